Source: an optimization exercise on an open RTL-to-GDS flow (aim: small area). Production flows keep margins and buffers that such runs may drop.
Where RTL was checked, it was by simulation tests only, not by an equivalence proof against the original.
Runs are listed by start time; runs that overlapped did not see each other's results, and the first one shown may already differ from the original design.
Not every run is shown, and edits may drop behaviour that the tests do not exercise.
The RTL of run 3 was laid out without a check of its function.
The clock port is modelled as an ideal driver; clocking choices that lean on that would not hold on a real chip.

<file path="config.mk">
export PLATFORM = sky130hd
export DESIGN_NAME = FSM
export DESIGN_NICKNAME = FSM
export VERILOG_FILES = /design/flow/design.v
export SDC_FILE = /design/flow/constraint.sdc
export NUM_CORES = 4
export LEC_CHECK = 0
export CAP_MARGIN = 20
export CORE_MARGIN = 2
export CORE_UTILIZATION = 40
export SLEW_MARGIN = 20
</file>
<file path="constraint.sdc">
create_clock -name core_clock -period 10.0 [get_ports {clk}]
set_input_delay 2.0000 -clock core_clock [delete_from_list [all_inputs] [get_ports {clk}]]
set_output_delay 2.0000 -clock core_clock [all_outputs]
set_load 0.01 [all_outputs]
</file>
<file path="design.v">
`timescale 1ns / 1ps
module CLKGEN(
	input wire clk,
	input wire reset,
	input wire DXMIT_BAR,
	output reg SYS_CLK,
	output  DCLK,
	input wire [31:0] TINT,
	output reg CONV,
	output wire sys_tick
    );
	 reg [4:0] cnt_10M;  
	 reg [27:0] cnt_int;  
	 assign sys_tick = !(cnt_10M<5-1) && !SYS_CLK;
	 always @(posedge clk or posedge reset)
	 begin
		if (reset)
		begin
			cnt_10M <=0;
			SYS_CLK <=0;
		end
		else
		begin
			if (cnt_10M<5-1) 
			begin
				cnt_10M 	<=cnt_10M+1;
			end
			else
			begin
				SYS_CLK	<=~SYS_CLK;
				cnt_10M 	<=0;
			end
		end
	 end	
	reg dxmit_bar_del;
	 always @(posedge clk or posedge reset)
	 begin
		if (reset)
		begin
			cnt_int 	<=0;
			CONV		<=0;
			dxmit_bar_del<=0;
		end
		else if (sys_tick)
		begin
			dxmit_bar_del<=DXMIT_BAR;
			if (cnt_int<TINT-1) 
			begin
				cnt_int <=cnt_int+1;
			end
			else
			begin
				CONV		<=~CONV;
				cnt_int 	<=0;
			end
		end
	 end
assign 	 DCLK = (dxmit_bar_del==0)? SYS_CLK:0;
endmodule
`timescale 1ns / 1ps
module READOUT(
	input wire clk,
	input wire sys_tick,
	input wire RST,
	input wire DVALID_BAR,
	input wire DOUT,
	input wire  [9:0] fifo_cnt,
	input wire  [31:0] TINT,
	output reg DXMIT_BAR,
	output wire fifo_flag,
	output reg [64-1:0] data2pipe,
	output reg state,
	output reg done,
	output reg [31:0] fifo_th
    );
	 parameter bitnum=40; 
	 reg [8:0] bitcnt;
	 reg [bitnum-1:0] doutreg;
	 reg dxmit_bar_old;
	 reg dvalid_bar_old;
	 parameter IDLE=0, RETRIEVE=1;
	 wire tintless1msec;
	 wire tintless5msec;
	 wire tintless10msec;
	 wire tintless05msec;
	 assign tintless05msec = ((TINT<5000))? 1:0;
	 assign tintless1msec = ((TINT<10000)&&(TINT>5000-1))? 1:0;
	 assign tintless5msec = ((TINT<50000)&&(TINT>10000-1))? 1:0;
	 assign tintless10msec = ((TINT<100000)&&(TINT>50000-1))? 1:0;
	 assign fifo_flag= (fifo_cnt>(2*fifo_th))? 1:0;
	 always @(posedge clk or posedge RST)
	 begin
		if (RST)
		begin
			doutreg			<=0;
			dxmit_bar_old	<=1;
			dvalid_bar_old	<=1;
			bitcnt			<=0;
			state				<= IDLE;
			done 				<=0;
			data2pipe 		<=0;
			DXMIT_BAR 		<=1;
			fifo_th			<=100;
		end
		else if (sys_tick)
		begin
			if (tintless05msec)
			begin
				fifo_th <= 400;
			end
			else
			begin
				if (tintless1msec)
				begin
					fifo_th <= 200;
				end
				else
				begin
					if (tintless5msec)
					begin
						fifo_th <= 50;
					end
					else
					begin
						if (tintless10msec)
						begin
							fifo_th <= 25;
						end
						else
						begin
							fifo_th <= 20;
						end
					end
				end
			end
			dvalid_bar_old	<=DVALID_BAR;
			case (state)
			IDLE:
			begin
				done 			<= 0;
				if ((DVALID_BAR==0)&(dvalid_bar_old==1))  
				begin
					state <=RETRIEVE;
					DXMIT_BAR <=0;
				end
				else
				begin
					state <=IDLE;
					DXMIT_BAR <=1;
				end
			end
			RETRIEVE:
			begin
				if (bitcnt<bitnum) 
				begin
					doutreg[bitcnt]	<=DOUT;  
					bitcnt	<= bitcnt+1;
					done 		<= 0;
					DXMIT_BAR<= 0;
				end
				else
				begin
					done 			<= 1;
					data2pipe 	<= doutreg;  
					state 		<= IDLE;
					DXMIT_BAR	<= 1;
					bitcnt		<= 0;
				end
			end
			default:
			begin
				doutreg		<= 0;
				data2pipe	<= 0;
				done			<= 0;
				bitcnt		<= 0;
				dxmit_bar_old		<= 1;
				state 		<= IDLE;
				DXMIT_BAR	<= 1;
			end
			endcase
		end
	 end
endmodule
`timescale 1ns / 1ps
module FSM(
        input wire clk,				 
		  input wire reset_fsm, 		 
		  input wire DOUT, 				 
		  input wire DVALID_BAR, 		 
		  output wire DXMIT_BAR, 		 
		  output wire SYS_CLK, 			 
		  output wire DCLK, 				 
		  output wire CONV, 				 
		  output wire fifo_flag, 		 
		  input wire [9:0] fifo_cnt,	 
		  output wire [63:0] data2pipe,	 
		  output wire done,				 
		  input [31:0] TINT,  
		  output [31:0] fifo_th 
    );
    wire sys_tick;
	 wire state;
	 CLKGEN clkgen1 (
			.clk(clk),
			.reset(reset_fsm),
			.DXMIT_BAR(DXMIT_BAR),
			.SYS_CLK(SYS_CLK),
			.DCLK(DCLK),
			.TINT(TINT),
			.CONV(CONV),
			.sys_tick(sys_tick)
		);
	READOUT readout1(
			.clk(clk),
			.sys_tick(sys_tick),
			.RST(reset_fsm),
			.DVALID_BAR(DVALID_BAR),
			.DOUT(DOUT),
			.DXMIT_BAR(DXMIT_BAR),
			.fifo_flag(fifo_flag),
			.data2pipe(data2pipe),
			.state(state),
			.done(done),
			.fifo_cnt(fifo_cnt),
			.fifo_th(fifo_th),
			.TINT(TINT)
    );
endmodule
</file>
<file path="run.sh">
#!/bin/bash
# synth_recipe.tcl (not shown) runs the flow's synth.tcl, then flattens the netlist and writes it again
# the make line also repeats each setting of config.mk as NAME=value (left out here)
make -C /OpenROAD-flow-scripts/flow DESIGN_CONFIG=/design/flow/config.mk WORK_HOME=/design/flow/orfs CLKGATE_MAP_FILE= SYNTH_SCRIPT=/design/flow/synth_recipe.tcl finish
</file>
==> flow_summary.yaml, run 1 <==
yosys:
  synth_top_flop_cell: "dfrtp_1"
  synthesis.area_per_instance_um2: 9.13
  number_of_enable_type_register_cells_in_the_synthesized_netlist: 0
  mappedNetlistArea_um2: 7900
  synth-seq-cells: 138
  share_of_async_settable_or_async_resettable_flops_after_synthesis_pct: 100
  synth_warnings: 2
  synthesis.instances: 865
  yosysSeqAreaShare_pct: 43.8
  synth_cell_types: 61
critical_path:
  timing.critical_path.cells: "clkdlybuf4s50_1 -> inv_1 -> ha_1 -> nand4_1 -> or4b_2 -> and3_1 -> a211o_1 -> clkdlybuf4s50_1"
  crit_fanout: 3
  rrSetupSlack_ns: 6.82
  crit_buf_inv: 3
  timing.rr.start: "readout1.bitcnt[3]"
  critPathCaptureType: "output port"
  critical_path.slowest_cell: "or4b_2"
  r2r.worst_path.cells: 7
  cpPeakStageDelay_ns: 0.67
  arrival_ns: 4.47
  timing_worst_setup_path_type: "in -> out"
  worst_ep_required_time_ns: 8.00
  worst_path_dominant_cell_family: "buffers and inverters"
  worst_path_most_repeated_cell: "clkdlybuf4s50_1"
  worstReg2RegEnd: "readout1.doutreg[31]"
  worstSetupStartpointType: "primary input"
finish:
  stdcell_count: 1238
  area_growth_pct: 20.8
  finish.net_count: 1051
  layout.cells.most_common: "nand2_1"
  fraction_of_layout_instances_using_a_drive_strength_above_1_pct: 9.56
  insertedDiodeCount: 0
  layout.cells.most_common_list: "nand2_1 (175), dfrtp_1 (133), clkdlybuf4s50_1 (100), nor2_1 (95), conb_1 (49)"
  fillers: 1901
floorplanning:
  core_box_area_um2: 19400
  die-area_um2: 20900
  die_y_um: 144
  num_io_pins: 148
  rows: 51
  die_width_um: 144
  initial_utilization_pct: 40.7
hold_path:
  hold_path.startpoint: "clkgen1.cnt_10M[0]"
  holdPathEnd: "clkgen1.cnt_10M[0]"
  min-delay-path-class: "reg -> reg"
  hold_path_depth: 1
timing:
  rsz0062_at_grt: "no"
  finalWorstPathRequiredPeriod_ns: 6.47
  fin_crit_share_pct: 64.7
  setup-violations-final: 0
  final_max_slew_viol_count: 0
  relSlewSlack_pct: 35.8
  final-hold-violation-count: 0
  timing.clock.skew_ns: 0.00832
  finalSetupTns_ns: 0
  maxClockFrequency_mhz: 155
  worstMarginPinSlew_ns: 0.963
routing:
  routed-via-count: 6100
  viasPerCell: 4.93
  drt_first_iter_violations: 327
  drtAntennaViolNets: 0
  drt-wirelength-per-cell_um: 14.5
  post-route-drc-count: 0
  drt-total-wl_um: 18000
  detail_route.first_pass.iterations: 4
placement:
  port_buffers: 100
  dp_hpwl_um: 13200
  finalWeightedCongestion: 0.873
  dp_cells: 1209
run_status:
  outcome: "complete, no violations"
grt:
  grt_overflow: 0
  grt_max_degree: 75
  vias_in_the_first_global_route: 5888
  antenna_found_initial: 0
  grt_first_pass_wirelength_um: 29900
  grt_usage_pct: 18.3
clock_tree:
  post_cts_buffers: 0
  cts_num_sinks: 138
  cts_inserted_buffers: 17
  cts-root-buf: "clkbuf_16"
  max-clock-path-buffers: 2
  cts.reportedPaths.clkPinSlew_ns: 0.06
  tritoncts_clock_tree: "yes"
  worstSkewPairLatency_ns: 0.42
  clock_tree.htree_level_count: 4
  cts_hold_buf: 0
  ctsResizeCount: 0
flow_run:
  max_capacitance_violation_count: 0
metal layers:
metal	part of all wire [%]	global-route usage, %	vias to the layer above
met2	44	27.5	151
met1	50	26.4	2905
met3	4.2	4.11	27
li1	-	-	3017
met5	0	0	-
met4	1.6	5.31	0
worst reg2reg max path, cell delays in order (launching register included):
cell,delay (ns)
dfrtp_1,0.48
or2_4,0.31
a2111oi_4,0.38
nand3_1,0.19
or4_4,0.58
or3b_1,0.60
nor2_2,0.18
mux2_1,0.34
cell usage after synthesis (3+ instances only):
| cell type | instances | share of area, % |
|---|---|---|
| a21oi_1 | 21 | 1.3 |
| a31oi_1 | 5 | 0.40 |
| and2_1 | 3 | 0.24 |
| and3_1 | 7 | 0.55 |
| buf_4 | 50 | 4.8 |
| clkbuf_1 | 22 | 1.0 |
| dfrtp_1 | 133 | 42 |
| dfstp_2 | 5 | 1.7 |
| ha_1 | 42 | 6.7 |
| inv_1 | 23 | 1.1 |
| mux2_1 | 8 | 1.1 |
| mux2_2 | 33 | 4.7 |
| nand2_1 | 175 | 8.3 |
| nand2b_1 | 7 | 0.55 |
| nand3_1 | 25 | 1.6 |
| nand4_1 | 15 | 1.2 |
| nor2_1 | 96 | 4.6 |
| nor2_2 | 9 | 0.71 |
| nor2b_1 | 8 | 0.63 |
| nor3_1 | 17 | 1.1 |
| nor3b_1 | 3 | 0.29 |
| nor4_1 | 13 | 1.0 |
| o211ai_1 | 4 | 0.38 |
| o21a_1 | 4 | 0.38 |
| o21ai_0 | 24 | 1.5 |
| or2_2 | 4 | 0.32 |
| or3_1 | 9 | 0.71 |
| or4_1 | 6 | 0.57 |
| xnor2_1 | 34 | 3.8 |
| xor2_1 | 25 | 2.8 |
stage by stage:
stage          cell area, µm²  hold WS [ns]  worst slack [ns]  util [%]
2_1_floorplan            8080         0.410              4.31         -
3_3_place_gp             8980         0.436              3.45      46.3
3_5_place_dp             8980         0.430              3.27      46.3
4_1_cts                  9540         0.445              3.50      49.2
5_1_grt                  9540         0.462              3.18      49.2
6_report                 9540         0.443              3.53      49.2
state kept, by name, indices dropped and copies added, names as in the netlist:
| name | flops |
|---|---|
| clkgen1.cnt_int | 28 |
| readout1.state | 1 |
| readout1.DXMIT_BAR | 1 |
| clkgen1.CONV | 1 |
| readout1.bitcnt | 9 |
| readout1.data2pipe | 40 |
| clkgen1.cnt_10M | 5 |
| clkgen1.dxmit_bar_del | 1 |
| clkgen1.SYS_CLK | 1 |
| readout1.done | 1 |
| readout1.doutreg | 40 |
| readout1.fifo_th | 9 |
| readout1.dvalid_bar_old | 1 |
worst max path at each step:
stage	start	end	slack, ns	cells after the start
after global routing	TINT[0]	clkgen1.CONV	3.18	17
after CTS	fifo_cnt[9]	fifo_flag	3.50	7
after global placement	TINT[0]	clkgen1.CONV	3.45	17
final	fifo_cnt[1]	fifo_flag	3.53	8
after detailed placement	TINT[0]	clkgen1.CONV	3.27	17
after floorplan	reset_fsm	clkgen1.CONV	4.31	1
final cells by class:
| cell class | instances | area [µm²] | area share, % |
|---|---|---|---|
| well taps | 265 | 332 | 3.48 |
| repair buffers | 106 | 1050 | 11.0 |
| multi-input cells | 677 | 4050 | 42.5 |
| inverters | 23 | 91.3 | 0.958 |
| flip-flops and latches | 138 | 3460 | 36.3 |
| clock buffers | 18 | 429 | 4.50 |
| clock inverters | 11 | 126 | 1.32 |
cells by family (layout without fill, tap and decap cells):
logic type | count (synthesis) | after routing | share of synthesized area, %
XOR/XNOR | 59 | 59 | 6.55
other | 1 | 49 | 0.0475
AO/OA/AOI/OAI | 76 | 76 | 6.12
flip-flops | 138 | 138 | 43.8
multiplexers | 42 | 42 | 5.97
buffers and inverters | 98 | 158 | 7.15
adder cells (fa/ha/maj) | 42 | 42 | 6.66
AND/OR/NAND/NOR | 409 | 409 | 23.7
Power of run 1 is not shown: the default activity estimate is doubtful for this run.
==> inputs of run 2 (changes only) <==
==> design.v (replaced) <==
`timescale 1ns / 1ps
module CLKGEN(
	input  wire        clk,
	input  wire        reset,
	input  wire [31:0] TINT,
	output reg         SYS_CLK,
	output reg         CONV,
	output wire        sys_tick
    );
	reg  [2:0]  cnt_10M;
	reg  [27:0] cnt_int;
	wire        last = (cnt_10M == 3'd4);
	assign sys_tick = last && !SYS_CLK;
	always @(posedge clk or posedge reset)
		if (reset) begin
			cnt_10M <= 0;
			SYS_CLK <= 0;
		end else if (last) begin
			cnt_10M <= 0;
			SYS_CLK <= ~SYS_CLK;
		end else
			cnt_10M <= cnt_10M + 1'b1;
	wire [28:0] k;
	wire [27:0] inc;
	assign k[0] = 1'b1;
	genvar i;
	generate for (i = 0; i < 28; i = i + 1) begin : g_inc
		assign k[i+1] = k[i] & cnt_int[i];
		assign inc[i] = cnt_int[i] ^ k[i];
	end endgenerate
	wire [32:0] ge;               
	assign ge[0] = 1'b1;
	generate for (i = 0; i < 32; i = i + 1) begin : g_cmp
		wire a = (i < 28) ? inc[i] : (i == 28) ? k[28] : 1'b0;
		assign ge[i+1] = (a & ~TINT[i]) | ((a | ~TINT[i]) & ge[i]);
	end endgenerate
	wire lt  = ~ge[32] | (TINT == 32'd0);
	wire clr = sys_tick & ~lt;
	always @(posedge clk or posedge reset)
		if (reset) begin
			cnt_int <= 0;
			CONV    <= 0;
		end else begin
			cnt_int <= clr ? 28'd0 : (sys_tick ? inc : cnt_int);
			if (clr)
				CONV <= ~CONV;
		end
endmodule
`timescale 1ns / 1ps
module READOUT(
	input  wire        clk,
	input  wire        RST,
	input  wire        sys_tick,
	input  wire        SYS_CLK,
	input  wire        DVALID_BAR,
	input  wire        DOUT,
	input  wire [9:0]  fifo_cnt,
	input  wire [31:0] TINT,
	output wire        DXMIT_BAR,
	output wire        DCLK,
	output wire        done,
	output wire [63:0] data2pipe,
	output wire [31:0] fifo_th,
	output wire        fifo_flag
    );
	reg [5:0]  st;
	reg        dvalid_old;
	reg [39:0] doutreg;
	reg [2:0]  th;
	wire idle = (st == 6'd0) || (st == 6'd42);
	assign DXMIT_BAR = idle;
	assign done      = (st == 6'd42);
	assign DCLK      = SYS_CLK && (st >= 6'd2);
	assign data2pipe = {24'd0, doutreg};
	always @(posedge clk or posedge RST)
		if (RST) begin
			st         <= 0;
			dvalid_old <= 1;
		end else if (sys_tick) begin
			dvalid_old <= DVALID_BAR;
			if (idle)
				st <= (!DVALID_BAR && dvalid_old) ? 6'd1 : 6'd0;
			else
				st <= st + 1'b1;
		end
	always @(posedge clk)
		if (sys_tick && !idle && st <= 6'd40)
			doutreg <= {DOUT, doutreg[39:1]};
	always @(posedge clk or posedge RST)
		if (RST)
			th <= 0;
		else if (sys_tick)
			th <= (TINT < 5000)   ? 3'd1 :
			      (TINT < 10000)  ? 3'd2 :
			      (TINT < 50000)  ? 3'd3 :
			      (TINT < 100000) ? 3'd4 : 3'd5;
	reg [8:0] thv;
	always @*
		case (th)
			3'd1: thv = 9'd400;
			3'd2: thv = 9'd200;
			3'd3: thv = 9'd50;
			3'd4: thv = 9'd25;
			3'd5: thv = 9'd20;
			default: thv = 9'd100;
		endcase
	assign fifo_th   = {23'd0, thv};
	assign fifo_flag = fifo_cnt > {thv, 1'b0};
endmodule
`timescale 1ns / 1ps
module FSM(
	input  wire        clk,
	input  wire        reset_fsm,
	input  wire        DOUT,
	input  wire        DVALID_BAR,
	output wire        DXMIT_BAR,
	output wire        SYS_CLK,
	output wire        DCLK,
	output wire        CONV,
	output wire        fifo_flag,
	input  wire [9:0]  fifo_cnt,
	output wire [63:0] data2pipe,
	output wire        done,
	input  wire [31:0] TINT,
	output wire [31:0] fifo_th
    );
	wire sys_tick;
	CLKGEN clkgen1 (
		.clk(clk), .reset(reset_fsm), .TINT(TINT),
		.SYS_CLK(SYS_CLK), .CONV(CONV), .sys_tick(sys_tick));
	READOUT readout1 (
		.clk(clk), .RST(reset_fsm), .sys_tick(sys_tick), .SYS_CLK(SYS_CLK),
		.DVALID_BAR(DVALID_BAR), .DOUT(DOUT), .fifo_cnt(fifo_cnt), .TINT(TINT),
		.DXMIT_BAR(DXMIT_BAR), .DCLK(DCLK), .done(done), .data2pipe(data2pipe),
		.fifo_th(fifo_th), .fifo_flag(fifo_flag));
endmodule
==> flow_summary.yaml, run 2 <==
run_status:
  outcome: "complete, no violations"
floorplanning:
  die_width_um: 114
  die_y_um: 114
  initial_utilization_pct: 40.5
  die-area_um2: 12900
  core_box_area_um2: 11900
  rows: 40
  num_io_pins: 148
grt:
  antenna_found_initial: 0
  grt_first_pass_wirelength_um: 16900
  grt_overflow: 0
  grt_max_degree: 44
  vias_in_the_first_global_route: 3454
  grt_usage_pct: 16.7
yosys:
  synth.area.top_cells: "edfxtp_1 (25%), dfrtp_1 (22%), ha_1 (11%)"
  synthesis.instances: 471
  mappedNetlistArea_um2: 4820
  number_of_enable_type_register_cells_in_the_synthesized_netlist: 40
  synth-seq-cells: 83
  share_of_async_settable_or_async_resettable_flops_after_synthesis_pct: 51.8
  synth_largest_type_area_fraction_pct: 24.9
  synth_top_flop_cell: "dfrtp_1"
  yosys.cell_count.top_type: "nor2_1"
  yosys-top-cells-count: "nor2_1 (61), buf_4 (47), dfrtp_1 (42), ha_1 (41), edfxtp_1 (40)"
  yosysSeqAreaShare_pct: 47.2
  synth_top_area_cell: "edfxtp_1"
  synth_cell_types: 56
  synth_warnings: 2
  synthesis.area_per_instance_um2: 10.2
hold_path:
  min-delay-path-class: "reg -> reg"
  hold_path.startpoint: "readout1.doutreg[33]"
  hold_path_depth: 0
  holdPathEnd: "readout1.doutreg[32]"
finish:
  insertedDiodeCount: 0
  stdcell_count: 725
  largest-register: "readout1.doutreg"
  finish.net_count: 660
  largest_reg_flops: 40
  layout.cells.most_common_list: "clkdlybuf4s50_1 (100), nor2_1 (60), conb_1 (47), dfrtp_1 (42), ha_1 (41)"
  fillers: 1113
  fraction_of_layout_instances_using_a_drive_strength_above_1_pct: 6.23
  reg.largest.list: "readout1.doutreg: 40 flops, clkgen1.cnt_int: 28 flops, readout1.st: 6 flops"
  area_growth_pct: 26.9
  layout.cells.most_common: "clkdlybuf4s50_1"
timing:
  timing.clock.skew_ns: 0.00503
  finalSetupTns_ns: 0
  setup-violations-final: 0
  relSlewSlack_pct: 49.9
  final-hold-violation-count: 0
  finalWorstPathRequiredPeriod_ns: 7.05
  maxClockFrequency_mhz: 142
  final_max_slew_viol_count: 0
  fin_crit_share_pct: 70.5
  rsz0062_at_grt: "no"
  worstMarginPinSlew_ns: 0.750
routing:
  drt-total-wl_um: 10300
  drtAntennaViolNets: 0
  viasPerCell: 4.95
  post-route-drc-count: 0
  drt-wirelength-per-cell_um: 14.2
  detail_route.first_pass.iterations: 4
  drt_first_iter_violations: 255
  routed-via-count: 3587
critical_path:
  worstSetupStartpointType: "flop"
  crit_fanout: 25
  worst_path_most_repeated_cell: "ha_1"
  arrival_ns: 7.30
  critPathCaptureType: "flop"
  cpPeakStageDelay_ns: 0.41
  critical_path.slowest_cell: "dfrtp_1"
  worst_path_dominant_cell_family: "adder cells"
  timing.rr.start: "clkgen1.cnt_int[0]"
  r2r.worst_path.cells: 33
  worst_ep_required_time_ns: 10.25
  worstReg2RegEnd: "clkgen1.cnt_int[22]"
  crit_buf_inv: 1
  rrSetupSlack_ns: 2.95
  timing_worst_setup_path_type: "reg -> reg"
flow_run:
  max_capacitance_violation_count: 0
clock_tree:
  tritoncts_clock_tree: "yes"
  cts-root-buf: "clkbuf_16"
  max-clock-path-buffers: 2
  post_cts_buffers: 0
  ctsResizeCount: 0
  cts_inserted_buffers: 9
  cts.reportedPaths.clkPinSlew_ns: 0.06
  cts_num_sinks: 83
  clock_tree.htree_level_count: 3
  cts_hold_buf: 0
  worstSkewPairLatency_ns: 0.35
placement:
  finalWeightedCongestion: 0.780
  port_buffers: 100
  dp_cells: 709
  dp_hpwl_um: 7740
-- run 2: cell count changes after synthesis, sizes merged, moves of 32 or more --
cell / delta
nor2: -45
nand2: -156
dfrtp: -91
xnor2: -32
mux2: -40
edfxtp: +40
-- run 2: cell type report --
cell class              count  area, µm²  share of cell area (%)
inverters                  38        143                    2.33
clock inverters             4       50.0                   0.818
multi-input cells         336       2180                    35.6
flip-flops and latches     83       2280                    37.2
repair buffers            105       1040                    17.0
well taps                 147        184                    3.01
clock buffers              12        246                    4.03
-- run 2: cells by family (layout without fill, tap and decap cells) --
logic type                 count (synthesis)  after routing  share of synthesized area, %
buffers and inverters                     98            159                          11.6
other                                      1             47                        0.0778
DFF                                       83             83                          47.2
muxes                                      2              2                         0.441
xor gates and xnor gates                   6              6                          1.09
and+or+nand+nor                          163            163                          17.2
adders and majority gates                 49             49                          12.4
AOI/OAI and AO/OA                         69             69                          9.99
-- run 2: worst max path at each step --
stage          cells after the start  slack (ns)          startpoint             endpoint
3_3_place_gp                      33        3.06  clkgen1.cnt_int[0]   clkgen1.cnt_int[3]
6_report                          33        2.95  clkgen1.cnt_int[0]  clkgen1.cnt_int[22]
3_5_place_dp                      33        2.95  clkgen1.cnt_int[0]   clkgen1.cnt_int[8]
5_1_grt                           33        2.57  clkgen1.cnt_int[0]   clkgen1.cnt_int[7]
4_1_cts                           33        2.90  clkgen1.cnt_int[0]  clkgen1.cnt_int[22]
2_1_floorplan                     34        3.47  clkgen1.cnt_int[0]   clkgen1.cnt_int[1]
-- run 2: per-stage QoR --
step | hold slack [ns] | setup slack [ns] | util [%] | cell area, µm²
CTS | 0.449 | 2.90 | 51.4 | 6120
global placement | 0.433 | 3.06 | 48.9 | 5820
floorplan | 0.427 | 3.47 | - | 4990
global route | 0.460 | 2.57 | 51.4 | 6120
finish | 0.448 | 2.95 | 51.4 | 6120
detailed placement | 0.434 | 2.95 | 48.9 | 5820
-- run 2: worst reg2reg max path: cells and delay by family (launching register included) --
| family | cells | cell delay, ns |
|---|---|---|
| adder cells (fa/ha/maj) | 29 | 5.81 |
| flip-flops | 1 | 0.41 |
| AO/OA/AOI/OAI | 2 | 0.32 |
| buffers and inverters | 1 | 0.29 |
| AND/OR/NAND/NOR | 1 | 0.10 |
-- run 2: per-layer routing --
metal | share of wire [%] | vias up | wire (µm) | global-route usage (%)
met3 | 6.5 | 14 | 666 | 4.57
met4 | 1.6 | 0 | 165 | 6.02
met5 | 0 | - | 0 | 0
met2 | 45 | 110 | 4600 | 26.8
li1 | - | 1776 | - | -
met1 | 47 | 1687 | 4880 | 21.9
Power of run 2 is not shown: the default activity estimate is doubtful for this run.
==> inputs of run 3 (changes only) <==
--- a/design.v
+++ b/design.v
@@ -67,24 +67,25 @@
 	reg        dvalid_old;
 	reg [39:0] doutreg;
 	reg [2:0]  th;
-	wire idle = (st == 6'd0) || (st == 6'd42);
+	wire idle = st[5] & st[4];
 	assign DXMIT_BAR = idle;
-	assign done      = (st == 6'd42);
-	assign DCLK      = SYS_CLK && (st >= 6'd2);
+	assign done      = idle & st[0];
+	wire r0 = st[5] & ~st[4] & st[3] & ~st[2] & ~st[1] & ~st[0];
+	assign DCLK      = SYS_CLK & ~(idle & ~st[0]) & ~r0;
 	assign data2pipe = {24'd0, doutreg};
 	always @(posedge clk or posedge RST)
 		if (RST) begin
-			st         <= 0;
+			st         <= 6'd62;
 			dvalid_old <= 1;
 		end else if (sys_tick) begin
 			dvalid_old <= DVALID_BAR;
 			if (idle)
-				st <= (!DVALID_BAR && dvalid_old) ? 6'd1 : 6'd0;
+				st <= (!DVALID_BAR && dvalid_old) ? 6'd40 : 6'd62;
 			else
-				st <= st + 1'b1;
+				st <= st - 1'b1;
 		end
 	always @(posedge clk)
-		if (sys_tick && !idle && st <= 6'd40)
+		if (sys_tick && !idle && st != 6'd0)
 			doutreg <= {DOUT, doutreg[39:1]};
 	always @(posedge clk or posedge RST)
 		if (RST)
==> flow/run.sh (new file) <==
#!/bin/bash
# ORFS layout (standard.sh) with these changes:
# - synthesis maps logic with an area-oriented ABC script (flow/abc_area.script);
#   everything else in synthesis is the standard flow's own script, so registers are unchanged
# - port buffers are buf_1
# - one tie cell per constant value (no tie fanout repair)
# - clock tree built from small clock buffers, without dummy loads
set -euo pipefail
W=$(pwd)
{
  echo 'proc abc {args} {'
  echo '  set i [lsearch $args -script]'
  echo "  if {\$i >= 0} { set args [lreplace \$args \$i [expr {\$i+1}] -script $W/flow/abc_area.script] }"
  echo '  yosys abc {*}$args'
  echo '}'
  cat synth_recipe.tcl
} > my_synth.tcl
sed "s#SYNTH_SCRIPT=[^ ]*#SYNTH_SCRIPT=$W/my_synth.tcl#" standard.sh > my_standard.sh
grep -q "SYNTH_SCRIPT=$W/my_synth.tcl" my_standard.sh
export BUFFER_PORTS_ARGS="-buffer_cell sky130_fd_sc_hd__buf_1"
export SKIP_REPAIR_TIE_FANOUT=1
export CTS_ARGS="${CTS_ARGS_OVERRIDE:--sink_clustering_enable -repair_clock_nets -buf_list sky130_fd_sc_hd__clkbuf_8 -root_buf sky130_fd_sc_hd__clkbuf_8 -sink_clustering_size 20 -dont_use_dummy_load}"
bash my_standard.sh finish > standard.log 2>&1
==> flow/abc_area.script (new file) <==
strash
dch -f
map -a
strash
dch -f
map -a
strash
dch -f
map -a
topo
==> standard.sh (new file) <==
#!/bin/bash
# synth_recipe.tcl (not shown) runs the flow's synth.tcl, then flattens the netlist and writes it again
# the make line also repeats each setting of config.mk as NAME=value (left out here)
make -C /OpenROAD-flow-scripts/flow DESIGN_CONFIG=/design/flow/config.mk WORK_HOME=/design/flow/orfs CLKGATE_MAP_FILE= SYNTH_SCRIPT=/design/flow/synth_recipe.tcl "${@:-finish}"
removed: run.sh
==> flow_summary.yaml, run 3 <==
timing:
  fin_crit_share_pct: 70.7
  rsz0062_at_grt: "no"
  timing.clock.skew_ns: 0.0275
  maxClockFrequency_mhz: 141
  worstMarginPinSlew_ns: 0.687
  finalSetupTns_ns: 0
  setup-violations-final: 0
  final-hold-violation-count: 0
  finalWorstPathRequiredPeriod_ns: 7.07
  final_max_slew_viol_count: 0
  relSlewSlack_pct: 54.1
grt:
  use_met3_pct: 3.62
  grt_usage_pct: 16.1
  grt_overflow: 0
  met2_usage_pct: 28.4
  grt_max_degree: 48
  grt_first_pass_wirelength_um: 15000
  grt.met1_usage_pct: 19.2
  vias_in_the_first_global_route: 3304
  top_usage_layer: "met2"
  antenna_found_initial: 0
floorplanning:
  rows: 38
  initial_utilization_pct: 41.1
  num_io_pins: 148
  die_y_um: 110
  die-area_um2: 12000
  core_box_area_um2: 10800
  die_width_um: 110
yosys:
  yosys.cell_count.top_type: "clkinv_1"
  synth_top_area_cell: "edfxtp_1"
  share_of_async_settable_or_async_resettable_flops_after_synthesis_pct: 51.8
  synth_warnings: 2
  synthesis.area_per_instance_um2: 9.97
  synth_top_flop_cell: "edfxtp_1"
  synth.area.top_cells: "edfxtp_1 (27%), dfrtp_1 (21%), ha_1 (11%)"
  yosysSeqAreaShare_pct: 51.3
  number_of_enable_type_register_cells_in_the_synthesized_netlist: 40
  synthesis.instances: 447
  yosys-top-cells-count: "clkinv_1 (69), nand2_1 (57), buf_4 (47), edfxtp_1 (40), ha_1 (40)"
  synth_cell_types: 31
  synth_largest_type_area_fraction_pct: 27.0
  synth-seq-cells: 83
  mappedNetlistArea_um2: 4460
finish:
  finish.net_count: 601
  layout.cells.most_common_list: "buf_1 (100), clkinv_1 (69), nand2_1 (57), ha_1 (40), edfxtp_1 (40)"
  largest_reg_flops: 40
  largest-register: "readout1.doutreg"
  area_growth_pct: 8.31
  fraction_of_layout_instances_using_a_drive_strength_above_1_pct: 4.48
  insertedDiodeCount: 0
  layout.cells.most_common: "buf_1"
  reg.largest.list: "readout1.doutreg: 40 flops, clkgen1.cnt_int: 28 flops, readout1.st: 6 flops"
placement:
  dp_hpwl_um: 7010
  finalWeightedCongestion: 0.858
  port_buffers: 100
critical_path:
  critPathCaptureType: "flop"
  cpPeakStageDelay_ns: 0.56
  critical_path.startpoint: "clkgen1.cnt_int[0]"
  worst_path_most_repeated_cell: "ha_1"
  worstSetupStartpointType: "flop"
  timing.rr.start: "clkgen1.cnt_int[0]"
  critical_path.slowest_cell: "nand2_1"
  worst_ep_required_time_ns: 10.23
  timing_worst_setup_path_type: "reg -> reg"
  arrival_ns: 7.30
  crit_fanout: 23
routing:
  routed-via-count: 3249
  detail_route.first_pass.iterations: 7
  viasPerCell: 4.98
  drt-total-wl_um: 9140
  drt_first_iter_violations: 105
  drt-wirelength-per-cell_um: 14.0
  post-route-drc-count: 0
  drtAntennaViolNets: 0
clock_tree:
  cts.reportedPaths.clkPinSlew_ns: 0.09
  tritoncts_clock_tree: "yes"
  worstSkewPairLatency_ns: 0.35
  clock_tree.htree_level_count: 3
  cts_inserted_buffers: 9
  cts-root-buf: "clkbuf_8"
  cts_hold_buf: 0
  ctsResizeCount: 0
  cts_num_sinks: 83
  max-clock-path-buffers: 2
  post_cts_buffers: 0
run_status:
  outcome: "complete, no violations"
hold_path:
  hold_path.startpoint: "readout1.doutreg[6]"
  min-delay-path-class: "reg -> reg"
flow_run:
  max_capacitance_violation_count: 0
run 3: cell count changes in the layout (fill, tap and decap cells not counted), sizes merged, moves of 12 or more:
cell           before  now
nor2b              12    0
nor2               61   25
o22ai               6   19
inv                39    0
clkinv              1   69
o21ai              12   36
buf                 5  104
nand2              19   57
conb               47    1
nor3               30    9
clkdlybuf4s50     100    0
run 3: kinds of logic after synthesis:
group           Yosys count  synth area share, %
other cells               1               0.0842
xor+xnor                  3                0.590
compound gates           95                 12.9
fa+ha+maj                40                 11.2
flops                    83                 51.3
buf+inv                 116                 13.7
simple gates            109                 10.2
run 3: worst paths after layout:
| check | depth (start not counted) | slack, ns | end |
|---|---|---|---|
| min | 0 | 0.43 | readout1.doutreg[5] |
| max in group asynchronous | 3 | 7.83 | readout1.th[0] |
| min reg2reg | 0 | 0.43 | readout1.doutreg[5] |
| max reg2reg | 32 | 2.93 | clkgen1.cnt_int[15] |
| min in group asynchronous | 3 | 1.76 | clkgen1.cnt_int[27] |
| max | 32 | 2.93 | clkgen1.cnt_int[15] |
run 3: per-stage QoR:
step / utilization [%] / hold slack (ns) / instances / setup slack [ns] / instance area, µm²
6_report: 44.5 / 0.429 / 653 / 2.93 / 4830
5_1_grt: 44.5 / 0.441 / 653 / 2.41 / 4830
4_1_cts: 44.5 / 0.431 / 653 / 2.86 / 4830
3_5_place_dp: 43.4 / 0.431 / 644 / 2.91 / 4700
3_3_place_gp: 43.4 / 0.426 / 644 / 3.10 / 4700
2_1_floorplan: - / 0.435 / 447 / 3.67 / 4460
run 3: layout make-up:
type,instances,area [µm²]
fill,1086,6010
sequential,83,2280
multi-input combinational,248,1580
timing repair buffer,104,405
inverter,69,259
tap,140,175
clock buffer,9,124
run 3: routing by layer:
| layer | vias up | wire length, µm |
|---|---|---|
| met2 | 84 | 4620 |
| met3 | 11 | 449 |
| met4 | 0 | 131 |
| li1 | 1635 | - |
| met5 | - | 0 |
| met1 | 1519 | 3950 |
run 3: worst max-delay path, delay by kind of cell, from the launching register on:
kind / cells / cell delay, ns
and+or+nand+nor: 1 / 0.56
DFF: 1 / 0.40
adders and majority gates: 27 / 5.02
AOI/OAI and AO/OA: 4 / 1.00
Power of run 3 is not shown: the default activity estimate is doubtful for this run.
==> inputs of run 4 (changes only) <==
--- a/design.v
+++ b/design.v
@@ -20,28 +20,27 @@
 			SYS_CLK <= ~SYS_CLK;
 		end else
 			cnt_10M <= cnt_10M + 1'b1;
-	wire [28:0] k;
-	wire [27:0] inc;
-	assign k[0] = 1'b1;
+	wire [28:0] t;
+	wire [27:0] xn;
+	assign t[0] = sys_tick;
 	genvar i;
 	generate for (i = 0; i < 28; i = i + 1) begin : g_inc
-		assign k[i+1] = k[i] & cnt_int[i];
-		assign inc[i] = cnt_int[i] ^ k[i];
+		assign t[i+1] = t[i] & cnt_int[i];
+		assign xn[i]  = ~(cnt_int[i] ^ t[i]);
 	end endgenerate
-	wire [32:0] ge;               
-	assign ge[0] = 1'b1;
+	wire [32:0] lt;
+	assign lt[0] = 1'b0;
 	generate for (i = 0; i < 32; i = i + 1) begin : g_cmp
-		wire a = (i < 28) ? inc[i] : (i == 28) ? k[28] : 1'b0;
-		assign ge[i+1] = (a & ~TINT[i]) | ((a | ~TINT[i]) & ge[i]);
+		wire na = (i < 28) ? xn[i] : (i == 28) ? ~t[28] : 1'b1;
+		assign lt[i+1] = (na & TINT[i]) | ((na | TINT[i]) & lt[i]);
 	end endgenerate
-	wire lt  = ~ge[32] | (TINT == 32'd0);
-	wire clr = sys_tick & ~lt;
+	wire clr = sys_tick & ~(lt[32] | (TINT == 32'd0));
 	always @(posedge clk or posedge reset)
 		if (reset) begin
 			cnt_int <= 0;
 			CONV    <= 0;
 		end else begin
-			cnt_int <= clr ? 28'd0 : (sys_tick ? inc : cnt_int);
+			cnt_int <= ~xn & {28{~clr}};
 			if (clr)
 				CONV <= ~CONV;
 		end
@@ -66,7 +65,6 @@
 	reg [5:0]  st;
 	reg        dvalid_old;
 	reg [39:0] doutreg;
-	reg [2:0]  th;
 	wire idle = st[5] & st[4];
 	assign DXMIT_BAR = idle;
 	assign done      = idle & st[0];
@@ -87,24 +85,23 @@
 	always @(posedge clk)
 		if (sys_tick && !idle && st != 6'd0)
 			doutreg <= {DOUT, doutreg[39:1]};
+	wire z   = (TINT[31:17] == 15'd0);
+	wire t1  = z && (TINT[16:0] < 17'd5000);
+	wire t2  = z && (TINT[16:0] < 17'd10000);
+	wire t3  = z && (TINT[16:0] < 17'd50000);
+	wire t4  = z && (TINT[16:0] < 17'd100000);
+	reg th7, th5, th4, th3;
 	always @(posedge clk or posedge RST)
-		if (RST)
-			th <= 0;
-		else if (sys_tick)
-			th <= (TINT < 5000)   ? 3'd1 :
-			      (TINT < 10000)  ? 3'd2 :
-			      (TINT < 50000)  ? 3'd3 :
-			      (TINT < 100000) ? 3'd4 : 3'd5;
-	reg [8:0] thv;
-	always @*
-		case (th)
-			3'd1: thv = 9'd400;
-			3'd2: thv = 9'd200;
-			3'd3: thv = 9'd50;
-			3'd4: thv = 9'd25;
-			3'd5: thv = 9'd20;
-			default: thv = 9'd100;
-		endcase
+		if (RST) begin
+			th7 <= 0; th5 <= 1; th4 <= 0; th3 <= 0;
+		end else if (sys_tick) begin
+			th7 <= t2;
+			th5 <= t3 & ~t2;
+			th4 <= t1 | ~t2;
+			th3 <= (t2 & ~t1) | (t4 & ~t3);
+		end
+	wire [8:0] thv = {th4 & th7, th7, ~th4, th5, th4, th3,
+	                  ~th7 & ~th3 & (th4 ^ th5), th4 & th5, th4 & th3};
 	assign fifo_th   = {23'd0, thv};
 	assign fifo_flag = fifo_cnt > {thv, 1'b0};
 endmodule
==> flow/run.sh (replaced) <==
#!/bin/bash
# ORFS layout (standard.sh) with these changes:
# - synthesis maps logic with an area-oriented ABC script (flow/abc_area.script) and
#   leaves adders to ABC (no half/full adder cells); everything else in synthesis is
#   the standard flow's own script, so the registers are the same
# - port buffers are buf_1
# - one tie cell per constant value (no tie fanout repair)
# - clock tree from mid-size clock buffers, without dummy loads
set -euo pipefail
W=$(pwd)
{
  echo 'proc abc {args} {'
  echo '  set i [lsearch $args -script]'
  echo "  if {\$i >= 0} { set args [lreplace \$args \$i [expr {\$i+1}] -script $W/flow/abc_area.script] }"
  echo '  yosys abc {*}$args'
  echo '}'
  cat synth_recipe.tcl
} > my_synth.tcl
sed "s#SYNTH_SCRIPT=[^ ]*#SYNTH_SCRIPT=$W/my_synth.tcl#" standard.sh > my_standard.sh
grep -q "SYNTH_SCRIPT=$W/my_synth.tcl" my_standard.sh
export ADDER_MAP_FILE=
export BUFFER_PORTS_ARGS="-buffer_cell sky130_fd_sc_hd__buf_1"
export SKIP_REPAIR_TIE_FANOUT=1
export CTS_ARGS="-sink_clustering_enable -repair_clock_nets -buf_list sky130_fd_sc_hd__clkbuf_4 -root_buf sky130_fd_sc_hd__clkbuf_8 -sink_clustering_size 7 -dont_use_dummy_load"
bash my_standard.sh finish > standard.log 2>&1
==> flow/abc_area.script (replaced) <==
strash
dc2
&get -n
&st
&dch -f
&nf -R 1000
&st
&dch -f
&nf -R 1000
&put
topo
==> flow_summary.yaml, run 4 <==
run_status:
  outcome: "complete, no violations"
critical_path:
  cpPeakStageDelay_ns: 0.90
  crit_buf_inv: 0
  crit_fanout: 29
  worst_path_dominant_cell_family: "simple AND/OR/NAND/NOR gates"
  critical_path.slowest_cell: "and4_1"
  critPathCaptureType: "flop"
  worst_path_most_repeated_cell: "nor2_1"
  worstSetupStartpointType: "flop"
  arrival_ns: 6.72
  worst_ep_required_time_ns: 10.16
  rrSetupSlack_ns: 3.44
  timing_worst_setup_path_type: "reg -> reg"
routing:
  drt-total-wl_um: 8180
  routed-via-count: 3037
  post-route-drc-count: 0
  drt_first_iter_violations: 193
  viasPerCell: 5.20
  detail_route.first_pass.iterations: 4
  drtAntennaViolNets: 0
  drt-wirelength-per-cell_um: 14.0
floorplanning:
  die-area_um2: 11100
  initial_utilization_pct: 40.6
  core_box_area_um2: 10100
  die_y_um: 105
  die_width_um: 105
  num_io_pins: 148
  rows: 37
yosys:
  yosys-top-cells-count: "nor2_1 (52), buf_4 (51), edfxtp_1 (40), dfrtp_1 (37), nand2_1 (31)"
  synth-seq-cells: 84
  number_of_enable_type_register_cells_in_the_synthesized_netlist: 40
  share_of_async_settable_or_async_resettable_flops_after_synthesis_pct: 52.4
  synth_largest_type_area_fraction_pct: 29.2
  yosysSeqAreaShare_pct: 56.2
  synthesis.instances: 388
  yosys.cell_count.top_type: "nor2_1"
  synth.area.top_cells: "edfxtp_1 (29%), dfrtp_1 (23%), buf_4 (9.3%)"
  synth_top_flop_cell: "edfxtp_1"
  synth_cell_types: 45
  synth_top_area_cell: "edfxtp_1"
  synthesis.area_per_instance_um2: 10.6
  synth_warnings: 2
  mappedNetlistArea_um2: 4110
finish:
  area_growth_pct: 7.82
  area_of_the_multi_input_gates_um2: 1350
  fraction_of_layout_instances_using_a_drive_strength_above_1_pct: 4.24
  regArea_um2: 2310
  layout.cells.most_common: "buf_1"
  insertedDiodeCount: 0
  largest-register: "readout1.doutreg"
  fillers: 986
  layout.cells.most_common_list: "buf_1 (100), nor2_1 (51), edfxtp_1 (40), dfrtp_1 (37), nand2_1 (31)"
  reg.largest.list: "readout1.doutreg: 40 flops, clkgen1.cnt_int: 28 flops, readout1.st: 6 flops"
  largest_reg_flops: 40
  finish.net_count: 496
grt:
  grt_usage_pct: 14.8
  grt_max_degree: 48
  top_usage_layer: "met2"
  antenna_found_initial: 0
  use_met3_pct: 3.28
  met2_usage_pct: 24.1
  grt_overflow: 0
  grt.met1_usage_pct: 19.1
  grt_first_pass_wirelength_um: 13000
  vias_in_the_first_global_route: 2783
timing:
  worstMarginPinSlew_ns: 1.05
  finalWorstPathRequiredPeriod_ns: 6.56
  timing.clock.skew_ns: 0.0284
  fin_crit_share_pct: 65.6
  rsz0062_at_grt: "no"
  setup-violations-final: 0
  maxClockFrequency_mhz: 152
  final_max_slew_viol_count: 0
  relSlewSlack_pct: 29.7
  final-hold-violation-count: 0
  finalSetupTns_ns: 0
clock_tree:
  cts_hold_buf: 0
  post_cts_buffers: 0
  worstSkewPairLatency_ns: 0.34
  cts_inserted_buffers: 9
  max-clock-path-buffers: 2
  cts-root-buf: "clkbuf_8"
  tritoncts_clock_tree: "yes"
  cts.reportedPaths.clkPinSlew_ns: 0.09
  clock_tree.htree_level_count: 3
  cts_num_sinks: 84
  ctsResizeCount: 0
placement:
  finalWeightedCongestion: 0.816
  dp_hpwl_um: 6070
  port_buffers: 100
flow_run:
  max_capacitance_violation_count: 0
hold_path:
  min-delay-path-class: "reg -> reg"
==> run 4: cell types whose count changed in the layout (fill, tap and decap cells not counted), sizes merged, moves of 7 or more <==
cell / previous run / this run
xnor2: 2 / 18
o21ai: 36 / 16
a21o: 0 / 7
nand2: 57 / 31
ha: 40 / 0
clkinv: 69 / 19
nor2: 25 / 52
==> run 4: through the flow <==
step / worst slack (ns) / util [%] / area, µm² / hold slack, ns / instances
3_3_place_gp: 3.61 / 42.3 / 4290 / 0.429 / 574
5_1_grt: 2.43 / 43.7 / 4430 / 0.449 / 584
2_1_floorplan: 4.40 / - / 4110 / 0.422 / 388
6_report: 3.44 / 43.7 / 4430 / 0.434 / 584
3_5_place_dp: 3.43 / 42.3 / 4290 / 0.433 / 574
4_1_cts: 3.40 / 43.5 / 4410 / 0.440 / 583
==> run 4: worst paths after layout <==
check | endpoint | depth (start not counted) | from
max | clkgen1.CONV | 27 | clkgen1.cnt_10M[0]
min | readout1.doutreg[34] | 0 | readout1.doutreg[35]
max reg2reg | clkgen1.CONV | 27 | clkgen1.cnt_10M[0]
min reg2reg | readout1.doutreg[34] | 0 | readout1.doutreg[35]
max in group asynchronous | clkgen1.cnt_int[25] | 3 | reset_fsm
min in group asynchronous | clkgen1.SYS_CLK | 3 | reset_fsm
==> run 4: final cells by class <==
cell class	count	share of cell area, %
multi-input combinational	234	30.5
tap	136	3.84
inverter	19	1.61
sequential	84	52.1
clock buffer	9	2.79
timing repair buffer	102	9.09
==> run 4: logic make-up (layout without fill, tap and decap cells) <==
| logic type | after synthesis | after routing | share of synthesized area, % |
|---|---|---|---|
| and+or+nand+nor | 123 | 123 | 13.4 |
| DFF | 84 | 84 | 56.2 |
| other | 1 | 1 | 0.0912 |
| adders and majority gates | 1 | 1 | 0.243 |
| AOI/OAI and AO/OA | 87 | 87 | 14.4 |
| xor gates and xnor gates | 22 | 22 | 4.69 |
| buffers and inverters | 70 | 130 | 11.0 |
==> run 4: metal layers <==
metal  wire (µm)  vias to the layer above
met5           0                        -
met4         175                        0
met3         382                       15
met2        3870                       80
met1        3750                     1465
li1            -                     1477
==> run 4: worst reg2reg max path, cell delays in order, from the launching register on <==
cell and delay [ns]:
dfrtp_1 0.40, nor2_1 0.20, nand2_1 0.11, nor2_1 0.60
and3_1 0.33, and3_1 0.23, nand3_1 0.16, nor2_1 0.23
nand3_1 0.17, nor2_1 0.21, nand3_1 0.16, nor2_1 0.21
nand3_1 0.16, nor2_1 0.21, nand3_1 0.16, nor2_1 0.22
nand3_1 0.17, nor2_1 0.23, nand3_1 0.17, nor2_1 0.26
xnor2_1 0.16, o22ai_1 0.15, a21oi_1 0.07, a221oi_1 0.20
o21ai_0 0.11, o21ai_0 0.07, and4_1 0.90, xor2_1 0.15
Power of run 4 is not shown: the default activity estimate is doubtful for this run.
==> inputs of run 5 (changes only) <==
--- a/flow/run.sh
+++ b/flow/run.sh
@@ -21,5 +21,5 @@
 export ADDER_MAP_FILE=
 export BUFFER_PORTS_ARGS="-buffer_cell sky130_fd_sc_hd__buf_1"
 export SKIP_REPAIR_TIE_FANOUT=1
-export CTS_ARGS="-sink_clustering_enable -repair_clock_nets -buf_list sky130_fd_sc_hd__clkbuf_4 -root_buf sky130_fd_sc_hd__clkbuf_8 -sink_clustering_size 7 -dont_use_dummy_load"
+export CTS_ARGS="-sink_clustering_enable -repair_clock_nets -buf_list sky130_fd_sc_hd__clkbuf_8 -root_buf sky130_fd_sc_hd__clkbuf_8 -sink_clustering_size 20 -dont_use_dummy_load"
 bash my_standard.sh finish > standard.log 2>&1
==> flow_summary.yaml, run 5 <==
grt:
  grt_first_pass_wirelength_um: 13000
  grt_max_degree: 48
  antenna_found_initial: 0
  grt_overflow: 0
  grt_usage_pct: 14.8
  vias_in_the_first_global_route: 2783
critical_path:
  worstSetupStartpointType: "flop"
  worst_path_most_repeated_cell: "nor2_1"
  timing_worst_setup_path_type: "reg -> reg"
  arrival_ns: 6.72
  worst_path_dominant_cell_family: "simple AND/OR/NAND/NOR gates"
  worst_ep_required_time_ns: 10.16
  cpPeakStageDelay_ns: 0.90
  r2r.worst_path.cells: 27
  critPathCaptureType: "flop"
  crit_buf_inv: 0
  critical_path.slowest_cell: "and4_1"
  crit_fanout: 29
  crit_cells: 27
yosys:
  synth_top_flop_cell: "edfxtp_1"
  yosys.cell_count.top_type: "nor2_1"
  synth_warnings: 2
  yosysSeqAreaShare_pct: 56.2
  synth_top_area_cell: "edfxtp_1"
  synth_largest_type_area_fraction_pct: 29.2
  yosys-top-cells-count: "nor2_1 (52), buf_4 (51), edfxtp_1 (40), dfrtp_1 (37), nand2_1 (31)"
  synth.area.top_cells: "edfxtp_1 (29%), dfrtp_1 (23%), buf_4 (9.3%)"
  synth-seq-cells: 84
  share_of_async_settable_or_async_resettable_flops_after_synthesis_pct: 52.4
  synth_cell_types: 45
  mappedNetlistArea_um2: 4110
  number_of_enable_type_register_cells_in_the_synthesized_netlist: 40
  synthesis.area_per_instance_um2: 10.6
  synthesis.instances: 388
finish:
  layout.cells.most_common_list: "buf_1 (100), nor2_1 (51), edfxtp_1 (40), dfrtp_1 (37), nand2_1 (31)"
  largest-register: "readout1.doutreg"
  layout.cells.most_common: "buf_1"
  fraction_of_layout_instances_using_a_drive_strength_above_1_pct: 4.24
  finish.net_count: 496
  insertedDiodeCount: 0
  reg.largest.list: "readout1.doutreg: 40 flops, clkgen1.cnt_int: 28 flops, readout1.st: 6 flops"
  area_growth_pct: 7.82
  largest_reg_flops: 40
floorplanning:
  die_width_um: 105
  initial_utilization_pct: 40.6
  num_io_pins: 148
  die-area_um2: 11100
  rows: 37
  die_y_um: 105
  core_box_area_um2: 10100
timing:
  finalSetupTns_ns: 0
  final-hold-violation-count: 0
  rsz0062_at_grt: "no"
  worstMarginPinSlew_ns: 1.05
  timing.clock.skew_ns: 0.0284
  finalWorstPathRequiredPeriod_ns: 6.56
  setup-violations-final: 0
  maxClockFrequency_mhz: 152
  fin_crit_share_pct: 65.6
  final_max_slew_viol_count: 0
  relSlewSlack_pct: 29.7
clock_tree:
  cts_inserted_buffers: 9
  cts.reportedPaths.clkPinSlew_ns: 0.09
  cts_hold_buf: 0
  tritoncts_clock_tree: "yes"
  max-clock-path-buffers: 2
  clock_tree.htree_level_count: 3
  cts_num_sinks: 84
  cts-root-buf: "clkbuf_8"
  worstSkewPairLatency_ns: 0.34
  post_cts_buffers: 0
  ctsResizeCount: 0
run_status:
  outcome: "complete, no violations"
flow_run:
  max_capacitance_violation_count: 0
routing:
  drt_first_iter_violations: 193
  post-route-drc-count: 0
  drtAntennaViolNets: 0
  routed-via-count: 3037
  drt-total-wl_um: 8180
  detail_route.first_pass.iterations: 4
  drt-wirelength-per-cell_um: 14.0
  viasPerCell: 5.20
hold_path:
  hold_path_depth: 0
  min-delay-path-class: "reg -> reg"
placement:
  dp_hpwl_um: 6070
  port_buffers: 100
  finalWeightedCongestion: 0.816
-- run 5: cell counts in the layout (fill, tap and decap cells not counted) --
No cell type changed its count.
-- run 5: metal layers --
layer  routed length, µm  up-vias  global-route usage, %
li1                    -     1477                      -
met1                3750     1465                   19.1
met2                3870       80                   24.1
met3                 382       15                   3.28
met4                 175        0                   6.48
met5                   0        -                      0
-- run 5: path summary, 6_finish.rpt --
kind | from | to | slack [ns]
max reg2reg | clkgen1.cnt_10M[0] | clkgen1.CONV | 3.44
max in group asynchronous | reset_fsm | clkgen1.cnt_int[25] | 7.84
min | readout1.doutreg[35] | readout1.doutreg[34] | 0.43
min in group asynchronous | reset_fsm | clkgen1.SYS_CLK | 1.76
min reg2reg | readout1.doutreg[35] | readout1.doutreg[34] | 0.43
max | clkgen1.cnt_10M[0] | clkgen1.CONV | 3.44
-- run 5: kinds of logic (layout without fill, tap and decap cells) --
kind of cell	Yosys count	count (layout)	synth area share, %
buf+inv	70	130	11.0
flops	84	84	56.2
fa+ha+maj	1	1	0.243
other cells	1	1	0.0912
compound gates	87	87	14.4
simple gates	123	123	13.4
xor+xnor	22	22	4.69
-- run 5: final cells by class --
cell class	instances	area [µm²]
Multi-Input combinational cell	234	1350
Tap cell	136	170
Fill cell	986	5710
Clock buffer	9	124
Inverter	19	71.3
Sequential cell	84	2310
Timing Repair Buffer	102	403
-- run 5: metrics by stage --
| step | utilization [%] | std cells | area, µm² | hold WS, ns | setup WS (ns) |
|---|---|---|---|---|---|
| global placement | 42.3 | 574 | 4290 | 0.429 | 3.61 |
| finish | 43.7 | 584 | 4430 | 0.434 | 3.44 |
| floorplan | - | 388 | 4110 | 0.422 | 4.40 |
| global route | 43.7 | 584 | 4430 | 0.449 | 2.43 |
| detailed placement | 42.3 | 574 | 4290 | 0.433 | 3.43 |
| CTS | 43.5 | 583 | 4410 | 0.440 | 3.40 |
Power of run 5 is not shown: the default activity estimate is doubtful for this run.
==> inputs of run 6 (changes only) <==
--- a/flow/run.sh
+++ b/flow/run.sh
@@ -5,7 +5,6 @@
 #   the standard flow's own script, so the registers are the same
 # - port buffers are buf_1
 # - one tie cell per constant value (no tie fanout repair)
-# - clock tree from mid-size clock buffers, without dummy loads
 set -euo pipefail
 W=$(pwd)
 {
@@ -21,5 +20,6 @@
 export ADDER_MAP_FILE=
 export BUFFER_PORTS_ARGS="-buffer_cell sky130_fd_sc_hd__buf_1"
 export SKIP_REPAIR_TIE_FANOUT=1
-export CTS_ARGS="-sink_clustering_enable -repair_clock_nets -buf_list sky130_fd_sc_hd__clkbuf_8 -root_buf sky130_fd_sc_hd__clkbuf_8 -sink_clustering_size 20 -dont_use_dummy_load"
+export CTS_ARGS="-sink_clustering_enable -repair_clock_nets -buf_list sky130_fd_sc_hd__clkbuf_4 -root_buf sky130_fd_sc_hd__clkbuf_4 -dont_use_dummy_load"
+export POST_CTS_TCL=$W/flow/post_cts.tcl
 bash my_standard.sh finish > standard.log 2>&1
==> flow/post_cts.tcl (new file) <==
estimate_parasitics -placement
set n_up 0
foreach inst [get_cells -hierarchical *] {
  if {[get_property $inst ref_name] != "sky130_fd_sc_hd__clkbuf_4"} { continue }
  set out [get_pins -of $inst -filter "direction == output"]
  set worst 0
  foreach p [get_pins -of [get_nets -of $out] -filter "direction == input"] {
    set s [get_property $p slew_max]
    if {$s > $worst} { set worst $s }
  }
  if {$worst > 0.118} {
    puts "upsizing [get_full_name $inst]: sink slew $worst"
    replace_cell $inst sky130_fd_sc_hd__clkbuf_8
    incr n_up
  }
}
if {$n_up > 0} {
  detailed_placement
  estimate_parasitics -placement
}
--- a/config.mk
+++ b/config.mk
@@ -7,5 +7,6 @@
 export LEC_CHECK = 0
 export CAP_MARGIN = 20
 export CORE_MARGIN = 2
-export CORE_UTILIZATION = 40
+export CORE_UTILIZATION = 65
+export PLACE_DENSITY = 0.75
 export SLEW_MARGIN = 20
==> flow_summary.yaml, run 6 <==
yosys:
  synth_top_area_cell: "edfxtp_1"
  synth_warnings: 2
  number_of_enable_type_register_cells_in_the_synthesized_netlist: 40
  yosys.cell_count.top_type: "nor2_1"
  yosys-top-cells-count: "nor2_1 (52), buf_4 (51), edfxtp_1 (40), dfrtp_1 (37), nand2_1 (31)"
  synth-seq-cells: 84
  synth.area.top_cells: "edfxtp_1 (29%), dfrtp_1 (23%), buf_4 (9.3%)"
  mappedNetlistArea_um2: 4110
  synthesis.instances: 388
  synth_top_flop_cell: "edfxtp_1"
  yosysSeqAreaShare_pct: 56.2
  share_of_async_settable_or_async_resettable_flops_after_synthesis_pct: 52.4
  synth_largest_type_area_fraction_pct: 29.2
  synthesis.area_per_instance_um2: 10.6
  synth_cell_types: 45
critical_path:
  worst_path_dominant_cell_family: "simple AND/OR/NAND/NOR gates"
  crit_fanout: 29
  critical_path.slowest_cell: "and4_1"
  r2r.worst_path.cells: 27
  crit_buf_inv: 1
  critPathCaptureType: "flop"
  arrival_ns: 6.31
  worst_ep_required_time_ns: 10.19
  cpPeakStageDelay_ns: 0.89
  worstReg2RegEnd: "clkgen1.CONV"
  worst_path_most_repeated_cell: "nor2_1"
  rrSetupSlack_ns: 3.88
  timing_worst_setup_path_type: "reg -> reg"
  worstSetupStartpointType: "flop"
  timing.rr.start: "clkgen1.cnt_10M[0]"
hold_path:
  hold_path.startpoint: "readout1.doutreg[33]"
  min-delay-path-class: "reg -> reg"
  holdPathEnd: "readout1.doutreg[32]"
  hold_path_depth: 0
clock_tree:
  tritoncts_clock_tree: "yes"
  cts.reportedPaths.clkPinSlew_ns: 0.10
  cts_num_sinks: 84
  worstSkewPairLatency_ns: 0.34
timing:
  worstMarginPinSlew_ns: 1.05
  rsz0062_at_grt: "no"
  setup-violations-final: 0
  timing.clock.skew_ns: 0.0292
  final-hold-violation-count: 0
  fin_crit_share_pct: 61.2
  finalWorstPathRequiredPeriod_ns: 6.12
  finalSetupTns_ns: 0
  final_max_slew_viol_count: 0
  maxClockFrequency_mhz: 163
  relSlewSlack_pct: 29.9
routing:
  viasPerCell: 5.76
  drt-total-wl_um: 7790
  drt-wirelength-per-cell_um: 14.9
  detail_route.first_pass.iterations: 4
  post-route-drc-count: 0
  routed-via-count: 3014
  drtAntennaViolNets: 0
  drt_first_iter_violations: 227
floorplanning:
  num_io_pins: 148
  initial_utilization_pct: 68.2
  core_box_area_um2: 6030
  die_width_um: 83.5
  die_y_um: 83.5
  rows: 28
  die-area_um2: 6980
grt:
  use_met3_pct: 4.95
  grt_usage_pct: 23.6
  top_usage_layer: "met2"
  antenna_found_initial: 0
  met2_usage_pct: 35.9
  vias_in_the_first_global_route: 2856
  grt_first_pass_wirelength_um: 13100
  grt_max_degree: 48
  grt.met1_usage_pct: 33.9
  grt_overflow: 0
flow_run:
  max_capacitance_violation_count: 0
finish:
  fillers: 508
  finish.net_count: 496
  area_growth_pct: 4.90
  reg.largest.list: "readout1.doutreg: 40 flops, clkgen1.cnt_int: 28 flops, readout1.st: 6 flops"
  fraction_of_layout_instances_using_a_drive_strength_above_1_pct: 4.24
  layout.cells.most_common: "buf_1"
  largest-register: "readout1.doutreg"
  largest_reg_flops: 40
  layout.cells.most_common_list: "buf_1 (100), nor2_1 (51), edfxtp_1 (40), dfrtp_1 (37), nand2_1 (31)"
  insertedDiodeCount: 0
run_status:
  outcome: "complete, no violations"
placement:
  finalWeightedCongestion: 0.871
  dp_hpwl_um: 5760
  port_buffers: 100
## run 6: cell count changes in the layout (fill, tap and decap cells not counted)
cell / before / now
buf_12: 1 / 0
buf_4: 1 / 2
clkbuf_4: 0 / 5
clkbuf_8: 9 / 4
## run 6: area by class of cell
type                            instances  area, µm²  area share [%]
Clock buffer                            9       92.6            2.15
Inverter                               19       71.3            1.65
Multi-Input combinational cell        234       1350            31.4
Sequential cell                        84       2310            53.6
Tap cell                               75       93.8            2.18
Timing Repair Buffer                  102        390            9.05
## run 6: worst max path at each step
stage / from / endpoint / slack [ns] / cells after the start
after floorplan: clkgen1.cnt_10M[0] / clkgen1.CONV / 4.40 / 26
after global placement: TINT[1] / clkgen1.CONV / 3.89 / 24
final: clkgen1.cnt_10M[0] / clkgen1.CONV / 3.88 / 27
after detailed placement: TINT[1] / clkgen1.CONV / 3.87 / 24
after global routing: clkgen1.cnt_10M[0] / clkgen1.CONV / 2.92 / 28
## run 6: layer usage
| metal | vias up | part of all wire (%) | routed length (µm) |
|---|---|---|---|
| met1 | 1412 | 44 | 3470 |
| li1 | 1482 | - | - |
| met4 | 0 | 0.73 | 57 |
| met3 | 6 | 7.2 | 561 |
| met2 | 114 | 48 | 3700 |
| met5 | - | 0 | 0 |
## run 6: cells by family (layout without fill, tap and decap cells)
group           after synthesis  in the layout  share of synthesized area, %
compound gates               87             87                          14.4
fa+ha+maj                     1              1                         0.243
simple gates                123            123                          13.4
xor+xnor                     22             22                          4.69
flops                        84             84                          56.2
other cells                   1              1                        0.0912
buf+inv                      70            130                          11.0
## run 6: stage by stage
step	utilization [%]	std cells	setup WS, ns	cell area [µm²]	hold WS, ns
3_3_place_gp	70.0	514	3.89	4220	0.429
3_5_place_dp	70.0	514	3.87	4220	0.434
6_report	71.6	523	3.88	4310	0.449
2_1_floorplan	-	388	4.40	4110	0.422
5_1_grt	71.6	523	2.92	4310	0.460
Power of run 6 is not shown: the default activity estimate is doubtful for this run.
==> inputs of run 7 (changes only) <==
--- a/config.mk
+++ b/config.mk
@@ -7,6 +7,6 @@
 export LEC_CHECK = 0
 export CAP_MARGIN = 20
 export CORE_MARGIN = 2
-export CORE_UTILIZATION = 65
-export PLACE_DENSITY = 0.75
+export CORE_UTILIZATION = 80
+export PLACE_DENSITY = 0.9
 export SLEW_MARGIN = 20
==> flow_summary.yaml, run 7 <==
yosys:
  synth_top_area_cell: "edfxtp_1"
  post_synth_xor_area_fraction_pct: 4.69
  share_of_async_settable_or_async_resettable_flops_after_synthesis_pct: 52.4
  mappedNetlistArea_um2: 4110
  synth_warnings: 2
  synth_adder_area_share_pct: 0.243
  synthesis.instances: 388
  yosysSeqAreaShare_pct: 56.2
  number_of_enable_type_register_cells_in_the_synthesized_netlist: 40
  synth_cell_types: 45
  yosys-top-cells-count: "nor2_1 (52), buf_4 (51), edfxtp_1 (40), dfrtp_1 (37), nand2_1 (31)"
  yosys.cell_count.top_type: "nor2_1"
  synth_largest_type_area_fraction_pct: 29.2
  largest_family_of_logic_cells_by_synthesized_area: "compound AO/OA/AOI/OAI gates"
  synth_top_flop_cell: "edfxtp_1"
  synth_simple_gate_area_share_pct: 13.4
  synthMuxAreaShare_pct: 0
  synth_compound_area_share_pct: 14.4
  synth.area.top_cells: "edfxtp_1 (29%), dfrtp_1 (23%), buf_4 (9.3%)"
  synthesis.area_per_instance_um2: 10.6
  synth-seq-cells: 84
timing:
  rsz0062_at_grt: "no"
  finalSetupTns_ns: 0
  finalWorstPathRequiredPeriod_ns: 6.72
  final_max_slew_viol_count: 0
  maxClockFrequency_mhz: 149
  relSlewSlack_pct: 30.0
  final-hold-violation-count: 0
  setup-violations-final: 0
  worstMarginPinSlew_ns: 1.05
  fin_crit_share_pct: 67.2
  timing.clock.skew_ns: 0.0272
clock_tree:
  cts_num_sinks: 84
  tritoncts_clock_tree: "yes"
  cts.reportedPaths.clkPinSlew_ns: 0.11
  worstSkewPairLatency_ns: 0.35
grt:
  grt_overflow: 0
  vias_in_the_first_global_route: 2793
  grt_usage_pct: 30.5
  grt_max_degree: 48
  top_usage_layer: "met2"
  grt_first_pass_wirelength_um: 12600
  use_met3_pct: 10.4
  antenna_found_initial: 1
  grt.met1_usage_pct: 35.8
  met2_usage_pct: 52.5
critical_path:
  crit_fanout: 29
  arrival_ns: 6.89
  critPathCaptureType: "flop"
  timing_worst_setup_path_type: "reg -> reg"
  timing.rr.start: "clkgen1.cnt_10M[0]"
  worstReg2RegEnd: "clkgen1.CONV"
  r2r.worst_path.cells: 27
  rrSetupSlack_ns: 3.28
  worstSetupStartpointType: "flop"
  worst_ep_required_time_ns: 10.17
finish:
  finish.net_count: 495
  reg.largest.list: "readout1.doutreg: 40 flops, clkgen1.cnt_int: 28 flops, readout1.st: 6 flops"
  layout.cells.most_common: "buf_1"
  largest-register: "readout1.doutreg"
  fraction_of_layout_instances_using_a_drive_strength_above_1_pct: 4.03
  layout.cells.most_common_list: "buf_1 (100), nor2_1 (51), edfxtp_1 (40), dfrtp_1 (37), nand2_1 (31)"
  area_growth_pct: 4.47
  largest_reg_flops: 40
hold_path:
  hold_path.startpoint: "readout1.doutreg[35]"
  hold_path_depth: 0
  min-delay-path-class: "reg -> reg"
  holdPathEnd: "readout1.doutreg[34]"
floorplanning:
  rows: 26
  num_io_pins: 148
  initial_utilization_pct: 81.5
  die-area_um2: 5730
  die_width_um: 75.7
  die_y_um: 75.7
  core_box_area_um2: 5040
flow_run:
  max_capacitance_violation_count: 0
routing:
  detail_route.first_pass.iterations: 5
  post-route-drc-count: 0
  drt-wirelength-per-cell_um: 16.3
  routed-via-count: 3109
  drt-total-wl_um: 8440
  drt_first_iter_violations: 156
  drtAntennaViolNets: 0
  viasPerCell: 6.00
placement:
  port_buffers: 100
  dp_hpwl_um: 6340
  finalWeightedCongestion: 0.869
run_status:
  outcome: "complete, no violations"
run 7: cell counts after synthesis:
Identical to the previous run, type by type.
run 7: worst max path at each step:
stage / from / to / slack, ns
floorplan: clkgen1.cnt_10M[0] / clkgen1.CONV / 4.40
global placement: clkgen1.cnt_10M[0] / clkgen1.CONV / 3.76
detailed placement: clkgen1.cnt_10M[0] / clkgen1.CONV / 3.34
global route: clkgen1.cnt_10M[0] / clkgen1.CONV / 2.48
finish: clkgen1.cnt_10M[0] / clkgen1.CONV / 3.28
run 7: worst max-delay path: stages (launching register included):
cell and delay [ns]:
dfrtp_1 0.41, nor2_1 0.20, nand2_1 0.11, nor2_1 0.61, and3_1 0.34, and3_1 0.26, nand3_1 0.17, nor2_1 0.21
nand3_1 0.17, nor2_1 0.22, nand3_1 0.16, nor2_1 0.23, nand3_1 0.17, nor2_1 0.24, nand3_1 0.18, nor2_1 0.22
nand3_1 0.17, nor2_1 0.21, nand3_1 0.16, nor2_1 0.25, xnor2_1 0.16, o22ai_1 0.17, a21oi_1 0.06, a221oi_1 0.21
o21ai_0 0.13, o21ai_0 0.09, and4_1 0.88, xor2_1 0.14
run 7: logic make-up (layout without fill, tap and decap cells):
| logic type | Yosys count | count (layout) |
|---|---|---|
| other cells | 1 | 2 |
| buf+inv | 70 | 129 |
| simple gates | 123 | 123 |
| flops | 84 | 84 |
| xor+xnor | 22 | 22 |
| compound gates | 87 | 87 |
| fa+ha+maj | 1 | 1 |
run 7: cell type report:
cell class,instances,area [µm²]
clock buffer,9,86.3
antenna,1,2.50
sequential,84,2310
tap,70,87.6
multi-input combinational,234,1350
fill,285,747
timing repair buffer,101,383
inverter,19,71.3
run 7: metrics by stage:
step	utilization, %	instances	area [µm²]	setup slack [ns]	hold slack [ns]
2_1_floorplan	-	388	4110	4.40	0.422
3_3_place_gp	83.4	508	4210	3.76	0.431
3_5_place_dp	83.4	508	4210	3.34	0.433
5_1_grt	85.1	517	4290	2.48	0.455
6_report	85.2	518	4300	3.28	0.438
run 7: metal layers:
metal	vias up	wire, µm
li1	1472	-
met5	-	0
met2	142	4400
met3	14	704
met1	1481	3230
met4	0	108
Power of run 7 is not shown: the default activity estimate is doubtful for this run.
==> inputs of run 8 (changes only) <==
--- a/design.v
+++ b/design.v
@@ -7,19 +7,17 @@
 	output reg         CONV,
 	output wire        sys_tick
     );
-	reg  [2:0]  cnt_10M;
+	reg  [3:0]  jc;
 	reg  [27:0] cnt_int;
-	wire        last = (cnt_10M == 3'd4);
-	assign sys_tick = last && !SYS_CLK;
+	assign sys_tick = jc[3] & ~SYS_CLK;
 	always @(posedge clk or posedge reset)
 		if (reset) begin
-			cnt_10M <= 0;
+			jc      <= 0;
 			SYS_CLK <= 0;
-		end else if (last) begin
-			cnt_10M <= 0;
-			SYS_CLK <= ~SYS_CLK;
-		end else
-			cnt_10M <= cnt_10M + 1'b1;
+		end else begin
+			jc      <= {jc[2:0], ~SYS_CLK};
+			SYS_CLK <= jc[3];
+		end
 	wire [28:0] t;
 	wire [27:0] xn;
 	assign t[0] = sys_tick;
@@ -62,9 +60,10 @@
 	output wire [31:0] fifo_th,
 	output wire        fifo_flag
     );
-	reg [5:0]  st;
-	reg        dvalid_old;
-	reg [39:0] doutreg;
+	reg  [5:0]  st_n;
+	reg         dvalid_old_n;
+	reg  [39:0] doutreg;
+	wire [5:0]  st = ~st_n;
 	wire idle = st[5] & st[4];
 	assign DXMIT_BAR = idle;
 	assign done      = idle & st[0];
@@ -73,14 +72,14 @@
 	assign data2pipe = {24'd0, doutreg};
 	always @(posedge clk or posedge RST)
 		if (RST) begin
-			st         <= 6'd62;
-			dvalid_old <= 1;
+			st_n         <= ~6'd62;
+			dvalid_old_n <= 0;
 		end else if (sys_tick) begin
-			dvalid_old <= DVALID_BAR;
+			dvalid_old_n <= ~DVALID_BAR;
 			if (idle)
-				st <= (!DVALID_BAR && dvalid_old) ? 6'd40 : 6'd62;
+				st_n <= (!DVALID_BAR && !dvalid_old_n) ? ~6'd40 : ~6'd62;
 			else
-				st <= st - 1'b1;
+				st_n <= st_n + 1'b1;
 		end
 	always @(posedge clk)
 		if (sys_tick && !idle && st != 6'd0)
@@ -90,15 +89,16 @@
 	wire t2  = z && (TINT[16:0] < 17'd10000);
 	wire t3  = z && (TINT[16:0] < 17'd50000);
 	wire t4  = z && (TINT[16:0] < 17'd100000);
-	reg th7, th5, th4, th3;
+	reg th7, th5_n, th4, th3;
+	wire th5 = ~th5_n;
 	always @(posedge clk or posedge RST)
 		if (RST) begin
-			th7 <= 0; th5 <= 1; th4 <= 0; th3 <= 0;
+			th7 <= 0; th5_n <= 0; th4 <= 0; th3 <= 0;
 		end else if (sys_tick) begin
-			th7 <= t2;
-			th5 <= t3 & ~t2;
-			th4 <= t1 | ~t2;
-			th3 <= (t2 & ~t1) | (t4 & ~t3);
+			th7   <= t2;
+			th5_n <= ~(t3 & ~t2);
+			th4   <= t1 | ~t2;
+			th3   <= (t2 & ~t1) | (t4 & ~t3);
 		end
 	wire [8:0] thv = {th4 & th7, th7, ~th4, th5, th4, th3,
 	                  ~th7 & ~th3 & (th4 ^ th5), th4 & th5, th4 & th3};
==> flow_summary.yaml, run 8 <==
run_status:
  outcome: "complete, no violations"
placement:
  port_buffers: 100
  dp_hpwl_um: 6530
  placedInstanceArea_um2: 4180
  finalWeightedCongestion: 0.830
  dp_cells: 498
  dp_worst_setup_slack_ns: 3.49
grt:
  grt_overflow: 0
  antenna_found_initial: 0
  grt_usage_pct: 32.5
  grt_first_pass_wirelength_um: 13200
  grt_max_degree: 48
  vias_in_the_first_global_route: 2899
timing:
  relSlewSlack_pct: 41.3
  finalWorstPathRequiredPeriod_ns: 6.70
  final-hold-violation-count: 0
  setup-violations-final: 0
  rsz0062_at_grt: "no"
  final_max_slew_viol_count: 0
  timing.clock.skew_ns: 0.0326
  maxClockFrequency_mhz: 149
  finalWorstSetupSlack_ns: 3.30
  fin_crit_share_pct: 67.0
  finalSetupTns_ns: 0
  worstMarginPinSlew_ns: 0.880
hold_path:
  min-delay-path-class: "reg -> reg"
finish:
  largest-register: "readout1.doutreg"
  insertedDiodeCount: 0
  stdcell_count: 508
  layout.cells.most_common: "buf_1"
  area_growth_pct: 5.44
  layout.cells.most_common_list: "buf_1 (100), nor2_1 (56), dfrtp_1 (44), edfxtp_1 (40), nand2_1 (28)"
  reg.largest.list: "readout1.doutreg: 40 flops, clkgen1.cnt_int: 28 flops, readout1.st_n: 6 flops"
  final_cell_area_um2: 4290
  finish.net_count: 489
  fillers: 223
  fraction_of_layout_instances_using_a_drive_strength_above_1_pct: 3.40
  largest_reg_flops: 40
critical_path:
  worst_path_dominant_cell_family: "simple AND/OR/NAND/NOR gates"
  crit_buf_inv: 1
  timing_worst_setup_path_type: "reg -> reg"
  crit_fanout: 17
  critPathCaptureType: "flop"
  timing.critical_path.cells: "nor2b_1 -> and4_1 -> nand3_1 -> nor2_1 -> nand3_1 -> nor2_1 -> nand3_1 -> nor2_1 -> nand3_1 -> nor2_1 -> nand3_1 -> nor2_1 -> nand3_1 -> nor2_1 -> nand3_1 -> nor2_1 -> nand3_1 -> xnor2_1 -> a221o_1 -> o221ai_1 -> a21oi_1 -> a211oi_2 -> buf_4 -> xor2_1"
  arrival_ns: 6.97
  critical_path.slowest_cell: "a211oi_2"
  worstSetupStartpointType: "flop"
  worst_ep_required_time_ns: 10.27
  cpPeakStageDelay_ns: 0.75
  worst_path_most_repeated_cell: "nand3_1"
  rrSetupSlack_ns: 3.30
floorplanning:
  die_y_um: 75.3
  initial_utilization_pct: 84.5
  core_box_area_um2: 4820
  num_io_pins: 148
  die-area_um2: 5670
  die_width_um: 75.3
  rows: 25
yosys:
  yosys.cell_count.top_type: "nor2_1"
  number_of_enable_type_register_cells_in_the_synthesized_netlist: 40
  yosysSeqAreaShare_pct: 57.2
  synth_largest_type_area_fraction_pct: 29.5
  synth_top_flop_cell: "dfrtp_1"
  synth_cell_types: 42
  yosys-top-cells-count: "nor2_1 (56), buf_4 (51), dfrtp_1 (44), edfxtp_1 (40), nand2_1 (28)"
  synthesis.instances: 380
  synth_top_area_cell: "edfxtp_1"
  synth-seq-cells: 85
  synth_warnings: 2
  share_of_async_settable_or_async_resettable_flops_after_synthesis_pct: 52.9
  synth.area.top_cells: "edfxtp_1 (30%), dfrtp_1 (27%), buf_4 (9.4%)"
  mappedNetlistArea_um2: 4070
  synthesis.area_per_instance_um2: 10.7
routing:
  drt-total-wl_um: 9070
  post-route-drc-count: 0
  detail_route.first_pass.iterations: 6
  drt_first_iter_violations: 327
  viasPerCell: 6.28
  drtAntennaViolNets: 0
  drt-wirelength-per-cell_um: 17.9
  routed-via-count: 3189
flow_run:
  max_capacitance_violation_count: 0
clock_tree:
  worstSkewPairLatency_ns: 0.37
  tritoncts_clock_tree: "yes"
  cts.reportedPaths.clkPinSlew_ns: 0.10
  cts_num_sinks: 85
[run 8: changes by cell type after synthesis, moves of 4 or more]
| cell | before | now |
|---|---|---|
| dfrtp_1 | 37 | 44 |
| nor2_1 | 52 | 56 |
| nor4_1 | 10 | 2 |
| dfstp_2 | 7 | 1 |
[run 8: layer usage]
metal	global-route usage (%)	vias up	share of wire [%]
met1	40.1	1473	36
met2	56.4	255	50
li1	-	1428	-
met4	10.7	0	2.9
met5	0	-	0
met3	8.33	33	11
[run 8: stage by stage]
stage	util [%]	hold WS (ns)
floorplan	-	0.331
global placement	86.7	0.333
detailed placement	86.7	0.337
global route	89.1	0.380
finish	89.1	0.363
[run 8: worst paths after layout]
check                                         to             from  cells past startpoint
min in group asynchronous  readout1.dvalid_old_n        reset_fsm                      3
hold reg to reg                    clkgen1.jc[1]    clkgen1.jc[0]                      0
max in group asynchronous    clkgen1.cnt_int[25]        reset_fsm                      3
hold / removal                     clkgen1.jc[1]    clkgen1.jc[0]                      0
setup reg to reg                    clkgen1.CONV  clkgen1.SYS_CLK                     24
setup / recovery                    clkgen1.CONV  clkgen1.SYS_CLK                     24
[run 8: layout make-up]
type	instances	area, µm²	share of cell area (%)
inverter	18	67.6	1.57
timing repair buffer	103	418	9.74
multi-input combinational	226	1310	30.5
tap	67	83.8	1.95
clock buffer	9	86.3	2.01
sequential	85	2330	54.3
[run 8: cell families after synthesis]
family | synth area share (%)
xor gates and xnor gates | 4.73
and+or+nand+nor | 13.0
AOI/OAI and AO/OA | 13.4
other | 0.0921
DFF | 57.2
adders and majority gates | 0.492
buffers and inverters | 11.1
Power of run 8 is not shown: the default activity estimate is doubtful for this run.
==> inputs of run 9 (changes only) <==
==> flow/abc_area.script (replaced) <==
strash
dc2
&get -n
&st
&dch -f
&nf -R 1000 -C 32 -p
&st
&dch -f
&nf -R 1000 -C 32 -p
&put
topo
==> flow_summary.yaml, run 9 <==
placement:
  dp_hpwl_um: 6380
  port_buffers: 100
  dp_cells: 488
  finalWeightedCongestion: 0.904
  placedInstanceArea_um2: 4160
grt:
  antenna_found_initial: 0
  vias_in_the_first_global_route: 2791
  grt_usage_pct: 32.6
  grt_first_pass_wirelength_um: 13100
  grt_overflow: 0
  grt_max_degree: 48
yosys:
  share_of_async_settable_or_async_resettable_flops_after_synthesis_pct: 52.9
  synth_warnings: 2
  synth_top_area_cell: "edfxtp_1"
  mappedNetlistArea_um2: 4050
  post_synth_xor_area_fraction_pct: 4.54
  synth_cell_types: 42
  synth_compound_area_share_pct: 13.5
  synthMuxAreaShare_pct: 0
  synth.area.top_cells: "edfxtp_1 (30%), dfrtp_1 (27%), buf_4 (9.4%)"
  largest_family_of_logic_cells_by_synthesized_area: "simple AND/OR/NAND/NOR gates"
  synth_top_flop_cell: "dfrtp_1"
  synth_simple_gate_area_share_pct: 13.5
  synth-seq-cells: 85
  number_of_enable_type_register_cells_in_the_synthesized_netlist: 40
  yosys-top-cells-count: "buf_4 (51), nor2_1 (48), dfrtp_1 (44), edfxtp_1 (40), nand2_1 (27)"
  yosys.cell_count.top_type: "buf_4"
  yosysSeqAreaShare_pct: 57.4
  synthesis.instances: 370
  synth_largest_type_area_fraction_pct: 29.6
  synth_adder_area_share_pct: 0.494
  synthesis.area_per_instance_um2: 11.0
finish:
  area_growth_pct: 5.62
  stdcell_count: 498
  largest-register: "readout1.doutreg"
  fillers: 238
  final_cell_area_um2: 4280
  largest_reg_flops: 40
  fraction_of_layout_instances_using_a_drive_strength_above_1_pct: 3.48
  layout.cells.most_common: "buf_1"
  insertedDiodeCount: 0
  layout.cells.most_common_list: "buf_1 (100), nor2_1 (48), dfrtp_1 (44), edfxtp_1 (40), nand2_1 (27)"
  finish.net_count: 479
  reg.largest.list: "readout1.doutreg: 40 flops, clkgen1.cnt_int: 28 flops, readout1.st_n: 6 flops"
timing:
  hold-worst-slack_ns: 0.369
  timing.clock.skew_ns: 0.0239
  maxClockFrequency_mhz: 148
  finalSetupTns_ns: 0
  final-hold-violation-count: 0
  setup-violations-final: 0
  rsz0062_at_grt: "no"
  final_max_slew_viol_count: 0
  relSlewSlack_pct: 50.0
  fin_crit_share_pct: 67.7
  worstMarginPinSlew_ns: 0.749
  finalWorstPathRequiredPeriod_ns: 6.77
floorplanning:
  num_io_pins: 148
  core_box_area_um2: 4820
  die_width_um: 75.2
  die_y_um: 75.2
  die-area_um2: 5650
  rows: 25
  initial_utilization_pct: 84.2
flow_run:
  max_capacitance_violation_count: 0
routing:
  drt-total-wl_um: 8890
  drt_first_iter_violations: 270
  drt-wirelength-per-cell_um: 17.8
  post-route-drc-count: 0
  drtAntennaViolNets: 0
  detail_route.first_pass.iterations: 6
  routed-via-count: 3080
  viasPerCell: 6.18
critical_path:
  worst_ep_required_time_ns: 10.22
  critPathCaptureType: "flop"
  crit_fanout: 20
  worstSetupStartpointType: "flop"
  arrival_ns: 6.99
  timing_worst_setup_path_type: "reg -> reg"
run_status:
  outcome: "complete, no violations"
clock_tree:
  worstSkewPairLatency_ns: 0.36
  cts.reportedPaths.clkPinSlew_ns: 0.09
  cts_num_sinks: 85
  tritoncts_clock_tree: "yes"
hold_path:
  min-delay-path-class: "reg -> reg"
## run 9: cell types whose count changed in the layout (fill, tap and decap cells not counted), moves of 8 or more
cell	previous run	this run
xor2_1	2	11
clkinv_1	18	10
nor2b_1	2	10
xnor2_1	20	10
nor2_1	56	48
## run 9: cell type report
| cell class | instances | area (µm²) | area share (%) |
|---|---|---|---|
| repair buffers | 103 | 418 | 9.76 |
| well taps | 67 | 83.8 | 1.96 |
| inverters | 10 | 37.5 | 0.877 |
| multi-input cells | 224 | 1320 | 30.9 |
| clock buffers | 9 | 92.6 | 2.16 |
| flip-flops and latches | 85 | 2330 | 54.4 |
## run 9: path summary, 6_finish.rpt
kind                                      start                  to  slack [ns]  cells past startpoint
worst max-delay path            clkgen1.SYS_CLK  clkgen1.cnt_int[8]        3.23                     27
worst min-delay path              clkgen1.jc[1]       clkgen1.jc[2]        0.37                      0
worst max register to register  clkgen1.SYS_CLK  clkgen1.cnt_int[8]        3.23                     27
worst min register to register    clkgen1.jc[1]       clkgen1.jc[2]        0.37                      0
max in group asynchronous             reset_fsm    readout1.st_n[0]        7.86                      3
min in group asynchronous             reset_fsm  clkgen1.cnt_int[3]        1.74                      3
## run 9: logic make-up (layout without fill, tap and decap cells)
kind of cell | count (synthesis) | in the layout
AOI/OAI and AO/OA | 80 | 80
buffers and inverters | 61 | 122
adders and majority gates | 2 | 2
xor gates and xnor gates | 21 | 21
and+or+nand+nor | 120 | 120
other | 1 | 1
DFF | 85 | 85
## run 9: through the flow
stage	setup WS (ns)	util [%]
2_1_floorplan	3.21	-
3_3_place_gp	3.81	86.4
5_1_grt	2.67	88.9
6_report	3.23	88.9
3_5_place_dp	3.40	86.4
## run 9: worst max-delay path, stage by stage, from the launching register on
cell and delay (ns):
dfrtp_1 0.43, nor2b_1 0.61, nand3_1 0.25, nor2b_1 0.28, nand3_1 0.17, nor2b_1 0.25, nand3_1 0.17, nor2b_1 0.25
nand3_1 0.17, nor2b_1 0.26, nand3_1 0.18, nor2b_1 0.27, nand3_1 0.17, nor2b_1 0.26, nand3_1 0.19, nor2b_1 0.25
nand3_1 0.17, nor2b_1 0.30, a21o_1 0.17, nand2_1 0.10, o22ai_1 0.16, a21oi_1 0.08, a221o_1 0.27, o221ai_1 0.08
a21oi_1 0.11, a211oi_2 0.60, buf_4 0.37, nor2_1 0.07
## run 9: per-layer routing
layer  track usage, %  routed length [µm]  up-vias
li1                 -                   -     1411
met1             38.3                3330     1468
met2             55.2                4520      179
met3             12.9                 895       22
met4             11.1                 149        0
met5                0                   0        -
Power of run 9 is not shown: the default activity estimate is doubtful for this run.
==> inputs of run 10 (changes only) <==
--- a/flow/run.sh
+++ b/flow/run.sh
@@ -5,6 +5,7 @@
 #   the standard flow's own script, so the registers are the same
 # - port buffers are buf_1
 # - one tie cell per constant value (no tie fanout repair)
+# - power recovery after global routing (downsizes cells off the critical paths)
 set -euo pipefail
 W=$(pwd)
 {
@@ -21,5 +22,6 @@
 export BUFFER_PORTS_ARGS="-buffer_cell sky130_fd_sc_hd__buf_1"
 export SKIP_REPAIR_TIE_FANOUT=1
 export CTS_ARGS="-sink_clustering_enable -repair_clock_nets -buf_list sky130_fd_sc_hd__clkbuf_4 -root_buf sky130_fd_sc_hd__clkbuf_4 -dont_use_dummy_load"
+export RECOVER_POWER=100
 export POST_CTS_TCL=$W/flow/post_cts.tcl
 bash my_standard.sh finish > standard.log 2>&1
--- a/flow/post_cts.tcl
+++ b/flow/post_cts.tcl
@@ -8,7 +8,7 @@
     set s [get_property $p slew_max]
     if {$s > $worst} { set worst $s }
   }
-  if {$worst > 0.118} {
+  if {$worst > 0.110} {
     puts "upsizing [get_full_name $inst]: sink slew $worst"
     replace_cell $inst sky130_fd_sc_hd__clkbuf_8
     incr n_up
==> flow_summary.yaml, run 10 <==
timing:
  finalSetupTns_ns: 0
  fin_crit_share_pct: 75.5
  timing.clock.skew_ns: 0.0262
  final-hold-violation-count: 0
  setup-violations-final: 0
  finalWorstPathRequiredPeriod_ns: 7.55
  rsz0062_at_grt: "no"
  worstMarginPinSlew_ns: 2.35
  final_max_slew_viol_count: 46
  maxClockFrequency_mhz: 132
  relSlewSlack_pct: -56.7
routing:
  post-route-drc-count: 0
  detail_route.first_pass.iterations: 5
  drt-wirelength-per-cell_um: 17.9
  drt-total-wl_um: 8890
  viasPerCell: 6.17
  routed-via-count: 3075
  drtAntennaViolNets: 0
  drt_first_iter_violations: 337
critical_path:
  critPathCaptureType: "flop"
  worstSetupStartpointType: "flop"
  rrSetupSlack_ns: 2.45
  worst_ep_required_time_ns: 10.21
  arrival_ns: 7.76
  crit_fanout: 20
  timing_worst_setup_path_type: "reg -> reg"
finish:
  layout.cells.most_common_list: "buf_1 (100), nor2_1 (48), dfrtp_1 (44), edfxtp_1 (40), nand2_1 (27)"
  largest-register: "readout1.doutreg"
  area_growth_pct: 4.44
  layout.cells.most_common: "buf_1"
  stdcell_count: 498
  finish.net_count: 479
  insertedDiodeCount: 0
  reg.largest.list: "readout1.doutreg: 40 flops, clkgen1.cnt_int: 28 flops, readout1.st_n: 6 flops"
  fraction_of_layout_instances_using_a_drive_strength_above_1_pct: 2.32
  largest_reg_flops: 40
yosys:
  synthMuxAreaShare_pct: 0
  mappedNetlistArea_um2: 4050
  synth-seq-cells: 85
  post_synth_xor_area_fraction_pct: 4.54
  number_of_enable_type_register_cells_in_the_synthesized_netlist: 40
  synth_adder_area_share_pct: 0.494
  synthesis.area_per_instance_um2: 11.0
  yosys.cell_count.top_type: "buf_4"
  synth_warnings: 2
  yosysSeqAreaShare_pct: 57.4
  synth_compound_area_share_pct: 13.5
  synth_largest_type_area_fraction_pct: 29.6
  largest_family_of_logic_cells_by_synthesized_area: "simple AND/OR/NAND/NOR gates"
  share_of_async_settable_or_async_resettable_flops_after_synthesis_pct: 52.9
  synth_simple_gate_area_share_pct: 13.5
  yosys-top-cells-count: "buf_4 (51), nor2_1 (48), dfrtp_1 (44), edfxtp_1 (40), nand2_1 (27)"
  synth.area.top_cells: "edfxtp_1 (30%), dfrtp_1 (27%), buf_4 (9.4%)"
  synth_top_flop_cell: "dfrtp_1"
  synth_top_area_cell: "edfxtp_1"
  synthesis.instances: 370
  synth_cell_types: 42
placement:
  dp_cells: 488
  dp_hpwl_um: 6380
  finalWeightedCongestion: 0.904
  port_buffers: 100
floorplanning:
  rows: 25
  die_y_um: 75.2
  die-area_um2: 5650
  num_io_pins: 148
  core_box_area_um2: 4820
  initial_utilization_pct: 84.2
  die_width_um: 75.2
flow_run:
  max_capacitance_violation_count: 1
grt:
  antenna_found_initial: 0
  grt_overflow: 0
  grt_max_degree: 48
  vias_in_the_first_global_route: 2791
  grt_usage_pct: 32.6
  grt_first_pass_wirelength_um: 13100
run_status:
  outcome: "finished with violations"
  so_faults: "capacitance limit, slew limit"
hold_path:
  min-delay-path-class: "reg -> reg"
clock_tree:
  worstSkewPairLatency_ns: 0.36
  cts_num_sinks: 85
  tritoncts_clock_tree: "yes"
  cts.reportedPaths.clkPinSlew_ns: 0.11
==> run 10: cell counts after synthesis <==
No cell type changed its count.
==> run 10: cells by family (layout without fill, tap and decap cells) <==
family | count (synthesis) | in the layout
simple gates | 120 | 120
xor+xnor | 21 | 21
flops | 85 | 85
compound gates | 80 | 80
buf+inv | 61 | 122
fa+ha+maj | 2 | 2
other cells | 1 | 1
==> run 10: path summary, 6_finish.rpt <==
kind	depth (start not counted)	from	end
max in group asynchronous	3	reset_fsm	clkgen1.cnt_int[5]
min in group asynchronous	3	reset_fsm	clkgen1.cnt_int[17]
worst min register to register	0	clkgen1.jc[1]	clkgen1.jc[2]
worst max register to register	27	clkgen1.SYS_CLK	clkgen1.cnt_int[18]
worst min-delay path	0	clkgen1.jc[1]	clkgen1.jc[2]
worst max-delay path	27	clkgen1.SYS_CLK	clkgen1.cnt_int[18]
==> run 10: routing by layer <==
metal	global-route usage (%)	vias to the layer above	wire length, µm
li1	-	1408	-
met1	38.3	1464	3430
met3	12.9	24	796
met5	0	-	0
met2	55.2	179	4510
met4	11.1	0	157
==> run 10: layout make-up <==
type | instances | area [µm²]
Fill cell | 248 | 583
Inverter | 10 | 37.5
Clock buffer | 9 | 92.6
Timing Repair Buffer | 103 | 387
Multi-Input combinational cell | 224 | 1310
Sequential cell | 85 | 2330
Tap cell | 67 | 83.8
==> run 10: metrics by stage <==
step	util [%]	worst slack [ns]	area, µm²	hold slack (ns)
floorplan	-	3.21	4050	0.331
global placement	86.4	3.81	4160	0.333
detailed placement	86.4	3.40	4160	0.348
global route	87.9	1.82	4230	0.390
finish	87.9	2.45	4230	0.367
==> run 10: critical path, stage by stage (launching register included) <==
cell and delay [ns]:
dfrtp_1 0.43, nor2b_1 0.61, nand3_1 0.25, nor2b_1 0.27, nand3_1 0.17, nor2b_1 0.25, nand3_1 0.17, nor2b_1 0.25
nand3_1 0.17, nor2b_1 0.26, nand3_1 0.19, nor2b_1 0.27, nand3_1 0.17, nor2b_1 0.26, nand3_1 0.18, nor2b_1 0.25
nand3_1 0.17, nor2b_1 0.30, a21o_1 0.17, nand2_1 0.10, o22ai_1 0.16, a21oi_1 0.08, a221o_1 0.27, o221ai_1 0.08
a21oi_1 0.10, a211oi_1 0.96, clkbuf_1 0.74, nor2_1 0.13
Power of run 10 is not shown: the default activity estimate is doubtful for this run.
==> inputs of run 11 (changes only) <==
--- a/flow/run.sh
+++ b/flow/run.sh
@@ -5,7 +5,6 @@
 #   the standard flow's own script, so the registers are the same
 # - port buffers are buf_1
 # - one tie cell per constant value (no tie fanout repair)
-# - power recovery after global routing (downsizes cells off the critical paths)
 set -euo pipefail
 W=$(pwd)
 {
@@ -22,6 +21,5 @@
 export BUFFER_PORTS_ARGS="-buffer_cell sky130_fd_sc_hd__buf_1"
 export SKIP_REPAIR_TIE_FANOUT=1
 export CTS_ARGS="-sink_clustering_enable -repair_clock_nets -buf_list sky130_fd_sc_hd__clkbuf_4 -root_buf sky130_fd_sc_hd__clkbuf_4 -dont_use_dummy_load"
-export RECOVER_POWER=100
 export POST_CTS_TCL=$W/flow/post_cts.tcl
 bash my_standard.sh finish > standard.log 2>&1
--- a/config.mk
+++ b/config.mk
@@ -8,5 +8,6 @@
 export CAP_MARGIN = 20
 export CORE_MARGIN = 2
 export CORE_UTILIZATION = 80
+export GPL_TIMING_DRIVEN = 0
 export PLACE_DENSITY = 0.9
 export SLEW_MARGIN = 20
==> flow_summary.yaml, run 11 <==
grt:
  grt_max_degree: 48
  grt_usage_pct: 76.7
  grt_overflow: 67
  vias_in_the_first_global_route: 4878
  grt_first_pass_wirelength_um: 30200
yosys:
  mappedNetlistArea_um2: 4050
  synth.area.top_cells: "edfxtp_1 (30%), dfrtp_1 (27%), buf_4 (9.4%)"
  synth_simple_gate_area_share_pct: 13.5
  number_of_enable_type_register_cells_in_the_synthesized_netlist: 40
  yosys-top-cells-count: "buf_4 (51), nor2_1 (48), dfrtp_1 (44), edfxtp_1 (40), nand2_1 (27)"
  synthesis.area_per_instance_um2: 11.0
  synth_adder_area_share_pct: 0.494
  largest_family_of_logic_cells_by_synthesized_area: "simple AND/OR/NAND/NOR gates"
  synthMuxAreaShare_pct: 0
  synth_largest_type_area_fraction_pct: 29.6
  synth_top_area_cell: "edfxtp_1"
  synthesis.instances: 370
  post_synth_xor_area_fraction_pct: 4.54
  yosysSeqAreaShare_pct: 57.4
  share_of_async_settable_or_async_resettable_flops_after_synthesis_pct: 52.9
  synth_compound_area_share_pct: 13.5
  synth_warnings: 2
  synth_cell_types: 42
  yosys.cell_count.top_type: "buf_4"
  synth_top_flop_cell: "dfrtp_1"
  synth-seq-cells: 85
run_status:
  outcome: "stopped before the end"
  failing_step: "global routing"
  firstError: "[ERROR GRT-0116] Global routing finished with congestion. Check the congestion regions in the DRC Viewer."
placement:
  dp_hpwl_um: 9030
  finalWeightedCongestion: 0.854
  port_buffers: 100
clock_tree:
  cts_num_sinks: 85
floorplanning:
  rows: 25
  die_width_um: 75.2
  die_y_um: 75.2
  initial_utilization_pct: 84.2
  num_io_pins: 148
## run 11: cell counts after synthesis
Identical to the previous run, type by type.
## run 11: logic make-up after synthesis
logic type,after synthesis
flops,85
other cells,1
xor+xnor,21
compound gates,80
simple gates,120
fa+ha+maj,2
buf+inv,61
## run 11: stage by stage
stage	setup WS (ns)	std cells	instance area (µm²)	hold slack, ns	utilization, %
3_5_place_dp	2.75	540	4600	0.345	95.5
3_3_place_gp	1.82	537	4510	0.334	93.7
2_1_floorplan	3.21	370	4050	0.331	-
## run 11: worst max-delay path by stage
stage                     from  depth (start not counted)  slack (ns)           end
2_1_floorplan  clkgen1.SYS_CLK                         24        3.21  clkgen1.CONV
3_3_place_gp   clkgen1.SYS_CLK                         24        1.82  clkgen1.CONV
3_5_place_dp   clkgen1.SYS_CLK                         25        2.75  clkgen1.CONV
## run 11: per-layer routing
layer,GRT usage (%),GRT overflow
met1,77.1,0
met3,54.9,1
met5,4.63,0
met2,95.7,35
met4,84.8,31
==> inputs of run 12 (changes only) <==
--- a/config.mk
+++ b/config.mk
@@ -7,7 +7,7 @@
 export LEC_CHECK = 0
 export CAP_MARGIN = 20
 export CORE_MARGIN = 2
-export CORE_UTILIZATION = 80
+export CORE_UTILIZATION = 70
 export GPL_TIMING_DRIVEN = 0
-export PLACE_DENSITY = 0.9
+export PLACE_DENSITY = 0.8
 export SLEW_MARGIN = 20
==> flow_summary.yaml, run 12 <==
finish:
  area_growth_pct: 15.9
  fillers: 316
  fraction_of_layout_instances_using_a_drive_strength_above_1_pct: 13.9
  final_cell_area_um2: 4700
  finish.net_count: 530
  layout.cells.most_common: "buf_1"
  largest_reg_flops: 40
  layout.cells.most_common_list: "buf_1 (100), buf_4 (51), nor2_1 (48), dfrtp_1 (44), edfxtp_1 (40)"
  insertedDiodeCount: 0
  reg.largest.list: "readout1.doutreg: 40 flops, clkgen1.cnt_int: 28 flops, readout1.st_n: 6 flops"
  largest-register: "readout1.doutreg"
critical_path:
  rrSetupSlack_ns: 3.24
  worst_path_dominant_cell_family: "simple AND/OR/NAND/NOR gates"
  crit_buf_inv: 1
  worstReg2RegEnd: "clkgen1.cnt_int[12]"
  r2r.worst_path.cells: 25
  crit_fanout: 20
  arrival_ns: 6.97
  critPathCaptureType: "flop"
  timing.rr.start: "clkgen1.SYS_CLK"
  worstSetupStartpointType: "flop"
  critical_path.slowest_cell: "nor2b_1"
  worst_ep_required_time_ns: 10.21
  timing_worst_setup_path_type: "reg -> reg"
  cpPeakStageDelay_ns: 0.67
  crit_cells: 25
grt:
  grt_max_degree: 48
  grt_first_pass_wirelength_um: 13700
  vias_in_the_first_global_route: 2891
  grt_overflow: 0
  antenna_found_initial: 0
  grt_usage_pct: 28.8
clock_tree:
  cts_num_sinks: 85
  worstSkewPairLatency_ns: 0.35
  tritoncts_clock_tree: "yes"
  cts.reportedPaths.clkPinSlew_ns: 0.09
timing:
  maxClockFrequency_mhz: 148
  fin_crit_share_pct: 67.6
  finalWorstPathRequiredPeriod_ns: 6.76
  finalSetupTns_ns: 0
  timing.clock.skew_ns: 0.0172
  final_max_slew_viol_count: 0
  finalWorstSetupSlack_ns: 3.24
  final-hold-violation-count: 0
  setup-violations-final: 0
  worstMarginPinSlew_ns: 0.849
  relSlewSlack_pct: 43.3
  rsz0062_at_grt: "no"
yosys:
  synthesis.area_per_instance_um2: 11.0
  synth_largest_type_area_fraction_pct: 29.6
  synth_cell_types: 42
  yosys.cell_count.top_type: "buf_4"
  synth_adder_area_share_pct: 0.494
  mappedNetlistArea_um2: 4050
  post_synth_xor_area_fraction_pct: 4.54
  synth_top_flop_cell: "dfrtp_1"
  synthesis.instances: 370
  synthMuxAreaShare_pct: 0
  yosys-top-cells-count: "buf_4 (51), nor2_1 (48), dfrtp_1 (44), edfxtp_1 (40), nand2_1 (27)"
  share_of_async_settable_or_async_resettable_flops_after_synthesis_pct: 52.9
  synth_warnings: 2
  synth.area.top_cells: "edfxtp_1 (30%), dfrtp_1 (27%), buf_4 (9.4%)"
  largest_family_of_logic_cells_by_synthesized_area: "simple AND/OR/NAND/NOR gates"
  synth_top_area_cell: "edfxtp_1"
  synth_compound_area_share_pct: 13.5
  yosysSeqAreaShare_pct: 57.4
  synth-seq-cells: 85
  number_of_enable_type_register_cells_in_the_synthesized_netlist: 40
  synth_simple_gate_area_share_pct: 13.5
flow_run:
  max_capacitance_violation_count: 0
routing:
  post-route-drc-count: 0
  routed-via-count: 3192
  drt_first_iter_violations: 168
  drtAntennaViolNets: 0
  viasPerCell: 5.76
  drt-wirelength-per-cell_um: 16.1
  drt-total-wl_um: 8940
  detail_route.first_pass.iterations: 5
placement:
  finalWeightedCongestion: 0.879
  port_buffers: 100
  dp_hpwl_um: 6800
  placedInstanceArea_um2: 4590
  dp_worst_setup_slack_ns: 3.39
floorplanning:
  die_width_um: 80.1
  rows: 27
  core_box_area_um2: 5540
  die_y_um: 80.1
  num_io_pins: 148
  initial_utilization_pct: 73.2
  die-area_um2: 6420
hold_path:
  holdPathEnd: "clkgen1.jc[1]"
  hold_path_depth: 0
  min-delay-path-class: "reg -> reg"
  hold_path.startpoint: "clkgen1.jc[0]"
run_status:
  outcome: "complete, no violations"
==> run 12: cell counts after synthesis <==
No cell type changed its count.
==> run 12: cell families after synthesis <==
| logic type | after synthesis |
|---|---|
| fa+ha+maj | 2 |
| xor+xnor | 21 |
| simple gates | 120 |
| other cells | 1 |
| compound gates | 80 |
| flops | 85 |
| buf+inv | 61 |
==> run 12: how the worst max path moves through the flow <==
stage	startpoint	to	slack (ns)
3_3_place_gp	clkgen1.SYS_CLK	clkgen1.CONV	1.66
6_report	clkgen1.SYS_CLK	clkgen1.cnt_int[12]	3.24
2_1_floorplan	clkgen1.SYS_CLK	clkgen1.CONV	3.21
5_1_grt	clkgen1.SYS_CLK	clkgen1.cnt_int[3]	2.34
3_5_place_dp	clkgen1.SYS_CLK	clkgen1.cnt_int[1]	3.39
==> run 12: through the flow <==
step | util (%) | cells | hold WS [ns]
6_report | 84.8 | 554 | 0.343
3_5_place_dp | 82.9 | 545 | 0.344
5_1_grt | 84.8 | 554 | 0.355
2_1_floorplan | - | 370 | 0.331
3_3_place_gp | 81.6 | 542 | 0.333
==> run 12: final cells by class <==
class                           instances  area (µm²)  share of cell area, %
Buffer                                 51         383                   8.15
Clock buffer                            9         105                   2.24
Inverter                               10        38.8                  0.825
Multi-Input combinational cell        224        1330                   28.3
Sequential cell                        85        2330                   49.5
Tap cell                               72        90.1                   1.92
Timing Repair Buffer                  103         425                   9.05
==> run 12: worst reg2reg max path, cell delays in order, from the launching register on <==
cell,delay (ns)
dfrtp_1,0.41
nor2b_1,0.67
nand3_1,0.28
nor2b_1,0.31
nand3_1,0.18
nor2b_1,0.27
nand3_1,0.19
nor2b_1,0.25
nand3_1,0.20
nor2b_1,0.26
nand3_1,0.18
nor2b_1,0.28
nand3_1,0.18
nor2b_1,0.26
nand3_1,0.19
nor2b_1,0.26
nand3_1,0.17
nor2b_1,0.31
nand3_1,0.21
xor2_1,0.21
a221o_1,0.36
o221ai_1,0.07
a21oi_1,0.13
a211oi_4,0.51
buf_8,0.25
nor2_1,0.06
==> run 12: routing by layer <==
| metal | routed length [µm] | vias up | track usage (%) | share of wire [%] |
|---|---|---|---|---|
| met5 | 0 | - | 0 | 0 |
| met4 | 112 | 0 | 8.98 | 1.3 |
| met3 | 680 | 14 | 7.42 | 7.6 |
| met2 | 4580 | 168 | 49.7 | 51 |
| met1 | 3570 | 1500 | 35.9 | 40 |
| li1 | - | 1510 | - | - |
Power of run 12 is not shown: the default activity estimate is doubtful for this run.
==> inputs of run 13 (changes only) <==
--- a/config.mk
+++ b/config.mk
@@ -7,7 +7,8 @@
 export LEC_CHECK = 0
 export CAP_MARGIN = 20
 export CORE_MARGIN = 2
-export CORE_UTILIZATION = 70
+export CORE_UTILIZATION = 80
+export GPL_ROUTABILITY_DRIVEN = 1
 export GPL_TIMING_DRIVEN = 0
-export PLACE_DENSITY = 0.8
+export PLACE_DENSITY = 0.9
 export SLEW_MARGIN = 20
==> flow_summary.yaml, run 13 <==
run_status:
  outcome: "stopped before the end"
  failing_step: "global routing"
  firstError: "[ERROR GRT-0116] Global routing finished with congestion. Check the congestion regions in the DRC Viewer."
yosys:
  mappedNetlistArea_um2: 4050
  yosys-top-cells-count: "buf_4 (51), nor2_1 (48), dfrtp_1 (44), edfxtp_1 (40), nand2_1 (27)"
  synth_warnings: 2
  synth_top_area_cell: "edfxtp_1"
  share_of_async_settable_or_async_resettable_flops_after_synthesis_pct: 52.9
  synth_top_flop_cell: "dfrtp_1"
  synthesis.instances: 370
  yosys.cell_count.top_type: "buf_4"
  synth_cell_types: 42
  synthesis.area_per_instance_um2: 11.0
  number_of_enable_type_register_cells_in_the_synthesized_netlist: 40
  synth.area.top_cells: "edfxtp_1 (30%), dfrtp_1 (27%), buf_4 (9.4%)"
  yosysSeqAreaShare_pct: 57.4
  synth-seq-cells: 85
  synth_largest_type_area_fraction_pct: 29.6
grt:
  vias_in_the_first_global_route: 4878
  grt_max_degree: 48
  grt_overflow: 67
  grt_usage_pct: 76.7
  grt_first_pass_wirelength_um: 30200
placement:
  dp_worst_setup_slack_ns: 2.75
  port_buffers: 100
  dp_hpwl_um: 9030
  finalWeightedCongestion: 0.854
floorplanning:
  rows: 25
  die_width_um: 75.2
  die_y_um: 75.2
  initial_utilization_pct: 84.2
  num_io_pins: 148
clock_tree:
  cts_num_sinks: 85
==> run 13: per-layer routing <==
| layer | overflow | global-route usage [%] |
|---|---|---|
| met1 | 0 | 77.1 |
| met2 | 35 | 95.7 |
| met3 | 1 | 54.9 |
| met4 | 31 | 84.8 |
| met5 | 0 | 4.63 |
==> run 13: per-stage QoR <==
step | util [%] | cells | instance area (µm²)
3_5_place_dp | 95.5 | 540 | 4600
2_1_floorplan | - | 370 | 4050
3_3_place_gp | 93.7 | 537 | 4510
==> run 13: cells by family after synthesis <==
kind of cell               synth area share [%]
AOI/OAI and AO/OA                          13.5
xor gates and xnor gates                   4.54
adders and majority gates                 0.494
buffers and inverters                      10.4
DFF                                        57.4
other                                    0.0925
and+or+nand+nor                            13.5
==> run 13: how the worst min path moves through the flow <==
stage	startpoint	to	slack (ns)	cells after the start
2_1_floorplan	clkgen1.jc[0]	clkgen1.jc[1]	0.33	0
3_3_place_gp	clkgen1.jc[1]	clkgen1.jc[2]	0.33	0
3_5_place_dp	clkgen1.jc[2]	clkgen1.jc[3]	0.34	0
==> inputs of run 14 (changes only) <==
--- a/flow/run.sh
+++ b/flow/run.sh
@@ -21,5 +21,6 @@
 export BUFFER_PORTS_ARGS="-buffer_cell sky130_fd_sc_hd__buf_1"
 export SKIP_REPAIR_TIE_FANOUT=1
 export CTS_ARGS="-sink_clustering_enable -repair_clock_nets -buf_list sky130_fd_sc_hd__clkbuf_4 -root_buf sky130_fd_sc_hd__clkbuf_4 -dont_use_dummy_load"
+export GPL_KEEP_OVERFLOW=0
 export POST_CTS_TCL=$W/flow/post_cts.tcl
 bash my_standard.sh finish > standard.log 2>&1
--- a/config.mk
+++ b/config.mk
@@ -8,7 +8,5 @@
 export CAP_MARGIN = 20
 export CORE_MARGIN = 2
 export CORE_UTILIZATION = 80
-export GPL_ROUTABILITY_DRIVEN = 1
-export GPL_TIMING_DRIVEN = 0
 export PLACE_DENSITY = 0.9
 export SLEW_MARGIN = 20
==> flow_summary.yaml, run 14 <==
hold_path:
  min-delay-path-class: "reg -> reg"
yosys:
  yosys.cell_count.top_type: "buf_4"
  synthesis.instances: 370
  synth-seq-cells: 85
  synthesis.area_per_instance_um2: 11.0
  synth_top_area_cell: "edfxtp_1"
  synth.area.top_cells: "edfxtp_1 (30%), dfrtp_1 (27%), buf_4 (9.4%)"
  share_of_async_settable_or_async_resettable_flops_after_synthesis_pct: 52.9
  synth_top_flop_cell: "dfrtp_1"
  yosys-top-cells-count: "buf_4 (51), nor2_1 (48), dfrtp_1 (44), edfxtp_1 (40), nand2_1 (27)"
  synth_largest_type_area_fraction_pct: 29.6
  mappedNetlistArea_um2: 4050
  number_of_enable_type_register_cells_in_the_synthesized_netlist: 40
  synth_warnings: 2
  yosysSeqAreaShare_pct: 57.4
  synth_cell_types: 42
floorplanning:
  rows: 25
  die-area_um2: 5650
  initial_utilization_pct: 84.2
  num_io_pins: 148
  die_width_um: 75.2
  die_y_um: 75.2
  core_box_area_um2: 4820
finish:
  layout.cells.most_common: "buf_1"
  final_cell_area_um2: 4320
  fillers: 208
  finish.net_count: 479
  stdcell_count: 498
  largest-register: "readout1.doutreg"
  insertedDiodeCount: 0
  regArea_um2: 2330
  area_of_the_multi_input_gates_um2: 1330
  largest_reg_flops: 40
  area_growth_pct: 6.51
  reg.largest.list: "readout1.doutreg: 40 flops, clkgen1.cnt_int: 28 flops, readout1.st_n: 6 flops"
  fraction_of_layout_instances_using_a_drive_strength_above_1_pct: 3.71
  layout.cells.most_common_list: "buf_1 (100), nor2_1 (48), dfrtp_1 (44), edfxtp_1 (40), nand2_1 (27)"
placement:
  dp_cells: 489
  finalWeightedCongestion: 0.893
  port_buffers: 100
  dp_hpwl_um: 6470
  placedInstanceArea_um2: 4230
timing:
  relSlewSlack_pct: 36.6
  finalWorstPathRequiredPeriod_ns: 6.79
  rsz0062_at_grt: "no"
  setup-violations-final: 0
  final_max_slew_viol_count: 0
  timing.clock.skew_ns: 0.0355
  finalSetupTns_ns: 0
  worstMarginPinSlew_ns: 0.939
  maxClockFrequency_mhz: 147
  fin_crit_share_pct: 67.9
  final-hold-violation-count: 0
  hold-worst-slack_ns: 0.361
critical_path:
  arrival_ns: 7.04
  cpPeakStageDelay_ns: 0.62
  critPathCaptureType: "flop"
  crit_fanout: 15
  worstSetupStartpointType: "flop"
  timing_worst_setup_path_type: "reg -> reg"
  critical_path.slowest_cell: "a211oi_4"
  worst_ep_required_time_ns: 10.26
routing:
  routed-via-count: 3156
  drtAntennaViolNets: 0
  viasPerCell: 6.34
  detail_route.first_pass.iterations: 5
  drt-wirelength-per-cell_um: 17.5
  post-route-drc-count: 0
  drt_first_iter_violations: 381
  drt-total-wl_um: 8740
grt:
  grt_overflow: 0
  vias_in_the_first_global_route: 2946
  grt_usage_pct: 34.2
  antenna_found_initial: 0
  grt_first_pass_wirelength_um: 13800
  grt_max_degree: 48
flow_run:
  max_capacitance_violation_count: 0
clock_tree:
  cts_num_sinks: 85
  worstSkewPairLatency_ns: 0.36
  cts.reportedPaths.clkPinSlew_ns: 0.11
  tritoncts_clock_tree: "yes"
run_status:
  outcome: "complete, no violations"
## run 14: cell counts after synthesis
Identical to the previous run, type by type.
## run 14: worst paths after layout
| path | from | end | slack, ns | cells after the start |
|---|---|---|---|---|
| setup / recovery | clkgen1.SYS_CLK | clkgen1.CONV | 3.21 | 25 |
| hold reg to reg | clkgen1.jc[0] | clkgen1.jc[1] | 0.36 | 0 |
| min in group asynchronous | reset_fsm | clkgen1.cnt_int[1] | 1.58 | 2 |
| max in group asynchronous | reset_fsm | clkgen1.cnt_int[2] | 7.95 | 3 |
| hold / removal | clkgen1.jc[0] | clkgen1.jc[1] | 0.36 | 0 |
| setup reg to reg | clkgen1.SYS_CLK | clkgen1.CONV | 3.21 | 25 |
## run 14: routing by layer
layer,vias up,global-route usage (%),part of all wire (%)
met5,-,0,0
met4,0,14.0,2.5
met3,26,11.8,10
met2,211,55.7,49
met1,1505,42.4,38
li1,1414,-,-
## run 14: cells by family (layout without fill, tap and decap cells)
kind of cell / after synthesis / in the layout / share of synthesized area (%)
AOI/OAI and AO/OA: 80 / 80 / 13.5
xor gates and xnor gates: 21 / 21 / 4.54
adders and majority gates: 2 / 2 / 0.494
buffers and inverters: 61 / 122 / 10.4
DFF: 85 / 85 / 57.4
other: 1 / 1 / 0.0925
and+or+nand+nor: 120 / 120 / 13.5
## run 14: per-stage QoR
stage               worst slack, ns  util [%]
floorplan                      3.21         -
global placement               2.17      85.7
detailed placement             3.47      87.7
global route                   2.35      89.6
finish                         3.21      89.6
## run 14: cell type report
class / count / share of cell area, %
clock buffers: 9 / 2.14
multi-input cells: 224 / 30.8
flip-flops and latches: 85 / 53.9
repair buffers: 103 / 10.3
well taps: 67 / 1.94
inverters: 10 / 0.898
## run 14: worst max-delay path: cells and delay by family, from the launching register on
kind,cells,cell delay [ns]
buffers and inverters,1,0.24
flip-flops,1,0.41
XOR/XNOR,2,0.39
AND/OR/NAND/NOR,18,4.43
AO/OA/AOI/OAI,4,1.20
Power of run 14 is not shown: the default activity estimate is doubtful for this run.
==> inputs of run 15 (changes only) <==
--- a/flow/run.sh
+++ b/flow/run.sh
@@ -21,6 +21,6 @@
 export BUFFER_PORTS_ARGS="-buffer_cell sky130_fd_sc_hd__buf_1"
 export SKIP_REPAIR_TIE_FANOUT=1
 export CTS_ARGS="-sink_clustering_enable -repair_clock_nets -buf_list sky130_fd_sc_hd__clkbuf_4 -root_buf sky130_fd_sc_hd__clkbuf_4 -dont_use_dummy_load"
-export GPL_KEEP_OVERFLOW=0
+export SYNTH_INSBUF=0
 export POST_CTS_TCL=$W/flow/post_cts.tcl
 bash my_standard.sh finish > standard.log 2>&1
--- a/config.mk
+++ b/config.mk
@@ -7,6 +7,7 @@
 export LEC_CHECK = 0
 export CAP_MARGIN = 20
 export CORE_MARGIN = 2
-export CORE_UTILIZATION = 80
-export PLACE_DENSITY = 0.9
+export CORE_UTILIZATION = 70
+export GPL_TIMING_DRIVEN = 0
+export PLACE_DENSITY = 0.8
 export SLEW_MARGIN = 20
==> flow_summary.yaml, run 15 <==
run_status:
  outcome: "complete, no violations"
timing:
  finalSetupTns_ns: 0
  final_max_slew_viol_count: 0
  finalWorstPathRequiredPeriod_ns: 6.81
  relSlewSlack_pct: 43.0
  final-hold-violation-count: 0
  finalWorstSetupSlack_ns: 3.19
  setup-violations-final: 0
  fin_crit_share_pct: 68.1
  rsz0062_at_grt: "no"
  maxClockFrequency_mhz: 147
  worstMarginPinSlew_ns: 0.853
  timing.clock.skew_ns: 0.0239
yosys:
  synth_top_flop_cell: "dfrtp_1"
  number_of_enable_type_register_cells_in_the_synthesized_netlist: 40
  yosysSeqAreaShare_pct: 63.4
  yosys.cell_count.top_type: "nor2_1"
  synthMuxAreaShare_pct: 0
  share_of_async_settable_or_async_resettable_flops_after_synthesis_pct: 52.9
  synth_simple_gate_area_share_pct: 15.0
  synth-seq-cells: 85
  synth_top_area_cell: "edfxtp_1"
  synthesis.instances: 319
  post_synth_xor_area_fraction_pct: 5.01
  synth.area.top_cells: "edfxtp_1 (33%), dfrtp_1 (30%), nor2_1 (4.9%)"
  synth_adder_area_share_pct: 0.545
  synth_largest_type_area_fraction_pct: 32.7
  mappedNetlistArea_um2: 3670
  synth_compound_area_share_pct: 14.9
  yosys-top-cells-count: "nor2_1 (48), dfrtp_1 (44), edfxtp_1 (40), nand2_1 (27), a21oi_1 (14)"
  synth_cell_types: 41
  synth_warnings: 2
  largest_family_of_logic_cells_by_synthesized_area: "simple AND/OR/NAND/NOR gates"
  synthesis.area_per_instance_um2: 11.5
flow_run:
  max_capacitance_violation_count: 0
routing:
  drtAntennaViolNets: 0
  drt-wirelength-per-cell_um: 16.3
  highest-signal-layer: "met4"
  drt-total-wl_um: 8180
  wirelength_met1_um: 3160
  drt_first_iter_violations: 192
  viasPerCell: 6.01
  detail_route.first_pass.iterations: 5
  met3_wirelength_from_detailed_routing_um: 528
  post-route-drc-count: 0
  routed-via-count: 3009
  met2_wirelength_um: 4340
clock_tree:
  cts_num_sinks: 85
  tritoncts_clock_tree: "yes"
  cts.reportedPaths.clkPinSlew_ns: 0.09
  worstSkewPairLatency_ns: 0.35
hold_path:
  min-delay-path-class: "reg -> reg"
critical_path:
  worst_ep_required_time_ns: 10.21
  cpPeakStageDelay_ns: 0.67
  timing_worst_setup_path_type: "reg -> reg"
  worstSetupStartpointType: "flop"
  critPathCaptureType: "flop"
  critical_path.slowest_cell: "nor2b_1"
  crit_buf_inv: 1
  worst_path_dominant_cell_family: "simple AND/OR/NAND/NOR gates"
  arrival_ns: 7.02
  crit_fanout: 20
finish:
  area_growth_pct: 17.9
  finish.net_count: 479
  fraction_of_layout_instances_using_a_drive_strength_above_1_pct: 3.71
  largest-register: "readout1.doutreg"
  largest_reg_flops: 40
  reg.largest.list: "readout1.doutreg: 40 flops, clkgen1.cnt_int: 28 flops, readout1.st_n: 6 flops"
  layout.cells.most_common: "buf_1"
  layout.cells.most_common_list: "buf_1 (100), nor2_1 (48), dfrtp_1 (44), edfxtp_1 (40), nand2_1 (27)"
  insertedDiodeCount: 0
placement:
  dp_hpwl_um: 6110
  dp_worst_setup_slack_ns: 3.30
  finalWeightedCongestion: 0.889
  port_buffers: 100
floorplanning:
  initial_utilization_pct: 72.3
  die_width_um: 76.4
  num_io_pins: 148
  die-area_um2: 5840
  rows: 26
  die_y_um: 76.4
  core_box_area_um2: 5070
grt:
  grt_first_pass_wirelength_um: 13400
  grt_overflow: 0
  vias_in_the_first_global_route: 2974
  antenna_found_initial: 0
  grt_max_degree: 48
  grt_usage_pct: 29.6
==> run 15: cell count changes in the layout (fill, tap and decap cells not counted) <==
cell,previous run,this run
buf_12,0,1
clkbuf_8,4,6
buf_16,2,1
clkbuf_4,5,3
==> run 15: final cells by class <==
cell class                      instances  area [µm²]
Timing Repair Buffer                  103         438
Fill cell                             294         748
Inverter                               10        38.8
Multi-Input combinational cell        224        1330
Tap cell                               70        87.6
Clock buffer                            9         105
Sequential cell                        85        2330
==> run 15: kinds of logic after synthesis <==
family                   count (synthesis)
AND/OR/NAND/NOR                        120
buffers and inverters                   10
XOR/XNOR                                21
AO/OA/AOI/OAI                           80
other                                    1
adder cells (fa/ha/maj)                  2
flip-flops                              85
==> run 15: worst paths after layout <==
| path | cells after the start | endpoint | slack [ns] | start |
|---|---|---|---|---|
| hold / removal | 0 | clkgen1.jc[3] | 0.37 | clkgen1.jc[2] |
| setup / recovery | 25 | clkgen1.cnt_int[2] | 3.19 | clkgen1.SYS_CLK |
| max in group asynchronous | 3 | clkgen1.cnt_int[6] | 8.01 | reset_fsm |
| hold reg to reg | 0 | clkgen1.jc[3] | 0.37 | clkgen1.jc[2] |
| min in group asynchronous | 2 | readout1.dvalid_old_n | 1.52 | reset_fsm |
| setup reg to reg | 25 | clkgen1.cnt_int[2] | 3.19 | clkgen1.SYS_CLK |
==> run 15: through the flow <==
step / hold WS (ns) / util [%] / area [µm²] / std cells
2_1_floorplan: 0.331 / - / 3670 / 319
3_3_place_gp: 0.336 / 81.5 / 4130 / 489
3_5_place_dp: 0.340 / 83.2 / 4220 / 492
5_1_grt: 0.385 / 85.3 / 4330 / 501
6_report: 0.375 / 85.3 / 4330 / 501
==> run 15: per-layer routing <==
metal / vias up / global-route usage, %
met5: - / 0
met4: 0 / 11.3
met3: 16 / 7.35
met2: 123 / 51.6
met1: 1464 / 35.5
li1: 1406 / -
Power of run 15 is not shown: the default activity estimate is doubtful for this run.
==> inputs of run 16 (changes only) <==
--- a/flow/run.sh
+++ b/flow/run.sh
@@ -21,6 +21,6 @@
 export BUFFER_PORTS_ARGS="-buffer_cell sky130_fd_sc_hd__buf_1"
 export SKIP_REPAIR_TIE_FANOUT=1
 export CTS_ARGS="-sink_clustering_enable -repair_clock_nets -buf_list sky130_fd_sc_hd__clkbuf_4 -root_buf sky130_fd_sc_hd__clkbuf_4 -dont_use_dummy_load"
-export SYNTH_INSBUF=0
+export DONT_USE_CELLS="sky130_fd_sc_hd__buf_8 sky130_fd_sc_hd__buf_12 sky130_fd_sc_hd__buf_16 sky130_fd_sc_hd__bufbuf_8 sky130_fd_sc_hd__bufbuf_16 sky130_fd_sc_hd__clkbuf_16"
 export POST_CTS_TCL=$W/flow/post_cts.tcl
 bash my_standard.sh finish > standard.log 2>&1
--- a/config.mk
+++ b/config.mk
@@ -7,7 +7,6 @@
 export LEC_CHECK = 0
 export CAP_MARGIN = 20
 export CORE_MARGIN = 2
-export CORE_UTILIZATION = 70
-export GPL_TIMING_DRIVEN = 0
-export PLACE_DENSITY = 0.8
+export CORE_UTILIZATION = 80
+export PLACE_DENSITY = 0.9
 export SLEW_MARGIN = 20
==> flow_summary.yaml, run 16 <==
run_status:
  outcome: "complete, no violations"
clock_tree:
  tritoncts_clock_tree: "yes"
  cts_num_sinks: 85
  worstSkewPairLatency_ns: 0.36
  cts.reportedPaths.clkPinSlew_ns: 0.09
grt:
  grt_overflow: 0
  grt_max_degree: 48
  grt_usage_pct: 32.6
  antenna_found_initial: 0
  vias_in_the_first_global_route: 2791
  grt_first_pass_wirelength_um: 13100
finish:
  reg.largest.list: "readout1.doutreg: 40 flops, clkgen1.cnt_int: 28 flops, readout1.st_n: 6 flops"
  insertedDiodeCount: 0
  largest_reg_flops: 40
  finish.net_count: 479
  fraction_of_layout_instances_using_a_drive_strength_above_1_pct: 3.48
  largest-register: "readout1.doutreg"
  final_cell_area_um2: 4280
  area_growth_pct: 5.62
  layout.cells.most_common: "buf_1"
  layout.cells.most_common_list: "buf_1 (100), nor2_1 (48), dfrtp_1 (44), edfxtp_1 (40), nand2_1 (27)"
timing:
  fin_crit_share_pct: 67.7
  relSlewSlack_pct: 50.0
  finalWorstPathRequiredPeriod_ns: 6.77
  setup-violations-final: 0
  hold-worst-slack_ns: 0.369
  final-hold-violation-count: 0
  worstMarginPinSlew_ns: 0.749
  maxClockFrequency_mhz: 148
  rsz0062_at_grt: "no"
  finalSetupTns_ns: 0
  final_max_slew_viol_count: 0
  timing.clock.skew_ns: 0.0239
critical_path:
  worstReg2RegEnd: "clkgen1.cnt_int[8]"
  critical_path.slowest_cell: "nor2b_1"
  timing.rr.start: "clkgen1.SYS_CLK"
  worstSetupStartpointType: "flop"
  arrival_ns: 6.99
  critPathCaptureType: "flop"
  worst_path_most_repeated_cell: "nor2b_1"
  timing_worst_setup_path_type: "reg -> reg"
  crit_fanout: 20
  cpPeakStageDelay_ns: 0.61
  r2r.worst_path.cells: 27
  rrSetupSlack_ns: 3.23
  worst_ep_required_time_ns: 10.22
yosys:
  synth-seq-cells: 85
  synth_largest_type_area_fraction_pct: 29.6
  synth_warnings: 2
  share_of_async_settable_or_async_resettable_flops_after_synthesis_pct: 52.9
  synthesis.instances: 370
  number_of_enable_type_register_cells_in_the_synthesized_netlist: 40
  yosysSeqAreaShare_pct: 57.4
  synth_top_area_cell: "edfxtp_1"
  yosys-top-cells-count: "buf_4 (51), nor2_1 (48), dfrtp_1 (44), edfxtp_1 (40), nand2_1 (27)"
  synth_cell_types: 42
  synth.area.top_cells: "edfxtp_1 (30%), dfrtp_1 (27%), buf_4 (9.4%)"
  mappedNetlistArea_um2: 4050
  yosys.cell_count.top_type: "buf_4"
  synth_top_flop_cell: "dfrtp_1"
  synthesis.area_per_instance_um2: 11.0
placement:
  placedInstanceArea_um2: 4160
  dp_hpwl_um: 6380
  finalWeightedCongestion: 0.904
  port_buffers: 100
floorplanning:
  die_y_um: 75.2
  num_io_pins: 148
  die_width_um: 75.2
  die-area_um2: 5650
  core_box_area_um2: 4820
  initial_utilization_pct: 84.2
  rows: 25
flow_run:
  max_capacitance_violation_count: 0
routing:
  viasPerCell: 6.18
  post-route-drc-count: 0
  drt_first_iter_violations: 270
  detail_route.first_pass.iterations: 6
  routed-via-count: 3080
  drtAntennaViolNets: 0
  drt-total-wl_um: 8890
  drt-wirelength-per-cell_um: 17.8
hold_path:
  min-delay-path-class: "reg -> reg"
  hold_path_depth: 0
  hold_path.startpoint: "clkgen1.jc[1]"
  holdPathEnd: "clkgen1.jc[2]"
==> run 16: cell count changes after synthesis, sizes merged <==
cell  before  now
buf        0   51
==> run 16: worst max path at each step <==
stage / start / end / slack [ns] / cells after the start
2_1_floorplan: clkgen1.SYS_CLK / clkgen1.CONV / 3.21 / 24
3_3_place_gp: clkgen1.SYS_CLK / clkgen1.cnt_int[15] / 3.81 / 27
3_5_place_dp: clkgen1.SYS_CLK / clkgen1.cnt_int[9] / 3.40 / 27
5_1_grt: clkgen1.SYS_CLK / clkgen1.cnt_int[8] / 2.67 / 25
6_report: clkgen1.SYS_CLK / clkgen1.cnt_int[8] / 3.23 / 27
==> run 16: layout make-up <==
cell class	count	area, µm²
flip-flops and latches	85	2330
multi-input cells	224	1320
well taps	67	83.8
clock buffers	9	92.6
fillers	238	536
repair buffers	103	418
inverters	10	37.5
==> run 16: per-stage QoR <==
step | worst slack [ns] | instances | util (%)
2_1_floorplan | 3.21 | 370 | -
3_3_place_gp | 3.81 | 488 | 86.4
3_5_place_dp | 3.40 | 488 | 86.4
5_1_grt | 2.67 | 498 | 88.9
6_report | 3.23 | 498 | 88.9
==> run 16: cell families after synthesis <==
| kind of cell | Yosys count | synth area share [%] |
|---|---|---|
| flip-flops | 85 | 57.4 |
| XOR/XNOR | 21 | 4.54 |
| other | 1 | 0.0925 |
| adder cells (fa/ha/maj) | 2 | 0.494 |
| AND/OR/NAND/NOR | 120 | 13.5 |
| buffers and inverters | 61 | 10.4 |
| AO/OA/AOI/OAI | 80 | 13.5 |
==> run 16: critical path, delay by kind of cell, from the launching register on <==
| family | cells | cell delay (ns) |
|---|---|---|
| AND/OR/NAND/NOR | 19 | 4.37 |
| AO/OA/AOI/OAI | 7 | 1.47 |
| flip-flops | 1 | 0.43 |
| buffers and inverters | 1 | 0.37 |
==> run 16: per-layer routing <==
| layer | vias up | track usage (%) | wire length, µm |
|---|---|---|---|
| met5 | - | 0 | 0 |
| met4 | 0 | 11.1 | 149 |
| met3 | 22 | 12.9 | 895 |
| met2 | 179 | 55.2 | 4520 |
| met1 | 1468 | 38.3 | 3330 |
| li1 | 1411 | - | - |
Power of run 16 is not shown: the default activity estimate is doubtful for this run.
==> inputs of run 17 (changes only) <==
--- a/flow/run.sh
+++ b/flow/run.sh
@@ -5,6 +5,7 @@
 #   the standard flow's own script, so the registers are the same
 # - port buffers are buf_1
 # - one tie cell per constant value (no tie fanout repair)
+# - the resizer may not use buffers larger than buf_6 (flow/dont_use.tcl)
 set -euo pipefail
 W=$(pwd)
 {
@@ -21,6 +22,6 @@
 export BUFFER_PORTS_ARGS="-buffer_cell sky130_fd_sc_hd__buf_1"
 export SKIP_REPAIR_TIE_FANOUT=1
 export CTS_ARGS="-sink_clustering_enable -repair_clock_nets -buf_list sky130_fd_sc_hd__clkbuf_4 -root_buf sky130_fd_sc_hd__clkbuf_4 -dont_use_dummy_load"
-export DONT_USE_CELLS="sky130_fd_sc_hd__buf_8 sky130_fd_sc_hd__buf_12 sky130_fd_sc_hd__buf_16 sky130_fd_sc_hd__bufbuf_8 sky130_fd_sc_hd__bufbuf_16 sky130_fd_sc_hd__clkbuf_16"
+for s in GLOBAL_PLACE RESIZE REPAIR_TIMING_POST_PLACE CTS GLOBAL_ROUTE DETAIL_ROUTE; do export PRE_${s}_TCL=$W/flow/dont_use.tcl; done
 export POST_CTS_TCL=$W/flow/post_cts.tcl
 bash my_standard.sh finish > standard.log 2>&1
==> flow/dont_use.tcl (new file) <==
# Keep the resizer from reaching for large buffers; it buffers with buf_2..buf_6.
set_dont_use {sky130_fd_sc_hd__buf_8 sky130_fd_sc_hd__buf_12 sky130_fd_sc_hd__buf_16 sky130_fd_sc_hd__bufbuf_8 sky130_fd_sc_hd__bufbuf_16 sky130_fd_sc_hd__clkbuf_16}
==> flow_summary.yaml, run 17 <==
run_status:
  outcome: "complete, no violations"
floorplanning:
  rows: 25
  die-area_um2: 5650
  die_y_um: 75.2
  num_io_pins: 148
  initial_utilization_pct: 84.2
  die_width_um: 75.2
  core_box_area_um2: 4820
timing:
  timing.clock.skew_ns: 0.0323
  setup-violations-final: 0
  final-hold-violation-count: 0
  relSlewSlack_pct: 42.9
  fin_crit_share_pct: 72.1
  final_max_slew_viol_count: 0
  maxClockFrequency_mhz: 139
  finalWorstPathRequiredPeriod_ns: 7.21
  finalSetupTns_ns: 0
  worstMarginPinSlew_ns: 0.857
  rsz0062_at_grt: "no"
grt:
  vias_in_the_first_global_route: 2886
  grt_first_pass_wirelength_um: 13800
  grt_max_degree: 48
  grt_usage_pct: 34.3
  grt_overflow: 0
  antenna_found_initial: 0
yosys:
  synth.area.top_cells: "edfxtp_1 (30%), dfrtp_1 (27%), buf_4 (9.4%)"
  synth_top_flop_cell: "dfrtp_1"
  synth_warnings: 2
  synthesis.instances: 370
  synthesis.area_per_instance_um2: 11.0
  share_of_async_settable_or_async_resettable_flops_after_synthesis_pct: 52.9
  yosysSeqAreaShare_pct: 57.4
  synth_cell_types: 42
  yosys.cell_count.top_type: "buf_4"
  mappedNetlistArea_um2: 4050
  synth-seq-cells: 85
  yosys-top-cells-count: "buf_4 (51), nor2_1 (48), dfrtp_1 (44), edfxtp_1 (40), nand2_1 (27)"
  number_of_enable_type_register_cells_in_the_synthesized_netlist: 40
  synth_largest_type_area_fraction_pct: 29.6
  synth_top_area_cell: "edfxtp_1"
finish:
  largest-register: "readout1.doutreg"
  fillers: 231
  area_growth_pct: 5.37
  finish.net_count: 480
  layout.cells.most_common: "buf_1"
  insertedDiodeCount: 0
  layout.cells.most_common_list: "buf_1 (100), nor2_1 (48), dfrtp_1 (44), edfxtp_1 (40), nand2_1 (27)"
  largest_reg_flops: 40
  fraction_of_layout_instances_using_a_drive_strength_above_1_pct: 3.70
  reg.largest.list: "readout1.doutreg: 40 flops, clkgen1.cnt_int: 28 flops, readout1.st_n: 6 flops"
flow_run:
  max_capacitance_violation_count: 0
critical_path:
  worst_ep_required_time_ns: 10.26
  crit_fanout: 19
  critical_path.slowest_cell: "a211oi_2"
  crit_buf_inv: 1
  worstSetupStartpointType: "flop"
  arrival_ns: 7.48
  cpPeakStageDelay_ns: 0.65
  worst_path_dominant_cell_family: "simple AND/OR/NAND/NOR gates"
  timing_worst_setup_path_type: "reg -> reg"
  critPathCaptureType: "flop"
routing:
  drtAntennaViolNets: 0
  routed-via-count: 3147
  viasPerCell: 6.31
  drt-total-wl_um: 9170
  post-route-drc-count: 0
  detail_route.first_pass.iterations: 8
  drt-wirelength-per-cell_um: 18.4
  drt_first_iter_violations: 305
clock_tree:
  cts.reportedPaths.clkPinSlew_ns: 0.11
  cts_num_sinks: 85
  worstSkewPairLatency_ns: 0.36
  tritoncts_clock_tree: "yes"
placement:
  dp_hpwl_um: 6700
  finalWeightedCongestion: 0.964
  port_buffers: 100
hold_path:
  min-delay-path-class: "reg -> reg"
-- run 17: cell counts after synthesis --
Identical to the previous run, type by type.
-- run 17: final cells by class --
class,instances,area [µm²],area share (%)
Tap cell,67,83.8,1.96
Sequential cell,85,2330,54.5
Timing Repair Buffer,104,402,9.40
Clock buffer,9,98.8,2.31
Inverter,10,37.5,0.879
Multi-Input combinational cell,224,1320,30.9
-- run 17: metal layers --
layer  track usage (%)  vias up  share of wire, %
li1                  -     1409                 -
met1              42.4     1491                37
met2              58.4      212                52
met3              7.36       35               9.2
met4              16.2        0               2.5
met5                 0        -                 0
-- run 17: stage by stage --
step	hold WS [ns]	area [µm²]	setup WS [ns]	instances	util, %
after floorplan	0.331	4050	3.21	370	-
after global placement	0.334	4160	3.70	489	86.4
after detailed placement	0.335	4160	3.08	489	86.4
after global routing	0.321	4270	2.12	499	88.7
final	0.323	4270	2.79	499	88.7
-- run 17: final timing paths --
kind / depth (start not counted) / end / slack (ns) / startpoint
worst max-delay path: 25 / clkgen1.CONV / 2.79 / clkgen1.SYS_CLK
worst min-delay path: 0 / clkgen1.jc[3] / 0.32 / clkgen1.jc[2]
worst max register to register: 25 / clkgen1.CONV / 2.79 / clkgen1.SYS_CLK
worst min register to register: 0 / clkgen1.jc[3] / 0.32 / clkgen1.jc[2]
max in group asynchronous: 4 / clkgen1.cnt_int[17] / 7.78 / reset_fsm
min in group asynchronous: 3 / clkgen1.cnt_int[16] / 1.62 / reset_fsm
-- run 17: kinds of logic after synthesis --
| logic type | share of synthesized area, % |
|---|---|
| adder cells (fa/ha/maj) | 0.494 |
| AND/OR/NAND/NOR | 13.5 |
| AO/OA/AOI/OAI | 13.5 |
| buffers and inverters | 10.4 |
| other | 0.0925 |
| flip-flops | 57.4 |
| XOR/XNOR | 4.54 |
Power of run 17 is not shown: the default activity estimate is doubtful for this run.
==> inputs of run 18 (changes only) <==
--- a/design.v
+++ b/design.v
@@ -60,29 +60,28 @@
 	output wire [31:0] fifo_th,
 	output wire        fifo_flag
     );
-	reg  [5:0]  st_n;
+	reg  [5:0]  st;
 	reg         dvalid_old_n;
 	reg  [39:0] doutreg;
-	wire [5:0]  st = ~st_n;
-	wire idle = st[5] & st[4];
+	wire st_idle = (st == 6'd0);
+	assign done      = &st;
+	wire idle = st_idle | done;
 	assign DXMIT_BAR = idle;
-	assign done      = idle & st[0];
-	wire r0 = st[5] & ~st[4] & st[3] & ~st[2] & ~st[1] & ~st[0];
-	assign DCLK      = SYS_CLK & ~(idle & ~st[0]) & ~r0;
+	assign DCLK      = SYS_CLK & (st > 6'd22);
 	assign data2pipe = {24'd0, doutreg};
 	always @(posedge clk or posedge RST)
 		if (RST) begin
-			st_n         <= ~6'd62;
+			st           <= 6'd0;
 			dvalid_old_n <= 0;
 		end else if (sys_tick) begin
 			dvalid_old_n <= ~DVALID_BAR;
-			if (idle)
-				st_n <= (!DVALID_BAR && !dvalid_old_n) ? ~6'd40 : ~6'd62;
-			else
-				st_n <= st_n + 1'b1;
+			if (idle && !DVALID_BAR && !dvalid_old_n)
+				st <= 6'd22;
+			else if (!st_idle)
+				st <= st + 1'b1;
 		end
 	always @(posedge clk)
-		if (sys_tick && !idle && st != 6'd0)
+		if (sys_tick && !st_idle && st[5:1] != 5'b11111)
 			doutreg <= {DOUT, doutreg[39:1]};
 	wire z   = (TINT[31:17] == 15'd0);
 	wire t1  = z && (TINT[16:0] < 17'd5000);
==> flow_summary.yaml, run 18 <==
run_status:
  outcome: "complete, no violations"
timing:
  finalWorstPathRequiredPeriod_ns: 7.17
  maxClockFrequency_mhz: 139
  final-hold-violation-count: 0
  timing.clock.skew_ns: 0.0263
  rsz0062_at_grt: "no"
  finalSetupTns_ns: 0
  fin_crit_share_pct: 71.7
  final_max_slew_viol_count: 0
  setup-violations-final: 0
  relSlewSlack_pct: 27.4
  worstMarginPinSlew_ns: 1.09
yosys:
  yosys.cell_count.top_type: "buf_4"
  number_of_enable_type_register_cells_in_the_synthesized_netlist: 40
  synth_cell_types: 38
  synth_largest_type_area_fraction_pct: 29.8
  synth_warnings: 2
  synthesis.instances: 367
  synth.area.top_cells: "edfxtp_1 (30%), dfrtp_1 (28%), buf_4 (9.5%)"
  yosysSeqAreaShare_pct: 57.7
  synth_top_flop_cell: "dfrtp_1"
  share_of_async_settable_or_async_resettable_flops_after_synthesis_pct: 52.9
  yosys-top-cells-count: "buf_4 (51), dfrtp_1 (45), edfxtp_1 (40), nor2_1 (40), nand2_1 (25)"
  synthesis.area_per_instance_um2: 11.0
  synth_top_area_cell: "edfxtp_1"
  mappedNetlistArea_um2: 4030
  synth-seq-cells: 85
finish:
  largest-register: "readout1.doutreg"
  reg.largest.list: "readout1.doutreg: 40 flops, clkgen1.cnt_int: 28 flops, readout1.st: 6 flops"
  layout.cells.most_common_list: "buf_1 (100), dfrtp_1 (45), edfxtp_1 (40), nor2_1 (39), nand2_1 (25)"
  area_growth_pct: 4.68
  insertedDiodeCount: 0
  layout.cells.most_common: "buf_1"
  stdcell_count: 494
  finish.net_count: 475
  final_util_pct: 88.2
  fraction_of_layout_instances_using_a_drive_strength_above_1_pct: 2.81
  final_cell_area_um2: 4220
  largest_reg_flops: 40
floorplanning:
  die-area_um2: 5630
  rows: 25
  core_box_area_um2: 4790
  die_y_um: 75.0
  num_io_pins: 148
  initial_utilization_pct: 84.3
  die_width_um: 75.0
routing:
  drt-total-wl_um: 9320
  viasPerCell: 6.42
  drt_first_iter_violations: 343
  drtAntennaViolNets: 0
  detail_route.first_pass.iterations: 5
  post-route-drc-count: 0
  drt-wirelength-per-cell_um: 18.9
  routed-via-count: 3170
placement:
  dp_cells: 484
  placedInstanceArea_um2: 4120
  port_buffers: 100
  finalWeightedCongestion: 0.929
  dp_hpwl_um: 6820
flow_run:
  max_capacitance_violation_count: 0
critical_path:
  arrival_ns: 7.33
  crit_fanout: 29
  r2r.worst_path.cells: 22
  rrSetupSlack_ns: 2.83
  worstSetupStartpointType: "flop"
  critical_path.startpoint: "clkgen1.SYS_CLK"
  worst_ep_required_time_ns: 10.16
  critical_path.endpoint: "clkgen1.cnt_int[15]"
  timing.critical_path.cells: "nor2b_1 -> nand3_1 -> nor2b_1 -> nand3_1 -> nor2b_1 -> nand3_1 -> nor2b_1 -> nand3_1 -> nor2b_1 -> nand3_1 -> nor2b_1 -> nand3_1 -> nor2b_1 -> nand3_1 -> nor2b_1 -> nand3_1 -> nor2b_1 -> nand3_1 -> nand3b_1 -> a2111oi_0 -> and4b_1 -> nor2_1"
  worstReg2RegEnd: "clkgen1.cnt_int[15]"
  cpPeakStageDelay_ns: 1.00
  timing.rr.start: "clkgen1.SYS_CLK"
  critPathCaptureType: "flop"
  critical_path.slowest_cell: "and4b_1"
  timing_worst_setup_path_type: "reg -> reg"
hold_path:
  min-delay-path-class: "reg -> reg"
clock_tree:
  tritoncts_clock_tree: "yes"
  cts.reportedPaths.clkPinSlew_ns: 0.08
  cts_num_sinks: 85
  worstSkewPairLatency_ns: 0.35
grt:
  grt_max_degree: 48
  grt_overflow: 0
  grt_usage_pct: 34.9
  antenna_found_initial: 0
  grt_first_pass_wirelength_um: 14100
  vias_in_the_first_global_route: 2929
[run 18: worst min-delay path by stage]
stage	from	to	slack, ns	cells past startpoint
after floorplan	clkgen1.jc[0]	clkgen1.jc[1]	0.33	0
after global placement	clkgen1.jc[0]	clkgen1.jc[1]	0.33	0
after detailed placement	clkgen1.jc[2]	clkgen1.jc[3]	0.36	0
after global routing	clkgen1.jc[2]	clkgen1.jc[3]	0.38	0
final	clkgen1.jc[2]	clkgen1.jc[3]	0.37	0
[run 18: worst max-delay path: cells and delay by family (launching register included)]
| kind | cells | cell delay [ns] |
|---|---|---|
| flip-flops | 1 | 0.41 |
| AND/OR/NAND/NOR | 21 | 6.10 |
| AO/OA/AOI/OAI | 1 | 0.46 |
[run 18: final cells by class]
class,instances,area (µm²)
Fill cell,236,563
Multi-Input combinational cell,220,1290
Clock buffer,9,86.3
Inverter,11,41.3
Sequential cell,85,2330
Timing Repair Buffer,102,394
Tap cell,67,83.8
[run 18: cell families (layout without fill, tap and decap cells)]
kind of cell / after synthesis / in the layout / share of synthesized area (%)
DFF: 85 / 85 / 57.7
adders and majority gates: 2 / 2 / 0.496
other: 1 / 1 / 0.0930
xor gates and xnor gates: 20 / 20 / 4.34
and+or+nand+nor: 113 / 113 / 13.2
AOI/OAI and AO/OA: 84 / 84 / 13.6
buffers and inverters: 62 / 122 / 10.5
[run 18: stage by stage]
stage	setup WS (ns)	hold slack [ns]
after floorplan	4.40	0.331
final	2.83	0.373
after detailed placement	3.12	0.357
after global placement	3.71	0.334
after global routing	2.17	0.378
[run 18: routing by layer]
| layer | vias to the layer above | GRT usage [%] | share of wire [%] |
|---|---|---|---|
| met5 | - | 0 | 0 |
| met4 | 0 | 14.1 | 2.4 |
| met3 | 28 | 6.96 | 8.9 |
| met2 | 208 | 60.4 | 51 |
| met1 | 1534 | 43.4 | 37 |
| li1 | 1400 | - | - |
Power of run 18 is not shown: the default activity estimate is doubtful for this run.
==> inputs of run 19 (changes only) <==
--- a/design.v
+++ b/design.v
@@ -88,19 +88,20 @@
 	wire t2  = z && (TINT[16:0] < 17'd10000);
 	wire t3  = z && (TINT[16:0] < 17'd50000);
 	wire t4  = z && (TINT[16:0] < 17'd100000);
-	reg th7, th5_n, th4, th3;
-	wire th5 = ~th5_n;
+	reg th8, th7, th5_n, th2_n;
+	wire th5 = ~th5_n, th2 = ~th2_n;
 	always @(posedge clk or posedge RST)
 		if (RST) begin
-			th7 <= 0; th5_n <= 0; th4 <= 0; th3 <= 0;
+			th8 <= 0; th7 <= 0; th5_n <= 0; th2_n <= 0;
 		end else if (sys_tick) begin
+			th8   <= t1;
 			th7   <= t2;
 			th5_n <= ~(t3 & ~t2);
-			th4   <= t1 | ~t2;
-			th3   <= (t2 & ~t1) | (t4 & ~t3);
+			th2_n <= t4;
 		end
-	wire [8:0] thv = {th4 & th7, th7, ~th4, th5, th4, th3,
-	                  ~th7 & ~th3 & (th4 ^ th5), th4 & th5, th4 & th3};
+	wire b6 = (th7 & ~th8) | (th5 & th2);
+	wire [8:0] thv = {th8, th7, b6, th5, ~b6, (th7 & ~th8) | (~th7 & ~th5 & ~th2),
+	                  th2, th5 & ~th2, ~th7 & ~th5 & ~th2};
 	assign fifo_th   = {23'd0, thv};
 	assign fifo_flag = fifo_cnt > {thv, 1'b0};
 endmodule
==> flow_summary.yaml, run 19 <==
routing:
  viasPerCell: 6.31
  drtAntennaViolNets: 0
  drt-wirelength-per-cell_um: 18.0
  post-route-drc-count: 0
  routed-via-count: 3121
  drt_first_iter_violations: 335
  detail_route.first_pass.iterations: 8
  drt-total-wl_um: 8900
timing:
  final-hold-violation-count: 0
  final_max_slew_viol_count: 0
  worstMarginPinSlew_ns: 1.12
  rsz0062_at_grt: "no"
  finalWorstSetupSlack_ns: 3.25
  fin_crit_share_pct: 67.5
  finalWorstPathRequiredPeriod_ns: 6.75
  timing.clock.skew_ns: 0.0326
  finalSetupTns_ns: 0
  setup-violations-final: 0
  relSlewSlack_pct: 25.6
  hold-worst-slack_ns: 0.348
  maxClockFrequency_mhz: 148
yosys:
  synth_warnings: 2
  synth_adder_area_share_pct: 0.995
  yosys-top-cells-count: "buf_4 (52), dfrtp_1 (45), nor2_1 (41), edfxtp_1 (40), nand2_1 (28)"
  synth_compound_area_share_pct: 12.7
  synth-seq-cells: 85
  synthesis.instances: 368
  yosysSeqAreaShare_pct: 57.8
  synth_cell_types: 33
  synth_top_flop_cell: "dfrtp_1"
  synth_simple_gate_area_share_pct: 13.1
  number_of_enable_type_register_cells_in_the_synthesized_netlist: 40
  mappedNetlistArea_um2: 4020
  synth_largest_type_area_fraction_pct: 29.9
  synth_top_area_cell: "edfxtp_1"
  post_synth_xor_area_fraction_pct: 4.57
  synthesis.area_per_instance_um2: 10.9
  yosys.cell_count.top_type: "buf_4"
  synthMuxAreaShare_pct: 0
  share_of_async_settable_or_async_resettable_flops_after_synthesis_pct: 52.9
  synth.area.top_cells: "edfxtp_1 (30%), dfrtp_1 (28%), buf_4 (9.7%)"
  largest_family_of_logic_cells_by_synthesized_area: "simple AND/OR/NAND/NOR gates"
critical_path:
  arrival_ns: 6.92
  crit_fanout: 29
  critPathCaptureType: "flop"
  worst_ep_required_time_ns: 10.17
  timing_worst_setup_path_type: "reg -> reg"
  worstSetupStartpointType: "flop"
floorplanning:
  die-area_um2: 5610
  rows: 25
  core_box_area_um2: 4790
  num_io_pins: 148
  die_width_um: 74.9
  die_y_um: 74.9
  initial_utilization_pct: 84.1
grt:
  grt_max_degree: 48
  grt_usage_pct: 32.5
  grt_first_pass_wirelength_um: 13200
  grt_overflow: 0
  antenna_found_initial: 0
  vias_in_the_first_global_route: 2856
clock_tree:
  worstSkewPairLatency_ns: 0.36
  cts_num_sinks: 85
  cts.reportedPaths.clkPinSlew_ns: 0.08
  tritoncts_clock_tree: "yes"
finish:
  fillers: 248
  largest-register: "readout1.doutreg"
  final_util_pct: 88.1
  largest_reg_flops: 40
  finish.net_count: 476
  layout.cells.most_common: "buf_1"
  fraction_of_layout_instances_using_a_drive_strength_above_1_pct: 3.04
  reg.largest.list: "readout1.doutreg: 40 flops, clkgen1.cnt_int: 28 flops, readout1.st: 6 flops"
  layout.cells.most_common_list: "buf_1 (100), dfrtp_1 (45), nor2_1 (40), edfxtp_1 (40), nand2_1 (28)"
  insertedDiodeCount: 0
  area_growth_pct: 4.73
placement:
  dp_hpwl_um: 6490
  port_buffers: 100
  dp_worst_setup_slack_ns: 3.55
  finalWeightedCongestion: 0.844
hold_path:
  min-delay-path-class: "reg -> reg"
run_status:
  outcome: "complete, no violations"
flow_run:
  max_capacitance_violation_count: 0
==> run 19: layout make-up <==
type / instances / area, µm² / share of cell area [%]
clock buffer: 9 / 92.6 / 2.20
inverter: 11 / 41.3 / 0.980
multi-input combinational: 220 / 1270 / 30.2
sequential: 85 / 2330 / 55.2
tap: 67 / 83.8 / 1.99
timing repair buffer: 103 / 397 / 9.41
==> run 19: per-stage QoR <==
step | instances | instance area (µm²)
2_1_floorplan | 368 | 4020
3_3_place_gp | 485 | 4110
3_5_place_dp | 485 | 4110
5_1_grt | 495 | 4210
6_report | 495 | 4210
==> run 19: path summary, 6_finish.rpt <==
check,from,end,slack (ns),cells after the start
max in group asynchronous,reset_fsm,clkgen1.jc[1],7.78,4
hold reg to reg,clkgen1.jc[1],clkgen1.jc[2],0.35,0
setup reg to reg,clkgen1.SYS_CLK,clkgen1.CONV,3.25,25
setup / recovery,clkgen1.SYS_CLK,clkgen1.CONV,3.25,25
min in group asynchronous,reset_fsm,clkgen1.cnt_int[8],1.62,3
hold / removal,clkgen1.jc[1],clkgen1.jc[2],0.35,0
==> run 19: critical path: stages (launching register included) <==
cell	delay [ns]
dfrtp_1	0.43
nor2b_1	0.11
buf_2	0.30
nand3_1	0.19
nor2b_1	0.26
nand3_1	0.18
nor2b_1	0.28
nand3_1	0.19
nor2b_1	0.26
nand3_1	0.22
nor2b_1	0.29
nand3_1	0.18
nor2b_1	0.25
nand3_1	0.20
nor2b_1	0.27
nand3_1	0.19
nor2b_1	0.25
nand3_1	0.18
nor2b_1	0.30
nand3_1	0.19
xor2_1	0.21
a221oi_1	0.32
o21ai_0	0.16
o21ai_0	0.10
and3_1	0.92
xor2_1	0.14
==> run 19: kinds of logic (layout without fill, tap and decap cells) <==
family,count (synthesis),count (layout)
AO/OA/AOI/OAI,79,79
flip-flops,85,85
other,1,1
XOR/XNOR,21,21
AND/OR/NAND/NOR,115,115
buffers and inverters,63,123
adder cells (fa/ha/maj),4,4
==> run 19: routing by layer <==
metal  vias up  track usage [%]  share of wire (%)
met5         -                0                  0
met4         0             13.5                3.0
met3        31             8.43                8.9
met2       187             57.8                 51
met1      1501             37.3                 37
li1       1402                -                  -
Power of run 19 is not shown: the default activity estimate is doubtful for this run.
==> inputs of run 20 (changes only) <==
==> flow/post_cts.tcl (replaced) <==
set limit 0.112
proc worst_sink_slew {inst} {
  set worst 0
  foreach p [get_pins -of [get_nets -of [get_pins -of $inst -filter "direction == output"]] -filter "direction == input"] {
    set s [get_property $p slew_max]
    if {$s > $worst} { set worst $s }
  }
  return $worst
}
proc clock_bufs {} {
  set r {}
  foreach inst [get_cells -hierarchical *] {
    if {[string match "sky130_fd_sc_hd__clkbuf_*" [get_property $inst ref_name]]} { lappend r $inst }
  }
  return $r
}
estimate_parasitics -placement
set changed 0
foreach inst [clock_bufs] {
  if {[string match "clkbuf_0_*" [get_full_name $inst]]} { continue }
  set w [worst_sink_slew $inst]
  if {$w > $limit && [get_property $inst ref_name] == "sky130_fd_sc_hd__clkbuf_4"} {
    puts "upsizing [get_full_name $inst]: sink slew $w"
    replace_cell $inst sky130_fd_sc_hd__clkbuf_8
    set changed 1
  }
}
if {$changed} { estimate_parasitics -placement }
set worst 0
foreach inst [clock_bufs] {
  if {[string match "clkbuf_0_*" [get_full_name $inst]]} { continue }
  set w [worst_sink_slew $inst]
  if {$w > $worst} { set worst $w }
}
if {$worst > $limit} {
  foreach inst [clock_bufs] {
    if {[string match "clkbuf_0_*" [get_full_name $inst]] && [get_property $inst ref_name] == "sky130_fd_sc_hd__clkbuf_4"} {
      puts "upsizing root [get_full_name $inst]: leaf sink slew $worst"
      replace_cell $inst sky130_fd_sc_hd__clkbuf_8
      set changed 1
    }
  }
}
if {$changed} {
  detailed_placement
  estimate_parasitics -placement
}
==> flow_summary.yaml, run 20 <==
timing:
  final_max_slew_viol_count: 0
  fin_crit_share_pct: 67.1
  final-hold-violation-count: 0
  maxClockFrequency_mhz: 149
  setup-violations-final: 0
  finalWorstSetupSlack_ns: 3.29
  relSlewSlack_pct: 27.1
  rsz0062_at_grt: "no"
  finalSetupTns_ns: 0
  worstMarginPinSlew_ns: 1.09
  timing.clock.skew_ns: 0.0314
  finalWorstPathRequiredPeriod_ns: 6.71
floorplanning:
  die_y_um: 74.9
  rows: 25
  initial_utilization_pct: 84.1
  die_width_um: 74.9
  die-area_um2: 5610
  core_box_area_um2: 4790
  num_io_pins: 148
routing:
  drtAntennaViolNets: 0
  detail_route.first_pass.iterations: 7
  post-route-drc-count: 0
  drt-wirelength-per-cell_um: 17.9
  routed-via-count: 3095
  drt-total-wl_um: 8850
  drt_first_iter_violations: 273
  viasPerCell: 6.25
clock_tree:
  tritoncts_clock_tree: "yes"
  cts_num_sinks: 85
  cts.reportedPaths.clkPinSlew_ns: 0.08
  worstSkewPairLatency_ns: 0.43
grt:
  grt_max_degree: 48
  met2_usage_pct: 57.7
  grt_usage_pct: 32.5
  vias_in_the_first_global_route: 2856
  grt_overflow: 0
  grt.met1_usage_pct: 37.3
  top_usage_layer: "met2"
  use_met3_pct: 8.43
  grt_first_pass_wirelength_um: 13200
  antenna_found_initial: 0
placement:
  dp_worst_setup_slack_ns: 3.55
  port_buffers: 100
  finalWeightedCongestion: 0.844
  placedInstanceArea_um2: 4110
  dp_hpwl_um: 6490
  dp_cells: 485
critical_path:
  worst_ep_required_time_ns: 10.25
  critical_path.slowest_cell: "and3_1"
  worstSetupStartpointType: "flop"
  crit_buf_inv: 1
  worst_path_dominant_cell_family: "simple AND/OR/NAND/NOR gates"
  crit_fanout: 29
  arrival_ns: 6.96
  cpPeakStageDelay_ns: 0.91
  critPathCaptureType: "flop"
  timing_worst_setup_path_type: "reg -> reg"
yosys:
  synth_warnings: 2
  number_of_enable_type_register_cells_in_the_synthesized_netlist: 40
  synthesis.area_per_instance_um2: 10.9
  synth_top_area_cell: "edfxtp_1"
  synthesis.instances: 368
  yosys-top-cells-count: "buf_4 (52), dfrtp_1 (45), nor2_1 (41), edfxtp_1 (40), nand2_1 (28)"
  synth.area.top_cells: "edfxtp_1 (30%), dfrtp_1 (28%), buf_4 (9.7%)"
  yosys.cell_count.top_type: "buf_4"
  yosysSeqAreaShare_pct: 57.8
  synth-seq-cells: 85
  synth_largest_type_area_fraction_pct: 29.9
  synth_top_flop_cell: "dfrtp_1"
  share_of_async_settable_or_async_resettable_flops_after_synthesis_pct: 52.9
  mappedNetlistArea_um2: 4020
  synth_cell_types: 33
finish:
  largest_reg_flops: 40
  fraction_of_layout_instances_using_a_drive_strength_above_1_pct: 3.04
  final_cell_area_um2: 4210
  area_growth_pct: 4.57
  fillers: 251
  largest-register: "readout1.doutreg"
  stdcell_count: 495
  reg.largest.list: "readout1.doutreg: 40 flops, clkgen1.cnt_int: 28 flops, readout1.st: 6 flops"
  layout.cells.most_common_list: "buf_1 (100), dfrtp_1 (45), nor2_1 (40), edfxtp_1 (40), nand2_1 (28)"
  finish.net_count: 476
  insertedDiodeCount: 0
  layout.cells.most_common: "buf_1"
flow_run:
  max_capacitance_violation_count: 0
hold_path:
  min-delay-path-class: "reg -> reg"
run_status:
  outcome: "complete, no violations"
[run 20: cell families after synthesis]
logic type               count (synthesis)  synth area share (%)
AO/OA/AOI/OAI                           79                  12.7
other                                    1                0.0932
flip-flops                              85                  57.8
AND/OR/NAND/NOR                        115                  13.1
adder cells (fa/ha/maj)                  4                 0.995
XOR/XNOR                                21                  4.57
buffers and inverters                   63                  10.7
[run 20: path summary, 6_finish.rpt]
check                      cells past startpoint                 end  slack (ns)            start
min in group asynchronous                      3  clkgen1.cnt_int[8]        1.55        reset_fsm
min reg2reg                                    0       clkgen1.jc[2]        0.35    clkgen1.jc[1]
max in group asynchronous                      4       clkgen1.jc[1]        7.85        reset_fsm
min                                            0       clkgen1.jc[2]        0.35    clkgen1.jc[1]
max                                           25        clkgen1.CONV        3.29  clkgen1.SYS_CLK
max reg2reg                                   25        clkgen1.CONV        3.29  clkgen1.SYS_CLK
[run 20: stage by stage]
step,utilization (%),hold slack (ns)
global route,87.9,0.353
detailed placement,85.9,0.338
global placement,85.9,0.337
finish,87.9,0.348
floorplan,-,0.331
[run 20: final cells by class]
type                       count  area [µm²]  share of cell area [%]
tap                           67        83.8                    1.99
clock buffer                   9        86.3                    2.05
timing repair buffer         103         397                    9.43
multi-input combinational    220        1270                    30.2
sequential                    85        2330                    55.3
inverter                      11        41.3                   0.981
[run 20: layer usage]
metal  up-vias  part of all wire, %
li1       1400                    -
met1      1503                   37
met2       169                   52
met3        23                  8.0
met4         0                  2.4
met5         -                    0
Power of run 20 is not shown: the default activity estimate is doubtful for this run.
==> inputs of run 21 (changes only) <==
--- a/config.mk
+++ b/config.mk
@@ -5,8 +5,8 @@
 export SDC_FILE = /design/flow/constraint.sdc
 export NUM_CORES = 4
 export LEC_CHECK = 0
-export CAP_MARGIN = 20
+export CAP_MARGIN = 5
 export CORE_MARGIN = 2
 export CORE_UTILIZATION = 80
 export PLACE_DENSITY = 0.9
-export SLEW_MARGIN = 20
+export SLEW_MARGIN = 5
==> flow_summary.yaml, run 21 <==
critical_path:
  worst_ep_required_time_ns: 10.25
  cpPeakStageDelay_ns: 0.89
  timing.rr.start: "clkgen1.SYS_CLK"
  r2r.worst_path.cells: 25
  crit_fanout: 29
  timing_worst_setup_path_type: "reg -> reg"
  worstSetupStartpointType: "flop"
  critical_path.slowest_cell: "and3_1"
  arrival_ns: 6.92
  critPathCaptureType: "flop"
  critical_path.startpoint: "clkgen1.SYS_CLK"
finish:
  reg.largest.list: "readout1.doutreg: 40 flops, clkgen1.cnt_int: 28 flops, readout1.st: 6 flops"
  finish.net_count: 475
  area_growth_pct: 4.29
  layout.cells.most_common_list: "buf_1 (100), dfrtp_1 (45), nor2_1 (40), edfxtp_1 (40), nand2_1 (28)"
  regArea_um2: 2330
  largest-register: "readout1.doutreg"
  largest_reg_flops: 40
  layout.cells.most_common: "buf_1"
  insertedDiodeCount: 0
  area_of_the_multi_input_gates_um2: 1270
  fillers: 251
  fraction_of_layout_instances_using_a_drive_strength_above_1_pct: 2.81
yosys:
  yosysSeqAreaShare_pct: 57.8
  synth-seq-cells: 85
  synth_simple_gate_area_share_pct: 13.1
  post_synth_xor_area_fraction_pct: 4.57
  synth.area.top_cells: "edfxtp_1 (30%), dfrtp_1 (28%), buf_4 (9.7%)"
  synthesis.instances: 368
  synth_compound_area_share_pct: 12.7
  yosys.cell_count.top_type: "buf_4"
  synthMuxAreaShare_pct: 0
  yosys-top-cells-count: "buf_4 (52), dfrtp_1 (45), nor2_1 (41), edfxtp_1 (40), nand2_1 (28)"
  synth_top_flop_cell: "dfrtp_1"
  number_of_enable_type_register_cells_in_the_synthesized_netlist: 40
  synth_top_area_cell: "edfxtp_1"
  largest_family_of_logic_cells_by_synthesized_area: "simple AND/OR/NAND/NOR gates"
  share_of_async_settable_or_async_resettable_flops_after_synthesis_pct: 52.9
  synthesis.area_per_instance_um2: 10.9
  synth_adder_area_share_pct: 0.995
  synth_warnings: 2
  synth_cell_types: 33
  synth_largest_type_area_fraction_pct: 29.9
  mappedNetlistArea_um2: 4020
timing:
  maxClockFrequency_mhz: 150
  finalWorstPathRequiredPeriod_ns: 6.67
  final-hold-violation-count: 0
  rsz0062_at_grt: "no"
  finalSetupTns_ns: 0
  final_max_slew_viol_count: 0
  fin_crit_share_pct: 66.7
  worstMarginPinSlew_ns: 1.06
  relSlewSlack_pct: 29.1
  setup-violations-final: 0
  timing.clock.skew_ns: 0.0318
grt:
  vias_in_the_first_global_route: 2856
  antenna_found_initial: 0
  grt_max_degree: 48
  grt_overflow: 0
  grt_first_pass_wirelength_um: 13200
  grt_usage_pct: 32.5
hold_path:
  hold_path_depth: 0
  min-delay-path-class: "reg -> reg"
  hold_path.startpoint: "clkgen1.jc[1]"
floorplanning:
  num_io_pins: 148
  rows: 25
  initial_utilization_pct: 84.1
  die_y_um: 74.9
  die_width_um: 74.9
  core_box_area_um2: 4790
  die-area_um2: 5610
clock_tree:
  tritoncts_clock_tree: "yes"
  worstSkewPairLatency_ns: 0.43
  cts.reportedPaths.clkPinSlew_ns: 0.08
  cts_num_sinks: 85
placement:
  port_buffers: 100
  finalWeightedCongestion: 0.844
  dp_hpwl_um: 6490
routing:
  detail_route.first_pass.iterations: 5
  drt-total-wl_um: 8800
  drtAntennaViolNets: 0
  drt_first_iter_violations: 301
  viasPerCell: 6.26
  routed-via-count: 3094
  drt-wirelength-per-cell_um: 17.8
  post-route-drc-count: 0
run_status:
  outcome: "complete, no violations"
flow_run:
  max_capacitance_violation_count: 0
-- run 21: cell counts after synthesis --
No cell type changed its count.
-- run 21: cell type report --
cell class / count / share of cell area, %
Inverter: 11 / 0.984
Tap cell: 67 / 2.00
Timing Repair Buffer: 102 / 9.18
Clock buffer: 9 / 2.06
Multi-Input combinational cell: 220 / 30.3
Sequential cell: 85 / 55.5
-- run 21: logic make-up after synthesis --
group,Yosys count
XOR/XNOR,21
flip-flops,85
adder cells (fa/ha/maj),4
buffers and inverters,63
AO/OA/AOI/OAI,79
AND/OR/NAND/NOR,115
other,1
-- run 21: metal layers --
layer / wire length [µm] / track usage, %
met1: 3290 / 37.3
met5: 0 / 0
met3: 685 / 8.43
met4: 251 / 13.5
met2: 4570 / 57.7
-- run 21: per-stage QoR --
stage	area, µm²	cells	worst slack, ns	hold slack, ns	util [%]
2_1_floorplan	4020	368	4.00	0.331	-
3_3_place_gp	4110	485	3.79	0.337	85.9
6_report	4200	494	3.33	0.346	87.7
5_1_grt	4200	494	2.54	0.353	87.7
3_5_place_dp	4110	485	3.55	0.338	85.9
-- run 21: path summary, 6_finish.rpt --
kind	end	slack, ns
max in group asynchronous	clkgen1.jc[3]	7.53
hold reg to reg	clkgen1.jc[2]	0.35
setup reg to reg	clkgen1.CONV	3.33
hold / removal	clkgen1.jc[2]	0.35
min in group asynchronous	clkgen1.cnt_int[8]	1.84
setup / recovery	clkgen1.CONV	3.33
-- run 21: worst max-delay path, delay by kind of cell, from the launching register on --
kind	cells	cell delay, ns
buffers and inverters	1	0.30
AOI/OAI and AO/OA	3	0.58
and+or+nand+nor	19	4.86
xor gates and xnor gates	2	0.35
DFF	1	0.43
Power of run 21 is not shown: the default activity estimate is doubtful for this run.

==> separate check: timing with driven ports <==
Ports are ideal in the flow. The routed layouts listed here were re-timed in OpenROAD.
Step 1 assumes that a clkbuf_16 drives the clock port and a buf_2 every other input.
Step 2, shift: input delay + t, output delay - t, t = (earliest + latest rising clock arrival at the registers) / 2. This alone moves slack from input paths to output paths.
Slacks: no drivers / after step 1 / after step 2; pairs: no drivers / after step 1.
| run | t (ns) | slack for setup (ns) | worst setup path after step 2 | worst data-port slew with drivers (ns) | pins driven straight from the clock port |
|---|---|---|---|---|---|
| run 1 | 0.457 | 3.534 / 3.501 / 3.211 | input to register | 0.05 | 1 |
| run 2 | 0.382 | 2.955 / 2.955 / 2.955 | register to register | 0.05 | 1 |
| run 3 | 0.366 | 2.929 / 2.929 / 2.929 | register to register | 0.05 | 1 |
| run 4 | 0.363 | 3.440 / 3.440 / 3.440 | register to register | 0.04 | 1 |
| run 5 | 0.363 | 3.440 / 3.440 / 3.440 | register to register | 0.04 | 1 |
| run 6 | 0.359 | 3.883 / 3.883 / 3.856 | input to register | 0.04 | 1 |
| run 7 | 0.370 | 3.279 / 3.279 / 3.279 | register to register | 0.05 | 1 |
| run 8 | 0.386 | 3.298 / 3.298 / 3.298 | register to register | 0.04 | 1 |
| run 9 | 0.376 | 3.231 / 3.231 / 3.231 | register to register | 0.05 | 1 |
| run 10 | 0.375 | 2.450 / 2.450 / 2.450 | register to register | 0.05 | 1 |
| run 12 | 0.367 | 3.239 / 3.239 / 3.239 | register to register | 0.04 | 1 |
| run 14 | 0.374 | 3.214 / 3.214 / 3.214 | register to register | 0.05 | 1 |
| run 15 | 0.369 | 3.188 / 3.188 / 3.188 | register to register | 0.04 | 1 |
| run 16 | 0.376 | 3.231 / 3.231 / 3.231 | register to register | 0.05 | 1 |
| run 17 | 0.376 | 2.785 / 2.785 / 2.785 | register to register | 0.07 | 1 |
| run 18 | 0.367 | 2.828 / 2.828 / 2.828 | register to register | 0.04 | 1 |
| run 19 | 0.374 | 3.251 / 3.251 / 3.251 | register to register | 0.06 | 1 |
| run 20 | 0.442 | 3.286 / 3.286 / 3.286 | register to register | 0.06 | 1 |
| run 21 | 0.440 | 3.326 / 3.326 / 3.326 | register to register | 0.06 | 1 |
For run 1, which loses most, drivers alone change the setup slack by -0.033 ns; drivers and shift together by -0.323 ns.
